This design comes from an exercise in tuning for small area on the open sky130 flow, not from production work. RTL that was checked went through simulation tests only; none was proved equivalent to the original. Order is by start time. A run may have started before the one above it ended, and the first run may already hold edits. The series may have gaps, and a smaller design here may also do less where the tests do not look. Only the layout flow was run in run 16; the RTL was not checked for function there. In runs 11 to 19 the design's own scripts or RTL, not TritonCTS, make the clock network. The clock input has no modelled driver; a real chip could not lean on it and would need a root buffer or a full tree. Power figures rest on the tool's default switching activity, not on a simulated workload.

`design/flow/config.mk`:
```
export PLATFORM = sky130hd
export DESIGN_NAME = enduro_video
export DESIGN_NICKNAME = enduro_video
export VERILOG_FILES = /design/flow/design.v
export SDC_FILE = /design/flow/constraint.sdc
export NUM_CORES = 4
export LEC_CHECK = 0
export CAP_MARGIN = 20
export CORE_MARGIN = 2
export CORE_UTILIZATION = 40
export SLEW_MARGIN = 20
```
`design/flow/constraint.sdc`:
```
create_clock -name core_clock -period 15.0 [get_ports {iVGA_CLK}]
set_input_delay 3.0000 -clock core_clock [delete_from_list [all_inputs] [get_ports {iVGA_CLK}]]
set_output_delay 3.0000 -clock core_clock [all_outputs]
set_load 0.01 [all_outputs]
```
`design/flow/design.v`:
```
module video_sync_generator(reset,
                            vga_clk,
                            blank_n,
                            HS,
                            VS);
input reset;
input vga_clk;
output reg blank_n;
output reg HS;
output reg VS;
parameter hori_line  = 800;                           
parameter hori_back  = 144;
parameter hori_front = 16;
parameter vert_line  = 525;
parameter vert_back  = 34;
parameter vert_front = 11;
parameter H_sync_cycle = 96;
parameter V_sync_cycle = 2;
reg [10:0] h_cnt;
reg [9:0]  v_cnt;
wire cHD,cVD,cDEN,hori_valid,vert_valid;
always@(posedge vga_clk,posedge reset)
begin
  if (reset)
  begin
     h_cnt<=11'd0;
     v_cnt<=10'd0;
  end
    else
    begin
      if (h_cnt==hori_line-1)
      begin 
         h_cnt<=11'd0;
         if (v_cnt==vert_line-1)
            v_cnt<=10'd0;
         else
            v_cnt<=v_cnt+1;
      end
      else
         h_cnt<=h_cnt+1;
    end
end
assign cHD = (h_cnt<H_sync_cycle)?1'b0:1'b1;
assign cVD = (v_cnt<V_sync_cycle)?1'b0:1'b1;
assign hori_valid = (h_cnt<(hori_line-hori_front)&& h_cnt>=hori_back)?1'b1:1'b0;
assign vert_valid = (v_cnt<(vert_line-vert_front)&& v_cnt>=vert_back)?1'b1:1'b0;
assign cDEN = hori_valid && vert_valid;
always@(posedge vga_clk)
begin
  HS<=cHD;
  VS<=cVD;
  blank_n<=cDEN;
end
endmodule
module mem_saida_seq(
    input [18:0] endereco,
    output [23:0] data_out);
wire [9:0] px = endereco % 19'd640;
wire [8:0] py = endereco / 19'd640;
wire faixa = ((py / 9'd10) % 2'd2) == 1'b1;  
reg [2:0] pixel;
always @(*) begin
    if (px < 10'd120 || px >= 10'd520)
        pixel = 3'b011;                        
    else if (px < 10'd128 || px >= 10'd512)
        pixel = faixa ? 3'b100 : 3'b111;       
    else if (px == 10'd223 || px == 10'd319 || px == 10'd414)
        pixel = 3'b111;                        
    else
        pixel = 3'b000;                        
end
assign data_out[23:16] = {8{pixel[2]}};  
assign data_out[15:8]  = {8{pixel[1]}};  
assign data_out[7:0]   = {8{pixel[0]}};  
endmodule
module draw_dynamic_cars(
input clk,
    input [18:0] addr,         
    input [23:0] bgr_data_in,
    input [5:0] CAR_WIDTH,
    input [5:0] CAR_HEIGHT,
    input [10:0] SCREEN_WIDTH,
    input [9:0] SCREEN_HEIGHT,
    input [9:0] car_user_x,
    input [8:0] CAR_USER_Y,            
    input [9:0] car2_x,               
    input [9:0] car2_y,               
    input [9:0] car3_x,               
    input [9:0] car3_y,
    input SHOW_CARS,
    output reg [23:0] bgr_data_out           
);
    wire [9:0] pixel_x = addr % SCREEN_WIDTH;
    wire [8:0] pixel_y = addr / SCREEN_WIDTH;
    always @(posedge clk) begin
		if (SHOW_CARS) begin
        	if (pixel_x >= car_user_x && pixel_x < car_user_x + CAR_WIDTH &&
            	    pixel_y >= CAR_USER_Y && pixel_y < CAR_USER_Y + CAR_HEIGHT) begin
			if (pixel_y <= (CAR_USER_Y + 1) && ((pixel_x <= (car_user_x + 4) &&
			    pixel_x >= (car_user_x + 3)) || (pixel_x <= (car_user_x + 19) && pixel_x >= (car_user_x + 18))))
				bgr_data_out = 24'hFFFFFF;
			else if ((pixel_y <= CAR_USER_Y + 10) && (pixel_y >= CAR_USER_Y + 7) && 
				(pixel_x <= car_user_x + 17) && (pixel_x >= car_user_x + 5))
				bgr_data_out = 24'hFFFFFF;
			else if ((pixel_y <= CAR_USER_Y + 29) && (pixel_y >= CAR_USER_Y + 27) && 
				(pixel_x <= car_user_x + 16) && (pixel_x >= car_user_x + 6))
				bgr_data_out = 24'hFFFFFF;
			else if (pixel_x == car_user_x + 2 || pixel_x == car_user_x + 3 ||
				 pixel_x == car_user_x + 19 || pixel_x == car_user_x + 20) begin
				if ((pixel_x == car_user_x + 2 || pixel_x == car_user_x + 20) && ((pixel_y <= CAR_USER_Y + 23)&&
				(pixel_y >= CAR_USER_Y + 13)))
				bgr_data_out = 24'hFFFFFF;
				else if ((pixel_x == car_user_x + 3 || pixel_x == car_user_x + 19) && ((pixel_y <= CAR_USER_Y + 24)&&
				(pixel_y >= CAR_USER_Y + 12)))
				bgr_data_out = 24'hFFFFFF;
				else bgr_data_out = 24'h007BFF;
			end
			else if (((pixel_y <= CAR_USER_Y + 6) && (pixel_y >= CAR_USER_Y + 3)) || 
				((pixel_y <= CAR_USER_Y + 32) && (pixel_y >= CAR_USER_Y + 29))) begin
				if (pixel_x == car_user_x || pixel_x == (car_user_x + CAR_WIDTH - 1)) 
					bgr_data_out = 24'h555555;
				else bgr_data_out = 24'h007BFF;
			end
			else if (((pixel_y == CAR_USER_Y) || (pixel_y == (CAR_USER_Y + CAR_HEIGHT - 1))) &&
    			   ((pixel_x == car_user_x) || (pixel_x == (car_user_x + CAR_WIDTH - 1)))) begin
    				bgr_data_out = 24'h000000;
			end
			else bgr_data_out = 24'h007BFF;
        	end
		else if ((pixel_y == CAR_USER_Y + 8) && (pixel_x == (car_user_x - 1) || pixel_x == (car_user_x + CAR_WIDTH))) 
			bgr_data_out = 24'h007BFF;
        	else if (pixel_x >= car2_x && pixel_x < car2_x + CAR_WIDTH &&
                	pixel_y >= car2_y && pixel_y < car2_y + CAR_HEIGHT && car2_y > 0) begin
			begin
				if (pixel_y <= (car2_y + 1) && ((pixel_x <= (car2_x + 4) &&
			    	    pixel_x >= (car2_x + 3)) || (pixel_x <= (car2_x + 19) && pixel_x >= (car2_x + 18))))
					bgr_data_out = 24'hFFFFFF;
				else if ((pixel_y <= car2_y + 10) && (pixel_y >= car2_y + 7) && 
				        (pixel_x <= car2_x + 17) && (pixel_x >= car2_x + 5))
					bgr_data_out = 24'hFFFFFF;
				else if ((pixel_y <= car2_y + 29) && (pixel_y >= car2_y + 27) && 
				        (pixel_x <= car2_x + 16) && (pixel_x >= car2_x + 6))
					bgr_data_out = 24'hFFFFFF;
				else if (pixel_x == car2_x + 2 || pixel_x == car2_x + 3 ||
				 	pixel_x == car2_x + 19 || pixel_x == car2_x + 20) begin
					if ((pixel_x == car2_x + 2 || pixel_x == car2_x + 20) && ((pixel_y <= car2_y + 23)&&
				   	   (pixel_y >= car2_y + 13)))
						bgr_data_out = 24'hFFFFFF;
					else if ((pixel_x == car2_x + 3 || pixel_x == car2_x + 19) && ((pixel_y <= car2_y + 24)&&
				        	(pixel_y >= car2_y + 12)))
						bgr_data_out = 24'hFFFFFF;
					else bgr_data_out = 24'hFF4500;
				end
				else if (((pixel_y <= car2_y + 6) && (pixel_y >= car2_y + 3)) || 
					((pixel_y <= car2_y + 32) && (pixel_y >= car2_y + 29))) begin
					if (pixel_x == car2_x || pixel_x == (car2_x + CAR_WIDTH - 1)) 
						bgr_data_out = 24'h555555;
					else bgr_data_out = 24'hFF4500;
				end
				else if (((pixel_y == car2_y) || (pixel_y == (car2_y + CAR_HEIGHT - 1))) &&
    			   		((pixel_x == car2_x) || (pixel_x == (car2_x + CAR_WIDTH - 1)))) begin
    					bgr_data_out = 24'h000000;
				end
				else bgr_data_out = 24'hFF4500;
			end
        	end
		else if ((pixel_y == car2_y + 8) && (pixel_x == (car2_x - 1) || pixel_x == (car2_x + CAR_WIDTH))) 
			bgr_data_out = 24'hFF4500;
        	else if (pixel_x >= car3_x && pixel_x < car3_x + CAR_WIDTH &&
                	pixel_y >= car3_y && pixel_y < car3_y + CAR_HEIGHT) begin
			if (pixel_y <= (car3_y + 1) && ((pixel_x <= (car3_x + 4) &&
			   pixel_x >= (car3_x + 3)) || (pixel_x <= (car3_x + 19) && pixel_x >= (car3_x + 18))))
				bgr_data_out = 24'hFFFFFF;
			else if ((pixel_y <= car3_y + 10) && (pixel_y >= car3_y + 7) && 
				(pixel_x <= car3_x + 17) && (pixel_x >= car3_x + 5))
				bgr_data_out = 24'hFFFFFF;
			else if ((pixel_y <= car3_y + 29) && (pixel_y >= car3_y + 27) && 
				(pixel_x <= car3_x + 16) && (pixel_x >= car3_x + 6))
				bgr_data_out = 24'hFFFFFF;
			else if (pixel_x == car3_x + 2 || pixel_x == car3_x + 3 ||
				 pixel_x == car3_x + 19 || pixel_x == car3_x + 20) begin
				if ((pixel_x == car3_x + 2 || pixel_x == car3_x + 20) && ((pixel_y <= car3_y + 23)&&
				  (pixel_y >= car3_y + 13)))
					bgr_data_out = 24'hFFFFFF;
				else if ((pixel_x == car3_x + 3 || pixel_x == car3_x + 19) && ((pixel_y <= car3_y + 24)&&
				        (pixel_y >= car3_y + 12)))
					bgr_data_out = 24'hFFFFFF;
				else bgr_data_out = 24'hFF4500;
			end
			else if (((pixel_y <= car3_y + 6) && (pixel_y >= car3_y + 3)) || 
				((pixel_y <= car3_y + 32) && (pixel_y >= car3_y + 29))) begin
				if (pixel_x == car3_x || pixel_x == (car3_x + CAR_WIDTH - 1)) 
					bgr_data_out = 24'h555555;
				else bgr_data_out = 24'hFF4500;
			end
			else if (((pixel_y == car3_y) || (pixel_y == (car3_y + CAR_HEIGHT - 1))) &&
    			   	((pixel_x == car3_x) || (pixel_x == (car3_x + CAR_WIDTH - 1)))) begin
    				bgr_data_out = 24'h000000;
			end
			else bgr_data_out = 24'hFF4500;
        	end
		else if ((pixel_y == car3_y + 8) && (pixel_x == (car3_x - 1) || pixel_x == (car3_x + CAR_WIDTH))) 
			bgr_data_out = 24'hFF4500;
		else bgr_data_out = bgr_data_in;
		end
		else bgr_data_out = bgr_data_in;
    end
endmodule
module enduro_video(iRST_n,
                    iVGA_CLK,
                    show_cars,
                    car_user_x,
                    car2_x,
                    car2_y,
                    car3_x,
                    car3_y,
                    oBLANK_n,
                    oHS,
                    oVS,
                    b_data,
                    g_data,
                    r_data);
input iRST_n;
input iVGA_CLK;
input show_cars;
input [9:0] car_user_x;
input [9:0] car2_x;
input [9:0] car2_y;
input [9:0] car3_x;
input [9:0] car3_y;
output reg oBLANK_n;
output reg oHS;
output reg oVS;
output [7:0] b_data;
output [7:0] g_data;
output [7:0] r_data;
wire rst;
reg [18:0] ADDR;
wire [9:0] SCREEN_HEIGHT;
wire [10:0] SCREEN_WIDTH;
wire [5:0] CAR_WIDTH, CAR_HEIGHT;
wire [8:0] CAR_USER_Y;
wire [23:0] BGR_data_out;
assign SCREEN_HEIGHT = 10'd480;
assign SCREEN_WIDTH = 11'd640;
assign CAR_WIDTH = 6'd23;
assign CAR_HEIGHT = 6'd36;
assign CAR_USER_Y = SCREEN_HEIGHT - CAR_HEIGHT;
wire [23:0] bgr_data_raw;
wire cBLANK_n,cHS,cVS;
assign rst = ~iRST_n;
video_sync_generator LTM_ins (.vga_clk(iVGA_CLK),
                              .reset(rst),
                              .blank_n(cBLANK_n),
                              .HS(cHS),
                              .VS(cVS));
always@(posedge iVGA_CLK, negedge iRST_n)
begin
  if (!iRST_n)
     ADDR<=19'd0;
  else if (cHS==1'b0 && cVS==1'b0)
     ADDR<=19'd0;
  else if (cBLANK_n==1'b1)
     ADDR<=ADDR+1;
end
    draw_dynamic_cars draw_cars(
			.clk(iVGA_CLK),
        .addr(ADDR),
        .bgr_data_in(bgr_data_raw),
        .bgr_data_out(BGR_data_out),
			.SHOW_CARS(show_cars),
        .CAR_WIDTH(CAR_WIDTH),
        .CAR_HEIGHT(CAR_HEIGHT),
        .SCREEN_WIDTH(SCREEN_WIDTH),
        .SCREEN_HEIGHT(SCREEN_HEIGHT),
			.CAR_USER_Y(CAR_USER_Y),
        .car_user_x(car_user_x),
        .car2_x(car2_x),
        .car2_y(car2_y),
        .car3_x(car3_x),
        .car3_y(car3_y)
    );
mem_saida_seq memu0 (
    .endereco(ADDR),
	.data_out(bgr_data_raw)
);
assign b_data = BGR_data_out[7:0];
assign g_data = BGR_data_out[15:8];
assign r_data = BGR_data_out[23:16];
always@(posedge iVGA_CLK)
begin
  oHS<=cHS;
  oVS<=cVS;
  oBLANK_n<=cBLANK_n;
end
endmodule
```
`design/flow/run.sh`:
```
#!/bin/bash
# synth_recipe.tcl (not shown) runs the flow's synth.tcl, then flattens the netlist and writes it again
# the make line also repeats each setting of config.mk as NAME=value (left out here)
make -C /OpenROAD-flow-scripts/flow DESIGN_CONFIG=/design/flow/config.mk WORK_HOME=/design/flow/orfs CLKGATE_MAP_FILE= SYNTH_SCRIPT=/design/flow/synth_recipe.tcl finish
```
==> notes.md, run 1 <==
layout cell share with drive strength beyond 1=4.210%; Tmin final=8.448 ns; cell accounting for the most synthesized area=ha_1; gate count after technology mapping=3431; die area=65970 um2; launch point of the worst path=car2_x[3]; RSZ-0062 raised after global routing=no; Slew headroom=31.25%; Core Box Area=63200 um2; die height=256.8 um; num ports=80; share of flip-flops with an asynchronous set or reset=75.47%; endpoints failing setup=0; RR Startpoint=ADDR[17]$_DFFE_PN0P_; hold crit path type=reg2reg; worst path required time=15.19 ns; TritonCTS buffer count=5; #FFs+latches synth=53; Total Neg Setup Slack=0 ns; Final period util=56.32%; achievable clock frequency=118.4 MHz; clock latency at the later pin of the worst-skew pair=0.31 ns; clock skew=0.01337 ns; Pleak=12.24 nW; Reg2Reg Capture Point=draw_cars.bgr_data_out[10]$_DFF_P_; Critical Path Sink Type=flop; area share of the largest cell type after synthesis=26.13%; Final Wtd Congestion=0.9467; Data arrival, critical path=8.64 ns; Post-Route WL=86900 um; hold_buf cts=0; PnR Total Power=730.2 uW; Post-synth EDFFs=0; Tightest Pin Transition=1.028 ns; Root Driver=clkbuf_16; pwr dens=26.88 nW/um2; Remaining Overflow, GRT=0; flop-to-flop setup slack=6.57 ns; pin count of the biggest net entering global routing=48; Peak VDD IR=0.00003734 V; Post-DRT Antenna Nets=0; H-Tree Depth=2; Startpoint Class=input pin; commonest non-fill, non-tap cells in the layout=534 x ha_1, 424 x xnor2_1, 303 x nor2_1; Fin. Hold Viols=0; Unique masters post-synth=119; clock slew at reported path FFs=0.08 ns; Area contributors post-synth=ha_1 26%, xnor2_1 15%, nor2_1 4.4%; Vias per Instance=5.963; initial antenna violation count=4; row count=92; Tot GR Track Use=25.63%; drt initial violations=2035; Final Max Tran Viols=0; Die X=256.8 um; DRC Markers=0; PortBufs=79; vias in the first global route=23690; crit path kind=in2reg; CTS tree=yes; Area growth, synth to finish=6.243%; fin util=42.99%; warning count from the yosys run=4; outcome=finished clean; drt first pass iters=6; sequential share of the synthesized area=4.932%; routed vias=25310; HPWL after DPL=65650 um; Max clock buf depth=2; clk sinks=53; critical path fanouts, max=14; syn avg cell area=7.453 um2; commonest non-fill, non-tap cell in the layout=ha_1; drt wl/cell=20.47 um; Primary FF master, synth=dfrtp_1; crit path capture=draw_cars.bgr_data_out[10]$_DFF_P_; Final #Nets=3983; post-synth net total=4018; post-synth design cell area=25570 um2; # Max-Cap Violations=0; Initial Util=40.46%; Post-CTS Setup Inserts=0; first-pass GRT wire length=137800 um; PostCTS Resize Cnt=0; r2r worst-path depth=30
-- worst max-delay path, stage by stage --
cell             delay [ns]
clkdlybuf4s50_1        0.92
ha_1                   0.54
a21oi_1                0.18
o21bai_1               0.49
nand3_1                0.17
xnor2_1                0.33
ha_1                   0.30
nor2b_1                0.13
o21ai_0                0.16
nand4_1                0.10
a21oi_1                0.14
o21ai_0                0.12
a31oi_1                0.14
and4_1                 0.29
and2_1                 0.17
o311a_1                0.17
o311ai_0               0.14
o41ai_2                0.44
o2111ai_1              0.28
o21ai_0                0.29
o211ai_1               0.14
-- cell usage after synthesis, types with 69 or more instances --
master,n
a21o_1,112
a21oi_1,213
clkbuf_1,96
ha_1,534
inv_1,137
nand2_1,219
nand3_1,125
nand4_1,79
nor2_1,303
nor2b_1,79
nor3_1,85
o21a_1,120
o21ai_0,137
xnor2_1,424
xor2_1,69
-- kinds of logic after synthesis --
group | after synthesis | share of synthesized area [%]
adders and majority gates | 535 | 26.17
DFF | 53 | 4.932
xor gates and xnor gates | 498 | 17.33
muxes | 15 | 0.6067
buffers and inverters | 329 | 5.402
AOI/OAI and AO/OA | 877 | 23.37
and+or+nand+nor | 1124 | 22.19
-- layout make-up --
cell class	instances	area (um2)
clock buffer	5	125.1
tap	846	1059
sequential	53	1266
antenna	2	5.005
timing repair buffer	123	1119
multi-input combinational	3049	22940
clock inverter	3	33.78
inverter	164	618.1
fill	6578	36030
-- stage by stage --
stage | cell area [um2] | instances | setup slack (ns) | hold WS (ns)
6_report | 27170 | 4245 | 6.552 | 0.3543
5_1_grt | 27170 | 4245 | 6.005 | 0.3628
4_1_cts | 27160 | 4243 | 6.541 | 0.3556
3_5_place_dp | 27000 | 4235 | 6.229 | 0.3408
3_3_place_gp | 27000 | 4235 | 6.290 | 0.3361
2_1_floorplan | 25570 | 3431 | 7.926 | 0.3290
-- routing by layer --
layer / global-route usage [%] / up-vias / wire [um]
met5: 0 / - / 0
met4: 7.106 / 0 / 2292
met3: 2.145 / 147 / 5520
met2: 41.58 / 933 / 38860
met1: 36.10 / 11920 / 40230
li1: - / 12310 / -
-- worst min path at each step --
stage / end / depth (start not counted) / slack [ns] / start
final: oVS$_DFF_P_ / 0 / 0.35 / LTM_ins.VS$_DFF_P_
after global routing: oVS$_DFF_P_ / 0 / 0.36 / LTM_ins.VS$_DFF_P_
after CTS: oVS$_DFF_P_ / 0 / 0.36 / LTM_ins.VS$_DFF_P_
after detailed placement: oVS$_DFF_P_ / 0 / 0.34 / LTM_ins.VS$_DFF_P_
after global placement: oVS$_DFF_P_ / 0 / 0.34 / LTM_ins.VS$_DFF_P_
after floorplan: oBLANK_n$_DFF_P_ / 0 / 0.33 / LTM_ins.blank_n$_DFF_P_
-- sequential cells by signal, indices dropped and copies added, names as in the netlist --
register,count
LTM_ins.blank_n,1
ADDR,19
oVS,1
LTM_ins.HS,1
LTM_ins.v_cnt,10
oBLANK_n,1
LTM_ins.h_cnt,11
draw_cars.bgr_data_out,7
oHS,1
LTM_ins.VS,1
-- power by group --
group | total [mW] | switching [mW] | leakage [nW] | internal, mW
sequential | 0.144 | 0.00150 | 0.644 | 0.143
combinational | 0.458 | 0.274 | 11.5 | 0.184
clock | 0.128 | 0.0637 | 0.0768 | 0.0642
total | 0.730 | 0.340 | 12.2 | 0.391
==> inputs of run 2 (changes only) <==
==> design/flow/design.v (replaced) <==
module enduro_video(iRST_n,
                    iVGA_CLK,
                    show_cars,
                    car_user_x,
                    car2_x,
                    car2_y,
                    car3_x,
                    car3_y,
                    oBLANK_n,
                    oHS,
                    oVS,
                    b_data,
                    g_data,
                    r_data);
input iRST_n;
input iVGA_CLK;
input show_cars;
input [9:0] car_user_x;
input [9:0] car2_x;
input [9:0] car2_y;
input [9:0] car3_x;
input [9:0] car3_y;
output reg oBLANK_n;
output reg oHS;
output reg oVS;
output [7:0] b_data;
output [7:0] g_data;
output [7:0] r_data;
reg [9:0] X;
reg [9:0] Y;
wire h0 = (X == 10'd655);           
wire eol = (X == 10'd654);          
always @(posedge iVGA_CLK, negedge iRST_n)
  if (!iRST_n) begin
    X <= 10'd655;
    Y <= 10'd491;
  end else begin
    X <= (X == 10'd799) ? 10'd0 : X + 10'd1;
    if (eol)
      Y <= (Y == 10'd524) ? 10'd0 : Y + 10'd1;
  end
always @(posedge iVGA_CLK, negedge iRST_n)
  if (!iRST_n) begin
    oHS <= 1'b0;
    oVS <= 1'b0;
    oBLANK_n <= 1'b0;
  end else begin
    oHS <= h0 ? oHS : !(X >= 10'd656 && X <= 10'd751);
    oVS <= h0 ? oVS : !(Y == 10'd491 || Y == 10'd492);
    oBLANK_n <= (X < 10'd640) && (Y < 10'd480);
  end
wire [2:0] code;
enduro_color color (.X(X), .y(Y[8:0]), .show_cars(show_cars), .car_user_x(car_user_x),
                    .car2_x(car2_x), .car2_y(car2_y), .car3_x(car3_x), .car3_y(car3_y),
                    .code(code));
reg [2:0] c;
always @(posedge iVGA_CLK)
  c <= code;
wire r_hi = c[2];
wire r_lo = c[2] | (c[0] & ~c[1]);
wire g7 = c[1] & c[0];
wire g6 = c[1] | c[0];
wire g5 = c[1];
wire g4 = c[1] | (c[0] & ~c[2]);
wire g2 = c[0];
assign r_data = {r_hi, r_lo, r_hi, r_lo, r_hi, r_lo, r_hi, r_lo};
assign g_data = {g7, g6, g5, g4, g5, g2, g5, g6};
assign b_data = {g5, g4, g5, g4, g5, g4, g5, g4};
endmodule
module enduro_color(
    input [9:0] X,
    input [8:0] y,
    input show_cars,
    input [9:0] car_user_x,
    input [9:0] car2_x,
    input [9:0] car2_y,
    input [9:0] car3_x,
    input [9:0] car3_y,
    output [2:0] code);
localparam BLK = 3'b000, GRY = 3'b001, BLU = 3'b010, CYN = 3'b011,
           RED = 3'b100, ORG = 3'b101, WHT = 3'b111;
wire band = ((y / 9'd10) % 2) == 1;
reg [2:0] track;
always @(*) begin
  if (X < 10'd120 || X >= 10'd520) track = CYN;
  else if (X < 10'd128 || X >= 10'd512) track = band ? RED : WHT;
  else if (X == 10'd223 || X == 10'd319 || X == 10'd414) track = WHT;
  else track = BLK;
end
function [1:0] sprite(input [4:0] dx, input [5:0] dy);
  reg side;
  begin
    side = (dx == 5'd0) || (dx == 5'd22);
    if ((dy <= 6'd1 && (dx == 5'd3 || dx == 5'd4 || dx == 5'd18 || dx == 5'd19)) ||
        (dy >= 6'd7 && dy <= 6'd10 && dx >= 5'd5 && dx <= 5'd17) ||
        (dy >= 6'd27 && dy <= 6'd29 && dx >= 5'd6 && dx <= 5'd16) ||
        ((dx == 5'd2 || dx == 5'd20) && dy >= 6'd13 && dy <= 6'd23) ||
        ((dx == 5'd3 || dx == 5'd19) && dy >= 6'd12 && dy <= 6'd24))
      sprite = 2'd1;
    else if (side && ((dy >= 6'd3 && dy <= 6'd6) || (dy >= 6'd29 && dy <= 6'd32)))
      sprite = 2'd2;
    else if (side && (dy == 6'd0 || dy == 6'd35))
      sprite = 2'd3;
    else
      sprite = 2'd0;
  end
endfunction
function [2:0] scol(input [1:0] s, input [2:0] body);
  scol = (s == 2'd1) ? WHT : (s == 2'd2) ? GRY : (s == 2'd3) ? BLK : body;
endfunction
wire [10:0] dx1 = {1'b0, X} - {1'b0, car_user_x};
wire [10:0] dx2 = {1'b0, X} - {1'b0, car2_x};
wire [10:0] dx3 = {1'b0, X} - {1'b0, car3_x};
wire [10:0] dy2 = {2'b0, y} - {1'b0, car2_y};
wire [10:0] dy3 = {2'b0, y} - {1'b0, car3_y};
wire [5:0]  dy1 = y[5:0] - 6'd60;    
wire inx1 = dx1 <= 11'd22;
wire inx2 = dx2 <= 11'd22;
wire inx3 = dx3 <= 11'd22;
wire iny1 = y >= 9'd444;
wire iny2 = dy2 <= 11'd35;
wire iny3 = dy3 <= 11'd35;
wire mx1 = dx1 == 11'h7ff || dx1[9:0] == 10'd23;
wire mx2 = dx2 == 11'h7ff || dx2[9:0] == 10'd23;
wire mx3 = dx3 == 11'h7ff || dx3[9:0] == 10'd23;
reg [2:0] code_r;
assign code = code_r;
always @(*) begin
  if (!show_cars) code_r = track;
  else if (inx1 && iny1) code_r = scol(sprite(dx1[4:0], dy1), BLU);
  else if (mx1 && y == 9'd452) code_r = BLU;
  else if (inx2 && iny2 && car2_y != 10'd0) code_r = scol(sprite(dx2[4:0], dy2[5:0]), ORG);
  else if (mx2 && dy2 == 11'd8) code_r = ORG;
  else if (inx3 && iny3) code_r = scol(sprite(dx3[4:0], dy3[5:0]), ORG);
  else if (mx3 && dy3 == 11'd8) code_r = ORG;
  else code_r = track;
end
endmodule
==> run 2 against run 1 <==
  * Synthesized cell count down 75%
  * Final cell count down 75%
  * Sequential share of layout area rose by 4.8 points
  * Clock power decreased by 48%
  * Core utilization grew 2.8 points
  * Combinational power is 78% lower
  * Synthesized area is 76% lower
  * Critical path type unchanged
  * Largest power group unchanged
  * Highest routed layer unchanged
==> notes.md, run 2 <==
outcome=finished clean; Initial Util=40.48%; Final Max Tran Viols=0; drt first pass iters=5; clock latency at the later pin of the worst-skew pair=0.27 ns; crit path kind=in2reg; HPWL after DPL=13350 um; Post-synth EDFFs=0; Final Wtd Congestion=0.8915; Final Non-Filler Cells=1077; finished layout cell area=6883 um2; Synth Area in XOR/XNOR=8.779%; cell accounting for the most synthesized area=ha_1; Critical Path Sink Type=flop; post-synthesis simple-gate area fraction=25.93%; RSZ-0062 raised after global routing=no; Post-DRT Antenna Nets=0; mux cell area share after synthesis=0.9868%; CTS tree=yes; Comb pwr share=41.8%; Synth Area in Compound Gates=29.11%; share of flip-flops with an asynchronous set or reset=88.46%; Post-CTS Setup Inserts=0; Data arrival, critical path=6.90 ns; Area after DPL=6809 um2; hold crit path type=reg2reg; # Max-Cap Violations=0; top cells by count, synth=82 x nor2_1, 76 x inv_1, 73 x nand2_1; Filler Cell Count=1556; Net Sw Frac=35.22%; Placed Instances=1073; commonest non-fill, non-tap cells in the layout=82 x nor2_1, 78 x clkdlybuf4s50_1, 76 x inv_1; first-pass GRT wire length=27740 um; drt wl/cell=15.83 um; vias in the first global route=5708; #FFs+latches synth=26; Peak VDD IR=0.00003909 V; Final period util=44.73%; Psw=83.22 uW; pin count of the biggest net entering global routing=34; layout cell share with drive strength beyond 1=5.062%; DRC Markers=0; post-synth net total=978; largest family of logic cells by synthesized area=compound AO/OA/AOI/OAI gates; achievable clock frequency=149.0 MHz; initial antenna violation count=0; area share of the largest cell type after synthesis=12.75%; die area=16220 um2; Tot GR Track Use=20.67%; Remaining Overflow, GRT=0; Tightest Pin Transition=0.8527 ns; diode count=0; PostCTS Resize Cnt=0; Die X=127.3 um; sequential share of the synthesized area=10.71%; routed vias=6200; Fin. Hold Viols=0; num ports=80; row count=45; Vias per Instance=5.757; Startpoint Class=input pin; die height=127.3 um; hold_buf cts=0; H-Tree Depth=1; Tmin final=6.710 ns; Unique masters post-synth=88; Area growth, synth to finish=13.10%; Root Driver=clkbuf_16; Max clock buf depth=2; Final #Nets=1010; PnR Total Power=236.3 uW; clk sinks=26; biggest regs=X (10), Y (10), c (3); most frequent cell after synthesis=nor2_1; Core Box Area=15030 um2; clock slew at reported path FFs=0.08 ns; Post-Route WL=17050 um; clock skew=0.004666 ns; syn avg cell area=7.093 um2; PortBufs=79; clock network fraction of design power=28.0%; drt initial violations=387; post-synth design cell area=6086 um2; Seq pwr share=30.1%; Pleak=2.874 nW; Total Neg Setup Slack=0 ns; commonest non-fill, non-tap cell in the layout=nor2_1; warning count from the yosys run=2; worst path required time=15.19 ns; Synth Area in Adders=14.58%; Area contributors post-synth=ha_1 13%, dfstp_2 5.6%, xnor2_1 5.3%; Primary FF master, synth=dfstp_2; pwr dens=34.33 nW/um2; endpoints failing setup=0; Int Pwr=153.1 uW; TritonCTS buffer count=3; critical path fanouts, max=3; gate count after technology mapping=858; Slew headroom=42.96%
## run 2: stage by stage
stage	setup slack [ns]	hold WS [ns]	util, %
2_1_floorplan	8.780	0.4673	-
3_3_place_gp	8.132	0.5158	45.29
3_5_place_dp	8.036	0.4990	45.29
4_1_cts	8.309	0.5156	45.82
5_1_grt	8.010	0.5504	45.78
6_report	8.290	0.5174	45.78
## run 2: critical path, cell delays in order
cell             delay (ns)
clkdlybuf4s50_1        0.46
ha_1                   0.16
inv_1                  0.05
fa_1                   0.41
a21o_1                 0.18
a21oi_1                0.21
o21ai_0                0.15
nor2_1                 0.13
xor2_1                 0.20
nand2_1                0.09
or4_1                  0.53
nand2b_1               0.17
a2111oi_1              0.60
nor2_1                 0.13
a211o_1                0.29
a22oi_1                0.14
## run 2: logic make-up after synthesis
family	Yosys count
buffers and inverters	130
adder cells (fa/ha/maj)	68
AO/OA/AOI/OAI	250
AND/OR/NAND/NOR	317
multiplexers	6
flip-flops	26
XOR/XNOR	61
## run 2: final timing paths
| check | slack, ns | depth (start not counted) | startpoint | end |
|---|---|---|---|---|
| setup / recovery | 8.29 | 16 | car2_x[0] | c[2]$_DFF_P_ |
| hold / removal | 0.52 | 1 | Y[9]$_DFFE_PN0N_ | oBLANK_n$_DFF_PN0_ |
| setup reg to reg | 10.60 | 14 | Y[7]$_DFFE_PN1N_ | c[0]$_DFF_P_ |
| hold reg to reg | 0.52 | 1 | Y[9]$_DFFE_PN0N_ | oBLANK_n$_DFF_PN0_ |
| max in group asynchronous | 11.94 | 1 | iRST_n | Y[8]$_DFFE_PN1N_ |
| min in group asynchronous | 2.69 | 1 | iRST_n | X[8]$_DFF_PN0_ |
## run 2: power groups by stage
stage / Clock (mW) / Sequential [mW] / Combinational, mW
after CTS: 0.0671 / 0.0712 / 0.0991
after global routing: 0.0691 / 0.0713 / 0.109
after floorplan: 0 / 0.0723 / 0.0669
after detailed placement: 0 / 0.0725 / 0.0986
after global placement: 0 / 0.0725 / 0.0988
final: 0.0662 / 0.0712 / 0.0989
## run 2: layer usage
layer	up-vias	track usage [%]	wire (um)
met1	2904	28.28	8178
met4	0	3.232	154
met3	12	1.466	558
met5	-	0	0
met2	131	36.40	8156
li1	3153	-	-
## run 2: final cells by class
cell class                      instances  area (um2)  area share, %
Clock buffer                            4       78.83          1.145
Inverter                               76       285.3          4.145
Multi-Input combinational cell        702        4831          70.19
Sequential cell                        26       651.9          9.471
Tap cell                              188       235.2          3.418
Timing Repair Buffer                   81       800.8          11.63
==> inputs of run 3 (changes only) <==
==> design/flow/design.v (replaced) <==
module enduro_video(iRST_n,
                    iVGA_CLK,
                    show_cars,
                    car_user_x,
                    car2_x,
                    car2_y,
                    car3_x,
                    car3_y,
                    oBLANK_n,
                    oHS,
                    oVS,
                    b_data,
                    g_data,
                    r_data);
input iRST_n;
input iVGA_CLK;
input show_cars;
input [9:0] car_user_x;
input [9:0] car2_x;
input [9:0] car2_y;
input [9:0] car3_x;
input [9:0] car3_y;
output oBLANK_n;
output reg oHS;
output reg oVS;
output [7:0] b_data;
output [7:0] g_data;
output [7:0] r_data;
function lt10(input [9:0] a, input [9:0] b);
  integer i;
  reg r;
  begin
    r = 1'b0;
    for (i = 0; i < 10; i = i + 1)
      r = (~a[i] & b[i]) | (~(a[i] ^ b[i]) & r);
    lt10 = r;
  end
endfunction
function [10:0] add10(input [9:0] a, input [9:0] b);
  integer i;
  reg c;
  begin
    c = 1'b0;
    for (i = 0; i < 10; i = i + 1) begin
      add10[i] = a[i] ^ b[i] ^ c;
      c = (a[i] & b[i]) | (c & (a[i] ^ b[i]));
    end
    add10[10] = c;
  end
endfunction
function [9:0] dec10(input [9:0] a);
  integer i;
  reg b;
  begin
    b = 1'b1;
    for (i = 0; i < 10; i = i + 1) begin
      dec10[i] = a[i] ^ b;
      b = b & ~a[i];
    end
  end
endfunction
reg [9:0] XN;
reg [9:0] YN;
wire [9:0] X = ~XN;
wire [9:0] Y = ~YN;
wire h0 = (X == 10'd655);           
wire eol = (X == 10'd654);          
always @(posedge iVGA_CLK, negedge iRST_n)
  if (!iRST_n) begin
    XN <= ~10'd655;
    YN <= ~10'd491;
  end else begin
    XN <= (X == 10'd799) ? ~10'd0 : dec10(XN);
    if (eol)
      YN <= (Y == 10'd524) ? ~10'd0 : dec10(YN);
  end
always @(posedge iVGA_CLK, negedge iRST_n)
  if (!iRST_n) begin
    oHS <= 1'b0;
    oVS <= 1'b0;
  end else begin
    oHS <= h0 ? oHS : (lt10(X, 10'd656) | ~lt10(X, 10'd752));
    oVS <= h0 ? oVS : ~(Y == 10'd491 || Y == 10'd492);
  end
assign oBLANK_n = ~lt10(X, 10'd1) & lt10(X, 10'd641) & lt10(Y, 10'd480);
reg [3:0] rmod;
reg band;
always @(posedge iVGA_CLK)
  if (eol) begin
    if (Y == 10'd524) begin
      rmod <= 4'd0;
      band <= 1'b0;
    end else if (rmod[3] & rmod[0]) begin
      rmod <= 4'd0;
      band <= ~band;
    end else
      rmod <= rmod + 4'd1;
  end
wire [2:0] code;
enduro_color color (.XN(XN), .YN(YN[8:0]), .band(band), .show_cars(show_cars),
                    .car_user_x(car_user_x), .car2_x(car2_x), .car2_y(car2_y),
                    .car3_x(car3_x), .car3_y(car3_y), .code(code));
reg [2:0] c;
always @(posedge iVGA_CLK)
  c <= code;
wire r_hi = c[2];
wire r_lo = c[2] | (c[0] & ~c[1]);
wire g7 = c[1] & c[0];
wire g6 = c[1] | c[0];
wire g5 = c[1];
wire g4 = c[1] | (c[0] & ~c[2]);
wire g2 = c[0];
assign r_data = {r_hi, r_lo, r_hi, r_lo, r_hi, r_lo, r_hi, r_lo};
assign g_data = {g7, g6, g5, g4, g5, g2, g5, g6};
assign b_data = {g5, g4, g5, g4, g5, g4, g5, g4};
endmodule
module enduro_color(
    input [9:0] XN,
    input [8:0] YN,
    input band,
    input show_cars,
    input [9:0] car_user_x,
    input [9:0] car2_x,
    input [9:0] car2_y,
    input [9:0] car3_x,
    input [9:0] car3_y,
    output reg [2:0] code);
localparam BLK = 3'b000, GRY = 3'b001, BLU = 3'b010, CYN = 3'b011,
           RED = 3'b100, ORG = 3'b101, WHT = 3'b111;
function lt10(input [9:0] a, input [9:0] b);
  integer i;
  reg r;
  begin
    r = 1'b0;
    for (i = 0; i < 10; i = i + 1)
      r = (~a[i] & b[i]) | (~(a[i] ^ b[i]) & r);
    lt10 = r;
  end
endfunction
function [10:0] add10(input [9:0] a, input [9:0] b);
  integer i;
  reg c;
  begin
    c = 1'b0;
    for (i = 0; i < 10; i = i + 1) begin
      add10[i] = a[i] ^ b[i] ^ c;
      c = (a[i] & b[i]) | (c & (a[i] ^ b[i]));
    end
    add10[10] = c;
  end
endfunction
wire [9:0] X = ~XN;
wire [8:0] y = ~YN;
reg [2:0] track;
always @(*) begin
  if (lt10(X, 10'd120) || ~lt10(X, 10'd520)) track = CYN;
  else if (lt10(X, 10'd128) || ~lt10(X, 10'd512)) track = band ? RED : WHT;
  else if (X == 10'd223 || X == 10'd319 || X == 10'd414) track = WHT;
  else track = BLK;
end
function [1:0] sprite(input [4:0] dx, input [5:0] dy);
  reg side;
  begin
    side = (dx == 5'd0) || (dx == 5'd22);
    if ((dy <= 6'd1 && (dx == 5'd3 || dx == 5'd4 || dx == 5'd18 || dx == 5'd19)) ||
        (dy >= 6'd7 && dy <= 6'd10 && dx >= 5'd5 && dx <= 5'd17) ||
        (dy >= 6'd27 && dy <= 6'd29 && dx >= 5'd6 && dx <= 5'd16) ||
        ((dx == 5'd2 || dx == 5'd20) && dy >= 6'd13 && dy <= 6'd23) ||
        ((dx == 5'd3 || dx == 5'd19) && dy >= 6'd12 && dy <= 6'd24))
      sprite = 2'd1;
    else if (side && ((dy >= 6'd3 && dy <= 6'd6) || (dy >= 6'd29 && dy <= 6'd32)))
      sprite = 2'd2;
    else if (side && (dy == 6'd0 || dy == 6'd35))
      sprite = 2'd3;
    else
      sprite = 2'd0;
  end
endfunction
wire [10:0] s1 = add10(XN, car_user_x);
wire [10:0] s2 = add10(XN, car2_x);
wire [10:0] s3 = add10(XN, car3_x);
wire [10:0] t2 = add10({1'b0, YN}, car2_y);
wire [10:0] t3 = add10({1'b0, YN}, car3_y);
wire inx1 = ~s1[10] & (&s1[9:5]) & (s1[4] | (s1[3] & (|s1[2:0])));
wire inx2 = ~s2[10] & (&s2[9:5]) & (s2[4] | (s2[3] & (|s2[2:0])));
wire inx3 = ~s3[10] & (&s3[9:5]) & (s3[4] | (s3[3] & (|s3[2:0])));
wire mx1 = (s1 == 11'd1024) | (s1[9:0] == 10'd1000);
wire mx2 = (s2 == 11'd1024) | (s2[9:0] == 10'd1000);
wire mx3 = (s3 == 11'd1024) | (s3[9:0] == 10'd1000);
wire iny2 = (t2[10:6] == 5'b00111) & (t2[5] | (&t2[4:2]));
wire iny3 = (t3[10:6] == 5'b00111) & (t3[5] | (&t3[4:2]));
wire my2 = t2 == 11'd503;
wire my3 = t3 == 11'd503;
wire iny1 = ~lt10({1'b0, y}, 10'd444);
wire my1 = y == 9'd452;
wire [5:0] dy1 = {y[5:2] + 4'd1, y[1:0]};
wire hit1 = inx1 & iny1;
wire m1 = mx1 & my1;
wire hit2 = inx2 & iny2 & (car2_y != 10'd0);
wire m2 = mx2 & my2;
wire hit3 = inx3 & iny3;
wire m3 = mx3 & my3;
wire [4:0] dxs = hit1 ? ~s1[4:0] : hit2 ? ~s2[4:0] : ~s3[4:0];
wire [5:0] dys = hit1 ? dy1 : hit2 ? ~t2[5:0] : ~t3[5:0];
wire [1:0] cls = sprite(dxs, dys);
wire [2:0] body = hit1 | m1 ? BLU : ORG;
wire [2:0] scl = (cls == 2'd1) ? WHT : (cls == 2'd2) ? GRY : (cls == 2'd3) ? BLK : body;
always @(*) begin
  if (!show_cars) code = track;
  else if (hit1) code = scl;
  else if (m1) code = BLU;
  else if (hit2 | (~m2 & hit3)) code = scl;
  else if (m2 | m3) code = ORG;
  else code = track;
end
endmodule
==> run 3 against run 2 <==
  * Still clean
  * Sequential share of layout area increased by 4.8 points
  * Synthesized cell count decreased by 40%
  * Clock skew increased by 0.0066 ns
  * Global-route usage decreased by 0.33 points
  * Worst setup slack got worse by 2.9 ns
  * Final cell count decreased by 35%
  * Fmax decreased by 30%
  * Design area decreased by 22%
  * Sequential power increased by 16%
  * Combinational power decreased by 33%
  * Critical endpoint is now c[0]$_DFF_P_
  * Largest power group is now clock
==> notes.md, run 3 <==
HPWL after DPL=10210 um; most frequent cell after synthesis=inv_1; clock latency at the later pin of the worst-skew pair=0.28 ns; Core Box Area=10980 um2; largest family of logic cells by synthesized area=adder cells; RSZ-0062 raised after global routing=no; Final Non-Filler Cells=699; Synth Area in Compound Gates=17.97%; PnR Total Power=257.5 uW; Placed Instances=691; clock skew=0.01123 ns; hold_sp=YN[2]$_DFFE_PN1P_; diode count=0; share of flip-flops with an asynchronous set or reset=73.33%; die area=12230 um2; Fin. Hold Viols=0; Slew headroom=42.32%; #FFs+latches synth=30; Post-CTS Setup Inserts=0; vias in the first global route=4035; pwr dens=47.77 nW/um2; Primary FF master, synth=dfrtp_1; Synth Area in XOR/XNOR=0.9634%; post-synth net total=641; worst path required time=15.21 ns; r2r worst-path depth=20; outcome=finished clean; flop-to-flop setup slack=7.94 ns; first-pass GRT wire length=20220 um; critical path fanouts, max=14; DRC Markers=0; mux cell area share after synthesis=1.101%; drt initial violations=184; Unique masters post-synth=80; die height=110.6 um; Final #Nets=685; RR Startpoint=XN[0]$_DFF_PN0_; PortBufs=79; crit-path cells=clkdlybuf4s50_1, ha_1, inv_1, fa_1, fa_1, fa_1, fa_1, fa_1, fa_1, fa_1, fa_1, fa_1, nor4_4, nand3_2, o41ai_1, a31oi_1, or4b_1, o211ai_1, a41oi_1, and3_4, a31oi_2; Min-Delay Endpoint=YN[2]$_DFFE_PN1P_; Post-Route WL=12300 um; syn avg cell area=8.844 um2; launch point of the worst path=car2_x[0]; TritonCTS buffer count=5; biggest regs=XN (10), YN (10), rmod (4); routed vias=4012; pin count of the biggest net entering global routing=26; Data arrival, critical path=9.87 ns; Setup WS post-layout=5.346 ns; Final Wtd Congestion=0.8913; CTS tree=yes; Synth Area in Adders=27.47%; Die X=110.6 um; Max clock buf depth=2; Seq. cell area=769.5 um2; # Max-Cap Violations=0; CP max stage cell=or4b_1; Area growth, synth to finish=18.61%; top cells by count, synth=75 x inv_1, 43 x fa_1, 41 x nand2_1; drt wl/cell=17.60 um; Critical Path Sink Type=flop; layout cell share with drive strength beyond 1=7.692%; Top cell by count, worst path=fa_1; Area contributors post-synth=fa_1 19%, ha_1 8.5%, dfrtp_1 8.3%; clk sinks=30; commonest non-fill, non-tap cells in the layout=78 x clkdlybuf4s50_1, 75 x inv_1, 43 x fa_1; drt first pass iters=5; achievable clock frequency=103.6 MHz; Tightest Pin Transition=0.8652 ns; endpoints failing setup=0; pre-CTS WS=5.151 ns; sequential share of the synthesized area=16.93%; commonest non-fill, non-tap cell in the layout=clkdlybuf4s50_1; Hold Crit Depth=2; Final Max Tran Viols=0; Post-synth EDFFs=5; Filler Cell Count=1056; warning count from the yosys run=2; post-synth design cell area=4546 um2; hold crit path type=reg2reg; row count=38; Root Driver=clkbuf_16; post-synthesis simple-gate area fraction=23.51%; finished layout cell area=5391 um2; Tmin final=9.654 ns; crit path kind=in2reg; Pleak=2.186 nW; area used by multi-input combinational logic=3228 um2; num ports=80; hold_buf cts=0; H-Tree Depth=2; clock slew at reported path FFs=0.06 ns; Reg2Reg Capture Point=c[0]$_DFF_P_; Initial Util=41.39%; PostCTS Resize Cnt=0; initial antenna violation count=0; Tot GR Track Use=20.34%; gate count after technology mapping=514; area share of the largest cell type after synthesis=18.94%; Vias per Instance=5.740; Area after DPL=5245 um2; Final period util=64.36%; Startpoint Class=input pin; Post-DRT Antenna Nets=0; Total Neg Setup Slack=0 ns; Peak VDD IR=0.00003856 V; cell accounting for the most synthesized area=fa_1; Remaining Overflow, GRT=0; CP max stage delay=0.58 ns
==> run 3: per-stage QoR <==
stage	hold slack, ns	utilization (%)
6_report	0.5300	49.09
5_1_grt	0.5629	49.09
4_1_cts	0.5274	49.13
3_5_place_dp	0.5192	47.76
3_3_place_gp	0.5157	47.76
2_1_floorplan	0.4975	-
==> run 3: cell type report <==
class / instances / share of cell area [%]
clock buffers: 6 / 2.576
inverters: 75 / 5.222
clock inverters: 2 / 0.2321
well taps: 140 / 3.249
repair buffers: 79 / 14.57
multi-input cells: 367 / 59.87
flip-flops and latches: 30 / 14.27
==> run 3: kinds of logic after synthesis <==
family          after synthesis
fa+ha+maj                    74
compound gates              100
mux                           5
buf+inv                     117
flops                        30
simple gates                183
xor+xnor                      5
==> run 3: how the worst max path moves through the flow <==
stage,endpoint,slack [ns]
floorplan,c[0]$_DFF_P_,6.16
global placement,c[0]$_DFF_P_,5.21
detailed placement,c[0]$_DFF_P_,5.15
CTS,c[0]$_DFF_P_,5.43
global route,c[0]$_DFF_P_,5.00
finish,c[0]$_DFF_P_,5.35
==> run 3: worst max-delay path, delay by kind of cell <==
kind	cells	cell delay (ns)
AO/OA/AOI/OAI	5	1.23
adder cells (fa/ha/maj)	10	3.80
buffers and inverters	2	0.52
AND/OR/NAND/NOR	4	1.33
==> run 3: routing by layer <==
layer	share of wire, %	GRT usage (%)	vias to the layer above
li1	-	-	1897
met1	43	27.24	1957
met2	49	34.07	142
met3	6.4	3.183	16
met4	1.7	5.833	0
met5	0	0	-
==> run 3: power by group <==
part / internal [mW] / total [mW] / switching (mW) / leakage [nW]
combinational: 0.0319 / 0.0662 / 0.0343 / 1.81
sequential: 0.0827 / 0.0828 / 0.000139 / 0.306
clock: 0.0658 / 0.108 / 0.0426 / 0.0729
total: 0.180 / 0.258 / 0.0771 / 2.19
==> inputs of run 4 (changes only) <==
--- a/design/flow/design.v
+++ b/design/flow/design.v
@@ -40,12 +40,12 @@
   integer i;
   reg c;
   begin
-    c = 1'b0;
+    c = 1'b1;
     for (i = 0; i < 10; i = i + 1) begin
-      add10[i] = a[i] ^ b[i] ^ c;
-      c = (a[i] & b[i]) | (c & (a[i] ^ b[i]));
+      add10[i] = ~(~a[i] ^ ~b[i] ^ c);
+      c = (~a[i] & ~b[i]) | (c & (~a[i] ^ ~b[i]));
     end
-    add10[10] = c;
+    add10[10] = ~c;
   end
 endfunction
 function [9:0] dec10(input [9:0] a);
@@ -141,12 +141,12 @@
   integer i;
   reg c;
   begin
-    c = 1'b0;
+    c = 1'b1;
     for (i = 0; i < 10; i = i + 1) begin
-      add10[i] = a[i] ^ b[i] ^ c;
-      c = (a[i] & b[i]) | (c & (a[i] ^ b[i]));
+      add10[i] = ~(~a[i] ^ ~b[i] ^ c);
+      c = (~a[i] & ~b[i]) | (c & (~a[i] ^ ~b[i]));
     end
-    add10[10] = c;
+    add10[10] = ~c;
   end
 endfunction
 wire [9:0] X = ~XN;
==> design/flow/flow/run.sh (new file) <==
#!/bin/bash
# Own layout flow: the standard flow (standard.sh) with two changes:
#  - synthesis maps the logic with the area-oriented ABC script flow/abc.script
#    (everything else in ORFS's synthesis, and the standard flow's wrapper around it, is unchanged,
#    so the registers keep the standard synthesis's names and cell types);
#  - the port buffers that global placement inserts are sky130_fd_sc_hd__buf_1.
# Each tool's output goes to a log file here; ORFS's own logs are under orfs/logs.
set -euo pipefail
W=$PWD
# ORFS's synth.tcl, with its abc call given our script
sed 's|^\( *\)log_cmd abc {\*}$abc_args|\1set abc_args [lreplace $abc_args 1 1 '"$W"'/flow/abc.script]\n\1log_cmd abc {*}$abc_args|' \
  "$FLOW_HOME/scripts/synth.tcl" > "$W/own_synth.tcl"
grep -q "flow/abc.script" "$W/own_synth.tcl"
sed "s|\$::env(SCRIPTS_DIR)/synth.tcl|$W/own_synth.tcl|" synth_recipe.tcl > own_synth_recipe.tcl
grep -q "own_synth.tcl" own_synth_recipe.tcl
sed "s|SYNTH_SCRIPT=[^ ]*|SYNTH_SCRIPT=$W/own_synth_recipe.tcl|" standard.sh > own_standard.sh
grep -q "own_synth_recipe.tcl" own_standard.sh
export BUFFER_PORTS_ARGS="-buffer_cell sky130_fd_sc_hd__buf_1"
bash own_standard.sh synth > synth.log 2>&1
bash own_standard.sh > layout.log 2>&1
==> design/flow/flow/abc.script (new file) <==
strash
&get -n
&fraig -x
&put
scorr
dc2
dretime
strash
&get -n
&dch -f
&nf
&put
==> design/flow/standard.sh (new file) <==
#!/bin/bash
# synth_recipe.tcl (not shown) runs the flow's synth.tcl, then flattens the netlist and writes it again
# the make line also repeats each setting of config.mk as NAME=value (left out here)
make -C /OpenROAD-flow-scripts/flow DESIGN_CONFIG=/design/flow/config.mk WORK_HOME=/design/flow/orfs CLKGATE_MAP_FILE= SYNTH_SCRIPT=/design/flow/synth_recipe.tcl "${@:-finish}"
removed: design/flow/run.sh
==> run 4 against run 3 <==
  * Register-to-register slack got worse by 0.63 ns
  * Critical path type unchanged
  * Synthesized cell count decreased by 15%
  * Synthesized area decreased by 14%
  * Fmax decreased by 2.7%
  * Design area decreased by 20%
  * Total power decreased by 22%
  * Combinational power decreased by 24%
==> notes.md, run 4 <==
drt first pass iters=4; most frequent cell after synthesis=clkinv_1; crit-path cells=buf_1, ha_1, fa_1, fa_1, fa_1, fa_1, fa_1, fa_1, fa_1, clkinv_1, fa_1, fa_1, nor4b_1, nand4_1, a21oi_1, o21ai_0, nor3b_1, o41ai_1, a22oi_1, o31ai_1, o22ai_1; hold crit path type=reg2reg; RSZ-0062 raised after global routing=no; Tightest Pin Transition=0.7677 ns; Die X=102.8 um; vias in the first global route=3414; Final Wtd Congestion=0.9515; Post-CTS Setup Inserts=0; CP top delay family=adder cells; Tmin final=9.919 ns; Fin Hold WS=0.5216 ns; warning count from the yosys run=2; top cells by count, synth=46 x clkinv_1, 43 x fa_1, 43 x nor2_1; critical path fanouts, max=16; Primary FF master, synth=dfrtp_1; Filler Cell Count=982; outcome=finished clean; gate count after technology mapping=438; syn avg cell area=8.910 um2; Fin. Hold Viols=0; initial antenna violation count=0; PortBufs=79; TritonCTS buffer count=5; clock latency at the later pin of the worst-skew pair=0.29 ns; achievable clock frequency=100.8 MHz; Max clock buf depth=2; Core Box Area=9639 um2; DRC Markers=0; drt wl/cell=15.92 um; PostCTS Resize Cnt=0; Unique masters post-synth=52; diode count=0; PnR Total Power=199.9 uW; launch point of the worst path=car_user_x[0]; worst path required time=15.16 ns; clock skew=0.004107 ns; routed vias=3473; H-Tree Depth=2; finished layout cell area=4293 um2; Startpoint Class=input pin; Post-synth EDFFs=5; die area=10560 um2; cell accounting for the most synthesized area=fa_1; CTS tree=yes; Vias per Instance=5.452; Slew headroom=47.49%; Tot GR Track Use=20.07%; share of flip-flops with an asynchronous set or reset=73.33%; Pleak=1.551 nW; HPWL after DPL=8501 um; commonest non-fill, non-tap cell in the layout=buf_1; CP max stage delay=0.71 ns; Area contributors post-synth=fa_1 22%, ha_1 9.9%, dfrtp_1 9.6%; pin count of the biggest net entering global routing=23; Final #Nets=630; die height=102.8 um; sequential share of the synthesized area=19.72%; Area after DPL=4208 um2; hold_sp=oHS$_DFFE_PN0P_; post-synth net total=565; fin util=44.54%; Initial Util=40.49%; biggest regs=XN (10), YN (10), rmod (4); # Max-Cap Violations=0; pwr dens=46.56 nW/um2; Final period util=66.13%; #FFs+latches synth=30; Peak VDD IR=0.00003125 V; Root Driver=clkbuf_8; crit path kind=in2reg; Post-Route WL=10140 um; post-synth design cell area=3902 um2; Critical Path Sink Type=flop; layout cell share with drive strength beyond 1=3.373%; endpoints failing setup=0; row count=36; hold_buf cts=0; RR Startpoint=XN[0]$_DFF_PN0_; num ports=80; Final Max Tran Viols=0; Top cell by count, worst path=fa_1; first-pass GRT wire length=16310 um; area share of the largest cell type after synthesis=22.06%; Total Neg Setup Slack=0 ns; buffer and inverter count on the worst path=2; clk sinks=30; Data arrival, critical path=10.08 ns; Remaining Overflow, GRT=0; drt initial violations=168; Post-DRT Antenna Nets=0; Area growth, synth to finish=10.00%; commonest non-fill, non-tap cells in the layout=79 x buf_1, 47 x clkinv_1, 43 x nor2_1, 43 x fa_1, 32 x nand2_1; CP max stage cell=nand4_1; clock slew at reported path FFs=0.07 ns
-- run 4: cell types whose count changed after synthesis, moves of 5 or more --
cell      previous run  this run
a21oi_1             11        28
a31oi_1             16         6
buf_2                9         0
clkbuf_1             7         0
clkinv_1             0        46
inv_1               75         0
mux2i_1              5        11
nand2_1             41        32
nand3_1             12        17
nand4b_1             7         2
nor2_1              31        43
o41a_1               5         0
-- run 4: final timing paths --
| kind | endpoint | slack [ns] | cells after the start |
|---|---|---|---|
| worst min register to register | oHS$_DFFE_PN0P_ | 0.52 | 2 |
| worst max-delay path | c[0]$_DFF_P_ | 5.08 | 21 |
| max in group asynchronous | XN[6]$_DFF_PN1_ | 12.04 | 2 |
| worst min-delay path | oHS$_DFFE_PN0P_ | 0.52 | 2 |
| worst max register to register | c[0]$_DFF_P_ | 7.31 | 20 |
| min in group asynchronous | YN[1]$_DFFE_PN0P_ | 2.67 | 2 |
-- run 4: cell families (layout without fill, tap and decap cells) --
| logic type | Yosys count | count (layout) | share of synthesized area [%] |
|---|---|---|---|
| mux | 11 | 11 | 2.822 |
| compound gates | 86 | 86 | 14.17 |
| xor+xnor | 5 | 5 | 1.122 |
| simple gates | 162 | 162 | 21.13 |
| flops | 30 | 30 | 19.72 |
| fa+ha+maj | 74 | 74 | 32.00 |
| buf+inv | 70 | 136 | 9.041 |
-- run 4: layer usage --
metal / vias up / track usage [%] / wire length, um
li1: 1675 / - / -
met1: 1671 / 25.65 / 4374
met2: 109 / 35.09 / 5086
met3: 18 / 2.780 / 438
met4: 0 / 6.680 / 243
met5: - / 0 / 0
-- run 4: through the flow --
step | worst slack (ns) | cells
after global routing | 4.525 | 637
after global placement | 5.104 | 629
after floorplan | 5.672 | 438
after CTS | 5.191 | 637
after detailed placement | 4.885 | 629
final | 5.081 | 637
-- run 4: where the power goes --
| group | internal (mW) | switching [mW] | total [mW] |
|---|---|---|---|
| logic | 0.0200 | 0.0302 | 0.0502 |
| registers | 0.0828 | 0.000420 | 0.0832 |
| clock network | 0.0318 | 0.0347 | 0.0665 |
| total | 0.135 | 0.0653 | 0.200 |
-- run 4: worst register-to-register path, cell delays in order, from the launching register on --
cell and delay, ns:
dfrtp_1 0.51, ha_1 0.27, fa_1 0.40, fa_1 0.39
fa_1 0.38, fa_1 0.38, fa_1 0.39, fa_1 0.38
fa_1 0.37, clkinv_1 0.06, fa_1 0.17, fa_1 0.43
nor4b_1 0.65, nand4_1 0.71, a21oi_1 0.69, o21ai_0 0.24
nor3b_1 0.19, o41ai_1 0.51, a22oi_1 0.13, o31ai_1 0.22
o22ai_1 0.09
-- run 4: area by class of cell --
type / count / area, um2 / area share, %
tap: 133 / 166.4 / 3.876
clock inverter: 3 / 16.27 / 0.3789
sequential: 30 / 769.5 / 17.92
inverter: 46 / 172.7 / 4.022
clock buffer: 5 / 68.82 / 1.603
timing repair buffer: 82 / 319.1 / 7.432
multi-input combinational: 338 / 2780 / 64.76
==> inputs of run 5 (changes only) <==
==> design/flow/design.v (replaced) <==
module enduro_video(iRST_n,
                    iVGA_CLK,
                    show_cars,
                    car_user_x,
                    car2_x,
                    car2_y,
                    car3_x,
                    car3_y,
                    oBLANK_n,
                    oHS,
                    oVS,
                    b_data,
                    g_data,
                    r_data);
input iRST_n;
input iVGA_CLK;
input show_cars;
input [9:0] car_user_x;
input [9:0] car2_x;
input [9:0] car2_y;
input [9:0] car3_x;
input [9:0] car3_y;
output oBLANK_n;
output reg oHS;
output reg oVS;
output [7:0] b_data;
output [7:0] g_data;
output [7:0] r_data;
function [9:0] dec10(input [9:0] a, input bin);
  integer i;
  reg b;
  begin
    b = bin;
    for (i = 0; i < 10; i = i + 1) begin
      dec10[i] = a[i] ^ b;
      b = b & ~a[i];
    end
  end
endfunction
reg [9:0] XN;
reg [9:0] YN;
wire x_wrap = (~XN[0] & ~XN[1] & ~XN[2] & ~XN[3] & ~XN[4] & ~XN[8] & ~XN[9]);      
wire x_h0 = (~XN[0] & ~XN[1] & ~XN[2] & ~XN[3] & XN[4] & XN[5] & XN[6] & ~XN[7] & ~XN[9]);          
wire x_eol = (XN[0] & ~XN[1] & ~XN[2] & ~XN[3] & XN[4] & XN[5] & XN[6] & ~XN[7] & ~XN[9]);        
wire x_hs = (~XN[4] & ~XN[5] & ~XN[6]) | (XN[4] & XN[5] & XN[6]) | (XN[7]) | (XN[9]);          
wire x_blank = (~XN[8] & XN[9]) | (~XN[7] & XN[9]) | (~XN[5] & XN[7]) | (~XN[6] & XN[7]) | (~XN[1] & XN[7] & XN[8]) | (~XN[4] & XN[7] & XN[8]) | (~XN[0] & XN[7] & XN[8]) | (XN[7] & XN[8] & ~XN[9]) | (~XN[3] & XN[9]) | (~XN[2] & XN[9]) | (XN[0] & XN[1] & XN[2] & XN[3] & XN[4] & XN[5] & XN[6] & ~XN[7]);    
wire y_wrap = (~YN[2] & ~YN[3] & ~YN[9]);      
wire y_vs = (~YN[4]) | (YN[3]) | (YN[5]) | (YN[6]) | (YN[7]) | (YN[8]) | (YN[0] & ~YN[1]) | (YN[1] & YN[2]) | (~YN[0] & ~YN[2]);          
wire y_blank = (YN[8] & YN[9]) | (YN[7] & ~YN[8]) | (YN[6] & ~YN[8]) | (YN[5] & ~YN[8]);    
always @(posedge iVGA_CLK, negedge iRST_n)
  if (!iRST_n) begin
    XN <= ~10'd655;
    YN <= ~10'd491;
  end else begin
    XN <= dec10(XN, 1'b1) | {10{x_wrap}};
    YN <= dec10(YN, x_eol) | {10{x_eol & y_wrap}};
  end
always @(posedge iVGA_CLK, negedge iRST_n)
  if (!iRST_n) begin
    oHS <= 1'b0;
    oVS <= 1'b0;
  end else begin
    oHS <= x_h0 ? oHS : x_hs;
    oVS <= x_h0 ? oVS : y_vs;
  end
assign oBLANK_n = x_blank & y_blank;
reg [3:0] rmod;
reg band;
wire r9 = rmod[3] & rmod[0];
wire rclr = x_eol & (y_wrap | r9);
reg [3:0] rinc;
reg rc;
integer k;
always @(*) begin
  rc = x_eol;
  for (k = 0; k < 4; k = k + 1) begin
    rinc[k] = rmod[k] ^ rc;
    rc = rc & rmod[k];
  end
end
always @(posedge iVGA_CLK) begin
  rmod <= rinc & {4{~rclr}};
  band <= (band ^ (x_eol & r9)) & ~(x_eol & y_wrap);
end
wire [2:0] code;
enduro_color color (.XN(XN), .YN(YN[8:0]), .band(band), .show_cars(show_cars),
                    .car_user_x(car_user_x), .car2_x(car2_x), .car2_y(car2_y),
                    .car3_x(car3_x), .car3_y(car3_y), .code(code));
reg [2:0] c;
always @(posedge iVGA_CLK)
  c <= code;
wire r_hi = c[2];
wire r_lo = c[2] | (c[0] & ~c[1]);
wire g7 = c[1] & c[0];
wire g6 = c[1] | c[0];
wire g5 = c[1];
wire g4 = c[1] | (c[0] & ~c[2]);
wire g2 = c[0];
assign r_data = {r_hi, r_lo, r_hi, r_lo, r_hi, r_lo, r_hi, r_lo};
assign g_data = {g7, g6, g5, g4, g5, g2, g5, g6};
assign b_data = {g5, g4, g5, g4, g5, g4, g5, g4};
endmodule
module enduro_color(
    input [9:0] XN,
    input [8:0] YN,
    input band,
    input show_cars,
    input [9:0] car_user_x,
    input [9:0] car2_x,
    input [9:0] car2_y,
    input [9:0] car3_x,
    input [9:0] car3_y,
    output reg [2:0] code);
localparam BLK = 3'b000, GRY = 3'b001, BLU = 3'b010, CYN = 3'b011,
           RED = 3'b100, ORG = 3'b101, WHT = 3'b111;
function [10:0] add10(input [9:0] a, input [9:0] b);
  integer i;
  reg c;
  begin
    c = 1'b1;
    for (i = 0; i < 10; i = i + 1) begin
      add10[i] = ~(~a[i] ^ ~b[i] ^ c);
      c = (~a[i] & ~b[i]) | (c & (~a[i] ^ ~b[i]));
    end
    add10[10] = ~c;
  end
endfunction
wire t_grass = (~XN[4] & ~XN[9]) | (XN[3] & XN[7] & XN[8] & XN[9]) | (~XN[3] & XN[4] & XN[7] & XN[8]) | (~XN[6] & ~XN[9]) | (~XN[4] & XN[5] & XN[7] & XN[8]) | (~XN[5] & XN[6] & XN[7] & XN[8]);    
wire t_kerb = (~XN[3] & ~XN[4] & ~XN[5] & ~XN[6] & XN[7] & XN[8] & XN[9]) | (XN[3] & XN[4] & XN[5] & XN[6] & ~XN[9]);      
wire t_lane = (~XN[0] & ~XN[1] & ~XN[2] & ~XN[3] & ~XN[4] & XN[5] & ~XN[6] & ~XN[7] & XN[8]) | (XN[0] & ~XN[1] & ~XN[2] & ~XN[3] & ~XN[4] & XN[5] & XN[6] & ~XN[7] & ~XN[8]) | (~XN[0] & ~XN[1] & ~XN[2] & ~XN[3] & ~XN[4] & ~XN[5] & XN[6] & XN[7] & ~XN[8]);      
wire [2:0] track = t_grass ? CYN : t_kerb ? (band ? RED : WHT) : t_lane ? WHT : BLK;
function [1:0] sprite(input [4:0] dx, input [5:0] dy);
  reg rA, rB, rC, rD, rE, rG, rK, cA, cB, cC, cD, cE, cS;
  begin
    rA = (~dy[1] & ~dy[2] & ~dy[3] & ~dy[4] & ~dy[5]);    
    rB = (~dy[1] & ~dy[2] & dy[3] & ~dy[4]) | (dy[0] & dy[1] & dy[2] & ~dy[3] & ~dy[4]) | (~dy[0] & ~dy[2] & dy[3] & ~dy[4]);    
    rC = (dy[0] & dy[1] & ~dy[2] & dy[3] & dy[4]) | (~dy[1] & dy[2] & dy[3] & dy[4]);    
    rD = (dy[0] & dy[2] & dy[3] & ~dy[4]) | (dy[1] & dy[2] & dy[3] & ~dy[4]) | (~dy[3] & dy[4]);    
    rE = (dy[2] & dy[3] & ~dy[4]) | (~dy[3] & dy[4]) | (~dy[0] & ~dy[1] & ~dy[2] & dy[4]);    
    rG = (~dy[0] & ~dy[1] & dy[5]) | (dy[0] & dy[1] & ~dy[2] & ~dy[3] & ~dy[4] & ~dy[5]) | (~dy[1] & dy[2] & ~dy[3] & ~dy[4]) | (~dy[0] & dy[2] & ~dy[3] & ~dy[4]) | (dy[0] & dy[2] & dy[3] & dy[4]) | (dy[1] & dy[2] & dy[3] & dy[4]);    
    rK = (~dy[0] & ~dy[1] & ~dy[2] & ~dy[3] & ~dy[4] & ~dy[5]) | (dy[0] & dy[1] & dy[5]);    
    cA = (dx[0] & dx[1] & ~dx[2] & ~dx[3]) | (dx[1] & ~dx[2] & dx[4]) | (~dx[0] & ~dx[1] & dx[2] & ~dx[3] & ~dx[4]);    
    cB = (dx[0] & dx[2] & ~dx[4]) | (dx[1] & dx[2] & ~dx[4]) | (dx[3]) | (~dx[1] & ~dx[2] & dx[4]);    
    cC = (dx[1] & dx[2] & ~dx[4]) | (dx[3]) | (~dx[0] & ~dx[1] & ~dx[2] & dx[4]);    
    cD = (~dx[0] & dx[1] & ~dx[2] & ~dx[3] & ~dx[4]) | (~dx[0] & ~dx[1] & dx[2] & dx[4]);    
    cE = (dx[0] & dx[1] & ~dx[2] & ~dx[3]);    
    cS = (~dx[0] & ~dx[1] & ~dx[2] & ~dx[3] & ~dx[4]) | (dx[1] & dx[2] & dx[4]);    
    if ((rA & cA) | (rB & cB) | (rC & cC) | (rD & cD) | (rE & cE))
      sprite = 2'd1;           
    else if (cS & rG)
      sprite = 2'd2;           
    else if (cS & rK)
      sprite = 2'd3;           
    else
      sprite = 2'd0;           
  end
endfunction
wire [10:0] s1 = add10(XN, car_user_x);
wire [10:0] s2 = add10(XN, car2_x);
wire [10:0] s3 = add10(XN, car3_x);
wire [10:0] t2 = add10({1'b0, YN}, car2_y);
wire [10:0] t3 = add10({1'b0, YN}, car3_y);
wire inx1 = ~s1[10] & (&s1[9:5]) & (s1[4] | (s1[3] & (|s1[2:0])));
wire inx2 = ~s2[10] & (&s2[9:5]) & (s2[4] | (s2[3] & (|s2[2:0])));
wire inx3 = ~s3[10] & (&s3[9:5]) & (s3[4] | (s3[3] & (|s3[2:0])));
wire mx1 = (s1 == 11'd1024) | (s1[9:0] == 10'd1000);
wire mx2 = (s2 == 11'd1024) | (s2[9:0] == 10'd1000);
wire mx3 = (s3 == 11'd1024) | (s3[9:0] == 10'd1000);
wire iny2 = (t2[10:6] == 5'b00111) & (t2[5] | (&t2[4:2]));
wire iny3 = (t3[10:6] == 5'b00111) & (t3[5] | (&t3[4:2]));
wire my2 = t2 == 11'd503;
wire my3 = t3 == 11'd503;
wire iny1 = (~YN[6] & ~YN[7] & ~YN[8]) | (~YN[2] & ~YN[3] & ~YN[4] & ~YN[5] & ~YN[7] & ~YN[8]);
wire my1 = (YN[0] & YN[1] & ~YN[2] & YN[3] & YN[4] & ~YN[6] & ~YN[7] & ~YN[8]);
wire [5:0] dy1 = {(~YN[2] & ~YN[3] & ~YN[4] & YN[5]), (YN[2] & ~YN[4]) | (YN[3] & ~YN[4]) | (~YN[2] & ~YN[3] & YN[4]), (YN[2] & ~YN[3]) | (~YN[2] & YN[3]), (YN[2]), (~YN[1]), (~YN[0])};
wire hit1 = inx1 & iny1;
wire m1 = mx1 & my1;
wire hit2 = inx2 & iny2 & (car2_y != 10'd0);
wire m2 = mx2 & my2;
wire hit3 = inx3 & iny3;
wire m3 = mx3 & my3;
wire sel2 = ~hit1 & hit2;
wire sel3 = ~hit1 & ~hit2;
wire [4:0] dxs = ({5{hit1}} & ~s1[4:0]) | ({5{sel2}} & ~s2[4:0]) | ({5{sel3}} & ~s3[4:0]);
wire [5:0] dys = ({6{hit1}} & dy1) | ({6{sel2}} & ~t2[5:0]) | ({6{sel3}} & ~t3[5:0]);
wire [1:0] cls = sprite(dxs, dys);
wire [2:0] body = hit1 | m1 ? BLU : ORG;
wire [2:0] scl = (cls == 2'd1) ? WHT : (cls == 2'd2) ? GRY : (cls == 2'd3) ? BLK : body;
always @(*) begin
  if (!show_cars) code = track;
  else if (hit1) code = scl;
  else if (m1) code = BLU;
  else if (hit2 | (~m2 & hit3)) code = scl;
  else if (m2 | m3) code = ORG;
  else code = track;
end
endmodule
==> run 5 against run 4 <==
  * Worst hold slack gained 0.038 ns
  * Largest power group unchanged
  * Design area shrank 3.1%
  * Fmax grew 0.57%
  * Largest cell class unchanged
  * Via count shrank 5.5%
  * Synthesized cell count shrank 1.8%
  * Flip-flop and latch count is the same
  * Combinational power shrank 2%
  * First-iteration DRC count shrank 26%
  * Non-clock buffer count shrank 1
  * Core utilization grew 0.72 points
  * Still clean on timing, DRC and antenna
  * Die area shrank 2.7%
  * Critical path type unchanged
==> notes.md, run 5 <==
Slew headroom=48.08%; Filler Cell Count=909; Vias per Instance=5.416; Peak VDD IR=0.00003538 V; commonest non-fill, non-tap cell in the layout=buf_1; top layer in use=met4; drt wl/cell=15.27 um; Post-CTS Setup Inserts=0; CTS tree=yes; H-Tree Depth=2; hold crit path type=reg2reg; num ports=80; Final Non-Filler Cells=606; WL met1=4109 um; cell accounting for the most synthesized area=fa_1; crit path kind=in2reg; clock slew at reported path FFs=0.07 ns; first-pass GRT wire length=15070 um; PostCTS Resize Cnt=0; initial antenna violation count=0; Post-Route WL=9254 um; fin util=45.25%; CP top delay family=adder cells; sequential share of the synthesized area=18.98%; Pleak=1.648 nW; critical path fanouts, max=12; drt initial violations=124; met3 WL=439 um; #FFs+latches synth=30; row count=35; HPWL after DPL=7948 um; outcome=finished clean; Unique masters post-synth=53; Max clock buf depth=2; biggest regs=XN (10), YN (10), rmod (4); warning count from the yosys run=2; routed vias=3282; Initial Util=41.22%; Tmin final=9.862 ns; commonest non-fill, non-tap cells in the layout=79 x buf_1, 62 x clkinv_1, 47 x nand2_1; met2 wire length=4512 um; finished layout cell area=4161 um2; Final Wtd Congestion=0.8747; Area after DPL=4061 um2; PortBufs=79; area share of the largest cell type after synthesis=22.71%; syn avg cell area=8.817 um2; die area=10270 um2; Die X=101.4 um; Tot GR Track Use=18.69%; vias in the first global route=3203; clock skew=0.005043 ns; top cells by count, synth=62 x clkinv_1, 47 x nand2_1, 43 x fa_1; TritonCTS buffer count=5; crit-path cells=buf_1, ha_1, fa_1, fa_1, fa_1, fa_1, fa_1, fa_1, clkinv_1, fa_1, fa_1, fa_1, nor4_1, nand3_1, and3_1, a211oi_1, nand3_1, and4_1, nor4_1, o21ai_0, a31o_1; Post-DRT Antenna Nets=0; Primary FF master, synth=dfrtp_1; clk sinks=30; buffer and inverter count on the worst path=2; gate count after technology mapping=430; endpoints failing setup=0; layout cell share with drive strength beyond 1=3.636%; Placed Instances=598; Remaining Overflow, GRT=0; achievable clock frequency=101.4 MHz; # Max-Cap Violations=0; most frequent cell after synthesis=clkinv_1; hold_sp=oHS$_DFFE_PN0N_; post-synth design cell area=3791 um2; Setup WS post-layout=5.138 ns; Final period util=65.75%; Area growth, synth to finish=9.769%; Critical Path Sink Type=flop; Total Neg Setup Slack=0 ns; die height=101.4 um; share of flip-flops with an asynchronous set or reset=73.33%; Data arrival, critical path=10.05 ns; Final Max Tran Viols=0; CP max stage cell=a211oi_1; worst path required time=15.19 ns; post-synth net total=559; launch point of the worst path=car_user_x[0]; pwr dens=48.13 nW/um2; diode count=0; Area contributors post-synth=fa_1 23%, ha_1 11%, dfrtp_1 9.9%; Tightest Pin Transition=0.7679 ns; RSZ-0062 raised after global routing=no; clock latency at the later pin of the worst-skew pair=0.29 ns; pre-CTS WS=4.680 ns; CP max stage delay=0.70 ns; Startpoint Class=input pin; Top cell by count, worst path=fa_1; DRC Markers=0; Final #Nets=623; hold_buf cts=0; Root Driver=clkbuf_8; Fin. Hold Viols=0; RR Startpoint=XN[0]$_DFF_PN0_; area used by multi-input combinational logic=2664 um2; pin count of the biggest net entering global routing=23; Post-synth EDFFs=0; Seq. cell area=719.4 um2; drt first pass iters=5; Core Box Area=9196 um2
-- run 5: cell types whose count changed in the layout (fill, tap and decap cells not counted), moves of 8 or more --
cell,previous run,this run
clkinv_1,47,62
and3_1,2,10
mux2i_1,11,0
a21oi_1,28,8
nand2_1,32,47
nor2_1,43,22
-- run 5: through the flow --
stage	hold WS, ns	power [mW]
final	0.5594	0.2003
after global routing	0.5847	0.2133
after CTS	0.5607	0.2031
after detailed placement	0.5264	0.1317
after global placement	0.5375	0.1313
after floorplan	0.5300	0.1169
-- run 5: worst paths after layout --
| kind | end | slack, ns | cells after the start |
|---|---|---|---|
| worst max-delay path | c[1]$_DFF_P_ | 5.14 | 21 |
| worst min-delay path | oHS$_DFFE_PN0N_ | 0.56 | 2 |
| worst max register to register | c[1]$_DFF_P_ | 7.36 | 20 |
| worst min register to register | oHS$_DFFE_PN0N_ | 0.56 | 2 |
| max in group asynchronous | YN[2]$_DFF_PN1_ | 12.03 | 2 |
| min in group asynchronous | XN[7]$_DFF_PN0_ | 2.68 | 2 |
-- run 5: area by class of cell --
cell class / count / area share, %
timing repair buffer: 81 / 7.486
multi-input combinational: 314 / 64.01
tap: 111 / 3.337
clock inverter: 2 / 0.3007
clock buffer: 6 / 1.984
sequential: 30 / 17.29
inverter: 62 / 5.592
-- run 5: routing by layer --
layer	GRT usage (%)	up-vias
met5	0	-
met3	2.830	12
met2	31.64	87
li1	-	1614
met4	5.509	0
met1	24.84	1569
-- run 5: worst min-delay path, cell delays in order, from the launching register on --
cell and delay, ns:
dfrtp_1 0.35, nor2_1 0.05, a21oi_1 0.11
-- run 5: logic make-up (layout without fill, tap and decap cells) --
| kind of cell | after synthesis | after routing | share of synthesized area (%) |
|---|---|---|---|
| buf+inv | 86 | 151 | 10.89 |
| compound gates | 70 | 70 | 13.17 |
| xor+xnor | 4 | 4 | 0.9243 |
| fa+ha+maj | 76 | 76 | 33.60 |
| simple gates | 164 | 164 | 22.44 |
| flops | 30 | 30 | 18.98 |
-- run 5: power by group --
group | switching (mW) | internal [mW] | total (mW)
registers | 0.000387 | 0.0809 | 0.0813
clock network | 0.0330 | 0.0368 | 0.0699
logic | 0.0289 | 0.0202 | 0.0491
total | 0.0623 | 0.138 | 0.200
==> inputs of run 6 (changes only) <==
==> design/flow/flow/abc.script (replaced) <==
strash
&get -n
&fraig -x
&put
scorr
dc2
strash
&get -n
&dch -f
&nf -R 1000
&put
--- a/design/flow/config.mk
+++ b/design/flow/config.mk
@@ -7,5 +7,8 @@
 export LEC_CHECK = 0
 export CAP_MARGIN = 20
 export CORE_MARGIN = 2
-export CORE_UTILIZATION = 40
+export CORE_UTILIZATION = 60
+export CTS_BUF_LIST = sky130_fd_sc_hd__clkbuf_8
+export CTS_CLUSTER_DIAMETER = 200
+export CTS_CLUSTER_SIZE = 40
 export SLEW_MARGIN = 20
==> run 6 against run 5 <==
  * Still clean
  * First-iteration DRC count rose by 48%
  * Global-route usage up 9.8 points
  * Design area shrank 4.0%
  * Synthesized cell count decreased by 0.47%
  * Flip-flop and latch count did not move
  * Total power rose by 0.65%
  * Sequential share of layout area grew 0.72 points
  * Sequential power about the same
  * Largest power group unchanged
==> notes.md, run 6 <==
Tightest Pin Transition=0.8477 ns; Max clock buf depth=2; sequential share of the synthesized area=19.54%; layout cell share with drive strength beyond 1=3.252%; CP max stage cell=nand4b_1; routed vias=3301; share of flip-flops with an asynchronous set or reset=73.33%; Synth Area in Compound Gates=12.74%; Final Wtd Congestion=0.9423; Total Neg Setup Slack=0 ns; pwr dens=50.47 nW/um2; endpoints failing setup=0; clock slew at reported path FFs=0.08 ns; die height=82.34 um; hold_sp=oHS$_DFFE_PN0N_; clock skew=0.009845 ns; die area=6780 um2; Remaining Overflow, GRT=0; num ports=80; Unique masters post-synth=47; Initial Util=62.19%; Filler Cell Count=541; PostCTS Resize Cnt=0; Min-Delay Endpoint=oHS$_DFFE_PN0N_; Slew headroom=42.69%; RSZ-0062 raised after global routing=no; Reg2Reg Capture Point=c[0]$_DFF_P_; drt initial violations=183; Critical Path Sink Type=flop; Startpoint Class=input pin; #FFs+latches synth=30; HPWL after DPL=7455 um; RR Startpoint=XN[0]$_DFF_PN0_; clk sinks=30; flop-to-flop setup slack=7.58 ns; commonest non-fill, non-tap cell in the layout=buf_1; largest family of logic cells by synthesized area=adder cells; Data arrival, critical path=9.82 ns; Tmin final=9.670 ns; Fin. Hold Viols=0; Area growth, synth to finish=8.495%; clock latency at the later pin of the worst-skew pair=0.29 ns; outcome=finished clean; Seq. cell area=719.4 um2; top cells by count, synth=57 x nand2_1, 55 x clkinv_1, 43 x fa_1; biggest regs=XN (10), YN (10), rmod (4); fin util=67.48%; CTS tree=yes; drt first pass iters=5; Synth Area in Adders=34.59%; Root Driver=clkbuf_8; diode count=0; warning count from the yosys run=2; critical path fanouts, max=17; Final period util=64.47%; Pleak=1.598 nW; most frequent cell after synthesis=nand2_1; hold_buf cts=0; Die X=82.34 um; Primary FF master, synth=dfrtp_1; Post-DRT Antenna Nets=0; DRC Markers=0; # Max-Cap Violations=0; cell accounting for the most synthesized area=fa_1; commonest non-fill, non-tap cells in the layout=79 x buf_1, 57 x nand2_1, 55 x clkinv_1; Synth Area in XOR/XNOR=0.9514%; Area contributors post-synth=fa_1 23%, ha_1 11%, dfrtp_1 10%; Post-Route WL=8919 um; vias in the first global route=3264; initial antenna violation count=0; Vias per Instance=5.822; Tot GR Track Use=28.45%; area used by multi-input combinational logic=2576 um2; gate count after technology mapping=428; Top cell by count, worst path=fa_1; Final #Nets=620; row count=28; drt wl/cell=15.73 um; TritonCTS buffer count=5; crit path kind=in2reg; Post-CTS Setup Inserts=0; Hold Crit Depth=2; CP max stage delay=0.54 ns; post-synth net total=557; Peak VDD IR=0.00005328 V; Core Box Area=5921 um2; worst path required time=15.15 ns; first-pass GRT wire length=14400 um; hold crit path type=reg2reg; Post-synth EDFFs=0; PortBufs=79; pin count of the biggest net entering global routing=23; syn avg cell area=8.603 um2; Final Max Tran Viols=0; H-Tree Depth=2; mux cell area share after synthesis=0%; post-synthesis simple-gate area fraction=21.68%; achievable clock frequency=103.4 MHz; area share of the largest cell type after synthesis=23.38%; post-synth design cell area=3682 um2; r2r worst-path depth=29
run 6: cell types whose count changed after synthesis, sizes merged, moves of 4 or more:
| cell | previous run | this run |
|---|---|---|
| o21ai | 11 | 21 |
| and3 | 10 | 6 |
| a211oi | 9 | 1 |
| a31oi | 3 | 8 |
| nor2 | 22 | 32 |
| clkinv | 62 | 55 |
| nand2 | 47 | 57 |
| a21oi | 8 | 13 |
| nand4 | 8 | 4 |
| o22ai | 4 | 10 |
run 6: per-stage QoR:
stage	power, mW	hold slack (ns)	setup WS [ns]	std cells	area, um2
finish	0.2016	0.5448	5.330	567	3995
global route	0.2122	0.6179	4.834	567	3995
CTS	0.2030	0.5640	5.468	567	3995
detailed placement	0.1306	0.5305	5.178	559	3900
global placement	0.1297	0.5336	5.350	559	3900
floorplan	0.1159	0.5300	5.954	428	3682
run 6: layout make-up:
class / count / area share (%)
flip-flops and latches: 30 / 18.01
repair buffers: 80 / 7.610
clock buffers: 6 / 2.067
well taps: 75 / 2.349
clock inverters: 2 / 0.3132
multi-input cells: 319 / 64.48
inverters: 55 / 5.168
run 6: worst max-delay path by stage:
stage / from / to / cells past startpoint
after global placement: car_user_x[0] / c[0]$_DFF_P_ / 30
final: car_user_x[0] / c[0]$_DFF_P_ / 30
after floorplan: car_user_x[0] / c[0]$_DFF_P_ / 25
after CTS: car_user_x[0] / c[2]$_DFF_P_ / 29
after detailed placement: car_user_x[0] / c[2]$_DFF_P_ / 29
after global routing: car_user_x[0] / c[1]$_DFF_P_ / 29
run 6: cells by family after synthesis:
kind of cell	Yosys count
compound gates	74
flops	30
simple gates	165
xor+xnor	4
fa+ha+maj	76
buf+inv	79
run 6: where the power goes:
| part | total (mW) | switching [mW] | internal, mW | leakage (nW) |
|---|---|---|---|---|
| registers | 0.0813 | 0.000396 | 0.0809 | 0.306 |
| clock network | 0.0720 | 0.0351 | 0.0369 | 0.0472 |
| logic | 0.0483 | 0.0287 | 0.0197 | 1.24 |
run 6: per-layer routing:
metal	wire length, um	GRT usage (%)	up-vias
li1	-	-	1582
met1	3772	36.16	1601
met2	4519	50.16	102
met3	479	3.804	16
met4	148	9.000	0
met5	0	0	-
run 6: worst max-delay path: cells and delay by family:
kind	cells	cell delay, ns
and+or+nand+nor	10	2.04
AOI/OAI and AO/OA	7	1.15
adders and majority gates	10	3.28
buffers and inverters	3	0.33
==> inputs of run 7 (changes only) <==
--- a/design/flow/config.mk
+++ b/design/flow/config.mk
@@ -8,7 +8,7 @@
 export CAP_MARGIN = 20
 export CORE_MARGIN = 2
 export CORE_UTILIZATION = 60
-export CTS_BUF_LIST = sky130_fd_sc_hd__clkbuf_8
+export CTS_BUF_LIST = sky130_fd_sc_hd__clkbuf_4
 export CTS_CLUSTER_DIAMETER = 200
 export CTS_CLUSTER_SIZE = 40
 export SLEW_MARGIN = 20
==> run 7 against run 6 <==
  * Final cell count unchanged
  * Worst setup slack improved by 0.038 ns
  * Critical endpoint unchanged
  * Still clean
  * Largest power group unchanged
  * Non-clock buffer count unchanged
  * Flip-flop and latch count unchanged
  * Core utilization decreased by 0.70 points
==> notes.md, run 7 <==
outcome=finished clean; warning count from the yosys run=2; H-Tree Depth=2; endpoints failing setup=0; DRC Markers=0; Post-synth EDFFs=0; worst path required time=15.21 ns; Pleak=1.579 nW; Filler Cell Count=545; vias in the first global route=3265; Die X=82.34 um; Final #Nets=620; crit path kind=in2reg; Area growth, synth to finish=7.373%; Data arrival, critical path=9.84 ns; PortBufs=79; Primary FF master, synth=dfrtp_1; Critical Path Sink Type=flop; clk sinks=30; # Max-Cap Violations=0; TritonCTS buffer count=5; Final period util=64.22%; Vias per Instance=5.785; layout cell share with drive strength beyond 1=3.049%; #FFs+latches synth=30; Seq. cell area=719.4 um2; Slew headroom=42.70%; Startpoint Class=input pin; Root Driver=clkbuf_4; Top cell by count, worst path=fa_1; Tot GR Track Use=28.45%; Final Max Tran Viols=0; drt first pass iters=5; RSZ-0062 raised after global routing=no; initial antenna violation count=0; met1 usage in global routing=36.16%; GR Layer Usage met3=3.804%; CTS tree=yes; fin util=66.78%; clock skew=0.01087 ns; PostCTS Resize Cnt=0; clock slew at reported path FFs=0.12 ns; Fin. Hold Viols=0; num ports=80; HPWL after DPL=7455 um; die area=6780 um2; drt wl/cell=15.77 um; cell accounting for the most synthesized area=fa_1; achievable clock frequency=103.8 MHz; biggest regs=XN (10), YN (10), rmod (4); row count=28; commonest non-fill, non-tap cell in the layout=buf_1; critical path fanouts, max=17; Initial Util=62.19%; pin count of the biggest net entering global routing=23; post-synth design cell area=3682 um2; hold crit path type=reg2reg; diode count=0; grt peak-use layer=met2; sequential share of the synthesized area=19.54%; Max clock buf depth=2; commonest non-fill, non-tap cells in the layout=79 x buf_1, 57 x nand2_1, 56 x clkinv_1; CP max stage delay=0.56 ns; Core Box Area=5921 um2; first-pass GRT wire length=14390 um; Post-CTS Setup Inserts=0; die height=82.34 um; Post-Route WL=8941 um; drt initial violations=178; routed vias=3280; hold_buf cts=0; CP max stage cell=nand4b_1; most frequent cell after synthesis=nand2_1; area share of the largest cell type after synthesis=23.38%; clock latency at the later pin of the worst-skew pair=0.34 ns; Peak VDD IR=0.00004151 V; pwr dens=45.61 nW/um2; area used by multi-input combinational logic=2576 um2; Area contributors post-synth=fa_1 23%, ha_1 11%, dfrtp_1 10%; share of flip-flops with an asynchronous set or reset=73.33%; Post-DRT Antenna Nets=0; top cells by count, synth=57 x nand2_1, 55 x clkinv_1, 43 x fa_1; Unique masters post-synth=47; Tightest Pin Transition=0.8476 ns; Tmin final=9.632 ns; syn avg cell area=8.603 um2; gate count after technology mapping=428; Final Wtd Congestion=0.9423; post-synth net total=557; met2 usage=50.16%; Total Neg Setup Slack=0 ns; Remaining Overflow, GRT=0
==> run 7: cell counts after synthesis <==
No cell type changed its count.
==> run 7: stage by stage <==
stage / std cells / hold slack (ns) / worst slack [ns] / power (mW) / instance area (um2)
2_1_floorplan: 428 / 0.5300 / 5.954 / 0.1159 / 3682
3_3_place_gp: 559 / 0.5336 / 5.350 / 0.1297 / 3900
3_5_place_dp: 559 / 0.5305 / 5.178 / 0.1306 / 3900
4_1_cts: 567 / 0.5730 / 5.532 / 0.1816 / 3954
5_1_grt: 567 / 0.6284 / 4.904 / 0.1909 / 3954
6_report: 567 / 0.5556 / 5.368 / 0.1803 / 3954
==> run 7: report_power, final <==
group,leakage (nW),internal (mW),switching [mW]
sequential,0.306,0.0809,0.000396
combinational,1.24,0.0197,0.0288
clock,0.0286,0.0174,0.0331
==> run 7: final timing paths <==
check / startpoint / to / slack (ns) / cells past startpoint
max in group asynchronous: iRST_n / YN[2]$_DFF_PN1_ / 12.10 / 2
setup reg to reg: XN[0]$_DFF_PN0_ / c[0]$_DFF_P_ / 7.56 / 29
setup / recovery: car_user_x[0] / c[0]$_DFF_P_ / 5.37 / 30
hold reg to reg: oHS$_DFFE_PN0N_ / oHS$_DFFE_PN0N_ / 0.56 / 2
min in group asynchronous: iRST_n / XN[7]$_DFF_PN0_ / 2.61 / 2
hold / removal: oHS$_DFFE_PN0N_ / oHS$_DFFE_PN0N_ / 0.56 / 2
==> run 7: critical path, delay by kind of cell <==
kind	cells	cell delay (ns)
compound gates	7	1.14
fa+ha+maj	10	3.27
buf+inv	3	0.33
simple gates	10	2.07
==> run 7: cell type report <==
| cell class | instances | share of cell area, % |
|---|---|---|
| inverters | 55 | 5.222 |
| multi-input cells | 319 | 65.16 |
| flip-flops and latches | 30 | 18.20 |
| repair buffers | 80 | 7.690 |
| clock buffers | 5 | 0.9494 |
| clock inverters | 3 | 0.4114 |
| well taps | 75 | 2.373 |
==> run 7: per-layer routing <==
metal | share of wire, % | vias up
met3 | 5.5 | 14
li1 | - | 1579
met5 | 0 | -
met4 | 1.6 | 0
met1 | 42 | 1572
met2 | 50 | 115
==> run 7: logic make-up after synthesis <==
logic type,after synthesis,synth area share (%)
buffers and inverters,79,10.50
and+or+nand+nor,165,21.68
xor gates and xnor gates,4,0.9516
DFF,30,19.54
adders and majority gates,76,34.59
AOI/OAI and AO/OA,74,12.74
==> inputs of run 8 (changes only) <==
--- a/design/flow/flow/run.sh
+++ b/design/flow/flow/run.sh
@@ -3,7 +3,9 @@
 #  - synthesis maps the logic with the area-oriented ABC script flow/abc.script
 #    (everything else in ORFS's synthesis, and the standard flow's wrapper around it, is unchanged,
 #    so the registers keep the standard synthesis's names and cell types);
-#  - the port buffers that global placement inserts are sky130_fd_sc_hd__buf_1.
+#  - the port buffers that global placement inserts are sky130_fd_sc_hd__buf_1;
+#  - clock tree synthesis builds its tree from sky130_fd_sc_hd__clkbuf_8 and adds
+#    no dummy loads.
 # Each tool's output goes to a log file here; ORFS's own logs are under orfs/logs.
 set -euo pipefail
 W=$PWD
@@ -16,5 +18,6 @@
 sed "s|SYNTH_SCRIPT=[^ ]*|SYNTH_SCRIPT=$W/own_synth_recipe.tcl|" standard.sh > own_standard.sh
 grep -q "own_synth_recipe.tcl" own_standard.sh
 export BUFFER_PORTS_ARGS="-buffer_cell sky130_fd_sc_hd__buf_1"
+export CTS_ARGS="-sink_clustering_enable -repair_clock_nets -buf_list sky130_fd_sc_hd__clkbuf_8 -dont_use_dummy_load"
 bash own_standard.sh synth > synth.log 2>&1
 bash own_standard.sh > layout.log 2>&1
--- a/design/flow/config.mk
+++ b/design/flow/config.mk
@@ -8,7 +8,4 @@
 export CAP_MARGIN = 20
 export CORE_MARGIN = 2
 export CORE_UTILIZATION = 60
-export CTS_BUF_LIST = sky130_fd_sc_hd__clkbuf_4
-export CTS_CLUSTER_DIAMETER = 200
-export CTS_CLUSTER_SIZE = 40
 export SLEW_MARGIN = 20
==> run 8 against run 7 <==
  * Largest cell class unchanged
  * Worst hold slack worse by 0.0092 ns
  * Critical path depth stayed put
  * Critical endpoint unchanged
  * Global-route usage is 0.093 points lower
  * Highest routed layer unchanged
==> notes.md, run 8 <==
routed vias=3279; hold_sp=oHS$_DFFE_PN0N_; Slew headroom=43.14%; endpoints failing setup=0; Final period util=64.62%; Tightest Pin Transition=0.8411 ns; gate count after technology mapping=428; HPWL after DPL=7455 um; #FFs+latches synth=30; share of flip-flops with an asynchronous set or reset=73.33%; critical path fanouts, max=17; post-synth design cell area=3682 um2; Total Neg Setup Slack=0 ns; Pleak=1.586 nW; commonest non-fill, non-tap cell in the layout=buf_1; first-pass GRT wire length=14350 um; Post-Route WL=8834 um; pwr dens=47.61 nW/um2; Post-DRT Antenna Nets=0; initial antenna violation count=0; Hold Crit Depth=2; drt initial violations=218; clock latency at the later pin of the worst-skew pair=0.28 ns; Tmin final=9.694 ns; Initial Util=62.19%; layout cell share with drive strength beyond 1=2.658%; drt first pass iters=5; DRC Markers=0; cell accounting for the most synthesized area=fa_1; clk sinks=30; area share of the largest cell type after synthesis=23.38%; diode count=0; Peak VDD IR=0.00005011 V; Filler Cell Count=542; Final Max Tran Viols=0; crit path kind=in2reg; achievable clock frequency=103.2 MHz; pre-CTS WS=5.178 ns; Setup WS post-layout=5.306 ns; Core Box Area=5921 um2; H-Tree Depth=2; TritonCTS buffer count=5; most frequent cell after synthesis=nand2_1; Area growth, synth to finish=7.781%; post-synth net total=557; Seq. cell area=719.4 um2; CP max stage delay=0.54 ns; RR Startpoint=XN[0]$_DFF_PN0_; PortBufs=79; hold crit path type=reg2reg; pin count of the biggest net entering global routing=23; die area=6780 um2; Post-CTS Setup Inserts=0; Critical Path Sink Type=flop; Startpoint Class=input pin; RSZ-0062 raised after global routing=no; Final #Nets=620; hold_buf cts=0; Min-Delay Endpoint=oHS$_DFFE_PN0N_; flop-to-flop setup slack=7.56 ns; drt wl/cell=15.66 um; CP max stage cell=nand4b_1; CTS tree=yes; Data arrival, critical path=9.82 ns; Unique masters post-synth=47; Reg2Reg Capture Point=c[0]$_DFF_P_; num ports=80; # Max-Cap Violations=0; Root Driver=clkbuf_8; Fin. Hold Viols=0; Max clock buf depth=2; PostCTS Resize Cnt=0; top cells by count, synth=57 x nand2_1, 55 x clkinv_1, 43 x fa_1; worst path required time=15.13 ns; Primary FF master, synth=dfrtp_1; row count=28; warning count from the yosys run=2; die height=82.34 um; fin util=67.03%; Top cell by count, worst path=fa_1; r2r worst-path depth=29; clock skew=0.007836 ns; launch point of the worst path=car_user_x[0]; Area contributors post-synth=fa_1 23%, ha_1 11%, dfrtp_1 10%; outcome=finished clean; Vias per Instance=5.814; sequential share of the synthesized area=19.54%; Tot GR Track Use=28.35%; Remaining Overflow, GRT=0; Die X=82.34 um; Final Wtd Congestion=0.9423; area used by multi-input combinational logic=2576 um2; commonest non-fill, non-tap cells in the layout=79 x buf_1, 57 x nand2_1, 55 x clkinv_1; syn avg cell area=8.603 um2; Post-synth EDFFs=0; vias in the first global route=3253; biggest regs=XN (10), YN (10), rmod (4); clock slew at reported path FFs=0.07 ns
==> run 8: cell families after synthesis <==
| logic type | Yosys count | share of synthesized area (%) |
|---|---|---|
| AOI/OAI and AO/OA | 74 | 12.74 |
| xor gates and xnor gates | 4 | 0.9516 |
| adders and majority gates | 76 | 34.59 |
| buffers and inverters | 79 | 10.50 |
| DFF | 30 | 19.54 |
| and+or+nand+nor | 165 | 21.68 |
==> run 8: stage by stage <==
step	hold slack [ns]	std cells	instance area, um2	total power, mW
6_report	0.5464	564	3969	0.1889
3_5_place_dp	0.5305	559	3900	0.1306
4_1_cts	0.5640	564	3969	0.1903
2_1_floorplan	0.5300	428	3682	0.1159
5_1_grt	0.6164	564	3969	0.2005
3_3_place_gp	0.5336	559	3900	0.1297
==> run 8: power by group <==
part / switching [mW] / total, mW / internal, mW / leakage (nW)
clock: 0.0293 / 0.0592 / 0.0299 / 0.0359
sequential: 0.000396 / 0.0814 / 0.0810 / 0.306
combinational: 0.0287 / 0.0484 / 0.0197 / 1.24
==> run 8: final cells by class <==
cell class                 count  area share, %
multi-input combinational    319          64.91
sequential                    30          18.13
timing repair buffer          80          7.661
inverter                      55          5.202
tap                           75          2.364
clock buffer                   5          1.734
==> run 8: critical path, delay by kind of cell <==
family | cells | cell delay (ns)
fa+ha+maj | 10 | 3.28
simple gates | 10 | 2.05
compound gates | 7 | 1.13
buf+inv | 3 | 0.34
==> run 8: how the worst max path moves through the flow <==
| stage | endpoint | slack [ns] |
|---|---|---|
| finish | c[0]$_DFF_P_ | 5.31 |
| global route | c[1]$_DFF_P_ | 4.81 |
| CTS | c[2]$_DFF_P_ | 5.45 |
| detailed placement | c[2]$_DFF_P_ | 5.18 |
| global placement | c[0]$_DFF_P_ | 5.35 |
| floorplan | c[0]$_DFF_P_ | 5.95 |
==> run 8: layer usage <==
metal	part of all wire, %	global-route usage [%]	vias up
met1	42	36.01	1562
met4	1.6	9.000	0
li1	-	-	1577
met3	5.8	3.804	16
met2	51	50.00	124
met5	0	0	-
==> inputs of run 9 (changes only) <==
--- a/design/flow/design.v
+++ b/design/flow/design.v
@@ -64,23 +64,24 @@
     oVS <= x_h0 ? oVS : y_vs;
   end
 assign oBLANK_n = x_blank & y_blank;
-reg [3:0] rmod;
+reg [2:0] r5;
 reg band;
-wire r9 = rmod[3] & rmod[0];
-wire rclr = x_eol & (y_wrap | r9);
-reg [3:0] rinc;
+wire r_step = x_eol & ~YN[0];           
+wire r_wrap = r_step & r5[2];           
+wire r_clr = r_wrap | (x_eol & y_wrap);
+reg [2:0] rinc;
 reg rc;
 integer k;
 always @(*) begin
-  rc = x_eol;
-  for (k = 0; k < 4; k = k + 1) begin
-    rinc[k] = rmod[k] ^ rc;
-    rc = rc & rmod[k];
+  rc = r_step;
+  for (k = 0; k < 3; k = k + 1) begin
+    rinc[k] = r5[k] ^ rc;
+    rc = rc & r5[k];
   end
 end
 always @(posedge iVGA_CLK) begin
-  rmod <= rinc & {4{~rclr}};
-  band <= (band ^ (x_eol & r9)) & ~(x_eol & y_wrap);
+  r5 <= rinc & {3{~r_clr}};
+  band <= (band ^ r_wrap) & ~(x_eol & y_wrap);
 end
 wire [2:0] code;
 enduro_color color (.XN(XN), .YN(YN[8:0]), .band(band), .show_cars(show_cars),
==> run 9 against run 8 <==
  * Still clean on timing, DRC and antenna
  * Worst hold slack barely moved
  * Sequential power fell by 3.3%
  * Synthesized cell count fell by 4.7%
  * Critical path depth fell by 6
  * Global-route usage fell by 0.63 points
  * Largest power group unchanged
==> notes.md, run 9 <==
outcome=finished clean; Startpoint Class=input pin; Synth Area in Compound Gates=13.56%; met2 wire length=4131 um; CP max stage delay=0.75 ns; fin util=66.57%; Tot GR Track Use=27.72%; # Max-Cap Violations=0; sequential share of the synthesized area=19.38%; Final #Nets=599; die area=6650 um2; Post-Route WL=8876 um; warning count from the yosys run=2; clock skew=0.01160 ns; Post-CTS Setup Inserts=0; hold crit path type=reg2reg; num ports=80; row count=28; cell accounting for the most synthesized area=fa_1; Total Neg Setup Slack=0 ns; post-synth design cell area=3608 um2; Fin. Hold Viols=0; Remaining Overflow, GRT=0; CTS tree=yes; top cells by count, synth=51 x clkinv_1, 44 x nand2_1, 43 x fa_1; clk sinks=29; Final period util=65.91%; achievable clock frequency=101.1 MHz; Post-synth EDFFs=0; PortBufs=79; crit path kind=in2reg; Pleak=1.556 nW; Tightest Pin Transition=0.8584 ns; hold_buf cts=0; diode count=0; drt wl/cell=16.32 um; H-Tree Depth=2; crit-path cells=buf_1, ha_1, fa_1, fa_1, fa_1, fa_1, fa_1, fa_1, clkinv_1, fa_1, fa_1, clkinv_1, fa_1, nor4b_1, nor4b_1, nand3b_1, nand2b_1, o21ai_0, nor3_1, a221oi_1, o22ai_1, a211oi_1, o2111ai_1, a31o_1; Area after DPL=3826 um2; Final Max Tran Viols=0; HPWL after DPL=7324 um; #FFs+latches synth=29; met3 WL=500 um; Filler Cell Count=515; Root Driver=clkbuf_8; worst path required time=15.17 ns; Vias per Instance=5.813; hold_sp=oHS$_DFFE_PN0N_; Primary FF master, synth=dfrtp_1; Peak VDD IR=0.00004621 V; mux cell area share after synthesis=0%; critical path fanouts, max=9; post-synthesis simple-gate area fraction=20.84%; CP max stage cell=o21ai_0; Core Box Area=5851 um2; Setup WS post-layout=5.113 ns; pin count of the biggest net entering global routing=23; commonest non-fill, non-tap cell in the layout=buf_1; launch point of the worst path=car2_x[0]; Max clock buf depth=2; clock slew at reported path FFs=0.06 ns; Unique masters post-synth=52; RR Startpoint=XN[0]$_DFF_PN0_; drt first pass iters=5; Initial Util=61.68%; Post-DRT Antenna Nets=0; Top cell by count, worst path=fa_1; pre-CTS WS=4.968 ns; Synth Area in Adders=34.95%; WL met1=4118 um; RSZ-0062 raised after global routing=no; largest family of logic cells by synthesized area=adder cells; routed vias=3162; Die X=81.55 um; Area contributors post-synth=fa_1 24%, ha_1 11%, dfrtp_1 10%; syn avg cell area=8.844 um2; area share of the largest cell type after synthesis=23.86%; layout cell share with drive strength beyond 1=2.772%; finished layout cell area=3895 um2; first-pass GRT wire length=13720 um; Final Wtd Congestion=0.9433; endpoints failing setup=0; die height=81.55 um; TritonCTS buffer count=5; pwr dens=47.64 nW/um2; Critical Path Sink Type=flop; most frequent cell after synthesis=clkinv_1; drt initial violations=226; clock latency at the later pin of the worst-skew pair=0.29 ns; Area growth, synth to finish=7.940%; top layer in use=met4; biggest regs=XN (10), YN (10); commonest non-fill, non-tap cells in the layout=79 x buf_1, 51 x clkinv_1, 44 x nand2_1; Synth Area in XOR/XNOR=0.9709%; initial antenna violation count=0; Tmin final=9.887 ns; post-synth net total=536; PostCTS Resize Cnt=0; vias in the first global route=2872; gate count after technology mapping=408; Slew headroom=42.17%; DRC Markers=0; share of flip-flops with an asynchronous set or reset=75.86%; Data arrival, critical path=10.06 ns
==> run 9: area by class of cell <==
class / instances / area, um2 / share of cell area, %
repair buffers: 80 / 304.0 / 7.806
clock buffers: 5 / 68.82 / 1.767
well taps: 75 / 93.84 / 2.409
multi-input cells: 304 / 2537 / 65.15
inverters: 51 / 191.4 / 4.915
flip-flops and latches: 29 / 699.4 / 17.96
==> run 9: per-stage QoR <==
stage / power, mW / std cells / hold slack [ns]
final: 0.1856 / 544 / 0.5463
after global routing: 0.1951 / 544 / 0.5909
after CTS: 0.1860 / 544 / 0.5462
after detailed placement: 0.1271 / 539 / 0.5175
after global placement: 0.1261 / 539 / 0.5239
after floorplan: 0.1121 / 408 / 0.5300
==> run 9: per-layer routing <==
layer | vias up | global-route usage (%)
li1 | 1528 | -
met1 | 1507 | 39.68
met2 | 116 | 43.61
met3 | 11 | 4.725
met4 | 0 | 7.797
met5 | - | 0
==> run 9: where the power goes <==
group          internal [mW]  leakage [nW]  switching, mW
Combinational         0.0193          1.22         0.0284
Sequential            0.0783         0.298       0.000395
Clock                 0.0298        0.0359         0.0294
Total                  0.127          1.56         0.0581
==> run 9: critical path: cells and delay by family <==
kind | cells | cell delay [ns]
buf+inv | 3 | 0.21
fa+ha+maj | 10 | 3.37
simple gates | 5 | 1.41
compound gates | 6 | 2.05
==> run 9: logic make-up after synthesis <==
group | after synthesis
buffers and inverters | 75
adders and majority gates | 75
and+or+nand+nor | 152
AOI/OAI and AO/OA | 73
DFF | 29
xor gates and xnor gates | 4
==> run 9: final timing paths <==
path	to	slack, ns	depth (start not counted)
min in group asynchronous	YN[6]$_DFF_PN0_	2.67	2
worst min register to register	oHS$_DFFE_PN0N_	0.55	2
worst min-delay path	oHS$_DFFE_PN0N_	0.55	2
worst max-delay path	c[0]$_DFF_P_	5.11	24
worst max register to register	c[0]$_DFF_P_	7.39	23
max in group asynchronous	XN[5]$_DFF_PN1_	12.03	2
==> inputs of run 10 (changes only) <==
--- a/design/flow/flow/run.sh
+++ b/design/flow/flow/run.sh
@@ -1,6 +1,7 @@
 #!/bin/bash
 # Own layout flow: the standard flow (standard.sh) with two changes:
 #  - synthesis maps the logic with the area-oriented ABC script flow/abc.script
+#    (which restructures the logic with &deepsyn for two minutes before mapping)
 #    (everything else in ORFS's synthesis, and the standard flow's wrapper around it, is unchanged,
 #    so the registers keep the standard synthesis's names and cell types);
 #  - the port buffers that global placement inserts are sky130_fd_sc_hd__buf_1;
==> design/flow/flow/abc.script (replaced) <==
strash
&get -n
&fraig -x
&put
scorr
dc2
strash
&get -n
&deepsyn -T 120
&dch -f
&nf -R 1000
&put
==> run 10 against run 9 <==
  * Global-route usage fell by 0.43 points
  * Count of clock-buffer cells in the layout is the same
  * Combinational power shrank 13%
  * Sequential power decreased by 0.8%
  * Die area is 3.6% lower
  * Still clean
  * Critical path depth increased by 2
==> notes.md, run 10 <==
Fin. Hold Viols=0; area share of the largest cell type after synthesis=24.79%; vias in the first global route=2870; # Max-Cap Violations=0; finished layout cell area=3755 um2; biggest regs=XN (10), YN (10); CP max stage delay=0.48 ns; achievable clock frequency=103.7 MHz; Post-synth EDFFs=0; Remaining Overflow, GRT=0; Area contributors post-synth=fa_1 25%, ha_1 12%, dfrtp_1 11%; CP top delay family=adder cells; Data arrival, critical path=9.85 ns; Seq pwr share=44.1%; drt initial violations=293; gate count after technology mapping=390; sequential share of the synthesized area=20.14%; Final #Nets=581; worst path required time=15.21 ns; warning count from the yosys run=2; die height=80.07 um; CTS tree=yes; share of flip-flops with an asynchronous set or reset=75.86%; TritonCTS buffer count=5; Peak VDD IR=0.00005249 V; outcome=finished clean; Die X=80.07 um; #FFs+latches synth=29; critical path fanouts, max=13; clock network fraction of design power=32.5%; num ports=80; Synth Area in Compound Gates=11.96%; Setup WS post-layout=5.358 ns; Vias per Instance=5.725; largest family of logic cells by synthesized area=adder cells; Area after DPL=3686 um2; pre-CTS WS=5.187 ns; Final Non-Filler Cells=523; clock skew=0.01276 ns; pwr dens=47.13 nW/um2; Pleak=1.477 nW; buffer and inverter count on the worst path=2; Post-CTS Setup Inserts=0; Core Box Area=5540 um2; HPWL after DPL=7003 um; Synth Area in Adders=36.32%; Comb pwr share=23.4%; Post-DRT Antenna Nets=0; Top cell by count, worst path=fa_1; RSZ-0062 raised after global routing=no; Unique masters post-synth=41; pin count of the biggest net entering global routing=23; Critical Path Sink Type=flop; Int Pwr=125.1 uW; top cells by count, synth=57 x clkinv_1, 43 x fa_1, 36 x nor2_1; PortBufs=79; post-synthesis simple-gate area fraction=18.95%; Startpoint Class=input pin; clock latency at the later pin of the worst-skew pair=0.28 ns; mux cell area share after synthesis=0%; Tot GR Track Use=27.29%; Placed Instances=518; initial antenna violation count=0; drt first pass iters=5; Primary FF master, synth=dfrtp_1; Synth Area in XOR/XNOR=1.261%; Slew headroom=50.53%; DRC Markers=0; first-pass GRT wire length=13320 um; CP max stage cell=or2_0; clock slew at reported path FFs=0.06 ns; die area=6411 um2; Max clock buf depth=2; Final Wtd Congestion=0.9162; hold crit path type=reg2reg; post-synth net total=518; Final Max Tran Viols=0; diode count=0; Initial Util=62.67%; H-Tree Depth=2; syn avg cell area=8.903 um2; Final period util=64.28%; row count=27; clk sinks=29; layout cell share with drive strength beyond 1=2.882%; most frequent cell after synthesis=clkinv_1; Root Driver=clkbuf_8; hold_buf cts=0; Area growth, synth to finish=8.144%; post-synth design cell area=3472 um2; Tightest Pin Transition=0.7421 ns; commonest non-fill, non-tap cells in the layout=79 x buf_1, 57 x clkinv_1, 43 x fa_1; Tmin final=9.642 ns; Filler Cell Count=483; Net Sw Frac=29.28%; endpoints failing setup=0; crit path kind=in2reg; Total Neg Setup Slack=0 ns; drt wl/cell=15.62 um; Post-Route WL=8170 um; PostCTS Resize Cnt=0; Psw=51.81 uW; routed vias=2994; commonest non-fill, non-tap cell in the layout=buf_1; cell accounting for the most synthesized area=fa_1
## run 10: path summary, 6_finish.rpt
kind | depth (start not counted) | slack, ns | end | startpoint
max | 26 | 5.36 | c[0]$_DFF_P_ | car_user_x[0]
min | 2 | 0.57 | oVS$_DFFE_PN0N_ | oVS$_DFFE_PN0N_
max reg2reg | 25 | 7.63 | c[0]$_DFF_P_ | XN[0]$_DFF_PN0_
min reg2reg | 2 | 0.57 | oVS$_DFFE_PN0N_ | oVS$_DFFE_PN0N_
max in group asynchronous | 2 | 12.03 | YN[4]$_DFF_PN1_ | iRST_n
min in group asynchronous | 2 | 2.68 | YN[1]$_DFF_PN0_ | iRST_n
## run 10: cells by family after synthesis
group                      count (synthesis)
xor gates and xnor gates                   5
DFF                                       29
buffers and inverters                     81
and+or+nand+nor                          133
adders and majority gates                 75
AOI/OAI and AO/OA                         67
## run 10: routing by layer
metal / GRT usage (%) / wire, um / up-vias
met3: 7.079 / 703 / 15
li1: - / - / 1438
met1: 36.30 / 3466 / 1388
met2: 45.00 / 3880 / 153
met4: 6.271 / 121 / 0
met5: 0 / 0 / -
## run 10: power groups by stage
stage / Sequential, mW / Combinational (mW) / Clock, mW
2_1_floorplan: 0.0795 / 0.0250 / 0
3_3_place_gp: 0.0795 / 0.0400 / 0
3_5_place_dp: 0.0795 / 0.0410 / 0
4_1_cts: 0.0781 / 0.0413 / 0.0585
5_1_grt: 0.0780 / 0.0469 / 0.0613
6_report: 0.0781 / 0.0414 / 0.0575
## run 10: cell type report
type / instances / area, um2 / share of cell area, %
multi-input cells: 280 / 2379 / 63.35
flip-flops and latches: 29 / 699.4 / 18.63
repair buffers: 80 / 304.0 / 8.097
clock buffers: 5 / 68.82 / 1.833
well taps: 72 / 90.09 / 2.399
inverters: 57 / 214.0 / 5.698
## run 10: stage by stage
step	hold WS [ns]	util [%]	power, mW
3_3_place_gp	0.5343	66.53	0.1195
4_1_cts	0.5657	67.77	0.1778
5_1_grt	0.5998	67.77	0.1863
3_5_place_dp	0.5533	66.53	0.1204
2_1_floorplan	0.5391	-	0.1045
6_report	0.5651	67.77	0.1770
## run 10: worst reg2reg max path: stages, from the launching register on
cell	delay (ns)
dfrtp_1	0.49
ha_1	0.25
fa_1	0.38
fa_1	0.39
fa_1	0.41
fa_1	0.39
fa_1	0.39
fa_1	0.37
clkinv_1	0.06
fa_1	0.17
fa_1	0.21
fa_1	0.45
nor4_1	0.36
o2111ai_1	0.17
or2_0	0.48
nand2b_1	0.44
o22ai_1	0.15
nor2_1	0.29
nor4_1	0.16
nor3_1	0.15
a21oi_1	0.08
o21a_1	0.21
nor3_1	0.22
o21ai_0	0.15
a311oi_1	0.31
o31a_1	0.17
==> inputs of run 11 (changes only) <==
--- a/design/flow/flow/run.sh
+++ b/design/flow/flow/run.sh
@@ -1,12 +1,13 @@
 #!/bin/bash
-# Own layout flow: the standard flow (standard.sh) with two changes:
+# Own layout flow: the standard flow (standard.sh) with these changes:
 #  - synthesis maps the logic with the area-oriented ABC script flow/abc.script
 #    (which restructures the logic with &deepsyn for two minutes before mapping)
 #    (everything else in ORFS's synthesis, and the standard flow's wrapper around it, is unchanged,
 #    so the registers keep the standard synthesis's names and cell types);
 #  - the port buffers that global placement inserts are sky130_fd_sc_hd__buf_1;
-#  - clock tree synthesis builds its tree from sky130_fd_sc_hd__clkbuf_8 and adds
-#    no dummy loads.
+#  - the clock tree is a single sky130_fd_sc_hd__clkbuf_16 between the clock port
+#    and the registers' clock pins (flow/cts_pre.tcl, run by ORFS's CTS step
+#    before its clock_tree_synthesis call, which it replaces).
 # Each tool's output goes to a log file here; ORFS's own logs are under orfs/logs.
 set -euo pipefail
 W=$PWD
@@ -19,6 +20,6 @@
 sed "s|SYNTH_SCRIPT=[^ ]*|SYNTH_SCRIPT=$W/own_synth_recipe.tcl|" standard.sh > own_standard.sh
 grep -q "own_synth_recipe.tcl" own_standard.sh
 export BUFFER_PORTS_ARGS="-buffer_cell sky130_fd_sc_hd__buf_1"
-export CTS_ARGS="-sink_clustering_enable -repair_clock_nets -buf_list sky130_fd_sc_hd__clkbuf_8 -dont_use_dummy_load"
+export PRE_CTS_TCL="$W/flow/cts_pre.tcl"
 bash own_standard.sh synth > synth.log 2>&1
 bash own_standard.sh > layout.log 2>&1
==> design/flow/flow/cts_pre.tcl (new file) <==
# Clock tree of a single buffer: the clock port drives one clock buffer, placed
# at the centre of the registers, and that buffer drives every register's clock
# pin. Replaces TritonCTS's tree (root buffer plus one level of leaf buffers) for
# this small design. The buffer cell is $::env(ONE_CLKBUF) (default clkbuf_16).
rename clock_tree_synthesis tritoncts_unused
proc clock_tree_synthesis {args} {
  set db [ord::get_db]
  set block [ord::get_db_block]
  set cell sky130_fd_sc_hd__clkbuf_16
  if { [info exists ::env(ONE_CLKBUF)] } { set cell $::env(ONE_CLKBUF) }
  set master [$db findMaster $cell]
  set clk [get_clocks]
  set port_name [get_property [lindex [get_property $clk sources] 0] name]
  set bterm [$block findBTerm $port_name]
  set net [$bterm getNet]
  set sinks {}
  set sx 0
  set sy 0
  foreach it [$net getITerms] {
    lappend sinks $it
    set inst [$it getInst]
    set loc [$inst getLocation]
    set sx [expr {$sx + [lindex $loc 0]}]
    set sy [expr {$sy + [lindex $loc 1]}]
  }
  set n [llength $sinks]
  if { $n == 0 } { error "no clock sinks" }
  set buf [odb::dbInst_create $block $master "clkbuf_one"]
  set out [odb::dbNet_create $block "clk_one"]
  $out setSigType CLOCK
  $net setSigType CLOCK
  foreach it $sinks {
    $it disconnect
    $it connect $out
  }
  [$buf findITerm A] connect $net
  [$buf findITerm X] connect $out
  $buf setLocation [expr {$sx / $n}] [expr {$sy / $n}]
  $buf setPlacementStatus PLACED
  puts "one clock buffer $cell drives $n clock pins"
  set_propagated_clock [all_clocks]
}
==> run 11 against run 10 <==
  * Largest cell class unchanged
  * Still clean
  * Clock skew is 0.0073 ns lower
  * First-iteration DRC count shrank 28%
  * Critical path type unchanged
  * Synthesized area is the same
  * Die area is the same
  * Sequential share of layout area rose by 0.22 points
  * Core utilization is 0.79 points lower
  * Worst setup slack got worse by 0.082 ns
  * Flip-flop and latch count is the same
==> notes.md, run 11 <==
outcome=finished clean; post-synth design cell area=3472 um2; critical path fanouts, max=13; clock skew=0.005442 ns; endpoints failing setup=0; Core Box Area=5540 um2; #FFs+latches synth=29; Die X=80.07 um; post-synth net total=518; Fin. Hold Viols=0; crit path kind=in2reg; commonest non-fill, non-tap cells in the layout=79 x buf_1, 57 x clkinv_1, 43 x fa_1; first-pass GRT wire length=13050 um; Psw=44.81 uW; Tmin final=9.723 ns; RR Startpoint=XN[0]$_DFF_PN0_; sequential share of the synthesized area=20.14%; share of flip-flops with an asynchronous set or reset=75.86%; HPWL after DPL=7003 um; diode count=0; achievable clock frequency=102.8 MHz; gate count after technology mapping=390; Data arrival, critical path=9.85 ns; Min-Delay Endpoint=oVS$_DFFE_PN0N_; Area contributors post-synth=fa_1 25%, ha_1 12%, dfrtp_1 11%; hold_sp=oVS$_DFFE_PN0N_; num ports=80; drt wl/cell=15.41 um; warning count from the yosys run=2; Int Pwr=107.7 uW; Tightest Pin Transition=0.7351 ns; Final period util=64.82%; Critical Path Sink Type=flop; die height=80.07 um; commonest non-fill, non-tap cell in the layout=buf_1; die area=6411 um2; Placed Instances=518; RSZ-0062 raised after global routing=no; Initial Util=62.67%; initial antenna violation count=0; vias in the first global route=2822; clock latency at the later pin of the worst-skew pair=0.17 ns; Reg2Reg Capture Point=c[0]$_DFF_P_; Peak VDD IR=0.00006981 V; Area growth, synth to finish=6.883%; Startpoint Class=input pin; row count=27; syn avg cell area=8.903 um2; pwr dens=41.10 nW/um2; hold crit path type=reg2reg; biggest regs=XN (10), YN (10); Total Neg Setup Slack=0 ns; Post-Route WL=8000 um; drt first pass iters=4; top cells by count, synth=57 x clkinv_1, 43 x fa_1, 36 x nor2_1; PortBufs=79; Pleak=1.453 nW; most frequent cell after synthesis=clkinv_1; worst path required time=15.13 ns; drt initial violations=211; cell accounting for the most synthesized area=fa_1; flop-to-flop setup slack=7.62 ns; Seq. cell area=699.4 um2; PostCTS Resize Cnt=0; area share of the largest cell type after synthesis=24.79%; Filler Cell Count=493; routed vias=2928; hold_buf cts=0; Primary FF master, synth=dfrtp_1; Unique masters post-synth=41; Post-DRT Antenna Nets=0; # Max-Cap Violations=0; Vias per Instance=5.642; Final #Nets=577; area used by multi-input combinational logic=2379 um2; DRC Markers=0; Post-synth EDFFs=0; Final Max Tran Viols=0; Post-CTS Setup Inserts=0; clock network fraction of design power=21.7%; Hold Crit Depth=2; clock slew at reported path FFs=0.11 ns; Remaining Overflow, GRT=0; Seq pwr share=51.1%; Final Non-Filler Cells=519; pin count of the biggest net entering global routing=30; layout cell share with drive strength beyond 1=2.013%; Slew headroom=50.99%; r2r worst-path depth=25; Final Wtd Congestion=0.9162; Net Sw Frac=29.38%; Tot GR Track Use=25.82%; Comb pwr share=27.2%
[run 11: area by class of cell]
type | count | area share, %
plain buffers | 1 | 0.6743
inverters | 57 | 5.765
multi-input cells | 280 | 64.09
flip-flops and latches | 29 | 18.85
well taps | 72 | 2.428
repair buffers | 80 | 8.193
[run 11: worst max path at each step]
stage | start | end | slack, ns | depth (start not counted)
3_5_place_dp | car_user_x[0] | c[0]$_DFF_P_ | 5.19 | 26
2_1_floorplan | car_user_x[0] | c[0]$_DFF_P_ | 6.02 | 24
3_3_place_gp | car_user_x[0] | c[0]$_DFF_P_ | 5.25 | 24
6_report | car_user_x[0] | c[0]$_DFF_P_ | 5.28 | 26
5_1_grt | car_user_x[0] | c[0]$_DFF_P_ | 4.77 | 26
4_1_cts | car_user_x[0] | c[0]$_DFF_P_ | 5.34 | 26
[run 11: logic make-up after synthesis]
kind of cell	after synthesis	share of synthesized area, %
and+or+nand+nor	133	18.96
xor gates and xnor gates	5	1.261
adders and majority gates	75	36.32
DFF	29	20.14
AOI/OAI and AO/OA	67	11.96
buffers and inverters	81	11.35
[run 11: routing by layer]
metal / GRT usage, % / up-vias / part of all wire [%]
li1: - / 1433 / -
met1: 36.23 / 1378 / 45
met2: 44.33 / 111 / 48
met3: 4.045 / 6 / 6.1
met4: 2.034 / 0 / 1.0
met5: 0 / - / 0
[run 11: power groups by stage]
stage	combinational, mW	clock [mW]	sequential [mW]
floorplan	0.0250	0	0.0795
global placement	0.0400	0	0.0795
detailed placement	0.0410	0	0.0795
CTS	0.0413	0.0341	0.0780
global route	0.0469	0.0358	0.0780
finish	0.0414	0.0331	0.0780
[run 11: worst max-delay path, cell delays in order]
cell	delay, ns
buf_1	0.07
ha_1	0.20
fa_1	0.38
fa_1	0.39
fa_1	0.40
fa_1	0.40
fa_1	0.39
fa_1	0.37
clkinv_1	0.06
fa_1	0.17
fa_1	0.20
fa_1	0.45
nor4_1	0.35
o2111ai_1	0.17
or2_0	0.48
nand2b_1	0.44
o22ai_1	0.15
nor2_1	0.29
nor4_1	0.17
nor3_1	0.15
a21oi_1	0.08
o21a_1	0.21
nor3_1	0.22
o21ai_0	0.15
a311oi_1	0.32
o31a_1	0.17
[run 11: metrics by stage]
stage                     power [mW]  utilization (%)  worst slack (ns)  area [um2]  hold WS (ns)
after floorplan               0.1045                -             6.020        3472        0.5391
after global placement        0.1195            66.53             5.250        3686        0.5343
after detailed placement      0.1204            66.53             5.187        3686        0.5533
after CTS                     0.1533            66.98             5.341        3711        0.5797
after global routing          0.1607            66.98             4.774        3711        0.6118
final                         0.1525            66.98             5.277        3711        0.5798
==> inputs of run 12 (changes only) <==
--- a/design/flow/config.mk
+++ b/design/flow/config.mk
@@ -7,5 +7,5 @@
 export LEC_CHECK = 0
 export CAP_MARGIN = 20
 export CORE_MARGIN = 2
-export CORE_UTILIZATION = 60
+export CORE_UTILIZATION = 80
 export SLEW_MARGIN = 20
==> run 12 against run 11 <==
  * Still clean on timing, DRC and antenna
  * Worst setup slack got worse by 0.37 ns
  * Design area fell by 0.91%
  * Register-to-register slack got worse by 0.37 ns
  * Total power rose by 2.7%
  * Synthesized cell count did not move
  * First-iteration DRC count rose by 120%
  * Global-route usage rose by 17 points
  * Synthesized area did not move
  * Largest power group unchanged
  * Highest routed layer unchanged
==> notes.md, run 12 <==
achievable clock frequency=99.05 MHz; Tightest Pin Transition=0.7721 ns; Tot GR Track Use=43.16%; Setup WS post-layout=4.904 ns; Final Max Tran Viols=0; pin count of the biggest net entering global routing=30; CP max stage delay=0.51 ns; Area contributors post-synth=fa_1 25%, ha_1 12%, dfrtp_1 11%; die area=4883 um2; hold_buf cts=0; pwr dens=42.61 nW/um2; clock latency at the later pin of the worst-skew pair=0.17 ns; worst path required time=15.12 ns; vias in the first global route=3583; row count=23; most frequent cell after synthesis=clkinv_1; share of flip-flops with an asynchronous set or reset=75.86%; clock network fraction of design power=21.9%; clock skew=0.002361 ns; Critical Path Sink Type=flop; gate count after technology mapping=390; Area growth, synth to finish=5.910%; Pleak=1.452 nW; #FFs+latches synth=29; Tmin final=10.10 ns; diode count=0; Post-CTS Setup Inserts=0; Int Pwr=108.2 uW; Seq. cell area=699.4 um2; Startpoint Class=input pin; routed vias=3511; area share of the largest cell type after synthesis=24.79%; syn avg cell area=8.903 um2; RSZ-0062 raised after global routing=no; buffer and inverter count on the worst path=2; first-pass GRT wire length=16770 um; Final #Nets=576; Post-Route WL=10330 um; endpoints failing setup=0; post-synth net total=518; Comb pwr share=28.4%; drt first pass iters=8; biggest regs=XN (10), YN (10); Net Sw Frac=30.97%; r2r worst-path depth=25; Unique masters post-synth=41; Slew headroom=48.52%; Final Wtd Congestion=0.9624; drt initial violations=467; Primary FF master, synth=dfrtp_1; top cells by count, synth=57 x clkinv_1, 43 x fa_1, 36 x nor2_1; Worst path depth=26; DRC Markers=0; Post-synth EDFFs=0; num ports=80; # Max-Cap Violations=0; Fin Hold WS=0.6062 ns; initial antenna violation count=0; Top cell by count, worst path=fa_1; drt wl/cell=20.83 um; sequential share of the synthesized area=20.14%; Final period util=67.31%; Seq pwr share=49.8%; critical path fanouts, max=13; Core Box Area=4086 um2; layout cell share with drive strength beyond 1=2.018%; Total Neg Setup Slack=0 ns; Fin. Hold Viols=0; HPWL after DPL=8218 um; pre-CTS WS=5.043 ns; Peak VDD IR=0.00007620 V; crit path kind=in2reg; die height=69.88 um; Data arrival, critical path=10.22 ns; warning count from the yosys run=2; area used by multi-input combinational logic=2379 um2; Post-DRT Antenna Nets=0; PortBufs=79; Filler Cell Count=190; Vias per Instance=7.079; outcome=finished clean; CP top delay family=adder cells; Psw=48.53 uW; Remaining Overflow, GRT=0; Hold Crit Depth=2; commonest non-fill, non-tap cell in the layout=buf_1; post-synth design cell area=3472 um2; cell accounting for the most synthesized area=fa_1; hold crit path type=reg2reg; clock slew at reported path FFs=0.12 ns; CP max stage cell=or2_0; Die X=69.88 um; commonest non-fill, non-tap cells in the layout=78 x buf_1, 57 x clkinv_1, 43 x fa_1; PostCTS Resize Cnt=0; Initial Util=84.97%
==> run 12: cell counts after synthesis <==
No cell type changed its count.
==> run 12: power by group through the flow <==
stage          Sequential (mW)  Clock (mW)  Combinational, mW
4_1_cts                 0.0780      0.0332             0.0424
6_report                0.0780      0.0343             0.0444
5_1_grt                 0.0780      0.0351             0.0481
3_3_place_gp            0.0795           0             0.0385
3_5_place_dp            0.0795           0             0.0414
2_1_floorplan           0.0795           0             0.0250
==> run 12: cell families after synthesis <==
family	Yosys count	share of synthesized area (%)
buffers and inverters	81	11.35
adder cells (fa/ha/maj)	75	36.32
XOR/XNOR	5	1.261
flip-flops	29	20.14
AO/OA/AOI/OAI	67	11.96
AND/OR/NAND/NOR	133	18.96
==> run 12: metal layers <==
metal / share of wire [%] / wire length [um] / GRT usage (%) / vias up
li1: - / - / - / 1435
met1: 32 / 3327 / 50.15 / 1571
met2: 47 / 4882 / 75.45 / 380
met3: 13 / 1346 / 10.82 / 125
met4: 7.5 / 774 / 19.02 / 0
met5: 0 / 0 / 0 / -
==> run 12: layout make-up <==
class / count / area share [%]
buffer: 1 / 0.6805
timing repair buffer: 79 / 8.098
sequential: 29 / 19.02
inverter: 57 / 5.818
multi-input combinational: 280 / 64.68
tap: 50 / 1.701
==> run 12: final timing paths <==
path                                      start              end  slack, ns
min in group asynchronous                iRST_n  YN[1]$_DFF_PN0_       2.80
worst min register to register    r5[0]$_DFF_P_    r5[0]$_DFF_P_       0.61
max in group asynchronous                iRST_n  XN[1]$_DFF_PN0_      11.81
worst max register to register  XN[0]$_DFF_PN0_     c[2]$_DFF_P_       7.25
worst min-delay path              r5[0]$_DFF_P_    r5[0]$_DFF_P_       0.61
worst max-delay path              car_user_x[0]     c[2]$_DFF_P_       4.90
==> run 12: per-stage QoR <==
stage	util [%]	cells	power, mW	instance area [um2]
after floorplan	-	390	0.1045	3472
after global placement	89.34	495	0.1180	3651
after detailed placement	89.34	495	0.1209	3651
after CTS	89.96	496	0.1535	3676
after global routing	89.99	496	0.1611	3677
final	89.99	496	0.1567	3677
==> run 12: worst reg2reg max path, delay by kind of cell, from the launching register on <==
family | cells | cell delay (ns)
adder cells (fa/ha/maj) | 10 | 3.49
buffers and inverters | 1 | 0.07
AND/OR/NAND/NOR | 5 | 1.59
flip-flops | 1 | 0.51
AO/OA/AOI/OAI | 9 | 2.03
==> inputs of run 13 (changes only) <==
--- a/design/flow/config.mk
+++ b/design/flow/config.mk
@@ -7,5 +7,5 @@
 export LEC_CHECK = 0
 export CAP_MARGIN = 20
 export CORE_MARGIN = 2
-export CORE_UTILIZATION = 80
+export CORE_UTILIZATION = 70
 export SLEW_MARGIN = 20
==> run 13 against run 12 <==
  * Core utilization shrank 12 points
  * Worst hold slack worse by 0.032 ns
  * Sequential share of layout area is 0.14 points lower
  * Design area increased by 0.75%
  * Register-to-register slack gained 0.31 ns
  * Critical path type unchanged
  * Critical path depth is the same
  * Combinational power decreased by 6.5%
  * First-iteration DRC count decreased by 48%
  * Clock power down 8.2%
  * Critical endpoint unchanged
  * Still clean
  * Sequential power is essentially flat
  * Clock skew up 0.0068 ns
==> notes.md, run 13 <==
outcome=finished clean; most frequent cell after synthesis=clkinv_1; routed vias=3000; Tightest Pin Transition=0.7490 ns; PostCTS Resize Cnt=0; drt initial violations=243; Vias per Instance=5.837; Final Wtd Congestion=0.9324; Fin. Hold Viols=0; Pleak=1.453 nW; vias in the first global route=2934; Area growth, synth to finish=6.703%; area share of the largest cell type after synthesis=24.79%; post-synth design cell area=3472 um2; top cells by count, synth=57 x clkinv_1, 43 x fa_1, 36 x nor2_1; Initial Util=73.03%; Die X=74.43 um; #FFs+latches synth=29; pin count of the biggest net entering global routing=30; syn avg cell area=8.903 um2; DRC Markers=0; initial antenna violation count=0; Post-Route WL=8423 um; Post-CTS Setup Inserts=0; die area=5540 um2; Final period util=65.39%; CP max stage cell=or2_0; drt first pass iters=5; Tot GR Track Use=31.26%; warning count from the yosys run=2; biggest regs=XN (10), YN (10); drt wl/cell=16.39 um; Post-DRT Antenna Nets=0; HPWL after DPL=7200 um; Remaining Overflow, GRT=0; share of flip-flops with an asynchronous set or reset=75.86%; commonest non-fill, non-tap cell in the layout=buf_1; Total Neg Setup Slack=0 ns; # Max-Cap Violations=0; post-synth net total=518; worst path required time=15.11 ns; Tmin final=9.809 ns; Primary FF master, synth=dfrtp_1; Post-synth EDFFs=0; CP top delay family=adder cells; critical path fanouts, max=13; commonest non-fill, non-tap cells in the layout=79 x buf_1, 57 x clkinv_1, 43 x fa_1; hold crit path type=reg2reg; Final #Nets=577; Critical Path Sink Type=flop; clock slew at reported path FFs=0.11 ns; crit path kind=in2reg; first-pass GRT wire length=13310 um; die height=74.43 um; cell accounting for the most synthesized area=fa_1; Startpoint Class=input pin; achievable clock frequency=102.0 MHz; CP max stage delay=0.48 ns; RSZ-0062 raised after global routing=no; Peak VDD IR=0.00007777 V; num ports=80; buffer and inverter count on the worst path=2; sequential share of the synthesized area=20.14%; PortBufs=79; Top cell by count, worst path=fa_1; pwr dens=40.76 nW/um2; row count=25; Area contributors post-synth=fa_1 25%, ha_1 12%, dfrtp_1 11%; Fin Hold WS=0.5747 ns; diode count=0; clock skew=0.009138 ns; clock latency at the later pin of the worst-skew pair=0.17 ns; Final Max Tran Viols=0; endpoints failing setup=0; hold_buf cts=0; Data arrival, critical path=9.92 ns; layout cell share with drive strength beyond 1=2.013%; Core Box Area=4755 um2; Unique masters post-synth=41; gate count after technology mapping=390; Slew headroom=50.07%
## run 13: cell types whose count changed in the layout (fill, tap and decap cells not counted), sizes merged
| cell | before | now |
|---|---|---|
| clkbuf | 2 | 1 |
| buf | 78 | 80 |
## run 13: tightest hold or removal path, stage by stage, from the launching register on
cell and delay, ns:
dfrtp_1 0.37, nor2_1 0.05, a21oi_1 0.12
## run 13: layer usage
metal | vias up | wire length, um | global-route usage [%]
li1 | 1436 | - | -
met1 | 1399 | 3458 | 41.76
met2 | 141 | 4223 | 55.16
met3 | 24 | 538 | 2.846
met4 | 0 | 202 | 7.937
met5 | - | 0 | 0
## run 13: path summary, 6_finish.rpt
kind	depth (start not counted)	endpoint	slack [ns]	from
max	26	c[2]$_DFF_P_	5.19	car_user_x[0]
max in group asynchronous	2	YN[9]$_DFF_PN1_	11.95	iRST_n
max reg2reg	25	c[2]$_DFF_P_	7.56	XN[0]$_DFF_PN0_
min in group asynchronous	2	XN[2]$_DFF_PN0_	2.78	iRST_n
min	2	oVS$_DFFE_PN0N_	0.57	oVS$_DFFE_PN0N_
min reg2reg	2	oVS$_DFFE_PN0N_	0.57	oVS$_DFFE_PN0N_
## run 13: cell families after synthesis
group | count (synthesis) | share of synthesized area (%)
AO/OA/AOI/OAI | 67 | 11.96
buffers and inverters | 81 | 11.35
flip-flops | 29 | 20.14
AND/OR/NAND/NOR | 133 | 18.96
XOR/XNOR | 5 | 1.261
adder cells (fa/ha/maj) | 75 | 36.32
## run 13: final cells by class
| type | instances | area, um2 |
|---|---|---|
| multi-input cells | 280 | 2379 |
| fillers | 360 | 1050 |
| repair buffers | 80 | 304.0 |
| plain buffers | 1 | 25.02 |
| flip-flops and latches | 29 | 699.4 |
| inverters | 57 | 214.0 |
| well taps | 67 | 83.83 |
## run 13: through the flow
| step | power [mW] | util, % | worst slack [ns] | std cells | cell area, um2 |
|---|---|---|---|---|---|
| finish | 0.1510 | 77.92 | 5.191 | 514 | 3705 |
| global route | 0.1601 | 77.92 | 4.857 | 514 | 3705 |
| CTS | 0.1531 | 77.92 | 5.304 | 514 | 3705 |
| detailed placement | 0.1204 | 77.39 | 5.184 | 513 | 3680 |
| global placement | 0.1187 | 77.39 | 5.333 | 513 | 3680 |
| floorplan | 0.1045 | - | 6.020 | 390 | 3472 |
## run 13: where the power goes
group	internal (mW)	switching (mW)
registers	0.0780	0.00000951
clock network	0.0124	0.0191
logic	0.0172	0.0243
==> inputs of run 14 (changes only) <==
--- a/design/flow/flow/run.sh
+++ b/design/flow/flow/run.sh
@@ -4,10 +4,15 @@
 #    (which restructures the logic with &deepsyn for two minutes before mapping)
 #    (everything else in ORFS's synthesis, and the standard flow's wrapper around it, is unchanged,
 #    so the registers keep the standard synthesis's names and cell types);
+#  - after synthesis, flow/pol.py removes inverters around the full adders by
+#    using some adders with all their pins complemented (a full adder is
+#    self-dual); flow/pol_eq.ys proves the result equivalent to the synthesised
+#    netlist, and the flow keeps the synthesised netlist if that proof fails;
 #  - the port buffers that global placement inserts are sky130_fd_sc_hd__buf_1;
-#  - the clock tree is a single sky130_fd_sc_hd__clkbuf_16 between the clock port
-#    and the registers' clock pins (flow/cts_pre.tcl, run by ORFS's CTS step
-#    before its clock_tree_synthesis call, which it replaces).
+#  - the clock tree is one level of two sky130_fd_sc_hd__clkbuf_8, each driving
+#    half of the registers' clock pins, fed directly by the clock port
+#    (flow/cts_pre.tcl, run by ORFS's CTS step before its clock_tree_synthesis
+#    call, which it replaces).
 # Each tool's output goes to a log file here; ORFS's own logs are under orfs/logs.
 set -euo pipefail
 W=$PWD
@@ -22,4 +27,17 @@
 export BUFFER_PORTS_ARGS="-buffer_cell sky130_fd_sc_hd__buf_1"
 export PRE_CTS_TCL="$W/flow/cts_pre.tcl"
 bash own_standard.sh synth > synth.log 2>&1
+RES="$W/orfs/results/$FLOW_PLATFORM/enduro_video/base"
+cp "$RES/1_2_yosys.v" "$W/netlist_abc.v"
+if python3 "$W/flow/pol.py" "$W/netlist_abc.v" "$W/netlist_pol.v" > pol.log 2>&1; then
+  sed -e "s|@LIB@|$FLOW_HOME/platforms/$FLOW_PLATFORM/lib/sky130_fd_sc_hd__tt_025C_1v80.lib|" \
+      -e "s|@GOLD@|$W/netlist_abc.v|" -e "s|@GATE@|$W/netlist_pol.v|" flow/pol_eq.ys > pol_eq.ys
+  YOSYS=$(command -v yosys || echo "$FLOW_HOME/../tools/install/yosys/bin/yosys")
+  if "$YOSYS" -q -l pol_eq.log pol_eq.ys > pol_eq.out 2>&1; then
+    cp "$W/netlist_pol.v" "$RES/1_2_yosys.v"
+    echo "using the netlist with fewer inverters" >> pol.log
+  else
+    echo "equivalence proof failed: keeping the synthesised netlist" >> pol.log
+  fi
+fi
 bash own_standard.sh > layout.log 2>&1
==> design/flow/flow/cts_pre.tcl (replaced) <==
# Clock tree of one level: the clock port drives two clock buffers directly,
# and each buffer drives the clock pins of one half of the registers (split at
# the median along the wider side of their spread), from the centre of that
# half. Replaces TritonCTS's tree (a root buffer plus leaf buffers) for this
# small design. Sourced by ORFS's CTS step (PRE_CTS_TCL) before its
# clock_tree_synthesis call, which this redefines.
rename clock_tree_synthesis tritoncts_unused
proc clock_tree_synthesis {args} {
  set db [ord::get_db]
  set block [ord::get_db_block]
  set master [$db findMaster sky130_fd_sc_hd__clkbuf_8]
  set clk [get_clocks]
  set port_name [get_property [lindex [get_property $clk sources] 0] name]
  set net [[$block findBTerm $port_name] getNet]
  set sinks {}
  foreach it [$net getITerms] {
    set loc [[$it getInst] getLocation]
    lappend sinks [list [lindex $loc 0] [lindex $loc 1] $it]
  }
  set n [llength $sinks]
  if { $n < 2 } { error "too few clock sinks" }
  set xs [lsort -integer [lmap s $sinks { lindex $s 0 }]]
  set ys [lsort -integer [lmap s $sinks { lindex $s 1 }]]
  set axis [expr { ([lindex $xs end] - [lindex $xs 0]) >= ([lindex $ys end] - [lindex $ys 0]) ? 0 : 1 }]
  set sorted [lsort -integer -index $axis $sinks]
  set half [expr { $n / 2 }]
  set groups [list [lrange $sorted 0 [expr { $half - 1 }]] [lrange $sorted $half end]]
  $net setSigType CLOCK
  set k 0
  foreach g $groups {
    set buf [odb::dbInst_create $block $master "clkbuf_leaf$k"]
    set out [odb::dbNet_create $block "clk_leaf$k"]
    $out setSigType CLOCK
    set sx 0
    set sy 0
    foreach s $g {
      set it [lindex $s 2]
      $it disconnect
      $it connect $out
      set sx [expr { $sx + [lindex $s 0] }]
      set sy [expr { $sy + [lindex $s 1] }]
    }
    [$buf findITerm A] connect $net
    [$buf findITerm X] connect $out
    $buf setLocation [expr { $sx / [llength $g] }] [expr { $sy / [llength $g] }]
    $buf setPlacementStatus PLACED
    puts "clock buffer clkbuf_leaf$k drives [llength $g] clock pins"
    incr k
  }
  set_propagated_clock [all_clocks]
}
==> design/flow/flow/pol.py (new file) <==
#!/usr/bin/env python3
"""Inverter clean-up around full adders in a flat Yosys netlist of sky130 cells.

A full adder is self-dual: fa(~a, ~b, ~c) = (~sum, ~cout). Yosys's extract_fa
picks each adder's polarity on its own, and ABC cannot move inverters across
the adder cells, so the mapped netlist keeps inverters in front of and behind
many of them. This pass removes every inverter (except one that drives an
output port), chooses for each full adder whether to use it as is or with all
its pins complemented, and then puts back one inverter for each net whose
complement is still needed, choosing the adder polarities that need the fewest
inverters. Registers and all other cells are kept as they are.

usage: pol.py IN.v OUT.v
"""
import random
import re
import sys

OUT_PINS = {"X", "Y", "Q", "Q_N", "SUM", "COUT", "HI", "LO"}
INV_RE = re.compile(r"^sky130_fd_sc_hd__(clk)?inv(lp)?_\d+$")
FA_RE = re.compile(r"^sky130_fd_sc_hd__fa_\d+$")
INST_RE = re.compile(r"^  (sky130_fd_sc_hd__\w+) (\\\S+ |\S+) \((.*?)\n  \);\n", re.M | re.S)
PIN_RE = re.compile(r"\.(\w+)\(([^()]*)\)")


def esc(v):
    """A net as written in Verilog: an escaped name ends with a space."""
    return v + " " if v.startswith("\\") else v


def main(src, dst):
    text = open(src).read()
    insts = []
    for m in INST_RE.finditer(text):
        pins = [(p, v.strip()) for p, v in PIN_RE.findall(m.group(3))]
        insts.append({"type": m.group(1), "name": m.group(2), "pins": pins,
                      "span": m.span()})
    head = text[: insts[0]["span"][0]]
    tail = text[insts[-1]["span"][1]:]
    between = [text[insts[i]["span"][1]: insts[i + 1]["span"][0]] for i in range(len(insts) - 1)]
    assert all(b.strip() == "" for b in between), "unexpected text between cells"
    assert "assign" not in head + tail, "assign statements are not handled"

    outputs = set()
    for m in re.finditer(r"^\s*output\s+(\[(\d+):(\d+)\]\s+)?(\S+);", head, re.M):
        if m.group(1):
            hi, lo = int(m.group(2)), int(m.group(3))
            for i in range(min(hi, lo), max(hi, lo) + 1):
                outputs.add(f"{m.group(4)}[{i}]")
        else:
            outputs.add(m.group(4))

    driver = {}
    for k, c in enumerate(insts):
        for p, v in c["pins"]:
            if p in OUT_PINS:
                assert v not in driver, f"net {v} has two drivers"
                driver[v] = (k, p)

    def is_net(v):
        return not re.match(r"^\d+'[bh]", v) and v != ""

    # inverters that stay: those driving an output port
    inv = [k for k, c in enumerate(insts) if INV_RE.match(c["type"])]
    removable = set()
    for k in inv:
        y = dict(insts[k]["pins"])["Y"]
        if y not in outputs:
            removable.add(k)

    memo = {}

    def resolve(v):
        """(base net, polarity) of net v, looking through removable inverters."""
        if v in memo:
            return memo[v]
        d = driver.get(v)
        if d is not None and d[0] in removable:
            b, pol = resolve(dict(insts[d[0]]["pins"])["A"])
            r = (b, pol ^ 1)
        else:
            r = (v, 0)
        memo[v] = r
        return r

    fas = [k for k, c in enumerate(insts) if FA_RE.match(c["type"])]
    fa_index = {k: i for i, k in enumerate(fas)}
    # consumers: (inst, pin, base, pol)
    cons = []
    for k, c in enumerate(insts):
        if k in removable:
            continue
        for p, v in c["pins"]:
            if p in OUT_PINS or not is_net(v):
                continue
            b, pol = resolve(v)
            cons.append((k, p, b, pol))
    # output ports read their net directly
    port_need = []
    for o in outputs:
        b, pol = resolve(o)
        assert b == o and pol == 0
        port_need.append(o)

    # base nets driven by a full adder, and which adder
    base_fa = {}
    for b in {c[2] for c in cons} | set(port_need):
        d = driver.get(b)
        if d is not None and d[0] in fa_index:
            base_fa[b] = fa_index[d[0]]
    fixed = {base_fa[o] for o in port_need if o in base_fa}

    by_base = {}
    for i, (k, p, b, pol) in enumerate(cons):
        by_base.setdefault(b, []).append(i)

    def need(i, x):
        k, p, b, pol = cons[i]
        n = pol
        if k in fa_index:
            n ^= x[fa_index[k]]
        if b in base_fa:
            n ^= x[base_fa[b]]
        return n

    def cost_base(b, x):
        return 1 if any(need(i, x) for i in by_base[b]) else 0

    bases_of_fa = [set() for _ in fas]
    for b, idx in by_base.items():
        for i in idx:
            k = cons[i][0]
            if k in fa_index:
                bases_of_fa[fa_index[k]].add(b)
        if b in base_fa:
            bases_of_fa[base_fa[b]].add(b)

    def total(x):
        return sum(cost_base(b, x) for b in by_base)

    x = [0] * len(fas)
    best = total(x)
    best_x = list(x)
    start = best
    rng = random.Random(1)
    free = [i for i in range(len(fas)) if i not in fixed]
    cur = best
    temp = 1.0
    for it in range(20000):
        if not free:
            break
        i = rng.choice(free)
        bs = bases_of_fa[i]
        before = sum(cost_base(b, x) for b in bs)
        x[i] ^= 1
        after = sum(cost_base(b, x) for b in bs)
        delta = after - before
        if delta <= 0 or rng.random() < pow(2.718, -delta / temp):
            cur += delta
            if cur < best:
                best, best_x = cur, list(x)
        else:
            x[i] ^= 1
        temp = max(0.05, 1.0 - it / 15000)
    x = best_x
    assert total(x) == best

    # rewrite
    inv_net = {}
    new_cells = []
    for b in sorted(by_base):
        if cost_base(b, x):
            n = len(inv_net)
            inv_net[b] = f"_polinv{n}_"
            new_cells.append(f"  sky130_fd_sc_hd__clkinv_1 _polinvc{n}_ (\n    .A({esc(b)}),\n    .Y(_polinv{n}_)\n  );\n")
    newpin = {}
    for i, (k, p, b, pol) in enumerate(cons):
        newpin[(k, p)] = inv_net[b] if need(i, x) else b
    out = [head.rstrip("\n") + "\n"]
    for n in range(len(inv_net)):
        out.append(f"  wire _polinv{n}_;\n")
    for k, c in enumerate(insts):
        if k in removable:
            continue
        pins = []
        for p, v in c["pins"]:
            pins.append(f"    .{p}({esc(newpin.get((k, p), v))})")
        out.append(f"  {c['type']} {c['name']} (\n" + ",\n".join(pins) + "\n  );\n")
    out.extend(new_cells)
    out.append(tail.lstrip("\n") if tail.startswith("\n") else tail)
    open(dst, "w").write("".join(out))
    flipped = sum(x)
    sys.stderr.write(f"pol.py: {len(inv)} inverters before, {len(inv) - len(removable) + len(inv_net)} after;"
                     f" {flipped} of {len(fas)} full adders complemented (cost {start} -> {best})\n")


if __name__ == "__main__":
    main(sys.argv[1], sys.argv[2])
==> design/flow/flow/pol_eq.ys (new file) <==
# Proves the netlist pol.py wrote (GATE) equivalent to the one synthesis wrote
# (GOLD): the same registers, and the same function at every register input and
# output port. Run by run.sh with the paths filled in.
read_liberty -ignore_miss_func @LIB@
read_verilog @GOLD@
rename enduro_video gold
read_verilog @GATE@
rename enduro_video gate
hierarchy -check
flatten gold gate
proc
opt_clean
async2sync
rename -hide gold/w:_* gate/w:_*
equiv_make gold gate eq
hierarchy -top eq
equiv_simple -seq 2
equiv_induct
equiv_status -assert
--- a/design/flow/config.mk
+++ b/design/flow/config.mk
@@ -7,5 +7,5 @@
 export LEC_CHECK = 0
 export CAP_MARGIN = 20
 export CORE_MARGIN = 2
-export CORE_UTILIZATION = 70
+export CORE_UTILIZATION = 60
 export SLEW_MARGIN = 20
==> run 14 against run 13 <==
  * Flip-flop and latch count stayed put
  * Synthesized area is 0.86% lower
  * Sequential power hardly changed
  * Routed wire length is 3.3% lower
  * Core utilization is 11 points lower
  * Worst setup slack worse by 0.36 ns
  * Clock power is 2% higher
  * Final cell count is 0.39% lower
  * Largest cell class unchanged
==> notes.md, run 14 <==
CP max stage cell=fa_1; initial antenna violation count=0; critical path fanouts, max=13; syn avg cell area=9.011 um2; Fin. Hold Viols=0; Slew headroom=49.39%; outcome=finished clean; post-synth net total=510; Post-Route WL=8146 um; Data arrival, critical path=10.27 ns; worst path required time=15.10 ns; vias in the first global route=2826; achievable clock frequency=98.36 MHz; routed vias=2956; Tightest Pin Transition=0.7592 ns; HPWL after DPL=6946 um; drt first pass iters=5; Pleak=1.484 nW; hold crit path type=reg2reg; clock slew at reported path FFs=0.10 ns; Startpoint Class=input pin; Final #Nets=570; diode count=0; warning count from the yosys run=2; PortBufs=79; Critical Path Sink Type=flop; layout cell share with drive strength beyond 1=2.273%; Area growth, synth to finish=7.016%; die height=79.74 um; Total Neg Setup Slack=0 ns; endpoints failing setup=0; Top cell by count, worst path=fa_1; commonest non-fill, non-tap cells in the layout=79 x buf_1, 49 x clkinv_1, 43 x fa_1; CP max stage delay=0.50 ns; clock latency at the later pin of the worst-skew pair=0.16 ns; Initial Util=62.13%; PostCTS Resize Cnt=0; Remaining Overflow, GRT=0; Tmin final=10.17 ns; Post-DRT Antenna Nets=0; Tot GR Track Use=26.45%; # Max-Cap Violations=0; Die X=79.74 um; Final Max Tran Viols=0; DRC Markers=0; first-pass GRT wire length=13400 um; Core Box Area=5540 um2; fin util=66.49%; pin count of the biggest net entering global routing=23; row count=27; num ports=80; hold_buf cts=0; RSZ-0062 raised after global routing=no; Peak VDD IR=0.00006283 V; Post-CTS Setup Inserts=0; crit path kind=in2reg; pwr dens=41.08 nW/um2; commonest non-fill, non-tap cell in the layout=buf_1; biggest regs=XN (10), YN (10); gate count after technology mapping=382; post-synth design cell area=3442 um2; die area=6358 um2; drt wl/cell=15.91 um; clock skew=0.01342 ns; Final period util=67.78%; drt initial violations=224; Vias per Instance=5.773; Final Wtd Congestion=0.9408
run 14: layout make-up:
| type | instances | area, um2 |
|---|---|---|
| multi-input cells | 280 | 2379 |
| inverters | 49 | 183.9 |
| flip-flops and latches | 29 | 699.4 |
| fillers | 494 | 1857 |
| plain buffers | 2 | 27.53 |
| repair buffers | 80 | 304.0 |
| well taps | 72 | 90.09 |
run 14: power breakdown:
part | total [mW] | internal, mW | leakage, nW | switching [mW]
Combinational | 0.0413 | 0.0169 | 1.17 | 0.0244
Clock | 0.0321 | 0.0123 | 0.0144 | 0.0198
Sequential | 0.0779 | 0.0779 | 0.297 | 0.00000888
run 14: worst paths after layout:
path                                       from              end  slack, ns  depth (start not counted)
worst max-delay path              car_user_x[0]     c[2]$_DFF_P_       4.83                         26
worst min-delay path            oVS$_DFFE_PN0N_  oVS$_DFFE_PN0N_       0.58                          2
worst max register to register  XN[0]$_DFF_PN0_     c[2]$_DFF_P_       7.23                         25
worst min register to register  oVS$_DFFE_PN0N_  oVS$_DFFE_PN0N_       0.58                          2
max in group asynchronous                iRST_n  YN[9]$_DFF_PN1_      11.92                          2
min in group asynchronous                iRST_n  YN[0]$_DFF_PN0_       2.79                          2
run 14: metal layers:
metal	vias to the layer above	share of wire (%)	GRT usage [%]
met5	-	0	0
met3	7	6.4	2.489
met2	130	47	43.87
met1	1402	45	39.25
li1	1417	-	-
met4	0	0.95	3.051
run 14: worst max-delay path, delay by kind of cell:
| kind | cells | cell delay (ns) |
|---|---|---|
| buffers and inverters | 2 | 0.15 |
| AOI/OAI and AO/OA | 9 | 1.93 |
| and+or+nand+nor | 5 | 1.36 |
| adders and majority gates | 10 | 3.82 |
run 14: stage by stage:
stage	instances	instance area (um2)	worst slack, ns	power, mW	hold WS [ns]
after floorplan	382	3442	5.516	0.1038	0.5391
after global placement	510	3656	4.872	0.1196	0.5598
after detailed placement	510	3656	4.769	0.1203	0.5551
after CTS	512	3684	4.917	0.1524	0.5887
after global routing	512	3684	4.237	0.1606	0.6110
final	512	3684	4.833	0.1513	0.5797
==> inputs of run 15 (changes only) <==
--- a/design/flow/flow/run.sh
+++ b/design/flow/flow/run.sh
@@ -6,8 +6,10 @@
 #    so the registers keep the standard synthesis's names and cell types);
 #  - after synthesis, flow/pol.py removes inverters around the full adders by
 #    using some adders with all their pins complemented (a full adder is
-#    self-dual); flow/pol_eq.ys proves the result equivalent to the synthesised
-#    netlist, and the flow keeps the synthesised netlist if that proof fails;
+#    self-dual), then flow/remap.ys maps all the logic between the full adders
+#    and the registers again with ABC (flow/abc_remap.script), half adders and
+#    inverters included; flow/pol_eq.ys proves each step's netlist equivalent
+#    to the synthesised one, and the flow keeps the last one so proven;
 #  - the port buffers that global placement inserts are sky130_fd_sc_hd__buf_1;
 #  - the clock tree is one level of two sky130_fd_sc_hd__clkbuf_8, each driving
 #    half of the registers' clock pins, fed directly by the clock port
@@ -28,16 +30,37 @@
 export PRE_CTS_TCL="$W/flow/cts_pre.tcl"
 bash own_standard.sh synth > synth.log 2>&1
 RES="$W/orfs/results/$FLOW_PLATFORM/enduro_video/base"
+LIB="$FLOW_HOME/platforms/$FLOW_PLATFORM/lib/sky130_fd_sc_hd__tt_025C_1v80.lib"
+YOSYS=$(command -v yosys || echo "$FLOW_HOME/../tools/install/yosys/bin/yosys")
 cp "$RES/1_2_yosys.v" "$W/netlist_abc.v"
+# prove a netlist equivalent to the synthesised one: prove NETLIST LOG
+prove() {
+  sed -e "s|@LIB@|$LIB|" -e "s|@GOLD@|$W/netlist_abc.v|" -e "s|@GATE@|$1|" flow/pol_eq.ys > "$2.ys"
+  "$YOSYS" -q -l "$2.log" "$2.ys" > "$2.out" 2>&1
+}
+use=""
 if python3 "$W/flow/pol.py" "$W/netlist_abc.v" "$W/netlist_pol.v" > pol.log 2>&1; then
-  sed -e "s|@LIB@|$FLOW_HOME/platforms/$FLOW_PLATFORM/lib/sky130_fd_sc_hd__tt_025C_1v80.lib|" \
-      -e "s|@GOLD@|$W/netlist_abc.v|" -e "s|@GATE@|$W/netlist_pol.v|" flow/pol_eq.ys > pol_eq.ys
-  YOSYS=$(command -v yosys || echo "$FLOW_HOME/../tools/install/yosys/bin/yosys")
-  if "$YOSYS" -q -l pol_eq.log pol_eq.ys > pol_eq.out 2>&1; then
-    cp "$W/netlist_pol.v" "$RES/1_2_yosys.v"
-    echo "using the netlist with fewer inverters" >> pol.log
-  else
-    echo "equivalence proof failed: keeping the synthesised netlist" >> pol.log
+  if prove "$W/netlist_pol.v" pol_eq; then
+    use="$W/netlist_pol.v"
+    DONTUSE=$(grep -o '^abc -script .*' "$W/orfs/logs/$FLOW_PLATFORM/enduro_video/base/1_2_yosys.log" | head -1 \
+              | grep -o -- '-dont_use [^ ]*' | tr '\n' ' ' || true)
+    sed -e "s|@LIB@|$LIB|g" -e "s|@IN@|$W/netlist_pol.v|" -e "s|@OUT@|$W/netlist_remap.v|" \
+        -e "s|@SCRIPT@|$W/flow/abc_remap.script|" -e "s|@DONTUSE@|$DONTUSE|" -e "s|@STAT@|$W/remap_stat.txt|" \
+        flow/remap.ys > remap.ys
+    if "$YOSYS" -q -l remap.log remap.ys > remap.out 2>&1 && prove "$W/netlist_remap.v" remap_eq; then
+      a_pol=$(python3 flow/area.py "$LIB" "$W/netlist_pol.v")
+      a_remap=$(python3 flow/area.py "$LIB" "$W/netlist_remap.v")
+      echo "cell area: $a_pol after pol.py, $a_remap after remap.ys" >> pol.log
+      if python3 -c "import sys; sys.exit(0 if $a_remap < $a_pol else 1)"; then
+        use="$W/netlist_remap.v"
+      fi
+    fi
   fi
 fi
+if [[ -n "$use" ]]; then
+  cp "$use" "$RES/1_2_yosys.v"
+  echo "netlist used: $use" >> pol.log
+else
+  echo "netlist used: the synthesised one" >> pol.log
+fi
 bash own_standard.sh > layout.log 2>&1
==> design/flow/flow/abc_remap.script (new file) <==
strash
&get -n
&fraig -x
&put
scorr
dc2
strash
&get -n
&dch -f
&nf -R 1000
&put
==> design/flow/flow/area.py (new file) <==
#!/usr/bin/env python3
"""Prints the total cell area of a flat netlist (cells read from a liberty file).
usage: area.py LIB NETLIST"""
import re
import sys
lib = open(sys.argv[1]).read()
area = {m.group(1): float(m.group(2)) for m in
        re.finditer(r'cell \("?(\w+)"?\)\s*\{.*?area : ([\d.]+)', lib, re.S)}
net = open(sys.argv[2]).read()
print(sum(area[c] for c in re.findall(r'^\s*(sky130_\w+)\s', net, re.M)))
==> design/flow/flow/remap.ys (new file) <==
# Maps again all the logic between the full adders and the registers of the
# netlist IN (the half adders and inverters included), with the full adders'
# polarities that pol.py chose. Run by run.sh with the paths filled in.
read_liberty -ignore_miss_func @LIB@
blackbox sky130_fd_sc_hd__fa_* sky130_fd_sc_hd__df* sky130_fd_sc_hd__edf* sky130_fd_sc_hd__sdf*
read_verilog @IN@
hierarchy -top enduro_video
flatten
opt_clean
abc -script @SCRIPT@ -liberty @LIB@ @DONTUSE@
opt_clean -purge
splitnets
hilomap -singleton -hicell sky130_fd_sc_hd__conb_1 HI -locell sky130_fd_sc_hd__conb_1 LO
insbuf -buf sky130_fd_sc_hd__buf_4 A X
opt_clean -purge
tee -o @STAT@ stat -liberty @LIB@
write_verilog -noattr -nohex -nodec @OUT@
==> run 15 against run 14 <==
  * Still clean on timing, DRC and antenna
  * Final cell count fell by 3.5%
  * Die area fell by 7.5%
  * First-iteration DRC count fell by 38%
  * Core utilization rose by 0.86 points
  * Clock power rose by 3%
  * Global-route usage rose by 1.2 points
  * Sequential share of layout area rose by 1.3 points
  * Critical path depth rose by 1
==> notes.md, run 15 <==
outcome=finished clean; Setup WS post-layout=4.950 ns; Hold Crit Depth=2; CP max stage delay=0.51 ns; crit path kind=in2reg; pin count of the biggest net entering global routing=23; Tightest Pin Transition=1.112 ns; drt wl/cell=15.79 um; HPWL after DPL=6508 um; Post-DRT Antenna Nets=0; Final period util=67.00%; critical path fanouts, max=7; hold_sp=YN[9]$_DFF_PN1_; Area growth, synth to finish=8.485%; DRC Markers=0; diode count=0; Tot GR Track Use=27.63%; vias in the first global route=2884; biggest regs=XN (10), YN (10); Core Box Area=5107 um2; commonest non-fill, non-tap cell in the layout=buf_1; hold_buf cts=0; CP max stage cell=fa_1; RSZ-0062 raised after global routing=no; initial antenna violation count=0; Pleak=1.252 nW; Final #Nets=522; commonest non-fill, non-tap cells in the layout=79 x buf_1, 46 x nand2_1, 44 x nor2_1; Seq. cell area=699.4 um2; Remaining Overflow, GRT=0; gate count after technology mapping=362; flop-to-flop setup slack=7.33 ns; Fin. Hold Viols=0; die area=5881 um2; pwr dens=43.90 nW/um2; pre-CTS WS=4.844 ns; clock latency at the later pin of the worst-skew pair=0.15 ns; post-synth design cell area=3171 um2; buffer and inverter count on the worst path=1; Initial Util=62.08%; Die X=76.69 um; clock skew=0.005227 ns; routed vias=2896; Filler Cell Count=437; Data arrival, critical path=10.09 ns; Vias per Instance=5.862; row count=26; PostCTS Resize Cnt=0; syn avg cell area=8.758 um2; Peak VDD IR=0.00005019 V; r2r worst-path depth=26; hold crit path type=reg2reg; Reg2Reg Capture Point=c[0]$_DFF_P_; clock slew at reported path FFs=0.10 ns; num ports=80; Slew headroom=23.96%; PortBufs=79; endpoints failing setup=0; first-pass GRT wire length=13300 um; Tmin final=10.05 ns; Startpoint Class=input pin; Post-CTS Setup Inserts=0; Final Max Tran Viols=0; area used by multi-input combinational logic=2287 um2; worst path required time=15.04 ns; die height=76.69 um; RR Startpoint=XN[0]$_DFF_PN0_; post-synth net total=458; drt first pass iters=5; warning count from the yosys run=2; # Max-Cap Violations=0; CP top delay family=adder cells; Top cell by count, worst path=fa_1; layout cell share with drive strength beyond 1=2.358%; drt initial violations=140; Final Wtd Congestion=0.9550; Critical Path Sink Type=flop; Min-Delay Endpoint=YN[9]$_DFF_PN1_; Post-Route WL=7800 um; Total Neg Setup Slack=0 ns; achievable clock frequency=99.50 MHz
-- run 15: worst max-delay path by stage --
| stage | from | end | slack, ns | depth (start not counted) |
|---|---|---|---|---|
| floorplan | car2_x[0] | c[0]$_DFF_P_ | 5.49 | 26 |
| global placement | car2_x[0] | c[0]$_DFF_P_ | 5.07 | 27 |
| detailed placement | car_user_x[0] | c[0]$_DFF_P_ | 4.84 | 28 |
| CTS | car2_x[0] | c[0]$_DFF_P_ | 5.03 | 27 |
| global route | car_user_x[0] | c[0]$_DFF_P_ | 4.44 | 28 |
| finish | car2_x[0] | c[0]$_DFF_P_ | 4.95 | 27 |
-- run 15: metal layers --
| layer | part of all wire, % | vias up | global-route usage, % |
|---|---|---|---|
| met5 | 0 | - | 0 |
| met4 | 2.3 | 0 | 6.182 |
| met3 | 4.6 | 17 | 2.353 |
| met2 | 48 | 103 | 46.93 |
| met1 | 45 | 1373 | 38.94 |
| li1 | - | 1403 | - |
-- run 15: final cells by class --
type	count	share of cell area, %
plain buffers	2	0.8003
repair buffers	80	8.840
multi-input cells	304	66.50
flip-flops and latches	29	20.33
well taps	70	2.546
inverters	9	0.9822
-- run 15: through the flow --
stage	hold slack (ns)	power, mW	instances	area [um2]	utilization, %
final	0.4772	0.1510	494	3440	67.34
after floorplan	0.4454	0.1029	362	3171	-
after detailed placement	0.4678	0.1189	492	3412	66.81
after global placement	0.4603	0.1182	492	3412	66.81
after CTS	0.4814	0.1517	494	3440	67.34
after global routing	0.5152	0.1596	494	3440	67.34
-- run 15: worst min-delay path: stages (launching register included) --
cell     delay (ns)
dfstp_2        0.39
nand2_1        0.05
nand2_1        0.04
-- run 15: power breakdown --
part,leakage (nW),internal [mW],switching (mW)
Clock,0.0144,0.0124,0.0208
Sequential,0.297,0.0779,0.00000966
Combinational,0.940,0.0169,0.0230
==> inputs of run 16 (changes only) <==
--- a/design/flow/design.v
+++ b/design/flow/design.v
@@ -21,8 +21,8 @@
 input [9:0] car3_x;
 input [9:0] car3_y;
 output oBLANK_n;
-output reg oHS;
-output reg oVS;
+output oHS;
+output oVS;
 output [7:0] b_data;
 output [7:0] g_data;
 output [7:0] r_data;
@@ -41,11 +41,13 @@
 reg [9:0] YN;
 wire x_wrap = (~XN[0] & ~XN[1] & ~XN[2] & ~XN[3] & ~XN[4] & ~XN[8] & ~XN[9]);      
 wire x_h0 = (~XN[0] & ~XN[1] & ~XN[2] & ~XN[3] & XN[4] & XN[5] & XN[6] & ~XN[7] & ~XN[9]);          
+wire x_h01 = (~XN[0] & ~XN[1] & ~XN[2] & ~XN[3] & XN[4] & XN[5] & XN[6] & ~XN[7] & ~XN[9]) | (XN[0] & XN[1] & XN[2] & XN[3] & ~XN[4] & XN[5] & XN[6] & ~XN[7] & ~XN[9]);        
 wire x_eol = (XN[0] & ~XN[1] & ~XN[2] & ~XN[3] & XN[4] & XN[5] & XN[6] & ~XN[7] & ~XN[9]);        
-wire x_hs = (~XN[4] & ~XN[5] & ~XN[6]) | (XN[4] & XN[5] & XN[6]) | (XN[7]) | (XN[9]);          
+wire x_hs = (~XN[3] & ~XN[4] & ~XN[5] & ~XN[6]) | (~XN[2] & ~XN[4] & ~XN[5] & ~XN[6]) | (~XN[1] & ~XN[4] & ~XN[5] & ~XN[6]) | (~XN[0] & ~XN[4] & ~XN[5] & ~XN[6]) | (XN[4] & XN[5] & XN[6]) | (XN[7]) | (XN[9]);         
 wire x_blank = (~XN[8] & XN[9]) | (~XN[7] & XN[9]) | (~XN[5] & XN[7]) | (~XN[6] & XN[7]) | (~XN[1] & XN[7] & XN[8]) | (~XN[4] & XN[7] & XN[8]) | (~XN[0] & XN[7] & XN[8]) | (XN[7] & XN[8] & ~XN[9]) | (~XN[3] & XN[9]) | (~XN[2] & XN[9]) | (XN[0] & XN[1] & XN[2] & XN[3] & XN[4] & XN[5] & XN[6] & ~XN[7]);    
 wire y_wrap = (~YN[2] & ~YN[3] & ~YN[9]);      
 wire y_vs = (~YN[4]) | (YN[3]) | (YN[5]) | (YN[6]) | (YN[7]) | (YN[8]) | (YN[0] & ~YN[1]) | (YN[1] & YN[2]) | (~YN[0] & ~YN[2]);          
+wire y_vs1 = (~YN[4]) | (~YN[1]) | (YN[2]) | (YN[3]) | (YN[5]) | (YN[6]) | (YN[7]) | (YN[8]);        
 wire y_blank = (YN[8] & YN[9]) | (YN[7] & ~YN[8]) | (YN[6] & ~YN[8]) | (YN[5] & ~YN[8]);    
 always @(posedge iVGA_CLK, negedge iRST_n)
   if (!iRST_n) begin
@@ -55,14 +57,14 @@
     XN <= dec10(XN, 1'b1) | {10{x_wrap}};
     YN <= dec10(YN, x_eol) | {10{x_eol & y_wrap}};
   end
+reg run;
 always @(posedge iVGA_CLK, negedge iRST_n)
-  if (!iRST_n) begin
-    oHS <= 1'b0;
-    oVS <= 1'b0;
-  end else begin
-    oHS <= x_h0 ? oHS : x_hs;
-    oVS <= x_h0 ? oVS : y_vs;
-  end
+  if (!iRST_n)
+    run <= 1'b0;
+  else
+    run <= run | ~x_h0;
+assign oHS = x_h01 ? run : x_hs;
+assign oVS = x_h01 ? (run & y_vs1) : y_vs;
 assign oBLANK_n = x_blank & y_blank;
 reg [2:0] r5;
 reg band;
==> run 16 against run 15 <==
  * Via count increased by 5.0%
  * Final cell count increased by 1.8%
  * Register-to-register slack improved by 0.02 ns
  * Core utilization increased by 0.45 points
  * Worst setup slack improved by 0.035 ns
  * Design area increased by 1.3%
  * Fmax increased by 0.35%
==> notes.md, run 16 <==
clock slew at reported path FFs=0.09 ns; Final #Nets=531; commonest non-fill, non-tap cell in the layout=buf_1; RSZ-0062 raised after global routing=no; Top cell by count, worst path=fa_1; commonest non-fill, non-tap cells in the layout=79 x buf_1, 56 x nor2_1, 43 x fa_1; # Max-Cap Violations=0; num ports=80; worst path required time=15.03 ns; first-pass GRT wire length=14270 um; PostCTS Resize Cnt=0; post-synth design cell area=3216 um2; Remaining Overflow, GRT=0; PnR Total Power=147.5 uW; Worst path depth=29; pwr dens=42.32 nW/um2; Data arrival, critical path=10.04 ns; Peak VDD IR=0.00006583 V; syn avg cell area=8.667 um2; Critical Path Sink Type=flop; fin util=67.79%; row count=26; die height=77.21 um; HPWL after DPL=6950 um; clock latency at the later pin of the worst-skew pair=0.15 ns; DRC Markers=0; Tmin final=10.01 ns; hold crit path type=reg2reg; die area=5961 um2; Final Max Tran Viols=0; Filler Cell Count=463; outcome=finished clean; Setup WS post-layout=4.986 ns; diode count=0; pin count of the biggest net entering global routing=22; drt wl/cell=16.58 um; pre-CTS WS=4.869 ns; gate count after technology mapping=371; clock skew=0.006744 ns; achievable clock frequency=99.86 MHz; CP max stage cell=fa_1; biggest regs=XN (10), YN (10); initial antenna violation count=0; Post-DRT Antenna Nets=0; Core Box Area=5140 um2; CP max stage delay=0.52 ns; Post-Route WL=8341 um; Slew headroom=46.63%; Vias per Instance=6.048; Total Neg Setup Slack=0 ns; PortBufs=79; Pleak=1.282 nW; Final period util=66.76%; critical path fanouts, max=8; Final Wtd Congestion=1.006; Tot GR Track Use=29.16%; Tightest Pin Transition=0.7932 ns; warning count from the yosys run=2; endpoints failing setup=0; drt first pass iters=4; CP top delay family=adder cells; Post-CTS Setup Inserts=0; hold_buf cts=0; Hold Crit Depth=1; Die X=77.21 um; vias in the first global route=3012; Area growth, synth to finish=8.366%; Startpoint Class=input pin; post-synth net total=467; Fin. Hold Viols=0; crit path kind=in2reg; r2r worst-path depth=28; Initial Util=62.56%; drt initial violations=170; buffer and inverter count on the worst path=1; layout cell share with drive strength beyond 1=2.309%; routed vias=3042
-- run 16: worst paths after layout --
| check | from | end | slack (ns) |
|---|---|---|---|
| worst max-delay path | car_user_x[0] | c[0]$_DFF_P_ | 4.99 |
| worst min-delay path | r5[2]$_DFF_P_ | r5[2]$_DFF_P_ | 0.51 |
| worst max register to register | XN[0]$_DFF_PN0_ | c[0]$_DFF_P_ | 7.35 |
| worst min register to register | r5[2]$_DFF_P_ | r5[2]$_DFF_P_ | 0.51 |
| max in group asynchronous | iRST_n | YN[9]$_DFF_PN1_ | 11.93 |
| min in group asynchronous | iRST_n | run$_DFF_PN0_ | 2.80 |
-- run 16: layout make-up --
type	count	area, um2	area share (%)
plain buffers	2	27.53	0.7899
inverters	10	37.54	1.077
multi-input cells	313	2354	67.54
flip-flops and latches	28	674.4	19.35
well taps	70	87.58	2.513
repair buffers	80	304.0	8.725
-- run 16: power breakdown --
group          internal (mW)  switching (mW)
Combinational         0.0173          0.0240
Sequential            0.0752       0.0000102
Clock                 0.0123          0.0186
Total                  0.105          0.0427
-- run 16: per-layer routing --
metal	vias up	routed length, um	global-route usage, %
li1	1443	-	-
met1	1461	3621	40.73
met2	115	4049	49.57
met3	23	378	1.412
met4	0	291	8.571
met5	-	0	0
-- run 16: stage by stage --
step / cell area, um2 / hold WS [ns] / std cells
after global routing: 3485 / 0.5160 / 503
final: 3485 / 0.5061 / 503
after CTS: 3485 / 0.5088 / 503
after detailed placement: 3457 / 0.4872 / 501
after floorplan: 3216 / 0.4582 / 371
after global placement: 3457 / 0.4837 / 501
==> inputs of run 17 (changes only) <==
--- a/design/flow/design.v
+++ b/design/flow/design.v
@@ -21,8 +21,8 @@
 input [9:0] car3_x;
 input [9:0] car3_y;
 output oBLANK_n;
-output oHS;
-output oVS;
+output reg oHS;
+output reg oVS;
 output [7:0] b_data;
 output [7:0] g_data;
 output [7:0] r_data;
@@ -41,13 +41,11 @@
 reg [9:0] YN;
 wire x_wrap = (~XN[0] & ~XN[1] & ~XN[2] & ~XN[3] & ~XN[4] & ~XN[8] & ~XN[9]);      
 wire x_h0 = (~XN[0] & ~XN[1] & ~XN[2] & ~XN[3] & XN[4] & XN[5] & XN[6] & ~XN[7] & ~XN[9]);          
-wire x_h01 = (~XN[0] & ~XN[1] & ~XN[2] & ~XN[3] & XN[4] & XN[5] & XN[6] & ~XN[7] & ~XN[9]) | (XN[0] & XN[1] & XN[2] & XN[3] & ~XN[4] & XN[5] & XN[6] & ~XN[7] & ~XN[9]);        
 wire x_eol = (XN[0] & ~XN[1] & ~XN[2] & ~XN[3] & XN[4] & XN[5] & XN[6] & ~XN[7] & ~XN[9]);        
-wire x_hs = (~XN[3] & ~XN[4] & ~XN[5] & ~XN[6]) | (~XN[2] & ~XN[4] & ~XN[5] & ~XN[6]) | (~XN[1] & ~XN[4] & ~XN[5] & ~XN[6]) | (~XN[0] & ~XN[4] & ~XN[5] & ~XN[6]) | (XN[4] & XN[5] & XN[6]) | (XN[7]) | (XN[9]);         
+wire x_hs = (~XN[4] & ~XN[5] & ~XN[6]) | (XN[4] & XN[5] & XN[6]) | (XN[7]) | (XN[9]);          
 wire x_blank = (~XN[8] & XN[9]) | (~XN[7] & XN[9]) | (~XN[5] & XN[7]) | (~XN[6] & XN[7]) | (~XN[1] & XN[7] & XN[8]) | (~XN[4] & XN[7] & XN[8]) | (~XN[0] & XN[7] & XN[8]) | (XN[7] & XN[8] & ~XN[9]) | (~XN[3] & XN[9]) | (~XN[2] & XN[9]) | (XN[0] & XN[1] & XN[2] & XN[3] & XN[4] & XN[5] & XN[6] & ~XN[7]);    
 wire y_wrap = (~YN[2] & ~YN[3] & ~YN[9]);      
 wire y_vs = (~YN[4]) | (YN[3]) | (YN[5]) | (YN[6]) | (YN[7]) | (YN[8]) | (YN[0] & ~YN[1]) | (YN[1] & YN[2]) | (~YN[0] & ~YN[2]);          
-wire y_vs1 = (~YN[4]) | (~YN[1]) | (YN[2]) | (YN[3]) | (YN[5]) | (YN[6]) | (YN[7]) | (YN[8]);        
 wire y_blank = (YN[8] & YN[9]) | (YN[7] & ~YN[8]) | (YN[6] & ~YN[8]) | (YN[5] & ~YN[8]);    
 always @(posedge iVGA_CLK, negedge iRST_n)
   if (!iRST_n) begin
@@ -57,14 +55,14 @@
     XN <= dec10(XN, 1'b1) | {10{x_wrap}};
     YN <= dec10(YN, x_eol) | {10{x_eol & y_wrap}};
   end
-reg run;
 always @(posedge iVGA_CLK, negedge iRST_n)
-  if (!iRST_n)
-    run <= 1'b0;
-  else
-    run <= run | ~x_h0;
-assign oHS = x_h01 ? run : x_hs;
-assign oVS = x_h01 ? (run & y_vs1) : y_vs;
+  if (!iRST_n) begin
+    oHS <= 1'b0;
+    oVS <= 1'b0;
+  end else begin
+    oHS <= x_h0 ? oHS : x_hs;
+    oVS <= x_h0 ? oVS : y_vs;
+  end
 assign oBLANK_n = x_blank & y_blank;
 reg [2:0] r5;
 reg band;
@@ -92,13 +90,13 @@
 reg [2:0] c;
 always @(posedge iVGA_CLK)
   c <= code;
-wire r_hi = c[2];
-wire r_lo = c[2] | (c[0] & ~c[1]);
-wire g7 = c[1] & c[0];
-wire g6 = c[1] | c[0];
-wire g5 = c[1];
-wire g4 = c[1] | (c[0] & ~c[2]);
-wire g2 = c[0];
+wire r_hi = (~c[1] & c[2]) | (~c[0] & c[2]);    
+wire r_lo = (~c[0] & c[2]) | (c[0] & ~c[1]);    
+wire g7 = (~c[0] & c[1]);
+wire g6 = (c[0]) | (c[1]);        
+wire g5 = (c[1]);        
+wire g4 = (c[0] & ~c[2]) | (c[1]);        
+wire g2 = (c[0] & ~c[1]) | (~c[0] & c[1]);
 assign r_data = {r_hi, r_lo, r_hi, r_lo, r_hi, r_lo, r_hi, r_lo};
 assign g_data = {g7, g6, g5, g4, g5, g2, g5, g6};
 assign b_data = {g5, g4, g5, g4, g5, g4, g5, g4};
@@ -114,8 +112,7 @@
     input [9:0] car3_x,
     input [9:0] car3_y,
     output reg [2:0] code);
-localparam BLK = 3'b000, GRY = 3'b001, BLU = 3'b010, CYN = 3'b011,
-           RED = 3'b100, ORG = 3'b101, WHT = 3'b111;
+localparam BLK = 3'd0, GRY = 3'd1, BLU = 3'd7, CYN = 3'd2, RED = 3'd4, ORG = 3'd5, WHT = 3'd6;
 function [10:0] add10(input [9:0] a, input [9:0] b);
   integer i;
   reg c;
==> run 17 against run 16 <==
  * Still clean on timing, DRC and antenna
  * Synthesized area shrank 2.2%
  * Synthesized cell count fell by 5.4%
  * Worst setup slack lost 0.14 ns
  * Critical path type unchanged
  * Critical endpoint is now c[1]$_DFF_P_
==> notes.md, run 17 <==
PortBufs=79; commonest non-fill, non-tap cells in the layout=79 x buf_1, 48 x nor2_1, 43 x fa_1; die area=5838 um2; Setup WS post-layout=4.850 ns; HPWL after DPL=6586 um; Critical Path Sink Type=flop; Core Box Area=5075 um2; first-pass GRT wire length=13470 um; clock network fraction of design power=22.6%; RR Startpoint=XN[0]$_DFF_PN0_; Post-DRT Antenna Nets=0; Pleak=1.238 nW; gate count after technology mapping=351; Peak VDD IR=0.00005373 V; Die X=76.41 um; commonest non-fill, non-tap cell in the layout=buf_1; drt initial violations=193; Initial Util=61.98%; worst path required time=15.09 ns; post-synth net total=447; initial antenna violation count=0; Remaining Overflow, GRT=0; Total Neg Setup Slack=0 ns; drt first pass iters=5; pin count of the biggest net entering global routing=23; Final Max Tran Viols=0; clock slew at reported path FFs=0.10 ns; clock skew=0.009351 ns; Post-Route WL=7948 um; hold crit path type=reg2reg; Tmin final=10.15 ns; Fin Hold WS=0.5089 ns; Area growth, synth to finish=9.029%; achievable clock frequency=98.52 MHz; vias in the first global route=2842; Slew headroom=42.72%; Filler Cell Count=450; num ports=80; pre-CTS WS=4.685 ns; Startpoint Class=input pin; Final Wtd Congestion=0.9345; pwr dens=44.25 nW/um2; row count=26; Comb pwr share=26.1%; Final #Nets=513; # Max-Cap Violations=0; RSZ-0062 raised after global routing=no; Seq pwr share=51.4%; endpoints failing setup=0; warning count from the yosys run=2; biggest regs=XN (10), YN (10); Post-CTS Setup Inserts=0; fin util=67.58%; launch point of the worst path=car2_x[0]; clock latency at the later pin of the worst-skew pair=0.16 ns; Tot GR Track Use=28.40%; hold_buf cts=0; syn avg cell area=8.962 um2; Tightest Pin Transition=0.8514 ns; Final period util=67.67%; PostCTS Resize Cnt=0; die height=76.41 um; layout cell share with drive strength beyond 1=2.410%; Fin. Hold Viols=0; critical path fanouts, max=11; diode count=0; drt wl/cell=16.39 um; Int Pwr=106.8 uW; Data arrival, critical path=10.24 ns; crit path kind=in2reg; Vias per Instance=5.959; Psw=44.94 uW; hold_sp=r5[2]$_DFF_P_; Net Sw Frac=29.61%; post-synth design cell area=3146 um2; DRC Markers=0; outcome=finished clean; routed vias=2890
==> run 17: changes by cell type in the layout (fill, tap and decap cells not counted), sizes merged, moves of 3 or more <==
cell and delta:
a21oi -6, o21ai +3, o2111ai -4, nand2b -3, and2 -3, nor2 -8
==> run 17: worst paths after layout <==
check	to	slack, ns	cells past startpoint
worst max-delay path	c[1]$_DFF_P_	4.85	26
worst min-delay path	r5[2]$_DFF_P_	0.51	1
worst max register to register	c[1]$_DFF_P_	7.18	25
worst min register to register	r5[2]$_DFF_P_	0.51	1
max in group asynchronous	YN[2]$_DFF_PN1_	11.91	2
min in group asynchronous	XN[7]$_DFF_PN0_	2.79	2
==> run 17: power groups by stage <==
stage / clock network [mW] / logic [mW] / registers, mW
floorplan: 0 / 0.0228 / 0.0795
global placement: 0 / 0.0384 / 0.0795
detailed placement: 0 / 0.0390 / 0.0795
CTS: 0.0354 / 0.0392 / 0.0780
global route: 0.0374 / 0.0450 / 0.0780
finish: 0.0343 / 0.0395 / 0.0780
==> run 17: per-layer routing <==
layer / wire length [um] / track usage [%] / vias to the layer above / part of all wire, %
met5: 0 / 0 / - / 0
met4: 177 / 5.091 / 0 / 2.2
met3: 493 / 3.081 / 13 / 6.2
li1: - / - / 1384 / -
met2: 3819 / 47.52 / 119 / 48
met1: 3457 / 40.89 / 1374 / 43
==> run 17: area by class of cell <==
| class | count | area, um2 | share of cell area (%) |
|---|---|---|---|
| Multi-Input combinational cell | 296 | 2281 | 66.51 |
| Timing Repair Buffer | 80 | 304.0 | 8.865 |
| Buffer | 2 | 27.53 | 0.8026 |
| Sequential cell | 29 | 699.4 | 20.39 |
| Inverter | 8 | 30.03 | 0.8756 |
| Tap cell | 70 | 87.58 | 2.554 |
==> run 17: critical path, stage by stage <==
cell      delay [ns]
buf_1           0.08
and2_0          0.18
fa_1            0.39
fa_1            0.39
fa_1            0.39
fa_1            0.39
fa_1            0.38
fa_1            0.39
fa_1            0.39
fa_1            0.40
fa_1            0.50
and3_1          0.14
nand3_1         0.08
or4_1           0.50
a311o_1         0.38
nand2_1         0.29
o22ai_1         0.12
a21oi_1         0.33
clkinv_1        0.22
o21ai_0         0.19
nand3_1         0.13
a2111o_1        0.40
o211a_1         0.20
o21ai_0         0.21
a21oi_1         0.07
a21oi_1         0.11
==> run 17: per-stage QoR <==
stage / cell area (um2) / power [mW] / instances
2_1_floorplan: 3146 / 0.1023 / 351
3_3_place_gp: 3402 / 0.1179 / 483
3_5_place_dp: 3402 / 0.1184 / 483
4_1_cts: 3430 / 0.1526 / 485
5_1_grt: 3430 / 0.1604 / 485
6_report: 3430 / 0.1518 / 485
==> inputs of run 18 (changes only) <==
--- a/design/flow/flow/run.sh
+++ b/design/flow/flow/run.sh
@@ -7,9 +7,10 @@
 #  - after synthesis, flow/pol.py removes inverters around the full adders by
 #    using some adders with all their pins complemented (a full adder is
 #    self-dual), then flow/remap.ys maps all the logic between the full adders
-#    and the registers again with ABC (flow/abc_remap.script), half adders and
-#    inverters included; flow/pol_eq.ys proves each step's netlist equivalent
-#    to the synthesised one, and the flow keeps the last one so proven;
+#    and the registers again with ABC, half adders and inverters included, once
+#    with each of flow/abc_remap[123].script; flow/pol_eq.ys proves each
+#    netlist equivalent to the synthesised one, and the flow keeps the smallest
+#    one so proven;
 #  - the port buffers that global placement inserts are sky130_fd_sc_hd__buf_1;
 #  - the clock tree is one level of two sky130_fd_sc_hd__clkbuf_8, each driving
 #    half of the registers' clock pins, fed directly by the clock port
@@ -44,17 +45,21 @@
     use="$W/netlist_pol.v"
     DONTUSE=$(grep -o '^abc -script .*' "$W/orfs/logs/$FLOW_PLATFORM/enduro_video/base/1_2_yosys.log" | head -1 \
               | grep -o -- '-dont_use [^ ]*' | tr '\n' ' ' || true)
-    sed -e "s|@LIB@|$LIB|g" -e "s|@IN@|$W/netlist_pol.v|" -e "s|@OUT@|$W/netlist_remap.v|" \
-        -e "s|@SCRIPT@|$W/flow/abc_remap.script|" -e "s|@DONTUSE@|$DONTUSE|" -e "s|@STAT@|$W/remap_stat.txt|" \
-        flow/remap.ys > remap.ys
-    if "$YOSYS" -q -l remap.log remap.ys > remap.out 2>&1 && prove "$W/netlist_remap.v" remap_eq; then
-      a_pol=$(python3 flow/area.py "$LIB" "$W/netlist_pol.v")
-      a_remap=$(python3 flow/area.py "$LIB" "$W/netlist_remap.v")
-      echo "cell area: $a_pol after pol.py, $a_remap after remap.ys" >> pol.log
-      if python3 -c "import sys; sys.exit(0 if $a_remap < $a_pol else 1)"; then
-        use="$W/netlist_remap.v"
+    best=$(python3 flow/area.py "$LIB" "$W/netlist_pol.v")
+    echo "cell area after pol.py: $best" >> pol.log
+    for k in 1 2 3; do
+      sed -e "s|@LIB@|$LIB|g" -e "s|@IN@|$W/netlist_pol.v|" -e "s|@OUT@|$W/netlist_remap$k.v|" \
+          -e "s|@SCRIPT@|$W/flow/abc_remap$k.script|" -e "s|@DONTUSE@|$DONTUSE|" \
+          -e "s|@STAT@|$W/remap${k}_stat.txt|" flow/remap.ys > remap$k.ys
+      if "$YOSYS" -q -l remap$k.log remap$k.ys > remap$k.out 2>&1 && prove "$W/netlist_remap$k.v" remap${k}_eq; then
+        a=$(python3 flow/area.py "$LIB" "$W/netlist_remap$k.v")
+        echo "cell area after remap.ys with abc_remap$k.script: $a" >> pol.log
+        if python3 -c "import sys; sys.exit(0 if $a < $best else 1)"; then
+          best=$a
+          use="$W/netlist_remap$k.v"
+        fi
       fi
-    fi
+    done
   fi
 fi
 if [[ -n "$use" ]]; then
==> design/flow/flow/abc_remap1.script (new file) <==
strash
&get -n
&fraig -x
&put
scorr
dc2
strash
&get -n
&dch -f
&nf -R 1000
&put
==> design/flow/flow/abc_remap2.script (new file) <==
strash
ifraig
scorr
dc2
balance
rewrite
refactor
balance
rewrite
rewrite -z
balance
refactor -z
rewrite -z
balance
strash
dch -f
amap
==> design/flow/flow/abc_remap3.script (new file) <==
strash
&get -n
&fraig -x
&put
scorr
dc2
strash
&get -n
&deepsyn -T 60
&dch -f
&nf -R 1000
&put
removed: design/flow/flow/abc_remap.script
==> run 18 against run 17 <==
  * Still clean on timing, DRC and antenna
  * Design area stayed put
  * Synthesized cell count stayed put
  * Via count stayed put
  * Core utilization stayed put
  * Critical path depth stayed put
  * Sequential share of layout area stayed put
  * Worst setup slack stayed put
  * First-iteration DRC count stayed put
  * Fmax stayed put
  * Clock skew stayed put
  * Flip-flop and latch count stayed put
  * Total power stayed put
  * Critical endpoint unchanged
==> notes.md, run 18 <==
outcome=finished clean; buffer and inverter count on the worst path=2; Final Wtd Congestion=0.9345; DRC Markers=0; syn avg cell area=8.962 um2; clock slew at reported path FFs=0.10 ns; CP top delay family=adder cells; Pleak=1.238 nW; area used by multi-input combinational logic=2281 um2; clock latency at the later pin of the worst-skew pair=0.16 ns; clock skew=0.009351 ns; hold_sp=r5[2]$_DFF_P_; r2r worst-path depth=25; flop-to-flop setup slack=7.18 ns; Filler Cell Count=450; # Max-Cap Violations=0; CP max stage delay=0.50 ns; Area growth, synth to finish=9.029%; vias in the first global route=2842; Reg2Reg Capture Point=c[1]$_DFF_P_; Core Box Area=5075 um2; drt wl/cell=16.39 um; Top cell by count, worst path=fa_1; gate count after technology mapping=351; Critical Path Sink Type=flop; Die X=76.41 um; Tot GR Track Use=28.40%; Final #Nets=513; layout cell share with drive strength beyond 1=2.410%; Slew headroom=42.72%; hold_buf cts=0; PortBufs=79; warning count from the yosys run=2; Initial Util=61.98%; post-synth design cell area=3146 um2; crit path kind=in2reg; Post-Route WL=7948 um; Hold Crit Depth=1; diode count=0; HPWL after DPL=6586 um; Placed Instances=483; Total Neg Setup Slack=0 ns; Tightest Pin Transition=0.8514 ns; first-pass GRT wire length=13470 um; commonest non-fill, non-tap cells in the layout=79 x buf_1, 48 x nor2_1, 43 x fa_1; endpoints failing setup=0; Final Non-Filler Cells=485; row count=26; worst path required time=15.09 ns; RSZ-0062 raised after global routing=no; Data arrival, critical path=10.24 ns; Vias per Instance=5.959; Min-Delay Endpoint=r5[2]$_DFF_P_; Final Max Tran Viols=0; Tmin final=10.15 ns; pwr dens=44.25 nW/um2; Final period util=67.67%; pin count of the biggest net entering global routing=23; commonest non-fill, non-tap cell in the layout=buf_1; initial antenna violation count=0; num ports=80; PostCTS Resize Cnt=0; CP max stage cell=fa_1; hold crit path type=reg2reg; Fin. Hold Viols=0; Startpoint Class=input pin; Post-DRT Antenna Nets=0; die area=5838 um2; biggest regs=XN (10), YN (10); post-synth net total=447; achievable clock frequency=98.52 MHz; critical path fanouts, max=11; drt first pass iters=5; die height=76.41 um; RR Startpoint=XN[0]$_DFF_PN0_; Post-CTS Setup Inserts=0; routed vias=2890; Remaining Overflow, GRT=0; Seq. cell area=699.4 um2; Peak VDD IR=0.00005373 V; drt initial violations=193
==> run 18: area by class of cell <==
type | count | share of cell area [%]
Tap cell | 70 | 2.554
Inverter | 8 | 0.8756
Sequential cell | 29 | 20.39
Multi-Input combinational cell | 296 | 66.51
Buffer | 2 | 0.8026
Timing Repair Buffer | 80 | 8.865
==> run 18: where the power goes <==
part	leakage [nW]	internal (mW)	switching, mW
Combinational	0.926	0.0165	0.0231
Clock	0.0144	0.0124	0.0219
Sequential	0.297	0.0780	0.0000119
==> run 18: how the worst max path moves through the flow <==
stage,start,to,slack (ns),depth (start not counted)
2_1_floorplan,car2_x[0],c[1]$_DFF_P_,5.24,25
3_3_place_gp,car2_x[0],c[1]$_DFF_P_,4.84,26
3_5_place_dp,car2_x[0],c[1]$_DFF_P_,4.69,26
4_1_cts,car2_x[0],c[1]$_DFF_P_,4.86,26
5_1_grt,car2_x[0],c[1]$_DFF_P_,4.38,27
6_report,car2_x[0],c[1]$_DFF_P_,4.85,26
==> run 18: metal layers <==
layer | share of wire, % | track usage [%] | wire length (um)
met1 | 43 | 40.89 | 3457
met2 | 48 | 47.52 | 3819
met3 | 6.2 | 3.081 | 493
met4 | 2.2 | 5.091 | 177
met5 | 0 | 0 | 0
==> run 18: metrics by stage <==
step | util (%) | power, mW | instance area, um2 | hold slack, ns | setup slack (ns)
finish | 67.58 | 0.1518 | 3430 | 0.5089 | 4.850
global route | 67.58 | 0.1604 | 3430 | 0.5425 | 4.379
CTS | 67.58 | 0.1526 | 3430 | 0.5107 | 4.861
detailed placement | 67.04 | 0.1184 | 3402 | 0.4871 | 4.685
global placement | 67.04 | 0.1179 | 3402 | 0.4762 | 4.842
floorplan | - | 0.1023 | 3146 | 0.4717 | 5.239
==> inputs of run 19 (changes only) <==
--- a/design/flow/flow/run.sh
+++ b/design/flow/flow/run.sh
@@ -8,7 +8,8 @@
 #    using some adders with all their pins complemented (a full adder is
 #    self-dual), then flow/remap.ys maps all the logic between the full adders
 #    and the registers again with ABC, half adders and inverters included, once
-#    with each of flow/abc_remap[123].script; flow/pol_eq.ys proves each
+#    with each of flow/abc_remap[123].script (the third runs &deepsyn for ten
+#    minutes); flow/pol_eq.ys proves each
 #    netlist equivalent to the synthesised one, and the flow keeps the smallest
 #    one so proven;
 #  - the port buffers that global placement inserts are sky130_fd_sc_hd__buf_1;
==> design/flow/flow/abc_remap3.script (replaced) <==
strash
&get -n
&fraig -x
&put
scorr
dc2
strash
&get -n
&deepsyn -T 600
&dch -f
&nf -R 1000
&put
==> run 19 against run 18 <==
  * Via count is 1.0% lower
  * Register-to-register slack worse by 0.38 ns
  * Critical path type unchanged
  * Sequential power hardly changed
  * Largest power group unchanged
  * Still clean on timing, DRC and antenna
==> notes.md, run 19 <==
outcome=finished clean; Top cell by count, worst path=fa_1; DRC Markers=0; num ports=80; PostCTS Resize Cnt=0; pwr dens=45.16 nW/um2; drt initial violations=146; commonest non-fill, non-tap cell in the layout=buf_1; Min-Delay Endpoint=YN[9]$_DFF_PN1_; hold_sp=YN[9]$_DFF_PN1_; Tmin final=10.55 ns; syn avg cell area=9.107 um2; r2r worst-path depth=28; routed vias=2861; Filler Cell Count=457; CP max stage cell=o21ai_0; layout cell share with drive strength beyond 1=2.469%; clock latency at the later pin of the worst-skew pair=0.16 ns; crit path kind=in2reg; post-synth net total=437; Die X=75.95 um; clock skew=0.01041 ns; Data arrival, critical path=10.57 ns; Vias per Instance=6.023; RSZ-0062 raised after global routing=no; die area=5768 um2; achievable clock frequency=94.75 MHz; Tot GR Track Use=27.82%; biggest regs=XN (10), YN (10); diode count=0; Remaining Overflow, GRT=0; initial antenna violation count=0; Critical Path Sink Type=flop; hold_buf cts=0; endpoints failing setup=0; Slew headroom=51.38%; Fin Hold WS=0.4740 ns; gate count after technology mapping=341; row count=26; commonest non-fill, non-tap cells in the layout=79 x buf_1, 43 x fa_1, 36 x nor2_1; Post-Route WL=7887 um; Area growth, synth to finish=9.146%; Post-DRT Antenna Nets=0; fin util=67.22%; drt first pass iters=4; clock slew at reported path FFs=0.11 ns; Seq. cell area=699.4 um2; warning count from the yosys run=2; RR Startpoint=XN[0]$_DFF_PN0_; flop-to-flop setup slack=6.80 ns; worst path required time=15.02 ns; Hold Crit Depth=2; post-synth design cell area=3105 um2; Final period util=70.36%; drt wl/cell=16.60 um; hold crit path type=reg2reg; # Max-Cap Violations=0; Fin. Hold Viols=0; Core Box Area=5042 um2; Final Wtd Congestion=0.9768; Initial Util=61.59%; area used by multi-input combinational logic=2218 um2; PortBufs=79; HPWL after DPL=6430 um; first-pass GRT wire length=13100 um; Total Neg Setup Slack=0 ns; Tightest Pin Transition=0.7272 ns; Pleak=1.240 nW; critical path fanouts, max=10; pin count of the biggest net entering global routing=23; vias in the first global route=2784; Final #Nets=503; CP max stage delay=0.53 ns; Post-CTS Setup Inserts=0; Peak VDD IR=0.00005567 V; Final Max Tran Viols=0; Startpoint Class=input pin; die height=75.95 um; Reg2Reg Capture Point=c[1]$_DFF_P_
[run 19: cell types whose count changed in the layout (fill, tap and decap cells not counted), moves of 4 or more]
cell	delta
nor3_1	-4
clkinv_1	+6
o21ai_0	-4
nor2_1	-12
a31oi_1	+6
and3_1	-4
or3_1	-4
[run 19: worst max-delay path by stage]
stage | from | to | slack [ns] | cells past startpoint
floorplan | car2_x[0] | c[1]$_DFF_P_ | 5.00 | 28
global placement | car2_x[0] | c[1]$_DFF_P_ | 4.59 | 29
detailed placement | car2_x[0] | c[1]$_DFF_P_ | 4.29 | 29
CTS | car2_x[0] | c[1]$_DFF_P_ | 4.49 | 29
global route | car_user_x[0] | c[1]$_DFF_P_ | 3.98 | 27
finish | car2_x[0] | c[1]$_DFF_P_ | 4.45 | 29
[run 19: routing by layer]
layer | share of wire (%) | global-route usage [%] | up-vias | wire (um)
li1 | - | - | 1348 | -
met1 | 44 | 39.44 | 1390 | 3477
met2 | 47 | 45.63 | 102 | 3689
met3 | 5.8 | 3.095 | 21 | 459
met4 | 3.3 | 8.364 | 0 | 261
met5 | 0 | 0 | - | 0
[run 19: area by class of cell]
type | count | area share (%)
Buffer | 2 | 0.8121
Inverter | 14 | 1.550
Multi-Input combinational cell | 280 | 65.45
Sequential cell | 29 | 20.63
Tap cell | 70 | 2.584
Timing Repair Buffer | 80 | 8.970
[run 19: stage by stage]
stage          instances  worst slack (ns)  area (um2)  power [mW]
2_1_floorplan        341             5.001        3105      0.1027
3_3_place_gp         473             4.595        3362      0.1181
3_5_place_dp         473             4.295        3362      0.1186
4_1_cts              475             4.494        3390      0.1523
5_1_grt              475             3.982        3390      0.1612
6_report             475             4.446        3390      0.1531
[run 19: power by group]
| part | internal [mW] | leakage, nW | switching (mW) |
|---|---|---|---|
| Clock | 0.0124 | 0.0144 | 0.0229 |
| Sequential | 0.0780 | 0.297 | 0.0000187 |
| Combinational | 0.0169 | 0.928 | 0.0229 |
[run 19: critical path: cells and delay by family]
kind,cells,cell delay [ns]
AND/OR/NAND/NOR,13,2.67
adder cells (fa/ha/maj),9,3.59
AO/OA/AOI/OAI,6,1.21
buffers and inverters,1,0.09

==> port drivers added, routing unchanged <==
No port has a modelled driver above. Below, the same layouts with a new extraction and two added sets of constraints.
Step 1 sets driving cells, clkbuf_16 on the clock port and buf_2 on the other inputs (assumed; they add their load-dependent delay and slew).
Step 2, shift: input delay + t, output delay - t, t = (earliest + latest rising clock arrival at the registers) / 2. This alone moves slack from input paths to output paths.
a / b / c = ideal ports / drivers / drivers and shift; a / b = the first two.
| run | t (ns) | slack for setup (ns) | worst setup path at the end |
|---|---|---|---|
| run 1 | 0.353 | 6.552 / 6.569 / 6.215 | input to register |
| run 2 | 0.311 | 8.290 / 8.296 / 7.985 | input to register |
| run 3 | 0.321 | 5.346 / 5.359 / 5.038 | input to register |
| run 4 | 0.312 | 5.081 / 5.086 / 4.773 | input to register |
| run 5 | 0.316 | 5.138 / 5.146 / 4.830 | input to register |
| run 6 | 0.315 | 5.330 / 5.336 / 5.021 | input to register |
| run 7 | 0.358 | 5.368 / 5.369 / 5.011 | input to register |
| run 8 | 0.305 | 5.306 / 5.310 / 5.005 | input to register |
| run 9 | 0.314 | 5.113 / 5.122 / 4.809 | input to register |
| run 10 | 0.302 | 5.358 / 5.363 / 5.061 | input to register |
| run 11 | 0.201 | 5.277 / 5.276 / 5.075 | input to register |
| run 12 | 0.205 | 4.904 / 4.911 / 4.706 | input to register |
| run 13 | 0.197 | 5.191 / 5.193 / 4.997 | input to register |
| run 14 | 0.189 | 4.833 / 4.851 / 4.662 | input to register |
| run 15 | 0.189 | 4.950 / 4.967 / 4.778 | input to register |
| run 16 | 0.181 | 4.986 / 4.999 / 4.817 | input to register |
| run 17 | 0.192 | 4.850 / 4.866 / 4.674 | input to register |
| run 18 | 0.192 | 4.850 / 4.866 / 4.674 | input to register |
| run 19 | 0.195 | 4.446 / 4.463 / 4.268 | input to register |
After both steps setup and hold are still met in every run listed. For run 7, which loses most, drivers alone change the setup slack by +0.001 ns; drivers and shift together by -0.357 ns.
